What follows belongs to an exercise in optimizing a design on an open flow for small area and a short achievable clock period; a production flow would make more cautious choices. At most, simulation tests tie the RTL to the original design; equivalence was not proved. Order is by start time. A run may have started before the one above it ended, and the first run may already hold edits. Not every run is shown, and edits may drop behaviour that the tests do not exercise. Function not checked in runs 2 to 5: the RTL went through the layout flow alone. No activity file was given, so power comes from the tool's default toggle rates.

[design.v]
package alu_opcodes_pkg;
localparam ALU_OP_WIDTH = 5;
localparam ALU_ADD  = 5'b00000;
localparam ALU_SUB  = 5'b01000;
localparam ALU_XOR  = 5'b00100;
localparam ALU_OR   = 5'b00110;
localparam ALU_AND  = 5'b00111;
localparam ALU_SRA  = 5'b01101;   
localparam ALU_SRL  = 5'b00101;   
localparam ALU_SLL  = 5'b00001;   
localparam ALU_LTS  = 5'b11100;   
localparam ALU_LTU  = 5'b11110;   
localparam ALU_GES  = 5'b11101;   
localparam ALU_GEU  = 5'b11111;   
localparam ALU_EQ   = 5'b11000;   
localparam ALU_NE   = 5'b11001;   
localparam ALU_SLTS = 5'b00010;   
localparam ALU_SLTU = 5'b00011;   
endpackage
package csr_pkg;
  localparam CSR_RW          = 3'b001;
  localparam CSR_RS          = 3'b010;
  localparam CSR_RC          = 3'b011;
  localparam CSR_RWI         = 3'b101;
  localparam CSR_RSI         = 3'b110;
  localparam CSR_RCI         = 3'b111;
  localparam MIE_ADDR        = 12'h304;
  localparam MTVEC_ADDR      = 12'h305;
  localparam MSCRATCH_ADDR   = 12'h340;
  localparam MEPC_ADDR       = 12'h341;
  localparam MCAUSE_ADDR     = 12'h342;
endpackage
package decoder_pkg;
  localparam LOAD_OPCODE     = 5'b00_000;
  localparam MISC_MEM_OPCODE = 5'b00_011;
  localparam OP_IMM_OPCODE   = 5'b00_100;
  localparam AUIPC_OPCODE    = 5'b00_101;
  localparam STORE_OPCODE    = 5'b01_000;
  localparam OP_OPCODE       = 5'b01_100;
  localparam LUI_OPCODE      = 5'b01_101;
  localparam BRANCH_OPCODE   = 5'b11_000;
  localparam JALR_OPCODE     = 5'b11_001;
  localparam JAL_OPCODE      = 5'b11_011;
  localparam SYSTEM_OPCODE   = 5'b11_100;
  localparam LDST_B          = 3'b000;
  localparam LDST_H          = 3'b001;
  localparam LDST_W          = 3'b010;
  localparam LDST_BU         = 3'b100;
  localparam LDST_HU         = 3'b101;
  localparam OP_A_RS1        = 2'b00;
  localparam OP_A_CURR_PC    = 2'b01;
  localparam OP_A_ZERO       = 2'b10;
  localparam OP_B_RS2        = 3'b000;
  localparam OP_B_IMM_I      = 3'b001;
  localparam OP_B_IMM_U      = 3'b010;
  localparam OP_B_IMM_S      = 3'b011;
  localparam OP_B_INCR       = 3'b100;
  localparam WB_EX_RESULT    = 2'd0;
  localparam WB_LSU_DATA     = 2'd1;
  localparam WB_CSR_DATA     = 2'd2;
endpackage
package memory_pkg;
  localparam INSTR_MEM_SIZE_BYTES = 512;
  localparam INSTR_MEM_SIZE_WORDS = INSTR_MEM_SIZE_BYTES / 4;
  localparam DATA_MEM_SIZE_BYTES  = 512;
  localparam DATA_MEM_SIZE_WORDS  = DATA_MEM_SIZE_BYTES / 4;
endpackage
module fulladder(
    input logic a_i,
    input logic b_i,
    input logic carry_i,  
    output logic sum_o, 
    output logic carry_o
);
assign sum_o = (a_i ^ b_i) ^ carry_i;
assign carry_o = (a_i & b_i) | ((a_i ^ b_i) & carry_i);
endmodule
module adder4(
    input logic [3:0] a_i,
    input logic [3:0] b_i,
    input logic carry_i,
    output logic [3:0] sum_o,
    output logic carry_o
);
    logic carry_0, carry_1, carry_2, carry_3;
    fulladder sum0(
        .a_i(a_i[0]),
        .b_i(b_i[0]),
        .carry_i(carry_i),
        .sum_o(sum_o[0]),
        .carry_o(carry_0)
    );
    fulladder sum1(
        .a_i(a_i[1]),
        .b_i(b_i[1]),
        .carry_i(carry_0),
        .sum_o(sum_o[1]),
        .carry_o(carry_1)
    );
    fulladder sum2(
        .a_i(a_i[2]),
        .b_i(b_i[2]),
        .carry_i(carry_1),
        .sum_o(sum_o[2]),
        .carry_o(carry_2)
    );
    fulladder sum3(
        .a_i(a_i[3]),
        .b_i(b_i[3]),
        .carry_i(carry_2),
        .sum_o(sum_o[3]),
        .carry_o(carry_o)
    );
endmodule
module adder32(
    input logic [31:0] a_i,
    input logic [31:0] b_i,
    input logic carry_i,
    output logic [31:0] sum_o,
    output logic carry_o
);
    logic carry_0, carry_1, carry_2, carry_3, carry_4, carry_5, carry_6;
    adder4 sum0 (
        .a_i(a_i[3:0]),
        .b_i(b_i[3:0]),
        .carry_i(carry_i),
        .sum_o(sum_o[3:0]),
        .carry_o(carry_0)
    );
    adder4 sum1 (
        .a_i(a_i[7:4]),
        .b_i(b_i[7:4]),
        .carry_i(carry_0),
        .sum_o(sum_o[7:4]),
        .carry_o(carry_1)
    );
    adder4 sum2 (
        .a_i(a_i[11:8]),
        .b_i(b_i[11:8]),
        .carry_i(carry_1),
        .sum_o(sum_o[11:8]),
        .carry_o(carry_2)
    );
    adder4 sum3 (
        .a_i(a_i[15:12]),
        .b_i(b_i[15:12]),
        .carry_i(carry_2),
        .sum_o(sum_o[15:12]),
        .carry_o(carry_3)
    );
    adder4 sum4 (
        .a_i(a_i[19:16]),
        .b_i(b_i[19:16]),
        .carry_i(carry_3),
        .sum_o(sum_o[19:16]),
        .carry_o(carry_4)
    );
    adder4 sum5 (
        .a_i(a_i[23:20]),
        .b_i(b_i[23:20]),
        .carry_i(carry_4),
        .sum_o(sum_o[23:20]),
        .carry_o(carry_5)
    );
    adder4 sum6 (
        .a_i(a_i[27:24]),
        .b_i(b_i[27:24]),
        .carry_i(carry_5),
        .sum_o(sum_o[27:24]),
        .carry_o(carry_6)
    );
    adder4 sum7 (
        .a_i(a_i[31:28]),
        .b_i(b_i[31:28]),
        .carry_i(carry_6),
        .sum_o(sum_o[31:28]),
        .carry_o(carry_o)
    );
endmodule
import alu_opcodes_pkg::*;
module alu (
    input  logic [31:0]  a_i,       
    input  logic [31:0]  b_i,       
    input  logic [4:0]   alu_op_i,  
    output logic [31:0]  result_o,  
    output logic         flag_o     
);
logic [31:0] tmp_res; 
   adder32 milashkaadder(
            .a_i(a_i),
            .b_i(b_i),
            .carry_i(1'b0),
            .sum_o(tmp_res),
            .carry_o()
            );
    always_comb begin
        result_o = 32'b0;  
        case (alu_op_i)
            ALU_ADD:  result_o = tmp_res;
            ALU_SUB:  result_o = a_i - b_i;
            ALU_XOR:  result_o = a_i ^ b_i;
            ALU_OR:   result_o = a_i | b_i;
            ALU_AND:  result_o = a_i & b_i;
            ALU_SLL:  result_o = a_i << b_i[4:0];  
            ALU_SRL:  result_o = a_i >> b_i[4:0];  
            ALU_SRA:  result_o = $signed(a_i) >>> b_i[4:0];  
            ALU_SLTS: result_o = ($signed(a_i) < $signed(b_i)) ? 32'd1 : 32'd0;
            ALU_SLTU: result_o = (a_i < b_i) ? 32'd1 : 32'd0;
            default:  result_o = 32'b0;
        endcase
    end
    always_comb begin
        flag_o = 1'b0;  
        case (alu_op_i)
            ALU_LTS:  flag_o = ($signed(a_i) < $signed(b_i));
            ALU_LTU:  flag_o = (a_i < b_i);
            ALU_GES:  flag_o = ($signed(a_i) >= $signed(b_i));
            ALU_GEU:  flag_o = (a_i >= b_i);
            ALU_EQ:   flag_o = (a_i == b_i);
            ALU_NE:   flag_o = (a_i != b_i);
            default:  flag_o = 1'b0;
        endcase
    end
endmodule
import memory_pkg::*;
module register_file (
  input  logic         clk_i,           
  input  logic         write_enable_i,  
  input  logic [4:0]   read_addr1_i,    
  input  logic [4:0]   read_addr2_i,    
  input  logic [4:0]   write_addr_i,    
  input  logic [31:0]  write_data_i,    
  output logic [31:0]  read_data1_o,    
  output logic [31:0]  read_data2_o     
);
  logic [31:0] rf_mem [31:0];
  assign read_data1_o = (read_addr1_i == 5'b0) ? 32'b0 : rf_mem[read_addr1_i];
  assign read_data2_o = (read_addr2_i == 5'b0) ? 32'b0 : rf_mem[read_addr2_i];
  always_ff @(posedge clk_i) begin
    if (write_enable_i && write_addr_i != 5'b0) begin
      rf_mem[write_addr_i] <= write_data_i;
    end
  end
endmodule
import alu_opcodes_pkg::*;
import csr_pkg::*;
import decoder_pkg::*;
module mega_decoder (
  input  logic [31:0]  fetched_instr_i,
  output logic [1:0]   a_sel_o,
  output logic [2:0]   b_sel_o,
  output logic [4:0]   alu_op_o,
  output logic [2:0]   csr_op_o,
  output logic         csr_we_o,
  output logic         mem_req_o,
  output logic         mem_we_o,
  output logic [2:0]   mem_size_o,
  output logic         gpr_we_o,
  output logic [1:0]   wb_sel_o,
  output logic         illegal_instr_o,
  output logic         branch_o,
  output logic         jal_o,
  output logic         jalr_o,
  output logic         mret_o
);
 logic [2:0]  funct3 ;
 logic [6:0]  funct7;
 logic [4:0] opcode;
assign funct3 = fetched_instr_i[14:12];
assign funct7 = fetched_instr_i[31:25];
assign opcode = fetched_instr_i[6:2];
  always_comb begin   
    illegal_instr_o = 1'b0;      
    mret_o = 1'b0;               
    jalr_o = 1'b0;               
    jal_o = 1'b0;                
    branch_o = 1'b0;             
    wb_sel_o = 2'b00;             
    alu_op_o = ALU_ADD;          
    csr_we_o = 1'b0;             
    csr_op_o = 3'd0;             
    mem_req_o = 1'b0;            
    mem_we_o = 1'b0;             
    gpr_we_o = 1'b0;             
    a_sel_o = 2'd0;              
    b_sel_o = 3'd0;              
    mem_size_o = 3'd0;           
    if(fetched_instr_i[1:0] == 2'b11) begin
    case (opcode)
    STORE_OPCODE: begin
              mem_req_o = 1;
              gpr_we_o = 0;
              mem_we_o = 1;
              b_sel_o = OP_B_IMM_S;
             case(funct3)
                    LDST_B, LDST_H, LDST_W: mem_size_o = funct3;     
                default : begin illegal_instr_o = 1;  mem_req_o = 0; mem_we_o = 0; end
              endcase
            end
     LOAD_OPCODE: begin
              mem_req_o = 1;
              gpr_we_o = 1;
              wb_sel_o = 1;
              b_sel_o = OP_B_IMM_I;
              case(funct3)
                    LDST_B, LDST_H, LDST_W, LDST_BU, LDST_HU: mem_size_o = funct3;     
              default: begin illegal_instr_o = 1; mem_req_o = 0; gpr_we_o = 0; end     
                endcase
            end 
        BRANCH_OPCODE: begin
            branch_o = 1'b1;  
            case({2'b11,funct3})
                ALU_EQ, ALU_NE, ALU_LTS, ALU_GES, ALU_LTU, ALU_GEU: mem_size_o = {2'b11,funct3};     
                default: begin  illegal_instr_o = 1; branch_o = 0; end    
            endcase
            alu_op_o = {2'b11, funct3};   
        end
        JALR_OPCODE: begin
           case(funct3)
            3'h0:  
              begin
                a_sel_o = OP_A_CURR_PC;    
                jalr_o = 1'b1; 
                b_sel_o = OP_B_INCR; 
                gpr_we_o = 1'b1; 
                alu_op_o = ALU_ADD;
              end
            default: illegal_instr_o = 1;
          endcase
        end
        JAL_OPCODE: begin
                  jal_o = 1;
                  gpr_we_o = 1;
                  a_sel_o = OP_A_CURR_PC;
                  b_sel_o  = OP_B_INCR;
                end
        AUIPC_OPCODE: begin
            a_sel_o = OP_A_CURR_PC;
            b_sel_o = OP_B_IMM_U;
            gpr_we_o = 1'b1;
        end
      MISC_MEM_OPCODE: begin
          case(funct3)
            3'h0 : begin alu_op_o = ALU_AND; b_sel_o = OP_B_IMM_I; end
            default: illegal_instr_o = 1;
          endcase
        end
 LUI_OPCODE: begin
          a_sel_o = OP_A_ZERO;
          b_sel_o = OP_B_IMM_U;
          alu_op_o = ALU_ADD;
          gpr_we_o = 1;
        end
        OP_OPCODE: begin
          gpr_we_o = 1;
            case(funct7)
                    7'b0100000 :case(funct3)
                         3'b000 : alu_op_o = ALU_SUB;
                         3'b101: alu_op_o = ALU_SRA;
                         default: begin illegal_instr_o = 1; gpr_we_o = 0; end
                         endcase 
                    7'b0000000 :case(funct3)      
                          3'b001: alu_op_o = ALU_SLL;
                        3'b010: alu_op_o = ALU_SLTS;
                        3'b011: alu_op_o = ALU_SLTU;
                        3'b100: alu_op_o = ALU_XOR;
                        3'b110: alu_op_o = ALU_OR;
                        3'b111: alu_op_o = ALU_AND;
                        3'b101:alu_op_o = ALU_SRL;
                        3'b000: alu_op_o = ALU_ADD;
                        default: begin illegal_instr_o = 1; gpr_we_o = 0; end
                        endcase
            default: begin illegal_instr_o = 1; gpr_we_o = 0; end
            endcase
         end   
      OP_IMM_OPCODE: begin
          gpr_we_o = 1;
          b_sel_o = OP_B_IMM_I;
          case(funct3)
               3'b001:  case(funct7)
                            7'b0:alu_op_o = ALU_SLL;
                            default: begin illegal_instr_o = 1; gpr_we_o = 0; end
                            endcase
                3'b101: case(funct7)
                            7'b0: alu_op_o = ALU_SRL;
                            7'b0100000: alu_op_o = ALU_SRA;
                            default: begin illegal_instr_o = 1; gpr_we_o = 0; end
                            endcase
                3'd0 : alu_op_o = ALU_ADD;
                3'd2 : alu_op_o = ALU_SLTS;
                3'd3 : alu_op_o = ALU_SLTU;
                3'd4 : alu_op_o = ALU_XOR;
                3'd6 : alu_op_o = ALU_OR;
                3'd7 : alu_op_o = ALU_AND;
          default: begin illegal_instr_o = 1; gpr_we_o = 0; end
          endcase
        end
  SYSTEM_OPCODE: begin
            case(funct3)
                          3'b000: begin 
                            case(funct7)
                              7'b000_0000: begin illegal_instr_o = 1'd1; gpr_we_o = 1'd0; end
                              7'b000_0001: begin illegal_instr_o = 1'd1; gpr_we_o = 1'd0; end
                              default:
                                        case(fetched_instr_i[31:0])
                                          32'b00110000001000000000000001110011: mret_o = 1'd1;
                                          default: illegal_instr_o = 1'd1;
                                        endcase
                              endcase
                              end
                          CSR_RW,CSR_RS, CSR_RC, CSR_RWI, CSR_RSI, CSR_RCI: begin
                            gpr_we_o = 1'd1;
                            wb_sel_o = WB_CSR_DATA;
                            csr_we_o = 1'd1;
                            csr_op_o = fetched_instr_i[14:12];
                            end
              default: begin illegal_instr_o = 1'd1;gpr_we_o = 1'd0; end
            endcase
          end
      default: begin illegal_instr_o = 1'd1;gpr_we_o = 1'd0; end
    endcase     
end
else begin 
      illegal_instr_o = 1; 
    end
    end
endmodule
module csr_controller (
    input logic clk_i,
    input logic rst_i,
    input logic trap_i,
    input logic [2:0] opcode_i,
    input logic [11:0] addr_i,
    input logic [31:0] pc_i,
    input logic [31:0] mcause_i,
    input logic [31:0] rs1_data_i,
    input logic [31:0] imm_data_i,
    input logic        write_enable_i,
    output logic [31:0] read_data_o,
    output logic [31:0] mie_o,
    output logic [31:0] mepc_o,
    output logic [31:0] mtvec_o
);
  logic [31:0] VeD, vXRXX, Tzi1KCKE, gfnK, gaSybr;
  logic [31:0] mcause, mscratch;
  logic asdfga;
  logic [31:0] fadfda;
  assign mscratch = Tzi1KCKE;
  logic adfader;
  logic [2:0] llafdh;
  logic [31:0] ljlkjavn;
  logic [31:0] ljljlj;
  assign mtvec_o = vXRXX;
  logic [31:0] abvD3l;
  assign mcause = gaSybr;
  logic [31:0] ljiuasdf;
  assign mepc_o = gfnK;
  logic [4:0] suabm1;
  assign asdfga = write_enable_i;
  logic [31:0] ljiufdqwq;
  assign suabm1[3] = asdfga & (fadfda == (32'h0a0f_030f & 32'hf500_0f05));
  assign adfader = trap_i;
  logic [31:0] lkjoiuqer;
  assign ljlkjavn = pc_i;
  assign fadfda = addr_i;
  assign suabm1[4] = asdfga & (fadfda == (32'h0000_0300 | 32'h0000_0004));
  assign lkjoiuqer = mcause_i;
  assign suabm1[2] = asdfga & (fadfda == (32'ha050_0300 ^ 32'ha050_0040));
  assign ljiuasdf = imm_data_i;
  assign llafdh = opcode_i;
  assign suabm1[1] = asdfga & (fadfda == (32'd1234 - 32'd401));
  assign mie_o   = VeD;
  assign suabm1[0] = asdfga & (fadfda == (32'h1dd + 32'h165));
  assign read_data_o = ljiufdqwq;
  assign ljljlj = rs1_data_i;
  always_comb begin
    case (llafdh[2:0])
      0: abvD3l = ljljlj ^ rs1_data_i;
      1: abvD3l = ljljlj;
      2: abvD3l = ljljlj | ljiufdqwq;
      3: abvD3l = ~ljljlj & ljiufdqwq;
      4: abvD3l = ~rs1_data_i ^ ~ljljlj;
      5: abvD3l = ljiuasdf;
      6: abvD3l = ljiuasdf | ljiufdqwq;
      7: abvD3l = ~ljiuasdf & ljiufdqwq;
    endcase
  end
  always_comb begin
    case (fadfda)
      772: ljiufdqwq = VeD;
      773: ljiufdqwq = vXRXX;
      832: ljiufdqwq = Tzi1KCKE;
      833: ljiufdqwq = gfnK;
      834: ljiufdqwq = gaSybr;
      default: ljiufdqwq = 32'd0;
    endcase
  end
  always_ff @(posedge clk_i) begin
    if (rst_i) begin
      VeD <= 32'd0;
    end else if (suabm1[4]) begin
      VeD <= abvD3l;
    end
  end
  always_ff @(posedge clk_i) begin
    if (rst_i) begin
      vXRXX <= 32'd0;
    end else if (suabm1[3]) begin
      vXRXX <= abvD3l;
    end
  end
  always_ff @(posedge clk_i) begin
    if (rst_i) begin
      Tzi1KCKE <= 32'd0;
    end else if (suabm1[2]) begin
      Tzi1KCKE <= abvD3l;
    end
  end
  always_ff @(posedge clk_i) begin
    if (rst_i) begin
      gfnK <= 32'd0;
    end else if (suabm1[1] | adfader) begin
      gfnK <= adfader ? ljlkjavn : abvD3l;
    end
  end
  always_ff @(posedge clk_i) begin
    if (rst_i) begin
      gaSybr <= 32'd0;
    end else if (suabm1[0] | adfader) begin
      gaSybr <= adfader ? lkjoiuqer : abvD3l;
    end
  end
endmodule
module interrupt_controller(
  input  logic        clk_i,
  input  logic        rst_i,
  input  logic        exception_i,
  input  logic        irq_req_i,
  input  logic        mie_i,
  input  logic        mret_i,
  output logic        irq_ret_o,
  output logic [31:0] irq_cause_o,
  output logic        irq_o
);
logic exc_h, irq_h;
always_ff @(posedge clk_i) begin
  if(rst_i) begin
    exc_h <= 1'b0;
  end
  else begin
    case({mret_i, exception_i, exc_h})
      0: exc_h <= 0;
      1: exc_h <= 1;
      2: exc_h <= 1;
      3: exc_h <= 1;
      4: exc_h <= 0;
      5: exc_h <= 0;
      6: exc_h <= 0;
      7: exc_h <= 0;
    endcase
  end
end
always_comb begin
  case({mret_i, exception_i, exc_h})
    0: irq_ret_o = 0;
    1: irq_ret_o = 0;
    2: irq_ret_o = 0;
    3: irq_ret_o = 0;
    4: irq_ret_o = 1;
    5: irq_ret_o = 0;
    6: irq_ret_o = 0;
    7: irq_ret_o = 0;
  endcase
end
always_ff @(posedge clk_i) begin
  if(rst_i) begin
    irq_h <= 1'b0;
  end
  else begin
    case({irq_ret_o, irq_o, irq_h})
      0: irq_h <= 0;
      1: irq_h <= 1;
      2: irq_h <= 1;
      3: irq_h <= 1;
      4: irq_h <= 0;
      5: irq_h <= 0;
      6: irq_h <= 0;
      7: irq_h <= 0;
    endcase
  end
end
assign irq_cause_o = 32'h8000_0010 | 32'haaaaaaaa & 32'h55555555;
always_comb begin
  case({irq_req_i, mie_i, exception_i, exc_h, irq_h})
  00: irq_o = 0;
  01: irq_o = 0;
  02: irq_o = 0;
  03: irq_o = 0;
  04: irq_o = 0;
  05: irq_o = 0;
  06: irq_o = 0;
  07: irq_o = 0;
  08: irq_o = 0;
  09: irq_o = 0;
  10: irq_o = 0;
  11: irq_o = 0;
  12: irq_o = 0;
  13: irq_o = 0;
  14: irq_o = 0;
  15: irq_o = 0;
  16: irq_o = 0;
  17: irq_o = 0;
  18: irq_o = 0;
  19: irq_o = 0;
  20: irq_o = 0;
  21: irq_o = 0;
  22: irq_o = 0;
  23: irq_o = 0;
  24: irq_o = 1;
  25: irq_o = 0;
  26: irq_o = 0;
  27: irq_o = 0;
  28: irq_o = 0;
  29: irq_o = 0;
  30: irq_o = 0;
  31: irq_o = 0;
  endcase
end
endmodule
import decoder_pkg::*;
module lsu (
  input logic clk_i,
  input logic rst_i,
  input  logic        core_req_i,
  input  logic        core_we_i,
  input  logic [ 2:0] core_size_i,
  input  logic [31:0] core_addr_i,
  input  logic [31:0] core_wd_i,
  output logic [31:0] core_rd_o,
  output logic        core_stall_o,
  output logic        mem_req_o,
  output logic        mem_we_o,
  output logic [ 3:0] mem_be_o,
  output logic [31:0] mem_addr_o,
  output logic [31:0] mem_wd_o,
  input  logic [31:0] mem_rd_i,
  input  logic        mem_ready_i
);
logic enable;
logic [32:0] cursed_numbers;
assign cursed_numbers = 33'd4_8_15_16_23_42;
assign core_stall_o = ({core_req_i, enable, mem_ready_i} >= (cursed_numbers >> 30)) && ({core_req_i, enable, mem_ready_i} != cursed_numbers[7:5]);
always_ff @(posedge clk_i) begin
  if(rst_i) begin
    enable <= 0;
  end
  else begin
    enable <= core_stall_o;
  end
end
logic [1:0] tesffo_etyb;
logic       tesffo_flah;
assign tesffo_etyb = core_addr_i[1:0];
assign tesffo_flah = core_addr_i[1];
always_comb begin
   case(core_size_i)
    LDST_B: begin
      case(tesffo_etyb)
        cursed_numbers[14:12]: for(int i=0; i < 32; i++)core_rd_o[i] <= i >= 7 ? mem_rd_i[7]    : mem_rd_i[i];
        cursed_numbers[ 4: 2]: for(int i=0; i < 32; i++)core_rd_o[i] <= i <= 7 ? mem_rd_i[i+8]  : mem_rd_i[15];
        cursed_numbers[12:10]: for(int i=0; i < 32; i++)core_rd_o[i] <= i <= 7 ? mem_rd_i[i+16] : mem_rd_i[23];
        cursed_numbers[10: 8]: for(int i=0; i < 32; i++)core_rd_o[i] <= i <= 7 ? mem_rd_i[i+24] : mem_rd_i[31];
        default: core_rd_o <= 32'd0;
      endcase
    end
    LDST_H: begin
      case(tesffo_flah)
       &'1: for(int i=0; i < 32; i++)core_rd_o[i] <= i <= 15 ? mem_rd_i[i+16] : mem_rd_i[31];
       |'0: for(int i=0; i < 32; i++)core_rd_o[i] <= i <= 15 ? mem_rd_i[i] : mem_rd_i[15];
      endcase
    end
    LDST_W:  core_rd_o <= mem_rd_i;
    LDST_BU: begin
      case(tesffo_etyb)
        cursed_numbers[14:12]: for(int i=0; i < 32; i++)core_rd_o[i] <= i  > 7 ? 0 : mem_rd_i[i];
        cursed_numbers[ 4: 2]: for(int i=0; i < 32; i++)core_rd_o[i] <= i <= 7 ? mem_rd_i[i+8] : 0;
        cursed_numbers[12:10]: for(int i=0; i < 32; i++)core_rd_o[i] <= i <= 7 ? mem_rd_i[i+16] : 0;
        cursed_numbers[10: 8]: for(int i=0; i < 32; i++)core_rd_o[i] <= i <= 7 ? mem_rd_i[i+24] : 0;
        default: core_rd_o <= 32'd0;
      endcase
    end
    LDST_HU: begin
      case(tesffo_flah)
       &'1: for(int i=0; i < 32; i++)core_rd_o[i] <= i <= 15 ? mem_rd_i[i+16] : 0;
       |'0: for(int i=0; i < 32; i++)core_rd_o[i] <= i <= 15 ? mem_rd_i[i] : 0;
      endcase
    end
    default: core_rd_o <= 32'd0;
  endcase
end
always_comb begin
  case(core_size_i)
    LDST_B: begin
      case(tesffo_etyb)
        cursed_numbers[14:12]: mem_be_o <= cursed_numbers[14:11];
        cursed_numbers[ 4: 2]: mem_be_o <= cursed_numbers[13:10];
        cursed_numbers[12:10]: mem_be_o <= {1'b0, cursed_numbers[32:30]};
        cursed_numbers[10: 8]: mem_be_o <= cursed_numbers[15:12];
        default: mem_be_o <= '0;
      endcase
    end
    LDST_H: begin
      case(tesffo_flah)
        |'0: mem_be_o <= cursed_numbers[30:27];
        &'1: mem_be_o <= cursed_numbers[16:13];
      endcase
    end
    default: mem_be_o <= 4'b1111;
  endcase
end
assign mem_we_o   = !core_we_i ? |'0 : &'1; assign mem_req_o  = core_req_i ? 1 : 0;
genvar gi;generate for(gi=0; gi<32; gi++)assign mem_addr_o[gi] = core_addr_i[gi];endgenerate
always_comb begin
  case(core_size_i)
    LDST_B: for(int i=0; i < 4; i++)for(int j=0; j < 8; j++)mem_wd_o[8*i+j] <= core_wd_i[j];
    LDST_H: for(int i=0; i < 2; i++)for(int j=0; j < 16; j++)mem_wd_o[16*i+j] <= core_wd_i[j];
    LDST_W: for(int i = 0; i < 32; i++)mem_wd_o[i] <= core_wd_i[i];
    default:mem_wd_o <= 32'd0;
  endcase
end
endmodule
`timescale 1ns / 1ps
module processor_core (
  input  logic        clk_i,
  input  logic        rst_i,
  input  logic        stall_i,
  input  logic [31:0] instr_i,
  input  logic [31:0] mem_rd_i,
  input  logic        irq_req_i,
  output logic [31:0] instr_addr_o,
  output logic [31:0] mem_addr_o,
  output logic [ 2:0] mem_size_o,
  output logic        mem_req_o,
  output logic        mem_we_o,
  output logic [31:0] mem_wd_o,
  output logic        irq_ret_o
);
  localparam ZERO = 32'd0;
  localparam FOUR = 32'd4;
  localparam TWO = 32'h0000_0002;
logic trap;
logic irq;
logic [31:0]  mie;
logic [31:0] mepc;
logic [31:0] mtvec;
logic [31:0] csr_wd;
logic [31:0] mcause;
logic [31:0] irq_cause;
  logic [11:0] imm_I;
  logic [11:0] imm_S;
  logic [12:0] imm_B;
  logic [20:0] imm_J; 
  logic [4:0]  imm_Z;
  logic [31:0] imm_U;
  assign imm_I = instr_i[31:20];                                                                    
  assign imm_U = { instr_i[31:12], 12'h000 };                                                       
  assign imm_S = { instr_i[31:25], instr_i[11:7] };                                                 
  assign imm_B = { instr_i[31], instr_i[7], instr_i[30:25], instr_i[11:8], 1'b0 };                  
  assign imm_J = { instr_i[31], instr_i[19:12], instr_i[20], instr_i[30:21], 1'b0 };                
  assign imm_Z = instr_i[19:15];     
  logic [31:0] SE_imm_I;
  logic [31:0] SE_imm_S;
  logic [31:0] SE_imm_B;
  logic [31:0] SE_imm_J;
  logic [31:0] ZE_imm_Z;
  assign SE_imm_I = { {20{imm_I[11]}}, imm_I };    
  assign SE_imm_S = { {20{imm_S[11]}}, imm_S };   
  assign SE_imm_B = { {19{imm_B[12]}}, imm_B };   
  assign SE_imm_J = { {11{imm_J[20]}}, imm_J };   
  assign ZE_imm_Z = { 27'd0, imm_Z};
  logic         b; 
  logic         jal; 
  logic         jalr; 
  logic         mret; 
  logic         illegal_instr; 
  logic         csr_we; 
  logic [2:0]   csr_op; 
  logic [1:0]   a_sel; 
  logic [2:0]   b_sel; 
  logic [4:0]   alu_op; 
  logic [1:0]   wb_sel; 
  logic         mem_we; 
  logic         mem_req; 
  logic         gpr_we; 
  mega_decoder decoder(
   .fetched_instr_i(instr_i),
  .a_sel_o(a_sel),
  .b_sel_o(b_sel),
  .alu_op_o(alu_op),
  .csr_op_o(csr_op),
  .csr_we_o(csr_we),
  .mem_req_o(mem_req),           
  .mem_we_o(mem_we),               
  .mem_size_o(mem_size_o),
  .gpr_we_o(gpr_we),
  .wb_sel_o(wb_sel),
  .illegal_instr_o(illegal_instr),
  .branch_o(b),
  .jal_o(jal),
  .jalr_o(jalr),
  .mret_o(mret)
  );
  logic [4:0]  RA1;
  logic [4:0]  RA2;
  logic [4:0]  WA;
  assign RA1 = instr_i[19:15];    
  assign RA2 = instr_i[24:20];    
  assign WA = instr_i[11:7];      
  logic [31:0] RD1;
  logic [31:0] RD2;
  logic        WE;
  logic [31:0] WD;
  assign mem_wd_o = RD2;
  assign WE = gpr_we &&!( trap || stall_i);  
  register_file RF(
    .clk_i(clk_i),
    .read_addr1_i(RA1),
    .read_addr2_i(RA2),
    .write_addr_i(WA),
    .write_data_i(WD),
    .read_data1_o(RD1),
    .read_data2_o(RD2),
    .write_enable_i(WE)
  );
  logic [31:0] a_i;
  logic [31:0] b_i;
  logic [31:0] result_o;
  logic        flag;
  alu ALU(
    .a_i(a_i),
    .b_i(b_i),
    .alu_op_i(alu_op),
    .flag_o(flag),
    .result_o(result_o)
  );
  logic [31:0] sum_for_PC;
  logic [31:0] PC;
  logic [31:0] jalr_mult;
  logic [31:0] jal_mult;
  logic [31:0] branch_mult;
  logic [31:0] trap_mult;
  logic [31:0] mret_mult;
  always_ff @(posedge clk_i) begin
    if(rst_i) begin
      PC <= ZERO;
    end 
    else begin
      if(!stall_i || trap)
        PC <= mret_mult;      
      end
    end
  always_comb begin
    case(trap)
      1'b0: trap_mult = jalr_mult;
      1'b1: trap_mult = mtvec;
    endcase
  end
  always_comb begin
    case(mret)
      1'b0: mret_mult = trap_mult;
      1'b1: mret_mult = mepc;
    endcase
  end
  logic [31:0] sum;
  adder32 pc_adder(  
    .a_i(RD1),                  
    .b_i(SE_imm_I),                  
    .sum_o(sum),                
    .carry_i('0)                      
  );
  logic [31:0] sum_left_summator_imm;
  assign sum_left_summator_imm = { sum[31:1], 1'b0 };  
  logic [31:0] sumator_praviy;
   adder32 pc_adder2( 
    .a_i(PC),                  
    .b_i(jal_mult),                  
    .sum_o(sumator_praviy),                
    .carry_i('0)                      
  );
  always_comb begin
    case(a_sel)
      2'd0: a_i = RD1;
      2'd1: a_i = PC;
      2'd2: a_i = ZERO;
      default: a_i = 0;
    endcase
  end
  always_comb begin
    case(b_sel)
      3'd0: b_i = RD2;
      3'd1: b_i = SE_imm_I;
      3'd2: b_i = imm_U;
      3'd3: b_i = SE_imm_S;
      3'd4: b_i = FOUR;
      default: b_i = 0;
    endcase
  end
  always_comb begin
    case(wb_sel)
      2'd0: WD = result_o;
      2'd1: WD = mem_rd_i;
      2'd2: WD = csr_wd;  
      default: WD = 0;
    endcase
  end
  always_comb begin
    case(b)
      1'b0: branch_mult = SE_imm_J;
      1'b1: branch_mult = SE_imm_B;
    endcase
  end
  always_comb begin
    case((flag && b) || jal)
      1'b0: jal_mult = FOUR;
      1'b1: jal_mult = branch_mult;
    endcase
  end
  always_comb begin
    case(jalr)
      1'b0: jalr_mult = sumator_praviy;
      1'b1: jalr_mult = sum_left_summator_imm;
    endcase
  end
assign mem_we_o = !trap && mem_we;
assign mem_req_o = !trap && mem_req;
  always_comb begin
    case(illegal_instr)
      1'b0: mcause = irq_cause;
      1'b1: mcause = TWO;
    endcase
  end
  csr_controller CSR(
    .clk_i(clk_i),
    .rst_i(rst_i),
    .trap_i(trap),
    .opcode_i(csr_op),
    .addr_i(instr_i[31:20]),
    .pc_i(PC),
    .mcause_i(mcause),
    .rs1_data_i(RD1),
    .imm_data_i(ZE_imm_Z),
    .write_enable_i(csr_we),
    .read_data_o(csr_wd),
    .mie_o(mie),
    .mepc_o(mepc),
    .mtvec_o(mtvec)
);
interrupt_controller IRQ(
  .clk_i(clk_i),
  .rst_i(rst_i),
  .exception_i(illegal_instr),
  .irq_req_i(irq_req_i),
  .mie_i(mie[16]),                                            
  .mret_i(mret),
  .irq_ret_o(irq_ret_o),
  .irq_cause_o(irq_cause),
  .irq_o(irq)
);
  assign trap = irq || illegal_instr;                
  assign instr_addr_o = PC;
  assign mem_addr_o = result_o;
  assign mem_wd_o = RD2;
endmodule
module rv32_core_lsu (
  input  logic        clk_i,
  input  logic        rst_i,
  input  logic [31:0] instr_i,
  output logic [31:0] instr_addr_o,
  output logic        mem_req_o,
  output logic        mem_we_o,
  output logic [ 3:0] mem_be_o,
  output logic [31:0] mem_addr_o,
  output logic [31:0] mem_wd_o,
  input  logic [31:0] mem_rd_i,
  input  logic        mem_ready_i,
  input  logic        irq_req_i,
  output logic        irq_ret_o
);
  logic        stall;
  logic        core_req;
  logic        core_we;
  logic [ 2:0] core_size;
  logic [31:0] core_wd;
  logic [31:0] core_addr;
  logic [31:0] core_rd;
  processor_core core (
    .clk_i        (clk_i),
    .rst_i        (rst_i),
    .stall_i      (stall),
    .instr_i      (instr_i),
    .mem_rd_i     (core_rd),
    .irq_req_i    (irq_req_i),
    .instr_addr_o (instr_addr_o),
    .mem_addr_o   (core_addr),
    .mem_size_o   (core_size),
    .mem_req_o    (core_req),
    .mem_we_o     (core_we),
    .mem_wd_o     (core_wd),
    .irq_ret_o    (irq_ret_o)
  );
  lsu lsu_i (
    .clk_i        (clk_i),
    .rst_i        (rst_i),
    .core_req_i   (core_req),
    .core_we_i    (core_we),
    .core_size_i  (core_size),
    .core_addr_i  (core_addr),
    .core_wd_i    (core_wd),
    .core_rd_o    (core_rd),
    .core_stall_o (stall),
    .mem_req_o    (mem_req_o),
    .mem_we_o     (mem_we_o),
    .mem_be_o     (mem_be_o),
    .mem_addr_o   (mem_addr_o),
    .mem_wd_o     (mem_wd_o),
    .mem_rd_i     (mem_rd_i),
    .mem_ready_i  (mem_ready_i)
  );
endmodule
[run.sh]
#!/bin/bash
# synth_recipe.tcl (not shown) runs the flow's synth.tcl, then flattens the netlist and writes it again
# the make line also repeats each setting of config.mk as NAME=value (left out here)
make -C /OpenROAD-flow-scripts/flow DESIGN_CONFIG=/design/flow/config.mk WORK_HOME=/design/flow/orfs CLKGATE_MAP_FILE= SYNTH_SCRIPT=/design/flow/synth_recipe.tcl finish
[config.mk]
export PLATFORM = sky130hd
export DESIGN_NAME = rv32_core_lsu
export DESIGN_NICKNAME = rv32_core_lsu
export VERILOG_FILES = /design/flow/design.v
export SDC_FILE = /design/flow/constraint.sdc
export NUM_CORES = 4
export LEC_CHECK = 0
export CAP_MARGIN = 20
export CORE_MARGIN = 2
export CORE_UTILIZATION = 40
export SLEW_MARGIN = 20
[constraint.sdc]
create_clock -name core_clock -period 25.0 [get_ports {clk_i}]
set_input_delay 5.0000 -clock core_clock [delete_from_list [all_inputs] [get_ports {clk_i}]]
set_output_delay 5.0000 -clock core_clock [all_outputs]
set_load 0.01 [all_outputs]
==> results of run 1 <==
## kinds of logic (layout without fill, tap and decap cells)
| logic type | count (synthesis) | after routing |
|---|---|---|
| xor+xnor | 15 | 15 |
| buf+inv | 614 | 941 |
| mux | 894 | 894 |
| flops | 1219 | 1219 |
| other cells | 1 | 44 |
| compound gates | 1301 | 1301 |
| simple gates | 1370 | 1370 |
| fa+ha+maj | 188 | 188 |
## worst min-delay path, stage by stage, from the launching register on
cell     delay [ns]
dfxtp_1        0.30
nand2_1        0.05
a21oi_1        0.05
## cell type report
class                           instances  area share (%)
Timing Repair Buffer                  583            6.14
Clock inverter                         67           0.867
Antenna cell                           12          0.0370
Tap cell                             2340            3.61
Sequential cell                      1219            42.7
Inverter                              121           0.566
Clock buffer                          170            4.44
Multi-Input combinational cell       3800            41.6
## sequential cells by signal, summed over array words and instances (netlist names)
register	flops
core.RF.rf_mem	1024
core.CSR.Tzi1KCKE	32
core.CSR.VeD	32
core.CSR.gaSybr	32
core.CSR.gfnK	32
core.CSR.vXRXX	32
core.PC	32
core.IRQ.exc_h	1
core.IRQ.irq_h	1
lsu_i.enable	1
## stage by stage
step / util, % / total power [mW] / cell area [um2] / hold WS (ns)
3_5_place_dp: 43.7 / 4.09 / 76700 / 0.446
3_3_place_gp: 43.7 / 4.08 / 76600 / 0.441
4_1_cts: 46.1 / 6.04 / 81000 / 0.454
2_1_floorplan: - / 3.34 / 70600 / 0.431
5_1_grt: 46.2 / 6.24 / 81100 / 0.474
6_report: 46.2 / 6.08 / 81100 / 0.454
## worst min path at each step
| stage | slack [ns] | to |
|---|---|---|
| 5_1_grt | 0.47 | core.CSR.gaSybr[2] |
| 2_1_floorplan | 0.43 | core.CSR.gaSybr[2] |
| 3_5_place_dp | 0.45 | core.CSR.VeD[3] |
| 3_3_place_gp | 0.44 | core.CSR.gaSybr[2] |
| 4_1_cts | 0.45 | core.CSR.Tzi1KCKE[8] |
| 6_report | 0.45 | core.CSR.Tzi1KCKE[8] |
## placed cells by master (no fill, tap or decap), drive strengths merged, types with 35 or more instances in the layout
cell           synthesis  layout
o221ai                38      38
clkdlybuf4s50          0     156
clkinv                 2      48
mux2                  64      64
o211ai                53      53
nand2                539     539
a211oi               128     128
and2                  40      40
fa                    90      90
ha                    98      98
nand3                 87      87
o21ai                135     135
o22ai                 64      64
mux2i                354     354
nor2                 440     440
buf                  190     425
inv                  119     129
a222oi                35      35
dfxtp                195     195
clkbuf               303     170
mux4                 476     476
edfxtp              1024    1024
a21oi                351     351
a22o                  64      64
nor3                  91      91
a22oi                172     172
## metal layers
| layer | global-route usage, % | up-vias |
|---|---|---|
| met2 | 52.2 | 3869 |
| met1 | 41.5 | 28300 |
| met5 | 0 | - |
| li1 | - | 22500 |
| met4 | 23.4 | 20 |
| met3 | 8.24 | 956 |
## power by group
| group | switching, mW | internal (mW) |
|---|---|---|
| registers | 0.0132 | 2.47 |
| clock network | 0.846 | 1.12 |
| logic | 1.12 | 0.509 |
| total | 1.98 | 4.10 |
## repair_timing
action,CTS,global route
setup buffers,0,0
pin swaps,1,3
gates resized for setup,8,22
setup endpoints to repair,2,5
==> key figures, run 1 <==
Worst setup path
  – Worst Setup Start Kind: input port
  – Crit path depth: a little under 50
  – R2r setup slk: ~5.5 ns
  – CP max stage delay: between 0.5 and 0.6 ns
  – Critical-path top delay cell: fa_1
  – Reg-to-reg startpoint: core.RF.rf_mem[11][15]
  – Critical Path RT: 20.00 ns
  – Crit path launch: instr_i[18]
  – CP endpoint: mem_addr_o[30]
  – Critical path buffer and inverter count: 9
  – Crit Path Category: input port to primary output
  – Setup crit end kind: primary output
  – R2r worst-path depth: 55
  – Arr. time, crit path: 19.54 ns
  – CP delay by family, top: adder cells
  – CP dominant cell by count: fa_1
  – CP max FO: 11
  – Reg2reg end: core.PC[31]

Synthesis
  – Largest family of logic cells by synthesized area: multiplexers
  – Sequential area share after synthesis: 49.2%
  – Count leader, synth: edfxtp_1
  – Post-synthesis xor/xnor area fraction: less than 1%
  – Most used DFF post-synth: edfxtp_1
  – Synth Cell Area: between 70000 and 80000 um2
  – Yosys warnings: 7
  – Synth Register Bits: between 1000 and 1500
  – Yosys top cell area share: 43.6%
  – Async SR Flop Fraction: 0%
  – Yosys top cell by area: edfxtp_1
  – Mean Syn Cell Area: 12.6 um2
  – Distinct cells, synth: between 90 and 100
  – Most instantiated cells after synthesis: edfxtp_1 (1024), nand2_1 (539), mux4_2 (476), nor2_1 (440), mux2i_1 (354)
  – Simple-gate share of the synthesized area: ~8.5%
  – Mux contribution to synthesized area: approximately a fifth
  – Cells after synthesis: about 5600
  – Main area contributors after synthesis: edfxtp_1 (44%), mux4_2 (15%), dfxtp_1 (5.5%)
  – Synth Area in Compound Gates: 12.8%
  – Post-synthesis adder-cell area fraction: 4.30%
  – Post-synth EDFFs: ~1000

Placement
  – Gpl congestion: ~1.0
  – Placed insts: between 8000 and 9000
  – Dpl hpwl: a little over 200000 um
  – Worst slack, placed: -0.437 ns
  – IO buf count: 170

Die
  – Die span in x: around 420 um
  – # IOs: between 150 and 200
  – Rows: between 150 and 200
  – Die area: around 180000 um2
  – DIE HEIGHT: between 400 and 500 um
  – Starting Density: between 40% and 50%
  – Core area: 176000 um2

Clock tree
  – Worst skew pair latency: ~0.80 ns
  – Post-CTS Hold Fix Bufs: 0
  – CTS clk-pin slew, worst paths: 0.05 ns
  – CTS tree: yes
  – Maximum root-to-sink buffer count: 3
  – H-Tree Depth: 4
  – Inserted Clock Buffers: 134
  – Clk sink count: ~1200
  – Root Driver: clkbuf_16

Timing
  – Slew headroom: around a tenth
  – Measured slew at the worst slew-check pin: between 1 and 1.5 ns
  – Final Hold Vio Count: 0
  – Final worst slack: between 0.4 and 0.5 ns
  – Setup TNS Final: 0 ns
  – Max Freq: roughly 40 MHz
  – Final Max Tran Viols: 0
  – Post-route minimum period: approximately 25 ns
  – Final setup violating endpoints: 0
  – Post-route clock period utilization: 98.2%
  – Clk_skew: between 0.04 and 0.05 ns

Drt
  – Vias post-DR: approximately 56000
  – Highest Signal Layer: met5
  – Count of antenna-violating nets left after detailed routing: 0
  – Final WL: approximately 310000 um
  – Post-route DRC violation count: 0
  – Met2 routed WL: between 100000 and 150000 um
  – DR WL/cell: about 37 um
  – 1st-iter DRT viols: 7737
  – Met3 routed WL: roughly 33000 um
  – Post-Route M1 WL: approximately 110000 um
  – Via density: 6.69
  – Pre-antenna DRT Iters: 7

Cells and area
  – Layout cells sized above 1: a little over a fifth
  – Final Net Count: roughly 6000
  – Non-filler cells, final: approximately 8300
  – Area of the multi-input gates: 33800 um2
  – Area grow syn2layout: 15.1%
  – Filler cell count: 15600
  – Flip-flop and latch area: 34700 um2

GRT
  – First-pass GRT wire length: around 430000 um
  – Largest net degree at the start of global routing: 103
  – Initial antenna violation count: 23
  – Vias in the first global route: 53200
  – Total grt overflow: 0
  – Total GRT Usage: about a third

Pwr
  – Pwr/cell area: roughly 75 nW/um2
  – Maximum vdd drop: ~0.000055 V
  – LEAKAGE: roughly 28 nW

Status
  – Outcome: timing/DRC/antenna clean

Worst hold path
  – Hold_sp: core.CSR.Tzi1KCKE[8]
  – Worst Hold Depth: 2
  – Worst hold path class: flop to flop

Flow run
  – Max_cap viols: 0
==> run 2, diff against run 1 <==
==> design.v (replaced) <==
package alu_opcodes_pkg;
localparam ALU_OP_WIDTH = 5;
localparam ALU_ADD  = 5'b00000;
localparam ALU_SUB  = 5'b01000;
localparam ALU_XOR  = 5'b00100;
localparam ALU_OR   = 5'b00110;
localparam ALU_AND  = 5'b00111;
localparam ALU_SRA  = 5'b01101;   
localparam ALU_SRL  = 5'b00101;   
localparam ALU_SLL  = 5'b00001;   
localparam ALU_LTS  = 5'b11100;   
localparam ALU_LTU  = 5'b11110;   
localparam ALU_GES  = 5'b11101;   
localparam ALU_GEU  = 5'b11111;   
localparam ALU_EQ   = 5'b11000;   
localparam ALU_NE   = 5'b11001;   
localparam ALU_SLTS = 5'b00010;   
localparam ALU_SLTU = 5'b00011;   
endpackage
package csr_pkg;
  localparam CSR_RW          = 3'b001;
  localparam CSR_RS          = 3'b010;
  localparam CSR_RC          = 3'b011;
  localparam CSR_RWI         = 3'b101;
  localparam CSR_RSI         = 3'b110;
  localparam CSR_RCI         = 3'b111;
  localparam MIE_ADDR        = 12'h304;
  localparam MTVEC_ADDR      = 12'h305;
  localparam MSCRATCH_ADDR   = 12'h340;
  localparam MEPC_ADDR       = 12'h341;
  localparam MCAUSE_ADDR     = 12'h342;
endpackage
package decoder_pkg;
  localparam LOAD_OPCODE     = 5'b00_000;
  localparam MISC_MEM_OPCODE = 5'b00_011;
  localparam OP_IMM_OPCODE   = 5'b00_100;
  localparam AUIPC_OPCODE    = 5'b00_101;
  localparam STORE_OPCODE    = 5'b01_000;
  localparam OP_OPCODE       = 5'b01_100;
  localparam LUI_OPCODE      = 5'b01_101;
  localparam BRANCH_OPCODE   = 5'b11_000;
  localparam JALR_OPCODE     = 5'b11_001;
  localparam JAL_OPCODE      = 5'b11_011;
  localparam SYSTEM_OPCODE   = 5'b11_100;
  localparam LDST_B          = 3'b000;
  localparam LDST_H          = 3'b001;
  localparam LDST_W          = 3'b010;
  localparam LDST_BU         = 3'b100;
  localparam LDST_HU         = 3'b101;
  localparam OP_A_RS1        = 2'b00;
  localparam OP_A_CURR_PC    = 2'b01;
  localparam OP_A_ZERO       = 2'b10;
  localparam OP_B_RS2        = 3'b000;
  localparam OP_B_IMM_I      = 3'b001;
  localparam OP_B_IMM_U      = 3'b010;
  localparam OP_B_IMM_S      = 3'b011;
  localparam OP_B_INCR       = 3'b100;
  localparam WB_EX_RESULT    = 2'd0;
  localparam WB_LSU_DATA     = 2'd1;
  localparam WB_CSR_DATA     = 2'd2;
endpackage
package memory_pkg;
  localparam INSTR_MEM_SIZE_BYTES = 512;
  localparam INSTR_MEM_SIZE_WORDS = INSTR_MEM_SIZE_BYTES / 4;
  localparam DATA_MEM_SIZE_BYTES  = 512;
  localparam DATA_MEM_SIZE_WORDS  = DATA_MEM_SIZE_BYTES / 4;
endpackage
module register_file (
  input  logic        clk_i,
  input  logic        we_i,
  input  logic [4:0]  ra1_i,
  input  logic [4:0]  ra2_i,
  input  logic [4:0]  wa_i,
  input  logic [31:0] wd_i,
  output logic [31:0] rd1_o,
  output logic [31:0] rd2_o
);
  logic [31:0] rf [1:31];
  always_comb begin
    rd1_o = '0;
    rd2_o = '0;
    for (int r = 1; r < 32; r++) begin
      if (ra1_i == r[4:0]) rd1_o = rf[r];
      if (ra2_i == r[4:0]) rd2_o = rf[r];
    end
  end
  always_ff @(posedge clk_i) begin
    for (int r = 1; r < 32; r++)
      if (we_i && wa_i == r[4:0]) rf[r] <= wd_i;
  end
endmodule
module rv32_core_lsu (
  input  logic        clk_i,
  input  logic        rst_i,
  input  logic [31:0] instr_i,
  output logic [31:0] instr_addr_o,
  output logic        mem_req_o,
  output logic        mem_we_o,
  output logic [ 3:0] mem_be_o,
  output logic [31:0] mem_addr_o,
  output logic [31:0] mem_wd_o,
  input  logic [31:0] mem_rd_i,
  input  logic        mem_ready_i,
  input  logic        irq_req_i,
  output logic        irq_ret_o
);
  logic [31:0] pc;
  logic [31:0] mie, mtvec, mscratch, mepc, mcause;
  logic        exc_h, irq_h;    
  logic        lsu_busy;        
  logic [31:0] ins;
  assign ins = instr_i;
  logic [4:0] opc;
  logic [2:0] f3;
  logic [6:0] f7;
  assign opc = ins[6:2];
  assign f3  = ins[14:12];
  assign f7  = ins[31:25];
  logic q;
  assign q = (ins[1:0] == 2'b11);
  logic op_load, op_misc, op_imm, op_auipc, op_store, op_op, op_lui, op_br, op_jalr, op_jal, op_sys;
  assign op_load  = q && opc == 5'b00000;
  assign op_misc  = q && opc == 5'b00011;
  assign op_imm   = q && opc == 5'b00100;
  assign op_auipc = q && opc == 5'b00101;
  assign op_store = q && opc == 5'b01000;
  assign op_op    = q && opc == 5'b01100;
  assign op_lui   = q && opc == 5'b01101;
  assign op_br    = q && opc == 5'b11000;
  assign op_jalr  = q && opc == 5'b11001;
  assign op_jal   = q && opc == 5'b11011;
  assign op_sys   = q && opc == 5'b11100;
  logic f7_zero, f7_alt;
  assign f7_zero = (f7 == 7'h00);
  assign f7_alt  = (f7 == 7'h20);
  logic ld_ok, st_ok, br_ok, op_ok, imm_ok, csr_ok, is_mret;
  assign ld_ok   = !(f3 == 3'd3 || f3 == 3'd6 || f3 == 3'd7);
  assign st_ok   = (f3 == 3'd0 || f3 == 3'd1 || f3 == 3'd2);
  assign br_ok   = !(f3 == 3'd2 || f3 == 3'd3);
  assign op_ok   = f7_zero || (f7_alt && (f3 == 3'd0 || f3 == 3'd5));
  assign imm_ok  = (f3 == 3'd1) ? f7_zero : (f3 == 3'd5) ? (f7_zero || f7_alt) : 1'b1;
  assign csr_ok  = !(f3 == 3'd0 || f3 == 3'd4);
  assign is_mret = (ins == 32'h3020_0073);
  logic is_load, is_store, is_alu, is_alui, is_branch, is_jalr, is_csr;
  assign is_load   = op_load  && ld_ok;
  assign is_store  = op_store && st_ok;
  assign is_alu    = op_op    && op_ok;
  assign is_alui   = op_imm   && imm_ok;
  assign is_branch = op_br    && br_ok;
  assign is_jalr   = op_jalr  && f3 == 3'd0;
  assign is_csr    = op_sys   && csr_ok;
  logic legal, illegal;
  assign legal = is_load || is_store || is_alu || is_alui || is_branch || is_jalr || is_csr ||
                 op_jal || op_lui || op_auipc || (op_misc && f3 == 3'd0) || is_mret;
  assign illegal = !legal;
  logic gpr_we;
  assign gpr_we = is_load || is_alu || is_alui || is_jalr || is_csr || op_jal || op_lui || op_auipc;
  logic irq, trap;
  assign irq  = irq_req_i && mie[16] && legal && !exc_h && !irq_h;
  assign trap = irq || illegal;
  assign irq_ret_o = is_mret && !exc_h;
  logic [31:0] imm_i, imm_s, imm_b, imm_j, imm_u;
  assign imm_i = {{20{ins[31]}}, ins[31:20]};
  assign imm_s = {{20{ins[31]}}, ins[31:25], ins[11:7]};
  assign imm_b = {{19{ins[31]}}, ins[31], ins[7], ins[30:25], ins[11:8], 1'b0};
  assign imm_j = {{11{ins[31]}}, ins[31], ins[19:12], ins[20], ins[30:21], 1'b0};
  assign imm_u = {ins[31:12], 12'h000};
  logic [31:0] rd1, rd2, wd;
  logic        rf_we;
  logic        stall;
  assign rf_we = gpr_we && !trap && !stall;
  register_file rf (
    .clk_i (clk_i),
    .we_i  (rf_we),
    .ra1_i (ins[19:15]),
    .ra2_i (ins[24:20]),
    .wa_i  (ins[11:7]),
    .wd_i  (wd),
    .rd1_o (rd1),
    .rd2_o (rd2)
  );
  logic [31:0] agu;
  assign agu = rd1 + (op_store ? imm_s : imm_i);
  logic [31:0] alu_b;
  logic        sub;
  assign alu_b = (op_op || op_br) ? rd2 : imm_i;
  assign sub   = op_br || (f3 != 3'd0) || (op_op && f7[5]);
  logic [32:0] diff;
  assign diff = {1'b0, rd1} + {1'b0, sub ? ~alu_b : alu_b} + {32'd0, sub};
  logic ltu, lts, eq;
  assign ltu = !diff[32];
  assign lts = (rd1[31] ^ alu_b[31]) ? rd1[31] : diff[31];
  assign eq  = (rd1 == alu_b);
  logic taken;
  assign taken = (f3[2] ? (f3[1] ? ltu : lts) : eq) ^ f3[0];
  logic [31:0] shl, shr;
  assign shl = rd1 << alu_b[4:0];
  assign shr = $signed({f7[5] & rd1[31], rd1}) >>> alu_b[4:0];
  logic [31:0] alu_res;
  always_comb begin
    case (f3)
      3'd0: alu_res = diff[31:0];
      3'd1: alu_res = shl;
      3'd2: alu_res = {31'd0, lts};
      3'd3: alu_res = {31'd0, ltu};
      3'd4: alu_res = rd1 ^ alu_b;
      3'd5: alu_res = shr;
      3'd6: alu_res = rd1 | alu_b;
      default: alu_res = rd1 & alu_b;
    endcase
  end
  logic [31:0] pc_inc, pc_tgt, pc_next;
  assign pc_inc = pc + 32'd4;
  assign pc_tgt = pc + (op_br ? imm_b : op_jal ? imm_j : imm_u);
  always_comb begin
    if (is_mret)                        pc_next = mepc;
    else if (trap)                      pc_next = mtvec;
    else if (is_jalr)                   pc_next = {agu[31:1], 1'b0};
    else if (op_jal || (is_branch && taken)) pc_next = pc_tgt;
    else                                pc_next = pc_inc;
  end
  always_ff @(posedge clk_i) begin
    if (rst_i)       pc <= '0;
    else if (!stall) pc <= pc_next;
  end
  assign instr_addr_o = pc;
  assign mem_req_o  = (is_load || is_store) && !trap;
  assign mem_we_o   = is_store && !trap;
  assign mem_addr_o = agu;
  assign stall      = mem_req_o && !(lsu_busy && mem_ready_i);
  always_ff @(posedge clk_i) begin
    if (rst_i) lsu_busy <= 1'b0;
    else       lsu_busy <= stall;
  end
  always_comb begin
    case (f3[1:0])
      2'd0:    mem_be_o = 4'b0001 << agu[1:0];
      2'd1:    mem_be_o = agu[1] ? 4'b1100 : 4'b0011;
      default: mem_be_o = 4'b1111;
    endcase
  end
  always_comb begin
    case (f3[1:0])
      2'd0:    mem_wd_o = {4{rd2[7:0]}};
      2'd1:    mem_wd_o = {2{rd2[15:0]}};
      default: mem_wd_o = rd2;
    endcase
  end
  logic [7:0]  ld_byte;
  logic [15:0] ld_half;
  logic [31:0] ld_data;
  assign ld_byte = mem_rd_i[8*agu[1:0] +: 8];
  assign ld_half = agu[1] ? mem_rd_i[31:16] : mem_rd_i[15:0];
  always_comb begin
    case (f3[1:0])
      2'd0:    ld_data = {{24{ld_byte[7] & !f3[2]}}, ld_byte};
      2'd1:    ld_data = {{16{ld_half[15] & !f3[2]}}, ld_half};
      default: ld_data = mem_rd_i;
    endcase
  end
  logic [11:0] csr_addr;
  assign csr_addr = ins[31:20];
  logic sel_mie, sel_mtvec, sel_mscratch, sel_mepc, sel_mcause;
  assign sel_mie      = (csr_addr == 12'h304);
  assign sel_mtvec    = (csr_addr == 12'h305);
  assign sel_mscratch = (csr_addr == 12'h340);
  assign sel_mepc     = (csr_addr == 12'h341);
  assign sel_mcause   = (csr_addr == 12'h342);
  logic [31:0] csr_rdata;
  assign csr_rdata = ({32{sel_mie}}      & mie)      |
                     ({32{sel_mtvec}}    & mtvec)    |
                     ({32{sel_mscratch}} & mscratch) |
                     ({32{sel_mepc}}     & mepc)     |
                     ({32{sel_mcause}}   & mcause);
  logic [31:0] csr_src, csr_wdata;
  assign csr_src = f3[2] ? {27'd0, ins[19:15]} : rd1;
  always_comb begin
    case (f3[1:0])
      2'd1:    csr_wdata = csr_src;
      2'd2:    csr_wdata = csr_src | csr_rdata;
      default: csr_wdata = ~csr_src & csr_rdata;
    endcase
  end
  always_ff @(posedge clk_i) begin
    if (rst_i) begin
      mie      <= '0;
      mtvec    <= '0;
      mscratch <= '0;
      mepc     <= '0;
      mcause   <= '0;
    end else begin
      if (is_csr && sel_mie)      mie      <= csr_wdata;
      if (is_csr && sel_mtvec)    mtvec    <= csr_wdata;
      if (is_csr && sel_mscratch) mscratch <= csr_wdata;
      if (trap)                   mepc     <= pc;
      else if (is_csr && sel_mepc) mepc    <= csr_wdata;
      if (trap)                   mcause   <= illegal ? 32'h0000_0002 : 32'h8000_0010;
      else if (is_csr && sel_mcause) mcause <= csr_wdata;
    end
  end
  always_ff @(posedge clk_i) begin
    if (rst_i) begin
      exc_h <= 1'b0;
      irq_h <= 1'b0;
    end else begin
      exc_h <= !is_mret && (illegal || exc_h);
      irq_h <= !irq_ret_o && (irq || irq_h);
    end
  end
  always_comb begin
    if (op_load)               wd = ld_data;
    else if (op_sys)           wd = csr_rdata;
    else if (op_lui)           wd = imm_u;
    else if (op_auipc)         wd = pc_tgt;
    else if (op_jal || op_jalr) wd = pc_inc;
    else                       wd = alu_res;
  end
endmodule
==> key figures, run 2 <==
Cells and area
  – Most frequent cells in the layout: edfxtp_1 (992), nor2_1 (707), nand2_1 (596)
  – Final Net Count: 7277 (+19%)
  – Largest Register: rf.rf
  – Commonest non-fill, non-tap cell in the layout: edfxtp_1
  – Max reg flops: 992 (-3.1%)
  – Layout cells sized above 1: 12.2% (-9.5 points)
  – Area grow syn2layout: 15.8%

Clock tree
  – Maximum root-to-sink buffer count: 3 (unchanged)
  – Inserted Clock Buffers: 135 (+0.75%)
  – CTS clk-pin slew, worst paths: 0.06 ns (about the same)
  – Post-CTS Hold Fix Bufs: 0 (unchanged)
  – Clk sink count: 1187 (-2.6%)
  – Worst skew pair latency: 0.85 ns (+0.05 ns)
  – CTS tree: yes
  – Root Driver: clkbuf_16
  – Post-CTS setup buffer count: 0 (unchanged)
  – H-Tree Depth: 4 (unchanged)
  – Cts repair resizes: 0 (-8)

Synthesis
  – Cells after synthesis: 6853 (+22%)
  – Count leader, synth: edfxtp_1
  – Most instantiated cells after synthesis: edfxtp_1 (992), nor2_1 (799), nand2_1 (599), a21oi_1 (494), a22oi_1 (417)
  – Sequential area share after synthesis: 49.4% (+0.27 points)
  – Synth Cell Area: 68200 um2 (-3.3%)
  – Synth Register Bits: 1187 (-2.6%)
  – Most used DFF post-synth: edfxtp_1
  – Mean Syn Cell Area: 9.95 um2 (-21%)
  – Async SR Flop Fraction: 0% (unchanged)
  – Yosys warnings: 3 (-4)
  – Yosys top cell area share: 43.7% (+0.082 points)
  – Post-synth EDFFs: 992 (-3.1%)
  – Distinct cells, synth: 94 (-3.1%)
  – Yosys top cell by area: edfxtp_1
  – Main area contributors after synthesis: edfxtp_1 (44%), dfxtp_1 (5.7%), a22oi_1 (4.6%)

GRT
  – Vias in the first global route: 63400 (+19%)
  – First-pass GRT wire length: 584000 um (+37%)
  – Largest net degree at the start of global routing: 85 (-17%)
  – Initial antenna violation count: 46 (+100%)
  – Total GRT Usage: 49.7% (+16 points)
  – Total grt overflow: 0 (unchanged)

Placement
  – Gpl congestion: 1.07 (+2.2%)
  – Dpl hpwl: 310000 um (+50%)
  – IO buf count: 170 (unchanged)
  – Worst slack, placed: 7.10 ns (+7.54 ns)

Drt
  – Count of antenna-violating nets left after detailed routing: 0 (unchanged)
  – Via density: 7.47 (+12%)
  – Vias post-DR: 70200 (+26%)
  – DR WL/cell: 47.4 um (+28%)
  – 1st-iter DRT viols: 13900 (+80%)
  – Final WL: 445000 um (+45%)
  – Pre-antenna DRT Iters: 13 (+6)
  – Post-route DRC violation count: 0 (unchanged)

Worst setup path
  – CP max FO: 33 (+22)
  – CP dominant cell by count: a21oi_1
  – CP max stage delay: 0.66 ns (+0.11 ns)
  – Arr. time, crit path: 13.18 ns (-6.36 ns)
  – Crit Path Category: input port to primary output
  – R2r setup slk: 14.32 ns (+8.79 ns)
  – Setup crit end kind: primary output
  – Critical Path RT: 20.00 ns (about the same)
  – Worst Setup Start Kind: input port
  – Critical-path top delay cell: or4_1

Pwr
  – Flop pwr share: 39.8% (-1.1 points)
  – LEAKAGE: 27.3 nW (-1.9%)
  – Switching Share: 33.4% (+0.90 points)
  – Sw power: 1.87 mW (-5.2%)
  – Clock network power share: 36.3% (+3.9 points)
  – Maximum vdd drop: 0.0000758 V (+37%)
  – Pwr/cell area: 71.0 nW/um2 (-5.2%)
  – Comb pwr share: 23.9% (-2.8 points)
  – Int Power: 3.74 mW (-9.0%)

Timing
  – Final setup violating endpoints: 0 (unchanged)
  – RSZ-0062 raised after global routing: no
  – Setup TNS Final: 0 ns (unchanged)
  – Final worst slack: 6.82 ns (+6.37 ns)
  – Post-route clock period utilization: 72.7% (-25 points)
  – Post-route minimum period: 18.18 ns (-6.37 ns)
  – Measured slew at the worst slew-check pin: 1.37 ns (+0.0272 ns)
  – Max Freq: 55.0 MHz (+35%)
  – Slew headroom: 8.82% (-1.5 points)
  – Clk_skew: 0.0438 ns (-0.00121 ns)
  – Final Max Tran Viols: 0 (unchanged)
  – Final Hold Vio Count: 0 (unchanged)

Status
  – Outcome: timing/DRC/antenna clean

Die
  – Die area: 174000 um2 (-3.3%)
  – # IOs: 171 (unchanged)
  – Core area: 169000 um2 (-3.6%)
  – Die span in x: 417 um (-1.7%)
  – Starting Density: 40.3% (+0.11 points)
  – Rows: 151 (-1.9%)
  – DIE HEIGHT: 417 um (-1.7%)

Worst hold path
  – Worst hold path class: flop to flop

Flow run
  – Max_cap viols: 0 (unchanged)
==> run 2: cell count changes after synthesis, moves of 64 or more <==
cell / delta
a21o_1: +74
a21oi_1: +143
a221oi_1: +65
a22oi_1: +246
fa_1: -87
ha_1: +64
mux2i_1: -149
mux4_2: -456
nand3_1: +68
nor2_1: +359
nor3_1: +74
o21ai_0: +248
xnor2_1: +82
==> run 2: worst max-delay path, delay by kind of cell <==
family	cells	cell delay, ns
buf+inv	6	2.16
simple gates	7	1.53
fa+ha+maj	2	0.69
compound gates	13	3.53
xor+xnor	1	0.20
==> run 2: power groups by stage <==
| stage | Sequential (mW) | Clock [mW] | Combinational [mW] |
|---|---|---|---|
| after CTS | 2.23 | 2.03 | 1.26 |
| after global placement | 2.27 | 0 | 1.26 |
| final | 2.23 | 2.04 | 1.34 |
| after floorplan | 2.28 | 0 | 0.589 |
| after global routing | 2.23 | 2.11 | 1.34 |
| after detailed placement | 2.27 | 0 | 1.26 |
==> run 2: kinds of logic after synthesis <==
group,after synthesis,synth area share (%)
buffers and inverters,603,3.47
flip-flops,1187,49.4
AND/OR/NAND/NOR,2117,14.0
adder cells (fa/ha/maj),165,3.06
XOR/XNOR,144,1.85
AO/OA/AOI/OAI,2337,23.3
multiplexers,300,4.91
==> run 2: final cells by class <==
type / count / area [um2]
Sequential cell: 1187 / 33700
Timing Repair Buffer: 544 / 4510
Tap cell: 2218 / 2780
Inverter: 113 / 424
Clock inverter: 77 / 946
Antenna cell: 37 / 92.6
Multi-Input combinational cell: 5063 / 33000
Fill cell: 15900 / 90300
Clock buffer: 159 / 3490
==> run 2: metal layers <==
metal | wire length, um | global-route usage [%]
met5 | 111 | 0.139
met4 | 50400 | 44.7
met3 | 60800 | 16.9
met2 | 181000 | 70.5
met1 | 153000 | 59.3
==> run 2: worst paths after layout <==
path	end	cells after the start	start
max	mem_addr_o[30]	29	instr_i[18]
min	mie[1]	2	mie[1]
min reg2reg	mie[1]	2	mie[1]
max reg2reg	pc[27]	27	rf.rf[2][1]
==> run 2: metrics by stage <==
step,hold slack (ns),total power [mW],area [um2],instances,util [%]
global route,0.479,5.68,78900,9365,46.6
CTS,0.457,5.53,78800,9360,46.5
floorplan,0.436,2.87,68200,6853,-
finish,0.460,5.61,78900,9398,46.6
detailed placement,0.449,3.53,74400,9124,43.9
global placement,0.441,3.54,74300,9123,43.9
==> run 3, diff against run 2 <==
--- a/design.v
+++ b/design.v
@@ -77,10 +77,17 @@
 );
   logic [31:0] rf [1:31];
+  logic [31:1] sel1, sel2;
+  always_comb begin
+    for (int r = 1; r < 32; r++) begin
+      sel1[r] = (ra1_i == r[4:0]);
+      sel2[r] = (ra2_i == r[4:0]);
+    end
+  end
   always_comb begin
     rd1_o = '0;
     rd2_o = '0;
     for (int r = 1; r < 32; r++) begin
-      if (ra1_i == r[4:0]) rd1_o = rf[r];
-      if (ra2_i == r[4:0]) rd2_o = rf[r];
+      rd1_o = rd1_o | ({32{sel1[r]}} & rf[r]);
+      rd2_o = rd2_o | ({32{sel2[r]}} & rf[r]);
     end
   end
==> flow/run.sh (new file) <==
#!/bin/bash
set -euo pipefail
bash standard.sh synth > synth.log 2>&1
bash standard.sh SETUP_SLACK_MARGIN=11 finish > layout.log 2>&1
==> standard.sh (new file) <==
#!/bin/bash
# synth_recipe.tcl (not shown) runs the flow's synth.tcl, then flattens the netlist and writes it again
# the make line also repeats each setting of config.mk as NAME=value (left out here)
make -C /OpenROAD-flow-scripts/flow DESIGN_CONFIG=/design/flow/config.mk WORK_HOME=/design/flow/orfs CLKGATE_MAP_FILE= SYNTH_SCRIPT=/design/flow/synth_recipe.tcl "${@:-finish}"
removed: run.sh
==> key figures, run 3 <==
Cells and area
  – Finished layout cell area: 80200 um2 (+1.6%)
  – Most frequent cells in the layout: edfxtp_1 (992), nand2_1 (477), a22oi_1 (443)
  – Area grow syn2layout: 21.8%
  – Largest Register: rf.rf
  – Max reg flops: 992 (unchanged)
  – Final Net Count: 6826 (-6.2%)
  – Filler cell count: 14800 (-7.4%)
  – Area of the multi-input gates: 31700 um2 (-3.9%)
  – Commonest non-fill, non-tap cell in the layout: edfxtp_1
  – Layout cells sized above 1: 17.0% (+4.8 points)
  – Flip-flop and latch area: 33700 um2 (unchanged)

Die
  – Die area: 168000 um2 (-3.4%)
  – Core area: 163000 um2 (-3.6%)
  – DIE HEIGHT: 410 um (-1.7%)
  – Starting Density: 40.3% (+0.078 points)
  – Rows: 148 (-2.0%)
  – # IOs: 171 (unchanged)
  – Die span in x: 410 um (-1.7%)

Timing
  – Final Hold Vio Count: 0 (unchanged)
  – Slew headroom: 13.2% (+4.4 points)
  – RSZ-0062 raised after global routing: yes
  – Measured slew at the worst slew-check pin: 1.29 ns (-0.0754 ns)
  – Worst Hold Margin: 0.455 ns (-0.00546 ns)
  – Max Freq: 67.7 MHz (+23%)
  – Clk_skew: 0.0876 ns (+0.0439 ns)
  – Post-route clock period utilization: 59.0% (-14 points)
  – Post-route minimum period: 14.76 ns (-3.41 ns)
  – Final setup violating endpoints: 0 (unchanged)
  – Setup TNS Final: 0 ns (unchanged)
  – Final Max Tran Viols: 0 (unchanged)

Worst hold path
  – Hold_sp: mcause[4]
  – WHS Endpoint: mcause[4]
  – Worst hold path class: flop to flop
  – Worst Hold Depth: 2 (unchanged)

Pwr
  – Clock network power share: 36.2% (about the same)
  – LEAKAGE: 28.4 nW (+3.9%)
  – Int Power: 3.77 mW (+1.0%)
  – Flop pwr share: 39.8% (about the same)
  – Maximum vdd drop: 0.0000770 V (+1.6%)
  – Pwr/cell area: 69.7 nW/um2 (-1.9%)
  – Sw power: 1.82 mW (-3.1%)
  – Switching Share: 32.5% (-0.92 points)
  – Comb pwr share: 24.0% (about the same)

Placement
  – Placed cell area: 71200 um2 (-4.2%)
  – Dpl hpwl: 261000 um (-16%)
  – IO buf count: 170 (unchanged)
  – Gpl congestion: 1.05 (-1.3%)

GRT
  – First-pass GRT wire length: 556000 um (-4.8%)
  – Largest net degree at the start of global routing: 77 (-9.4%)
  – Vias in the first global route: 62400 (-1.5%)
  – Initial antenna violation count: 40 (-13%)
  – Total grt overflow: 0 (unchanged)
  – Total GRT Usage: 48.8% (-0.83 points)

Synthesis
  – Yosys warnings: 3 (unchanged)
  – Synth Register Bits: 1187 (unchanged)
  – Async SR Flop Fraction: 0% (unchanged)
  – Synth Cell Area: 65800 um2 (-3.4%)
  – Most used DFF post-synth: edfxtp_1
  – Most instantiated cells after synthesis: edfxtp_1 (992), nand2_1 (482), a22oi_1 (449), nor2_1 (432), clkbuf_1 (425)
  – Distinct cells, synth: 90 (-4.3%)
  – Sequential area share after synthesis: 51.2% (+1.8 points)
  – Yosys top cell area share: 45.3% (+1.6 points)
  – Yosys top cell by area: edfxtp_1
  – Count leader, synth: edfxtp_1
  – Post-synth EDFFs: 992 (unchanged)
  – Mean Syn Cell Area: 10.5 um2 (+5.5%)
  – Main area contributors after synthesis: edfxtp_1 (45%), dfxtp_1 (5.9%), a22oi_1 (5.1%)
  – Cells after synthesis: 6275 (-8.4%)

Clock tree
  – CTS clk-pin slew, worst paths: 0.05 ns (about the same)
  – Clk sink count: 1187 (unchanged)
  – Worst skew pair latency: 0.86 ns (about the same)
  – Maximum root-to-sink buffer count: 3 (unchanged)
  – Root Driver: clkbuf_16
  – H-Tree Depth: 4 (unchanged)
  – Inserted Clock Buffers: 134 (-0.74%)
  – Post-CTS Hold Fix Bufs: 0 (unchanged)
  – CTS tree: yes

Worst setup path
  – Reg-to-reg startpoint: rf.rf[25][1]
  – R2r setup slk: 15.97 ns (+1.65 ns)
  – Setup crit end kind: primary output
  – Reg2reg end: pc[30]
  – Critical Path RT: 20.00 ns (about the same)
  – Critical-path top delay cell: o31a_1
  – CP max FO: 15 (-55%)
  – Arr. time, crit path: 9.76 ns (-3.42 ns)
  – R2r worst-path depth: 26 (-3.7%)
  – Critical path buffer and inverter count: 8 (+2)
  – CP delay by family, top: compound AO/OA/AOI/OAI gates
  – Crit Path Category: input port to primary output
  – Worst Setup Start Kind: input port
  – CP max stage delay: 0.32 ns (-0.34 ns)

Drt
  – DR WL/cell: 47.9 um (+1.1%)
  – Count of antenna-violating nets left after detailed routing: 0 (unchanged)
  – 1st-iter DRT viols: 15000 (+8.1%)
  – Post-route DRC violation count: 0 (unchanged)
  – Vias post-DR: 68100 (-3.0%)
  – Final WL: 427000 um (-4.2%)
  – Via density: 7.65 (+2.4%)
  – Pre-antenna DRT Iters: 9 (-4)

Status
  – Outcome: timing/DRC/antenna clean

Flow run
  – Max_cap viols: 0 (unchanged)
[run 3: cell types whose count changed after synthesis, sizes merged, moves of 84 or more]
cell	before	now
a21oi	494	290
a22o	37	127
and3	72	178
nand2	599	482
nand3	149	324
nor2	801	432
nor3	165	77
o21ai	388	234
o22ai	109	25
[run 3: worst max-delay path by stage]
stage / startpoint / endpoint / slack (ns) / cells after the start
4_1_cts: instr_i[18] / mem_addr_o[31] / 10.39 / 23
5_1_grt: instr_i[18] / mem_addr_o[31] / 10.18 / 23
6_report: instr_i[18] / mem_addr_o[31] / 10.24 / 25
2_1_floorplan: instr_i[18] / mem_addr_o[30] / 11.00 / 22
3_5_place_dp: instr_i[19] / mem_addr_o[31] / 7.37 / 24
3_3_place_gp: instr_i[19] / mem_addr_o[30] / 7.44 / 25
[run 3: layout make-up]
class | instances | area share [%]
clock inverters | 80 | 1.13
flip-flops and latches | 1187 | 42.0
well taps | 2175 | 3.39
diodes | 31 | 0.0967
inverters | 110 | 0.524
repair buffers | 701 | 8.89
multi-input cells | 4459 | 39.6
clock buffers | 163 | 4.38
[run 3: tightest hold or removal path, cell delays in order (launching register included)]
cell	delay, ns
dfxtp_1	0.31
nand2_1	0.05
a21oi_1	0.05
[run 3: power by group through the flow]
stage,combinational [mW],clock [mW],sequential (mW)
floorplan,0.522,0,2.27
global placement,1.11,0,2.27
detailed placement,1.11,0,2.27
CTS,1.21,2.02,2.23
global route,1.34,2.10,2.23
finish,1.34,2.02,2.23
[run 3: through the flow]
stage	cells	setup WS (ns)	utilization (%)	total power, mW
3_5_place_dp	8386	7.37	43.7	3.38
5_1_grt	8878	10.18	49.1	5.66
2_1_floorplan	6275	11.00	-	2.79
6_report	8906	10.24	49.2	5.59
3_3_place_gp	8386	7.44	43.7	3.38
4_1_cts	8821	10.39	48.5	5.46
[run 3: what timing repair did]
item                       4_1_cts  5_1_grt
setup endpoints to repair      104       86
cloned                          18        2
pin swaps                       81       63
setup buffers                  174       51
resized for setup              477      111
[run 3: cells by family after synthesis]
kind of cell    synth area share, %
simple gates                   14.5
compound gates                 21.2
flops                          51.2
buf+inv                        3.72
mux                            4.32
fa+ha+maj                      3.17
xor+xnor                       1.88
[run 3: metal layers]
layer | part of all wire, % | global-route usage (%) | vias to the layer above
met1 | 33 | 56.1 | 32700
met2 | 39 | 67.9 | 7411
met3 | 16 | 22.3 | 2560
li1 | - | - | 25400
met5 | 0.15 | 1.26 | -
met4 | 12 | 42.8 | 28
==> run 4, diff against run 3 <==
==> flow/run.sh (replaced) <==
#!/bin/bash
set -euo pipefail
bash standard.sh synth > synth.log 2>&1
bash standard.sh SETUP_SLACK_MARGIN=11 CORE_UTILIZATION=65 finish > layout.log 2>&1
==> key figures, run 4 <==
GRT
  – Total grt overflow: 403
  – Total GRT Usage: between 80% and 90%
  – Vias in the first global route: 78000
  – Largest net degree at the start of global routing: ~100
  – First-pass GRT wire length: approximately 640000 um

Status
  – Stop err: [ERROR GRT-0116] Global routing finished with congestion. Check the congestion regions in the DRC Viewer.
  – Last stage: global routing (5_1_grt)
  – Outcome: aborted with a tool error

Synthesis
  – Synth Cell Area: 65800 um2 (unchanged)
  – Post-synth EDFFs: 992 (unchanged)
  – Yosys warnings: 3 (unchanged)
  – Sequential area share after synthesis: 51.2% (unchanged)
  – Yosys top cell area share: 45.3% (unchanged)
  – Most used DFF post-synth: edfxtp_1
  – Synth Register Bits: 1187 (unchanged)
  – Yosys top cell by area: edfxtp_1
  – Cells after synthesis: 6275 (unchanged)
  – Most instantiated cells after synthesis: edfxtp_1 (992), nand2_1 (482), a22oi_1 (449), nor2_1 (432), clkbuf_1 (425)
  – Distinct cells, synth: 90 (unchanged)
  – Count leader, synth: edfxtp_1
  – Async SR Flop Fraction: 0% (unchanged)
  – Main area contributors after synthesis: edfxtp_1 (45%), dfxtp_1 (5.9%), a22oi_1 (5.1%)
  – Mean Syn Cell Area: 10.5 um2 (unchanged)

Placement
  – Worst slack, placed: 7.70 ns (+0.334 ns)
  – Dpl hpwl: 217000 um (-17%)
  – Gpl congestion: 1.14 (+8.2%)
  – IO buf count: 170 (unchanged)

Die
  – Die span in x: 322 um (-21%)
  – # IOs: 171 (unchanged)
  – DIE HEIGHT: 322 um (-21%)
  – Rows: 116 (-22%)
  – Starting Density: 65.6% (+25 points)

Clock tree
  – Maximum root-to-sink buffer count: 3 (unchanged)
  – Root Driver: clkbuf_16
  – Clk sink count: 1187 (unchanged)
  – H-Tree Depth: 3 (-1)
  – Inserted Clock Buffers: 114 (-15%)
## run 4: cell counts after synthesis
Identical to the previous run, type by type.
## run 4: stage by stage
| stage | total power [mW] | hold WS, ns | std cells | instance area [um2] |
|---|---|---|---|---|
| floorplan | 2.79 | 0.432 | 6275 | 65900 |
| global placement | 3.26 | 0.442 | 7523 | 69800 |
| detailed placement | 3.27 | 0.449 | 7523 | 69800 |
| CTS | 5.12 | 0.459 | 7978 | 78200 |
## run 4: repair_timing
action,CTS
endpoints found under the setup margin,69
gates cloned,34
endpoints found under the hold margin,0
hold buffers,0
pin swaps,106
setup buffers,210
resized for setup,531
## run 4: worst min path at each step
stage	from	endpoint	slack, ns	depth (start not counted)
4_1_cts	mcause[31]	mcause[31]	0.46	2
3_5_place_dp	mcause[31]	mcause[31]	0.45	2
3_3_place_gp	mcause[31]	mcause[31]	0.44	2
2_1_floorplan	mcause[31]	mcause[31]	0.43	2
## run 4: power groups by stage
stage	Combinational, mW	Sequential, mW	Clock [mW]
2_1_floorplan	0.522	2.27	0
3_3_place_gp	0.995	2.27	0
3_5_place_dp	1.00	2.27	0
4_1_cts	1.12	2.23	1.77
## run 4: per-layer routing
| layer | GRT usage, % | overflow |
|---|---|---|
| met5 | 60.5 | 10 |
| met1 | 87.4 | 49 |
| met4 | 85.0 | 138 |
| met2 | 95.3 | 152 |
| met3 | 79.8 | 54 |
## run 4: logic make-up after synthesis
kind of cell    share of synthesized area (%)
compound gates                           21.2
mux                                      4.32
fa+ha+maj                                3.17
flops                                    51.2
xor+xnor                                 1.88
simple gates                             14.5
buf+inv                                  3.72
==> run 5, diff against run 4 <==
==> design.v (replaced) <==
package alu_opcodes_pkg;
localparam ALU_OP_WIDTH = 5;
localparam ALU_ADD  = 5'b00000;
localparam ALU_SUB  = 5'b01000;
localparam ALU_XOR  = 5'b00100;
localparam ALU_OR   = 5'b00110;
localparam ALU_AND  = 5'b00111;
localparam ALU_SRA  = 5'b01101;   
localparam ALU_SRL  = 5'b00101;   
localparam ALU_SLL  = 5'b00001;   
localparam ALU_LTS  = 5'b11100;   
localparam ALU_LTU  = 5'b11110;   
localparam ALU_GES  = 5'b11101;   
localparam ALU_GEU  = 5'b11111;   
localparam ALU_EQ   = 5'b11000;   
localparam ALU_NE   = 5'b11001;   
localparam ALU_SLTS = 5'b00010;   
localparam ALU_SLTU = 5'b00011;   
endpackage
package csr_pkg;
  localparam CSR_RW          = 3'b001;
  localparam CSR_RS          = 3'b010;
  localparam CSR_RC          = 3'b011;
  localparam CSR_RWI         = 3'b101;
  localparam CSR_RSI         = 3'b110;
  localparam CSR_RCI         = 3'b111;
  localparam MIE_ADDR        = 12'h304;
  localparam MTVEC_ADDR      = 12'h305;
  localparam MSCRATCH_ADDR   = 12'h340;
  localparam MEPC_ADDR       = 12'h341;
  localparam MCAUSE_ADDR     = 12'h342;
endpackage
package decoder_pkg;
  localparam LOAD_OPCODE     = 5'b00_000;
  localparam MISC_MEM_OPCODE = 5'b00_011;
  localparam OP_IMM_OPCODE   = 5'b00_100;
  localparam AUIPC_OPCODE    = 5'b00_101;
  localparam STORE_OPCODE    = 5'b01_000;
  localparam OP_OPCODE       = 5'b01_100;
  localparam LUI_OPCODE      = 5'b01_101;
  localparam BRANCH_OPCODE   = 5'b11_000;
  localparam JALR_OPCODE     = 5'b11_001;
  localparam JAL_OPCODE      = 5'b11_011;
  localparam SYSTEM_OPCODE   = 5'b11_100;
  localparam LDST_B          = 3'b000;
  localparam LDST_H          = 3'b001;
  localparam LDST_W          = 3'b010;
  localparam LDST_BU         = 3'b100;
  localparam LDST_HU         = 3'b101;
  localparam OP_A_RS1        = 2'b00;
  localparam OP_A_CURR_PC    = 2'b01;
  localparam OP_A_ZERO       = 2'b10;
  localparam OP_B_RS2        = 3'b000;
  localparam OP_B_IMM_I      = 3'b001;
  localparam OP_B_IMM_U      = 3'b010;
  localparam OP_B_IMM_S      = 3'b011;
  localparam OP_B_INCR       = 3'b100;
  localparam WB_EX_RESULT    = 2'd0;
  localparam WB_LSU_DATA     = 2'd1;
  localparam WB_CSR_DATA     = 2'd2;
endpackage
package memory_pkg;
  localparam INSTR_MEM_SIZE_BYTES = 512;
  localparam INSTR_MEM_SIZE_WORDS = INSTR_MEM_SIZE_BYTES / 4;
  localparam DATA_MEM_SIZE_BYTES  = 512;
  localparam DATA_MEM_SIZE_WORDS  = DATA_MEM_SIZE_BYTES / 4;
endpackage
module aoi222 (
  input  logic a1, a2, b1, b2, c1, c2,
  output logic y
);
  assign y = ~((a1 & a2) | (b1 & b2) | (c1 & c2));
endmodule
module aoi22 (
  input  logic a1, a2, b1, b2,
  output logic y
);
  assign y = ~((a1 & a2) | (b1 & b2));
endmodule
module mux2i (
  input  logic a, b, s,
  output logic y
);
  assign y = ~(s ? b : a);
endmodule
module mux2 (
  input  logic a, b, s,
  output logic y
);
  assign y = s ? b : a;
endmodule
module agu_adder (
  input  logic [31:0] a_i,
  input  logic [31:0] b_i,
  output logic [31:0] s_o
);
  localparam int W = 32;
  localparam int L = 5;
  logic [W-1:0] g [0:L];
  logic [W-1:0] p [0:L];
  logic [W-1:0] p0;
  assign p0   = a_i ^ b_i;
  assign g[0] = a_i & b_i;
  assign p[0] = p0;
  for (genvar k = 1; k <= L; k++) begin : g_lvl
    localparam int D = 1 << (k - 1);
    for (genvar j = 0; j < W; j++) begin : g_bit
      if (j < D) begin : g_pass
        assign g[k][j] = ~g[k-1][j];
        assign p[k][j] = 1'b0;
      end else if (j < 2 * D) begin : g_last
        if (k % 2 == 1) begin : g_a
          g_aoi u (.gh_i(g[k-1][j]), .ph_i(p[k-1][j]), .gl_i(g[k-1][j-D]), .g_o(g[k][j]));
        end else begin : g_o
          g_oai u (.gh_i(g[k-1][j]), .ph_i(p[k-1][j]), .gl_i(g[k-1][j-D]), .g_o(g[k][j]));
        end
        assign p[k][j] = 1'b0;
      end else if (k % 2 == 1) begin : g_aoi
        pg_aoi u (.gh_i(g[k-1][j]), .ph_i(p[k-1][j]), .gl_i(g[k-1][j-D]), .pl_i(p[k-1][j-D]),
                  .g_o(g[k][j]), .p_o(p[k][j]));
      end else begin : g_oai
        pg_oai u (.gh_i(g[k-1][j]), .ph_i(p[k-1][j]), .gl_i(g[k-1][j-D]), .pl_i(p[k-1][j-D]),
                  .g_o(g[k][j]), .p_o(p[k][j]));
      end
    end
  end
  assign s_o[0] = p0[0];
  for (genvar j = 1; j < W; j++) begin : g_sum
    assign s_o[j] = ~(p0[j] ^ g[L][j-1]);
  end
endmodule
module pg_aoi (
  input  logic gh_i, ph_i, gl_i, pl_i,
  output logic g_o, p_o
);
  assign g_o = ~(gh_i | (ph_i & gl_i));
  assign p_o = ~(ph_i & pl_i);
endmodule
module pg_oai (
  input  logic gh_i, ph_i, gl_i, pl_i,
  output logic g_o, p_o
);
  assign g_o = ~(gh_i & (ph_i | gl_i));
  assign p_o = ~(ph_i | pl_i);
endmodule
module g_aoi (
  input  logic gh_i, ph_i, gl_i,
  output logic g_o
);
  assign g_o = ~(gh_i | (ph_i & gl_i));
endmodule
module g_oai (
  input  logic gh_i, ph_i, gl_i,
  output logic g_o
);
  assign g_o = ~(gh_i & (ph_i | gl_i));
endmodule
module bk_adder #(
  parameter int W = 32
) (
  input  logic [W-1:0] a_i,
  input  logic [W-1:0] b_i,
  input  logic         c_i,
  output logic [W-1:0] s_o,
  output logic [W-1:0] p_o,      
  output logic [W-1:0] g_o,      
  output logic         c_o
);
  localparam int L = $clog2(W);
  logic [W-1:0] p0, g, p;
  always_comb begin
    p0 = a_i ^ b_i;
    g  = a_i & b_i;
    p  = p0;
    g[0] = g[0] | (p[0] & c_i);
    for (int d = 0; d < L; d++) begin
      for (int j = (2 << d) - 1; j < W; j += (2 << d)) begin
        g[j] = g[j] | (p[j] & g[j - (1 << d)]);
        p[j] = p[j] & p[j - (1 << d)];
      end
    end
    for (int d = L - 2; d >= 0; d--) begin
      for (int j = 3 * (1 << d) - 1; j < W; j += (2 << d)) begin
        g[j] = g[j] | (p[j] & g[j - (1 << d)]);
        p[j] = p[j] & p[j - (1 << d)];
      end
    end
  end
  assign s_o = p0 ^ {g[W-2:0], c_i};
  assign p_o = p0;
  assign g_o = a_i & b_i;
  assign c_o = g[W-1];
endmodule
module alu (
  input  logic [31:0] a_i,
  input  logic [31:0] b_i,
  input  logic [2:0]  f3_i,       
  input  logic        alt_i,      
  input  logic        sub_i,      
  output logic [31:0] result_o,
  output logic        taken_o     
);
  logic [31:0] bx, sum, p, g;
  logic        carry;
  assign bx = b_i ^ {32{sub_i}};
  bk_adder #(.W(32)) adder (
    .a_i (a_i),
    .b_i (bx),
    .c_i (sub_i),
    .s_o (sum),
    .p_o (p),
    .g_o (g),
    .c_o (carry)
  );
  logic ltu, lts, eq;
  assign ltu = !carry;
  assign lts = (a_i[31] ^ b_i[31]) ? a_i[31] : sum[31];
  assign eq  = (sum == 32'd0);
  assign taken_o = (f3_i[2] ? (f3_i[1] ? ltu : lts) : eq) ^ f3_i[0];
  logic        shl, fill;
  logic [31:0] x [0:5];
  logic [31:0] sh;
  assign shl  = !f3_i[2];
  assign fill = alt_i & !shl & a_i[31];
  for (genvar i = 0; i < 32; i++) begin : g_rev_in
    mux2i u (.a(a_i[i]), .b(a_i[31 - i]), .s(shl), .y(x[0][i]));
  end
  for (genvar k = 0; k < 5; k++) begin : g_lvl
    localparam int D = 1 << k;
    logic f;
    assign f = (k % 2 == 0) ? !fill : fill;
    for (genvar i = 0; i < 32; i++) begin : g_bit
      if (i + D < 32) begin : g_m
        mux2i u (.a(x[k][i]), .b(x[k][i + D]), .s(b_i[k]), .y(x[k+1][i]));
      end else begin : g_f
        mux2i u (.a(x[k][i]), .b(f), .s(b_i[k]), .y(x[k+1][i]));
      end
    end
  end
  for (genvar i = 0; i < 32; i++) begin : g_rev_out
    mux2 u (.a(x[5][i]), .b(x[5][31 - i]), .s(shl), .y(sh[i]));
  end
  logic s_sum, s_sh, s_p, s_g, s_slt, slt;
  assign s_sum = (f3_i == 3'd0);
  assign s_sh  = (f3_i[1:0] == 2'd1);
  assign s_p   = (f3_i == 3'd4) || (f3_i == 3'd6);
  assign s_g   = (f3_i == 3'd6) || (f3_i == 3'd7);
  assign s_slt = (f3_i[2:1] == 2'd1);
  assign slt   = f3_i[0] ? ltu : lts;
  for (genvar i = 0; i < 32; i++) begin : g_res
    logic n0, n1;
    aoi22 u0 (.a1(s_sum), .a2(sum[i]), .b1(s_sh), .b2(sh[i]), .y(n0));
    if (i == 0) begin : g_b0
      aoi222 u1 (.a1(s_p), .a2(p[i]), .b1(s_g), .b2(g[i]), .c1(s_slt), .c2(slt), .y(n1));
    end else begin : g_bn
      aoi22  u1 (.a1(s_p), .a2(p[i]), .b1(s_g), .b2(g[i]), .y(n1));
    end
    assign result_o[i] = ~(n0 & n1);
  end
endmodule
module register_file (
  input  logic        clk_i,
  input  logic        we_i,
  input  logic [4:0]  ra1_i,
  input  logic [4:0]  ra2_i,
  input  logic [4:0]  wa_i,
  input  logic [31:0] wd_i,
  output logic [31:0] rd1_o,
  output logic [31:0] rd2_o
);
  logic [31:0]  rf [1:31];
  logic [991:0] rows;
  always_ff @(posedge clk_i) begin
    for (int r = 1; r < 32; r++)
      if (we_i && wa_i == r[4:0]) rf[r] <= wd_i;
  end
  always_comb begin
    for (int r = 1; r < 32; r++) rows[32*(r-1) +: 32] = rf[r];
  end
  rf_read_port port1 (.addr_i(ra1_i), .rows_i(rows), .data_o(rd1_o));
  rf_read_port port2 (.addr_i(ra2_i), .rows_i(rows), .data_o(rd2_o));
endmodule
module rf_read_port (
  input  logic [4:0]   addr_i,
  input  logic [991:0] rows_i,
  output logic [31:0]  data_o
);
  logic [30:0] sel;
  always_comb begin
    for (int r = 1; r < 32; r++) sel[r-1] = (addr_i == r[4:0]);
  end
  for (genvar b = 0; b < 32; b++) begin : g_bit
    logic [30:0] col;
    for (genvar r = 0; r < 31; r++) begin : g_row
      assign col[r] = rows_i[32*r + b];
    end
    rf_read_bit u_bit (.sel_i(sel), .col_i(col), .data_o(data_o[b]));
  end
endmodule
module rf_read_bit (
  input  logic [30:0] sel_i,
  input  logic [30:0] col_i,
  output logic        data_o
);
  logic [10:0] n;
  for (genvar k = 0; k < 10; k++) begin : g_aoi
    aoi222 u_aoi (
      .a1(sel_i[3*k]),   .a2(col_i[3*k]),
      .b1(sel_i[3*k+1]), .b2(col_i[3*k+1]),
      .c1(sel_i[3*k+2]), .c2(col_i[3*k+2]),
      .y (n[k])
    );
  end
  assign n[10] = ~(sel_i[30] & col_i[30]);
  assign data_o = ~&n;
endmodule
module csr_controller (
  input  logic        clk_i,
  input  logic        rst_i,
  input  logic        trap_i,
  input  logic        illegal_i,    
  input  logic        we_i,         
  input  logic [2:0]  op_i,         
  input  logic [11:0] addr_i,
  input  logic [31:0] pc_i,
  input  logic [31:0] rs1_i,
  input  logic [4:0]  zimm_i,
  output logic [31:0] rdata_o,
  output logic        mie16_o,
  output logic [31:0] mtvec_o,
  output logic [31:0] mepc_o
);
  logic [31:0] mie, mtvec, mscratch, mepc, mcause;
  logic sel_mie, sel_mtvec, sel_mscratch, sel_mepc, sel_mcause;
  assign sel_mie      = (addr_i == 12'h304);
  assign sel_mtvec    = (addr_i == 12'h305);
  assign sel_mscratch = (addr_i == 12'h340);
  assign sel_mepc     = (addr_i == 12'h341);
  assign sel_mcause   = (addr_i == 12'h342);
  for (genvar b = 0; b < 32; b++) begin : g_rd
    logic n0, n1;
    aoi222 u0 (.a1(sel_mie), .a2(mie[b]), .b1(sel_mtvec), .b2(mtvec[b]),
               .c1(sel_mscratch), .c2(mscratch[b]), .y(n0));
    aoi22  u1 (.a1(sel_mepc), .a2(mepc[b]), .b1(sel_mcause), .b2(mcause[b]), .y(n1));
    assign rdata_o[b] = ~(n0 & n1);
  end
  logic [31:0] src, wdata;
  assign src = op_i[2] ? {27'd0, zimm_i} : rs1_i;
  always_comb begin
    case (op_i[1:0])
      2'd1:    wdata = src;
      2'd2:    wdata = src | rdata_o;
      default: wdata = ~src & rdata_o;
    endcase
  end
  logic keep, take_trap, take_wr;
  assign keep      = !rst_i;
  assign take_trap = trap_i && !rst_i;
  assign take_wr   = !trap_i && !rst_i;
  logic [31:0] wdata_r, mepc_d, mcause_d, trap_cause;
  assign wdata_r    = wdata & {32{keep}};
  assign trap_cause = illegal_i ? 32'h0000_0002 : 32'h8000_0010;
  assign mepc_d     = (pc_i & {32{take_trap}}) | (wdata & {32{take_wr}});
  assign mcause_d   = (trap_cause & {32{take_trap}}) | (wdata & {32{take_wr}});
  always_ff @(posedge clk_i) begin
    if (rst_i || (we_i && sel_mie))               mie      <= wdata_r;
    if (rst_i || (we_i && sel_mtvec))             mtvec    <= wdata_r;
    if (rst_i || (we_i && sel_mscratch))          mscratch <= wdata_r;
    if (rst_i || trap_i || (we_i && sel_mepc))    mepc     <= mepc_d;
    if (rst_i || trap_i || (we_i && sel_mcause))  mcause   <= mcause_d;
  end
  assign mie16_o = mie[16];
  assign mtvec_o = mtvec;
  assign mepc_o  = mepc;
endmodule
module lsu (
  input  logic [2:0]  size_i,      
  input  logic [1:0]  addr_i,      
  input  logic [31:0] wd_i,        
  input  logic [31:0] rd_i,        
  output logic [3:0]  be_o,
  output logic [31:0] wd_o,
  output logic [31:0] ld_o
);
  always_comb begin
    case (size_i[1:0])
      2'd0:    be_o = 4'b0001 << addr_i;
      2'd1:    be_o = addr_i[1] ? 4'b1100 : 4'b0011;
      default: be_o = 4'b1111;
    endcase
  end
  always_comb begin
    case (size_i[1:0])
      2'd0:    wd_o = {4{wd_i[7:0]}};
      2'd1:    wd_o = {2{wd_i[15:0]}};
      default: wd_o = wd_i;
    endcase
  end
  logic [7:0]  ld_byte;
  logic [15:0] ld_half;
  assign ld_byte = rd_i[8*addr_i +: 8];
  assign ld_half = addr_i[1] ? rd_i[31:16] : rd_i[15:0];
  always_comb begin
    case (size_i[1:0])
      2'd0:    ld_o = {{24{ld_byte[7] & !size_i[2]}}, ld_byte};
      2'd1:    ld_o = {{16{ld_half[15] & !size_i[2]}}, ld_half};
      default: ld_o = rd_i;
    endcase
  end
endmodule
module rv32_core_lsu (
  input  logic        clk_i,
  input  logic        rst_i,
  input  logic [31:0] instr_i,
  output logic [31:0] instr_addr_o,
  output logic        mem_req_o,
  output logic        mem_we_o,
  output logic [ 3:0] mem_be_o,
  output logic [31:0] mem_addr_o,
  output logic [31:0] mem_wd_o,
  input  logic [31:0] mem_rd_i,
  input  logic        mem_ready_i,
  input  logic        irq_req_i,
  output logic        irq_ret_o
);
  logic [31:0] pc;
  logic        exc_h, irq_h;    
  logic        lsu_busy;        
  logic [31:0] ins;
  assign ins = instr_i;
  logic [4:0] opc;
  logic [2:0] f3;
  logic [6:0] f7;
  assign opc = ins[6:2];
  assign f3  = ins[14:12];
  assign f7  = ins[31:25];
  logic q;
  assign q = (ins[1:0] == 2'b11);
  logic op_load, op_misc, op_imm, op_auipc, op_store, op_op, op_lui, op_br, op_jalr, op_jal, op_sys;
  assign op_load  = q && opc == 5'b00000;
  assign op_misc  = q && opc == 5'b00011;
  assign op_imm   = q && opc == 5'b00100;
  assign op_auipc = q && opc == 5'b00101;
  assign op_store = q && opc == 5'b01000;
  assign op_op    = q && opc == 5'b01100;
  assign op_lui   = q && opc == 5'b01101;
  assign op_br    = q && opc == 5'b11000;
  assign op_jalr  = q && opc == 5'b11001;
  assign op_jal   = q && opc == 5'b11011;
  assign op_sys   = q && opc == 5'b11100;
  logic f7_zero, f7_alt;
  assign f7_zero = (f7 == 7'h00);
  assign f7_alt  = (f7 == 7'h20);
  logic ld_ok, st_ok, br_ok, op_ok, imm_ok, csr_ok, is_mret;
  assign ld_ok   = !(f3 == 3'd3 || f3 == 3'd6 || f3 == 3'd7);
  assign st_ok   = (f3 == 3'd0 || f3 == 3'd1 || f3 == 3'd2);
  assign br_ok   = !(f3 == 3'd2 || f3 == 3'd3);
  assign op_ok   = f7_zero || (f7_alt && (f3 == 3'd0 || f3 == 3'd5));
  assign imm_ok  = (f3 == 3'd1) ? f7_zero : (f3 == 3'd5) ? (f7_zero || f7_alt) : 1'b1;
  assign csr_ok  = !(f3 == 3'd0 || f3 == 3'd4);
  assign is_mret = (ins == 32'h3020_0073);
  logic is_load, is_store, is_alu, is_alui, is_branch, is_jalr, is_csr;
  assign is_load   = op_load  && ld_ok;
  assign is_store  = op_store && st_ok;
  assign is_alu    = op_op    && op_ok;
  assign is_alui   = op_imm   && imm_ok;
  assign is_branch = op_br    && br_ok;
  assign is_jalr   = op_jalr  && f3 == 3'd0;
  assign is_csr    = op_sys   && csr_ok;
  logic legal, illegal;
  assign legal = is_load || is_store || is_alu || is_alui || is_branch || is_jalr || is_csr ||
                 op_jal || op_lui || op_auipc || (op_misc && f3 == 3'd0) || is_mret;
  assign illegal = !legal;
  logic gpr_we;
  assign gpr_we = is_load || is_alu || is_alui || is_jalr || is_csr || op_jal || op_lui || op_auipc;
  logic mie16, irq, trap;
  assign irq  = irq_req_i && mie16 && legal && !exc_h && !irq_h;
  assign trap = irq || illegal;
  assign irq_ret_o = is_mret && !exc_h;
  always_ff @(posedge clk_i) begin
    if (rst_i) begin
      exc_h <= 1'b0;
      irq_h <= 1'b0;
    end else begin
      exc_h <= !is_mret && (illegal || exc_h);
      irq_h <= !irq_ret_o && (irq || irq_h);
    end
  end
  logic [31:0] imm_i, imm_s, imm_b, imm_j, imm_u;
  assign imm_i = {{20{ins[31]}}, ins[31:20]};
  assign imm_s = {{20{ins[31]}}, ins[31:25], ins[11:7]};
  assign imm_b = {{19{ins[31]}}, ins[31], ins[7], ins[30:25], ins[11:8], 1'b0};
  assign imm_j = {{11{ins[31]}}, ins[31], ins[19:12], ins[20], ins[30:21], 1'b0};
  assign imm_u = {ins[31:12], 12'h000};
  logic [31:0] rd1, rd2, wd;
  logic        stall;
  register_file rf (
    .clk_i (clk_i),
    .we_i  (gpr_we && !trap && !stall),
    .ra1_i (ins[19:15]),
    .ra2_i (ins[24:20]),
    .wa_i  (ins[11:7]),
    .wd_i  (wd),
    .rd1_o (rd1),
    .rd2_o (rd2)
  );
  logic [31:0] agu;
  agu_adder agu_add (
    .a_i (rd1),
    .b_i (op_store ? imm_s : imm_i),
    .s_o (agu)
  );
  logic [31:0] alu_res;
  logic        taken;
  alu alu_i (
    .a_i      (rd1),
    .b_i      ((op_op || op_br) ? rd2 : imm_i),
    .f3_i     (f3),
    .alt_i    (f7[5]),
    .sub_i    (op_br || f3 == 3'd2 || f3 == 3'd3 || (op_op && f7[5] && f3 == 3'd0)),
    .result_o (alu_res),
    .taken_o  (taken)
  );
  logic [31:0] csr_rdata, mtvec, mepc;
  csr_controller csr (
    .clk_i     (clk_i),
    .rst_i     (rst_i),
    .trap_i    (trap),
    .illegal_i (illegal),
    .we_i      (is_csr),
    .op_i      (f3),
    .addr_i    (ins[31:20]),
    .pc_i      (pc),
    .rs1_i     (rd1),
    .zimm_i    (ins[19:15]),
    .rdata_o   (csr_rdata),
    .mie16_o   (mie16),
    .mtvec_o   (mtvec),
    .mepc_o    (mepc)
  );
  logic [31:0] pc_inc, pc_tgt, pc_next;
  assign pc_inc = pc + 32'd4;
  bk_adder #(.W(32)) tgt_adder (
    .a_i (pc),
    .b_i (op_br ? imm_b : op_jal ? imm_j : imm_u),
    .c_i (1'b0),
    .s_o (pc_tgt),
    .p_o (),
    .g_o (),
    .c_o ()
  );
  logic s_mepc, s_mtvec, s_jalr, s_tgt, s_inc;
  assign s_mepc  = !rst_i && is_mret;
  assign s_mtvec = !rst_i && !is_mret && trap;
  assign s_jalr  = !rst_i && !trap && is_jalr;
  assign s_tgt   = !rst_i && !trap && (op_jal || (is_branch && taken));
  assign s_inc   = !rst_i && !is_mret && !trap && !is_jalr && !op_jal && !(is_branch && taken);
  for (genvar i = 0; i < 32; i++) begin : g_pc
    logic n0, n1;
    aoi222 u0 (.a1(s_mepc), .a2(mepc[i]), .b1(s_mtvec), .b2(mtvec[i]),
               .c1(s_jalr), .c2(i == 0 ? 1'b0 : agu[i]), .y(n0));
    aoi22  u1 (.a1(s_tgt), .a2(pc_tgt[i]), .b1(s_inc), .b2(pc_inc[i]), .y(n1));
    assign pc_next[i] = ~(n0 & n1);
  end
  always_ff @(posedge clk_i) begin
    if (rst_i || !stall) pc <= pc_next;
  end
  assign instr_addr_o = pc;
  logic [31:0] ld_data;
  assign mem_req_o  = (is_load || is_store) && !trap;
  assign mem_we_o   = is_store && !trap;
  assign mem_addr_o = agu;
  assign stall      = mem_req_o && !(lsu_busy && mem_ready_i);
  always_ff @(posedge clk_i) begin
    if (rst_i) lsu_busy <= 1'b0;
    else       lsu_busy <= stall;
  end
  lsu lsu_i (
    .size_i (f3),
    .addr_i (agu[1:0]),
    .wd_i   (rd2),
    .rd_i   (mem_rd_i),
    .be_o   (mem_be_o),
    .wd_o   (mem_wd_o),
    .ld_o   (ld_data)
  );
  logic s_ld, s_csr, s_lui, s_auipc, s_link, s_alu;
  assign s_ld    = op_load;
  assign s_csr   = op_sys;
  assign s_lui   = op_lui;
  assign s_auipc = op_auipc;
  assign s_link  = op_jal || op_jalr;
  assign s_alu   = op_op || op_imm;
  for (genvar i = 0; i < 32; i++) begin : g_wb
    logic n0, n1;
    aoi222 u0 (.a1(s_ld), .a2(ld_data[i]), .b1(s_csr), .b2(csr_rdata[i]),
               .c1(s_lui), .c2(imm_u[i]), .y(n0));
    aoi222 u1 (.a1(s_auipc), .a2(pc_tgt[i]), .b1(s_link), .b2(pc_inc[i]),
               .c1(s_alu), .c2(alu_res[i]), .y(n1));
    assign wd[i] = ~(n0 & n1);
  end
endmodule
==> flow/run.sh (replaced) <==
#!/bin/bash
# Standard ORFS layout (standard.sh, unchanged synthesis), with:
#  - small port buffers (every port still gets one);
#  - power/area recovery on paths that keep their slack.
set -euo pipefail
bash standard.sh synth > synth.log 2>&1
bash standard.sh SETUP_SLACK_MARGIN=11.5 TNS_END_PERCENT=20 RECOVER_POWER=100 \
  "BUFFER_PORTS_ARGS=-buffer_cell sky130_fd_sc_hd__buf_2" finish > layout.log 2>&1
--- a/config.mk
+++ b/config.mk
@@ -8,4 +8,5 @@
 export CAP_MARGIN = 20
 export CORE_MARGIN = 2
-export CORE_UTILIZATION = 40
+export CORE_UTILIZATION = 50
 export SLEW_MARGIN = 20
+export SYNTH_HIERARCHICAL = 1
==> key figures, run 5 <==
Worst setup path
  – Critical Path RT: ~26 ns
  – Crit Path Category: input port to flop
  – Worst Setup Start Kind: input port
  – Arr. time, crit path: slightly below 20 ns
  – CP max FO: 33
  – Setup crit end kind: flop
  – Critical path buffer and inverter count: 6
  – CP dominant cell by count: clkbuf_1
  – Critical-path top delay cell: clkbuf_1
  – CP max stage delay: between 1.5 and 2 ns
  – CP delay by family, top: buffers and inverters

Status
  – SO Viols: capacitance limit, slew limit
  – Outcome: complete, but fails checks

Drt
  – Vias post-DR: just over 50000
  – Pre-antenna DRT Iters: 14
  – Post-route DRC violation count: 0
  – 1st-iter DRT viols: ~14000
  – Count of antenna-violating nets left after detailed routing: 0
  – Via density: slightly below 8
  – Final WL: 274000 um
  – DR WL/cell: 42.1 um

GRT
  – Initial antenna violation count: 35
  – First-pass GRT wire length: between 300000 and 400000 um
  – Vias in the first global route: around 46000
  – Total grt overflow: 0
  – Largest net degree at the start of global routing: 98
  – Total GRT Usage: between 40% and 50%

Clock tree
  – Root Driver: clkbuf_16
  – Clk sink count: 1187 (unchanged)
  – CTS clk-pin slew, worst paths: 0.06 ns
  – Inserted Clock Buffers: 121 (+6.1%)
  – H-Tree Depth: 3 (unchanged)
  – Worst skew pair latency: around 0.79 ns
  – CTS tree: yes
  – Maximum root-to-sink buffer count: 3 (unchanged)

Die
  – Die area: approximately 120000 um2
  – Core area: approximately 120000 um2
  – Die span in x: 352 um (+9.3%)
  – # IOs: 171 (unchanged)
  – DIE HEIGHT: 352 um (+9.3%)
  – Starting Density: 50.5% (-15 points)
  – Rows: 127 (+9.5%)

Synthesis
  – Cells after synthesis: 4266 (-32%)
  – Synth Cell Area: 60600 um2 (-7.9%)
  – Mean Syn Cell Area: 14.2 um2 (+36%)
  – Yosys warnings: 20 (+17)

Placement
  – Placed insts: 6154 (-18%)
  – IO buf count: 170 (unchanged)
  – Gpl congestion: 1.02 (-9.9%)
  – Dpl hpwl: 176000 um (-19%)

Cells and area
  – Commonest non-fill, non-tap cell in the layout: edfxtp_1
  – Most frequent cells in the layout: edfxtp_1 (1184), a222oi_1 (769), nand2_1 (333)
  – Final Net Count: ~5000
  – Filler cell count: a little under 10000
  – Max reg flops: 992
  – Largest Register: rf.rf
  – Area grow syn2layout: 17.0%
  – Non-filler cells, final: around 6500
  – Layout cells sized above 1: 21.0%

Timing
  – Post-route minimum period: around 19 ns
  – Clk_skew: approximately 0.066 ns
  – Setup TNS Final: 0 ns
  – Final Max Tran Viols: between 2000 and 3000
  – Measured slew at the worst slew-check pin: 4.03 ns
  – RSZ-0062 raised after global routing: yes
  – Final Hold Vio Count: 0
  – Final setup violating endpoints: 0
  – Post-route clock period utilization: 76.8%
  – Slew headroom: -169%
  – Max Freq: ~52 MHz

Pwr
  – Final total power: between 5 and 6 mW
  – Maximum vdd drop: 0.0000763 V
  – LEAKAGE: roughly 25 nW
  – Pwr/cell area: 71.2 nW/um2

Worst hold path
  – Worst hold path class: flop to flop

Flow run
  – Max_cap viols: 80
## run 5: cell type report
type | count | area [um2] | share of cell area [%]
tap | 1612 | 2020 | 2.84
clock inverter | 81 | 917 | 1.29
inverter | 69 | 260 | 0.367
sequential | 1187 | 35600 | 50.2
antenna | 10 | 25.0 | 0.0353
multi-input combinational | 2933 | 25700 | 36.3
timing repair buffer | 464 | 3250 | 4.58
clock buffer | 145 | 3140 | 4.42
## run 5: path summary, 6_finish.rpt
kind,start,end,slack (ns),cells after the start
worst max register to register,rf.rf[1][1],pc[17],13.82,27
worst min register to register,csr.mtvec[9],pc[9],0.58,2
worst min-delay path,csr.mtvec[9],pc[9],0.58,2
worst max-delay path,instr_i[20],pc[17],5.81,31
## run 5: power breakdown
part | internal, mW | total, mW | switching, mW | leakage [nW]
Sequential | 2.19 | 2.21 | 0.0191 | 11.7
Clock | 1.05 | 1.87 | 0.813 | 1.96
Combinational | 0.322 | 0.973 | 0.652 | 11.6
Total | 3.57 | 5.05 | 1.48 | 25.3
## run 5: metal layers
metal  part of all wire [%]  vias to the layer above  track usage [%]
li1                       -                    20000                -
met1                     37                    25300             59.0
met2                     40                     4935             57.7
met3                     18                      781             17.3
met4                    5.6                       30             18.1
met5                  0.076                        -                0
## run 5: timing repair
item / 4_1_cts / 5_1_grt
hold buffers: 0 / 0
setup buffers: 87 / 16
cloned: 4 / 1
gates resized for setup: 295 / 27
pin swaps: 148 / 22
endpoints found under the setup margin: 83 / 83
## run 5: worst register-to-register path: cells and delay by family, from the launching register on
family | cells | cell delay, ns
buf+inv | 4 | 2.38
xor+xnor | 3 | 0.75
compound gates | 10 | 3.36
flops | 1 | 0.40
mux | 1 | 1.07
fa+ha+maj | 2 | 0.97
simple gates | 7 | 2.05
## run 5: metrics by stage
| stage | instance area [um2] | util, % | hold slack (ns) | worst slack (ns) |
|---|---|---|---|---|
| 3_3_place_gp | 65300 | 54.4 | 0.547 | 9.88 |
| 5_1_grt | 70900 | 59.0 | 0.590 | 5.65 |
| 4_1_cts | 71600 | 59.6 | 0.572 | 11.10 |
| 2_1_floorplan | 60700 | - | 0.454 | 11.61 |
| 3_5_place_dp | 65300 | 54.4 | 0.564 | 9.94 |
| 6_report | 71000 | 59.1 | 0.577 | 5.81 |
==> run 6, diff against run 5 <==
--- a/design.v
+++ b/design.v
@@ -90,4 +90,22 @@
   assign y = s ? b : a;
 endmodule
+module nand2 (
+  input  logic a, b,
+  output logic y
+);
+  assign y = ~(a & b);
+endmodule
+module nand3 (
+  input  logic a, b, c,
+  output logic y
+);
+  assign y = ~(a & b & c);
+endmodule
+module nor2 (
+  input  logic a, b,
+  output logic y
+);
+  assign y = ~(a | b);
+endmodule
 module agu_adder (
   input  logic [31:0] a_i,
@@ -167,5 +185,5 @@
   output logic         c_o
 );
-  localparam int L = $clog2(W);
+  localparam int L = (W > 16) ? 5 : (W > 8) ? 4 : (W > 4) ? 3 : (W > 2) ? 2 : 1;
   logic [W-1:0] p0, g, p;
   always_comb begin
@@ -198,6 +216,6 @@
   input  logic        alt_i,      
   input  logic        sub_i,      
-  output logic [31:0] result_o,
-  output logic        taken_o     
+  output logic [31:0] sum_o,      
+  output logic [31:0] result_o
 );
   logic [31:0] bx, sum, p, g;
@@ -213,9 +231,8 @@
     .c_o (carry)
   );
-  logic ltu, lts, eq;
+  logic ltu, lts;
   assign ltu = !carry;
   assign lts = (a_i[31] ^ b_i[31]) ? a_i[31] : sum[31];
-  assign eq  = (sum == 32'd0);
-  assign taken_o = (f3_i[2] ? (f3_i[1] ? ltu : lts) : eq) ^ f3_i[0];
+  assign sum_o = sum;
   logic        shl, fill;
   logic [31:0] x [0:5];
@@ -312,6 +329,14 @@
     );
   end
-  assign n[10] = ~(sel_i[30] & col_i[30]);
-  assign data_o = ~&n;
+  nand2 u_t30 (.a(sel_i[30]), .b(col_i[30]), .y(n[10]));
+  logic [3:0] x;
+  logic [1:0] z;
+  nand3 u_x0 (.a(n[0]), .b(n[1]), .c(n[2]), .y(x[0]));
+  nand3 u_x1 (.a(n[3]), .b(n[4]), .c(n[5]), .y(x[1]));
+  nand3 u_x2 (.a(n[6]), .b(n[7]), .c(n[8]), .y(x[2]));
+  nand2 u_x3 (.a(n[9]), .b(n[10]), .y(x[3]));
+  nor2  u_z0 (.a(x[0]), .b(x[1]), .y(z[0]));
+  nor2  u_z1 (.a(x[2]), .b(x[3]), .y(z[1]));
+  nand2 u_d  (.a(z[0]), .b(z[1]), .y(data_o));
 endmodule
 module csr_controller (
@@ -409,4 +434,16 @@
   end
 endmodule
+module branch_cmp (
+  input  logic [31:0] a_i,
+  input  logic [31:0] b_i,
+  input  logic [2:0]  f3_i,
+  output logic        taken_o
+);
+  logic sgn, eq, lt;
+  assign sgn = !f3_i[1];
+  assign eq  = (a_i == b_i);
+  assign lt  = {a_i[31] ^ sgn, a_i[30:0]} < {b_i[31] ^ sgn, b_i[30:0]};
+  assign taken_o = (f3_i[2] ? lt : eq) ^ f3_i[0];
+endmodule
 module rv32_core_lsu (
   input  logic        clk_i,
@@ -511,14 +548,24 @@
     .s_o (agu)
   );
-  logic [31:0] alu_res;
-  logic        taken;
+  logic [31:0] alu_res, alu_sum, alu_a, alu_b, imm_x;
+  logic        use_pc, taken;
+  assign use_pc = op_br || op_jal || op_auipc;
+  assign alu_a  = use_pc ? pc : rd1;
+  assign imm_x  = op_br ? imm_b : op_jal ? imm_j : op_auipc ? imm_u : imm_i;
+  assign alu_b  = op_op ? rd2 : imm_x;
   alu alu_i (
-    .a_i      (rd1),
-    .b_i      ((op_op || op_br) ? rd2 : imm_i),
+    .a_i      (alu_a),
+    .b_i      (alu_b),
     .f3_i     (f3),
     .alt_i    (f7[5]),
-    .sub_i    (op_br || f3 == 3'd2 || f3 == 3'd3 || (op_op && f7[5] && f3 == 3'd0)),
-    .result_o (alu_res),
-    .taken_o  (taken)
+    .sub_i    ((op_op || op_imm) && (f3 == 3'd2 || f3 == 3'd3 || (op_op && f7[5] && f3 == 3'd0))),
+    .sum_o    (alu_sum),
+    .result_o (alu_res)
+  );
+  branch_cmp cmp (
+    .a_i     (rd1),
+    .b_i     (rd2),
+    .f3_i    (f3),
+    .taken_o (taken)
   );
   logic [31:0] csr_rdata, mtvec, mepc;
@@ -541,13 +588,5 @@
   logic [31:0] pc_inc, pc_tgt, pc_next;
   assign pc_inc = pc + 32'd4;
-  bk_adder #(.W(32)) tgt_adder (
-    .a_i (pc),
-    .b_i (op_br ? imm_b : op_jal ? imm_j : imm_u),
-    .c_i (1'b0),
-    .s_o (pc_tgt),
-    .p_o (),
-    .g_o (),
-    .c_o ()
-  );
+  assign pc_tgt = alu_sum;
   logic s_mepc, s_mtvec, s_jalr, s_tgt, s_inc;
   assign s_mepc  = !rst_i && is_mret;
==> flow/run.sh (replaced) <==
#!/bin/bash
# Standard ORFS layout (standard.sh, unchanged synthesis), with:
#  - small port buffers (every port still gets one);
#  - smaller clock buffers in larger clusters.
set -euo pipefail
bash standard.sh synth > synth.log 2>&1
bash standard.sh SETUP_SLACK_MARGIN=12 TNS_END_PERCENT=20 \
  "BUFFER_PORTS_ARGS=-buffer_cell sky130_fd_sc_hd__buf_2" \
  CTS_CLUSTER_SIZE=22 CTS_CLUSTER_DIAMETER=50 CTS_BUF_LIST=sky130_fd_sc_hd__clkbuf_8 \
  finish > layout.log 2>&1
==> key figures, run 6 <==
Worst setup path
  – Setup crit end kind: primary output
  – R2r setup slk: 17.25 ns (+3.43 ns)
  – R2r worst-path depth: 26 (-3.7%)
  – Crit path launch: instr_i[15]
  – Arr. time, crit path: 8.58 ns (-11.21 ns)
  – Reg2reg end: rf.rf[22][0]
  – CP endpoint: mem_addr_o[31]
  – Critical Path RT: 20.00 ns (-5.59 ns)
  – Crit Path Category: input port to primary output
  – Worst Setup Start Kind: input port
  – CP max FO: 8 (-76%)
  – Reg-to-reg startpoint: rf.rf[4][0]

GRT
  – Total GRT Usage: 42.4% (+0.19 points)
  – Largest net degree at the start of global routing: 68 (-31%)
  – Vias in the first global route: 47800 (+2.7%)
  – Total grt overflow: 0 (unchanged)
  – Initial antenna violation count: 23 (-34%)
  – First-pass GRT wire length: 372000 um (+0.28%)

Synthesis
  – Main area contributors after synthesis: edfxtp_1 (58%), a222oi_1 (13%), mux2i_1 (3.5%)
  – Yosys warnings: 20 (unchanged)
  – Count leader, synth: edfxtp_1
  – Most used DFF post-synth: edfxtp_1
  – Most instantiated cells after synthesis: edfxtp_1 (1184), a222oi_1 (769), nand2_1 (495), nor2_1 (397), nand3_1 (222)
  – Post-synth EDFFs: between 1000 and 1500
  – Sequential area share after synthesis: 58.5%
  – Cells after synthesis: 4532 (+6.2%)
  – Synth Register Bits: approximately 1200
  – Async SR Flop Fraction: 0%
  – Mean Syn Cell Area: 13.4 um2 (-5.5%)
  – Distinct cells, synth: around 90
  – Yosys top cell area share: around three fifths
  – Synth Cell Area: 60900 um2 (+0.36%)
  – Yosys top cell by area: edfxtp_1

Pwr
  – LEAKAGE: 26.2 nW (+3.4%)
  – Maximum vdd drop: 0.0000607 V (-20%)
  – Pwr/cell area: 63.9 nW/um2 (-10%)

Timing
  – Setup TNS Final: 0 ns (unchanged)
  – Slew headroom: 20.0% (+190 points)
  – Final worst slack: 11.42 ns (+5.61 ns)
  – Final setup violating endpoints: 0 (unchanged)
  – Post-route clock period utilization: 54.3% (-22 points)
  – Max Freq: 73.6 MHz (+41%)
  – Final Max Tran Viols: 0 (-100%)
  – Post-route minimum period: 13.58 ns (-5.61 ns)
  – Measured slew at the worst slew-check pin: 1.20 ns (-2.83 ns)
  – Clk_skew: 0.0586 ns (-0.00720 ns)
  – Final Hold Vio Count: 0 (unchanged)
  – RSZ-0062 raised after global routing: yes

Cells and area
  – Most frequent cells in the layout: edfxtp_1 (1184), a222oi_1 (769), nand2_1 (400)
  – Commonest non-fill, non-tap cell in the layout: edfxtp_1
  – Filler cell count: 9748 (+1.0%)
  – Max reg flops: 992 (unchanged)
  – Area of the multi-input gates: 27900 um2 (+8.4%)
  – Largest Register: rf.rf
  – Final Net Count: 5216 (+4.8%)
  – Area grow syn2layout: 19.0%
  – Flip-flop and latch area: 35600 um2 (unchanged)
  – Final Util: 59.8% (+0.70 points)
  – Layout cells sized above 1: 29.3% (+8.3 points)

Drt
  – Count of antenna-violating nets left after detailed routing: 0 (unchanged)
  – Post-route DRC violation count: 0 (unchanged)
  – 1st-iter DRT viols: 12400 (-9.7%)
  – Pre-antenna DRT Iters: 17 (+3)
  – Via density: 7.59 (-3.5%)
  – DR WL/cell: 40.6 um (-3.6%)
  – Vias post-DR: 51300 (+0.36%)
  – Final WL: 274000 um (+0.32%)

Clock tree
  – Inserted Clock Buffers: 110 (-9.1%)
  – CTS clk-pin slew, worst paths: 0.11 ns (+0.05 ns)
  – CTS tree: yes
  – Worst skew pair latency: 0.92 ns (+0.13 ns)
  – Clk sink count: 1187 (unchanged)
  – Maximum root-to-sink buffer count: 3 (unchanged)
  – Post-CTS Hold Fix Bufs: 0 (unchanged)
  – Root Driver: clkbuf_8
  – H-Tree Depth: 3 (unchanged)

Worst hold path
  – Worst hold path class: flop to flop
  – Hold_sp: irq_h

Placement
  – Dpl hpwl: 173000 um (-1.7%)
  – Worst slack, placed: 9.72 ns (-0.223 ns)
  – IO buf count: 170 (unchanged)
  – Gpl congestion: 1.02 (-0.65%)

Die
  – Die area: 125000 um2 (+0.36%)
  – Rows: 128 (+0.79%)
  – Core area: 121000 um2 (+0.92%)
  – DIE HEIGHT: 353 um (+0.18%)
  – Starting Density: 50.2% (-0.28 points)
  – # IOs: 171 (unchanged)
  – Die span in x: 353 um (+0.18%)

Flow run
  – Max_cap viols: 0 (-100%)

Status
  – Outcome: timing/DRC/antenna clean
==> run 6: worst max-delay path: stages <==
cell	delay (ns)
buf_12	0.12
buf_8	0.12
nand3b_1	0.15
buf_4	0.16
nor2_4	0.07
buf_16	0.17
a222oi_1	0.50
nand3_2	0.24
nor2_4	0.38
nand2_4	0.15
ha_4	0.29
a21oi_4	0.18
o21ai_4	0.10
a21oi_4	0.18
o21ai_2	0.08
a21oi_2	0.17
xnor3_2	0.34
buf_6	0.15
==> run 6: what timing repair did <==
item	in CTS	in global routing
endpoints found under the setup margin	98	208
setup buffers	104	25
cloned	14	2
resized for setup	572	85
pin swaps	267	96
endpoints found under the hold margin	0	0
==> run 6: routing by layer <==
| metal | global-route usage (%) | vias up | routed length [um] |
|---|---|---|---|
| met5 | 0 | - | 103 |
| met4 | 30.2 | 16 | 23800 |
| met3 | 14.4 | 839 | 41300 |
| met2 | 61.2 | 4436 | 115000 |
| met1 | 53.6 | 25500 | 94100 |
| li1 | - | 20600 | - |
==> run 6: per-module statistics from Yosys (local to each module, per instance), excerpt <==
module | flip-flops and latches | cells | copies in the design | cell area [um2]
csr_controller | 160 | 544 | 1 | 7160
register_file | 992 | 1041 | 1 | 30000
branch_cmp | 0 | 114 | 1 | 833
rf_read_port | 0 | 46 | 2 | 218
aoi22 | 0 | 1 | 127 | 12.5
aoi222 | 0 | 1 | 769 | 10.0
==> run 6: kinds of logic (layout without fill, tap and decap cells) <==
family | count (synthesis) | after routing | share of synthesized area, %
other | 1 | 23 | 0.00616
adders and majority gates | 117 | 117 | 2.61
and+or+nand+nor | 1358 | 1362 | 10.2
xor gates and xnor gates | 108 | 108 | 1.58
AOI/OAI and AO/OA | 1286 | 1286 | 20.4
muxes | 295 | 295 | 5.25
buffers and inverters | 180 | 760 | 1.40
DFF | 1187 | 1187 | 58.5
==> run 6: worst min path at each step <==
| stage | end | slack [ns] | depth (start not counted) |
|---|---|---|---|
| floorplan | irq_h | 0.43 | 2 |
| global placement | irq_h | 0.44 | 2 |
| detailed placement | irq_h | 0.45 | 2 |
| CTS | irq_h | 0.47 | 2 |
| global route | irq_h | 0.50 | 2 |
| finish | irq_h | 0.47 | 2 |
==> run 6: per-stage QoR <==
stage / power [mW] / hold WS (ns) / instance area, um2 / cells
after floorplan: 2.75 / 0.434 / 61000 / 4544
after global placement: 3.09 / 0.441 / 65300 / 6398
after detailed placement: 3.09 / 0.452 / 65300 / 6400
after CTS: 4.57 / 0.467 / 71800 / 6726
after global routing: 4.73 / 0.497 / 72400 / 6756
final: 4.63 / 0.471 / 72500 / 6763
==> run 6: final cells by class <==
| class | instances | share of cell area (%) |
|---|---|---|
| antenna | 10 | 0.0345 |
| clock inverter | 96 | 1.52 |
| multi-input combinational | 3181 | 38.5 |
| sequential | 1187 | 49.2 |
| clock buffer | 112 | 2.13 |
| tap | 1625 | 2.81 |
| timing repair buffer | 473 | 5.44 |
| inverter | 79 | 0.411 |
==> run 6: power by group <==
group / internal (mW) / switching [mW]
Sequential: 2.19 / 0.0188
Clock: 0.552 / 0.811
Combinational: 0.368 / 0.691
Total: 3.11 / 1.52
==> run 7, diff against run 6 <==
--- a/design.v
+++ b/design.v
@@ -108,6 +108,14 @@
   assign y = ~(a | b);
 endmodule
+module aoi21 (
+  input  logic a1, a2, b1,
+  output logic y
+);
+  assign y = ~((a1 & a2) | b1);
+endmodule
 module agu_adder (
   input  logic [31:0] a_i,
+  input  logic [31:0] az0_i,
+  input  logic [31:0] az1_i,
   input  logic [31:0] b_i,
   output logic [31:0] s_o
@@ -118,7 +126,9 @@
   logic [W-1:0] p [0:L];
   logic [W-1:0] p0;
-  assign p0   = a_i ^ b_i;
-  assign g[0] = a_i & b_i;
-  assign p[0] = p0;
+  assign p0 = a_i ^ b_i;
+  for (genvar j = 0; j < W; j++) begin : g_pg0
+    aoi21 u_g (.a1(az0_i[j]), .a2(az1_i[j]), .b1(~b_i[j]), .y(g[0][j]));
+    nand3 u_t (.a(az0_i[j]), .b(az1_i[j]), .c(~b_i[j]), .y(p[0][j]));
+  end
   for (genvar k = 1; k <= L; k++) begin : g_lvl
     localparam int D = 1 << (k - 1);
@@ -217,5 +227,8 @@
   input  logic        sub_i,      
   output logic [31:0] sum_o,      
-  output logic [31:0] result_o
+  output logic [31:0] shr_o,      
+  output logic [31:0] p_o,        
+  output logic [31:0] g_o,        
+  output logic        slt_o       
 );
   logic [31:0] bx, sum, p, g;
@@ -237,5 +250,4 @@
   logic        shl, fill;
   logic [31:0] x [0:5];
-  logic [31:0] sh;
   assign shl  = !f3_i[2];
   assign fill = alt_i & !shl & a_i[31];
@@ -255,24 +267,8 @@
     end
   end
-  for (genvar i = 0; i < 32; i++) begin : g_rev_out
-    mux2 u (.a(x[5][i]), .b(x[5][31 - i]), .s(shl), .y(sh[i]));
-  end
-  logic s_sum, s_sh, s_p, s_g, s_slt, slt;
-  assign s_sum = (f3_i == 3'd0);
-  assign s_sh  = (f3_i[1:0] == 2'd1);
-  assign s_p   = (f3_i == 3'd4) || (f3_i == 3'd6);
-  assign s_g   = (f3_i == 3'd6) || (f3_i == 3'd7);
-  assign s_slt = (f3_i[2:1] == 2'd1);
-  assign slt   = f3_i[0] ? ltu : lts;
-  for (genvar i = 0; i < 32; i++) begin : g_res
-    logic n0, n1;
-    aoi22 u0 (.a1(s_sum), .a2(sum[i]), .b1(s_sh), .b2(sh[i]), .y(n0));
-    if (i == 0) begin : g_b0
-      aoi222 u1 (.a1(s_p), .a2(p[i]), .b1(s_g), .b2(g[i]), .c1(s_slt), .c2(slt), .y(n1));
-    end else begin : g_bn
-      aoi22  u1 (.a1(s_p), .a2(p[i]), .b1(s_g), .b2(g[i]), .y(n1));
-    end
-    assign result_o[i] = ~(n0 & n1);
-  end
+  assign shr_o = x[5];
+  assign p_o   = p;
+  assign g_o   = g;
+  assign slt_o = f3_i[0] ? ltu : lts;
 endmodule
 module register_file (
@@ -284,5 +280,7 @@
   input  logic [31:0] wd_i,
   output logic [31:0] rd1_o,
-  output logic [31:0] rd2_o
+  output logic [31:0] rd2_o,
+  output logic [31:0] rd1_z0_o,    
+  output logic [31:0] rd1_z1_o
 );
   logic [31:0]  rf [1:31];
@@ -295,11 +293,13 @@
     for (int r = 1; r < 32; r++) rows[32*(r-1) +: 32] = rf[r];
   end
-  rf_read_port port1 (.addr_i(ra1_i), .rows_i(rows), .data_o(rd1_o));
-  rf_read_port port2 (.addr_i(ra2_i), .rows_i(rows), .data_o(rd2_o));
+  rf_read_port port1 (.addr_i(ra1_i), .rows_i(rows), .data_o(rd1_o), .z0_o(rd1_z0_o), .z1_o(rd1_z1_o));
+  rf_read_port port2 (.addr_i(ra2_i), .rows_i(rows), .data_o(rd2_o), .z0_o(), .z1_o());
 endmodule
 module rf_read_port (
   input  logic [4:0]   addr_i,
   input  logic [991:0] rows_i,
-  output logic [31:0]  data_o
+  output logic [31:0]  data_o,
+  output logic [31:0]  z0_o,
+  output logic [31:0]  z1_o
 );
   logic [30:0] sel;
@@ -312,5 +312,5 @@
       assign col[r] = rows_i[32*r + b];
     end
-    rf_read_bit u_bit (.sel_i(sel), .col_i(col), .data_o(data_o[b]));
+    rf_read_bit u_bit (.sel_i(sel), .col_i(col), .data_o(data_o[b]), .z0_o(z0_o[b]), .z1_o(z1_o[b]));
   end
 endmodule
@@ -318,5 +318,7 @@
   input  logic [30:0] sel_i,
   input  logic [30:0] col_i,
-  output logic        data_o
+  output logic        data_o,
+  output logic        z0_o,       
+  output logic        z1_o
 );
   logic [10:0] n;
@@ -339,4 +341,6 @@
   nor2  u_z1 (.a(x[2]), .b(x[3]), .y(z[1]));
   nand2 u_d  (.a(z[0]), .b(z[1]), .y(data_o));
+  assign z0_o = z[0];
+  assign z1_o = z[1];
 endmodule
 module csr_controller (
@@ -530,5 +534,5 @@
   assign imm_j = {{11{ins[31]}}, ins[31], ins[19:12], ins[20], ins[30:21], 1'b0};
   assign imm_u = {ins[31:12], 12'h000};
-  logic [31:0] rd1, rd2, wd;
+  logic [31:0] rd1, rd2, wd, rd1_z0, rd1_z1;
   logic        stall;
   register_file rf (
@@ -540,13 +544,18 @@
     .wd_i  (wd),
     .rd1_o (rd1),
-    .rd2_o (rd2)
+    .rd2_o (rd2),
+    .rd1_z0_o (rd1_z0),
+    .rd1_z1_o (rd1_z1)
   );
   logic [31:0] agu;
   agu_adder agu_add (
     .a_i (rd1),
+    .az0_i (rd1_z0),
+    .az1_i (rd1_z1),
     .b_i (op_store ? imm_s : imm_i),
     .s_o (agu)
   );
-  logic [31:0] alu_res, alu_sum, alu_a, alu_b, imm_x;
+  logic [31:0] alu_sum, alu_shr, alu_p, alu_g, alu_a, alu_b, imm_x;
+  logic        alu_slt;
   logic        use_pc, taken;
   assign use_pc = op_br || op_jal || op_auipc;
@@ -561,5 +570,8 @@
     .sub_i    ((op_op || op_imm) && (f3 == 3'd2 || f3 == 3'd3 || (op_op && f7[5] && f3 == 3'd0))),
     .sum_o    (alu_sum),
-    .result_o (alu_res)
+    .shr_o    (alu_shr),
+    .p_o      (alu_p),
+    .g_o      (alu_g),
+    .slt_o    (alu_slt)
   );
   branch_cmp cmp (
@@ -624,18 +636,32 @@
     .ld_o   (ld_data)
   );
-  logic s_ld, s_csr, s_lui, s_auipc, s_link, s_alu;
-  assign s_ld    = op_load;
-  assign s_csr   = op_sys;
-  assign s_lui   = op_lui;
-  assign s_auipc = op_auipc;
-  assign s_link  = op_jal || op_jalr;
-  assign s_alu   = op_op || op_imm;
+  logic s_ld, s_csr, s_lui, s_sum, s_link, s_shr, s_shl, s_p, s_g, s_slt, s_alu;
+  assign s_alu  = op_op || op_imm;
+  assign s_ld   = op_load;
+  assign s_csr  = op_sys;
+  assign s_lui  = op_lui;
+  assign s_sum  = op_auipc || (s_alu && f3 == 3'd0);
+  assign s_link = op_jal || op_jalr;
+  assign s_shr  = s_alu && f3 == 3'd5;
+  assign s_shl  = s_alu && f3 == 3'd1;
+  assign s_p    = s_alu && (f3 == 3'd4 || f3 == 3'd6);
+  assign s_g    = s_alu && (f3 == 3'd6 || f3 == 3'd7);
+  assign s_slt  = s_alu && (f3 == 3'd2 || f3 == 3'd3);
   for (genvar i = 0; i < 32; i++) begin : g_wb
-    logic n0, n1;
+    logic n0, n1, n2;
     aoi222 u0 (.a1(s_ld), .a2(ld_data[i]), .b1(s_csr), .b2(csr_rdata[i]),
-               .c1(s_lui), .c2(imm_u[i]), .y(n0));
-    aoi222 u1 (.a1(s_auipc), .a2(pc_tgt[i]), .b1(s_link), .b2(pc_inc[i]),
-               .c1(s_alu), .c2(alu_res[i]), .y(n1));
-    assign wd[i] = ~(n0 & n1);
+               .c1(s_sum), .c2(alu_sum[i]), .y(n0));
+    aoi222 u1 (.a1(s_link), .a2(pc_inc[i]), .b1(s_shr), .b2(alu_shr[i]),
+               .c1(s_shl), .c2(alu_shr[31 - i]), .y(n1));
+    if (i == 0) begin : g_b0
+      aoi222 u2 (.a1(s_p), .a2(alu_p[i]), .b1(s_g), .b2(alu_g[i]),
+                 .c1(s_slt), .c2(alu_slt), .y(n2));
+    end else if (i < 12) begin : g_lo
+      aoi22  u2 (.a1(s_p), .a2(alu_p[i]), .b1(s_g), .b2(alu_g[i]), .y(n2));
+    end else begin : g_hi
+      aoi222 u2 (.a1(s_p), .a2(alu_p[i]), .b1(s_g), .b2(alu_g[i]),
+                 .c1(s_lui), .c2(imm_u[i]), .y(n2));
+    end
+    nand3 u3 (.a(n0), .b(n1), .c(n2), .y(wd[i]));
   end
 endmodule
==> flow/run.sh (replaced) <==
#!/bin/bash
# Standard ORFS layout (standard.sh, unchanged synthesis), with:
#  - small port buffers (every port still gets one);
#  - smaller clock buffers in larger clusters.
# Each step's full log is in synth.log / layout.log here and in orfs/logs/.
set -euo pipefail
bash standard.sh synth > synth.log 2>&1
bash standard.sh SETUP_SLACK_MARGIN=11.75 TNS_END_PERCENT=20 \
  "BUFFER_PORTS_ARGS=-buffer_cell sky130_fd_sc_hd__buf_2" \
  CTS_CLUSTER_SIZE=22 CTS_CLUSTER_DIAMETER=50 CTS_BUF_LIST=sky130_fd_sc_hd__clkbuf_8 \
  finish > layout.log 2>&1
--- a/config.mk
+++ b/config.mk
@@ -6,7 +6,7 @@
 export NUM_CORES = 4
 export LEC_CHECK = 0
-export CAP_MARGIN = 20
+export CAP_MARGIN = 10
 export CORE_MARGIN = 2
-export CORE_UTILIZATION = 50
-export SLEW_MARGIN = 20
+export CORE_UTILIZATION = 54
+export SLEW_MARGIN = 10
 export SYNTH_HIERARCHICAL = 1
==> key figures, run 7 <==
Placement
  – Gpl congestion: 1.05 (+2.9%)
  – Worst slack, placed: 10.27 ns (+0.552 ns)
  – Dpl hpwl: 169000 um (-2.4%)
  – IO buf count: 170 (unchanged)
  – Placed insts: 6240 (-2.5%)

Pwr
  – Clock network power share: 29.9% (+0.5 points)
  – Sw power: 1.44 mW (-5.1%)
  – Comb pwr share: 20.6% (-2.3 points)
  – Maximum vdd drop: 0.0000681 V (+12%)
  – Final total power: 4.46 mW (-3.7%)
  – Switching Share: 32.3% (-0.50 points)
  – Int Power: 3.02 mW (-3.0%)
  – Pwr/cell area: 63.4 nW/um2 (-0.75%)
  – LEAKAGE: 25.6 nW (-2.1%)
  – Flop pwr share: 49.5% (+1.8 points)

Synthesis
  – Most instantiated cells after synthesis: edfxtp_1 (1184), a222oi_1 (789), nand2_1 (445), nor2_1 (396), nand3_1 (288)
  – Main area contributors after synthesis: edfxtp_1 (59%), a222oi_1 (13%), mux2i_1 (3.5%)
  – Cells after synthesis: 4514 (-0.40%)
  – Sequential area share after synthesis: 58.9% (+0.39 points)
  – Post-synth EDFFs: 1184 (unchanged)
  – Yosys top cell area share: 58.8% (+0.39 points)
  – Distinct cells, synth: 96 (+4.3%)
  – Synth Register Bits: 1187 (unchanged)
  – Synth Cell Area: 60500 um2 (-0.66%)
  – Most used DFF post-synth: edfxtp_1
  – Async SR Flop Fraction: 0% (unchanged)
  – Yosys warnings: 20 (unchanged)
  – Mean Syn Cell Area: 13.4 um2 (-0.26%)
  – Count leader, synth: edfxtp_1
  – Yosys top cell by area: edfxtp_1

GRT
  – Total GRT Usage: 44.9% (+2.5 points)
  – Initial antenna violation count: 15 (-35%)
  – First-pass GRT wire length: 363000 um (-2.3%)
  – Vias in the first global route: 46600 (-2.5%)
  – Total grt overflow: 0 (unchanged)
  – Largest net degree at the start of global routing: 83 (+22%)

Worst hold path
  – Worst Hold Depth: 2 (unchanged)
  – Worst hold path class: flop to flop
  – WHS Endpoint: irq_h
  – Hold_sp: irq_h

Drt
  – 1st-iter DRT viols: 13700 (+11%)
  – Vias post-DR: 51700 (+0.70%)
  – Count of antenna-violating nets left after detailed routing: 0 (unchanged)
  – Pre-antenna DRT Iters: 14 (-3)
  – DR WL/cell: 41.4 um (+2.1%)
  – Post-route DRC violation count: 0 (unchanged)
  – Via density: 7.90 (+4.2%)
  – Final WL: 271000 um (-1.4%)

Worst setup path
  – Crit path cell chain: buf_2 -> buf_4 -> or3b_4 -> nor2_2 -> buf_4 -> a222oi_1 -> nand3_1 -> nor2_2 -> nand2_1 -> mux2_2 -> buf_2
  – Crit Path Category: input port to primary output
  – Reg-to-reg startpoint: rf.rf[16][0]
  – Critical-path top delay cell: a222oi_1
  – Crit path launch: instr_i[21]
  – Worst Setup Start Kind: input port
  – Critical Path RT: 20.00 ns (about the same)
  – Setup crit end kind: primary output
  – CP max FO: 32 (+24)
  – Arr. time, crit path: 8.56 ns (-0.02 ns)
  – CP max stage delay: 0.57 ns (+0.07 ns)
  – R2r setup slk: 16.98 ns (-0.27 ns)
  – CP delay by family, top: simple AND/OR/NAND/NOR gates
  – Reg2reg end: rf.rf[6][29]
  – R2r worst-path depth: 22 (-15%)
  – Critical path buffer and inverter count: 4 (-1)
  – Crit path depth: 11 (-7)

Die
  – Die span in x: 339 um (-4.0%)
  – DIE HEIGHT: 339 um (-4.0%)
  – Die area: 115000 um2 (-7.9%)
  – Core area: 111000 um2 (-8.6%)
  – # IOs: 171 (unchanged)
  – Starting Density: 54.6% (+4.4 points)
  – Rows: 122 (-4.7%)

Clock tree
  – Worst skew pair latency: 0.90 ns (-0.02 ns)
  – Inserted Clock Buffers: 105 (-4.5%)
  – CTS tree: yes
  – Clk sink count: 1187 (unchanged)
  – CTS clk-pin slew, worst paths: 0.07 ns (-0.04 ns)
  – Post-CTS Hold Fix Bufs: 0 (unchanged)
  – Maximum root-to-sink buffer count: 3 (unchanged)
  – H-Tree Depth: 3 (unchanged)
  – Root Driver: clkbuf_8

Timing
  – Final setup violating endpoints: 0 (unchanged)
  – RSZ-0062 raised after global routing: yes
  – Clk_skew: 0.100 ns (+0.0415 ns)
  – Setup TNS Final: 0 ns (unchanged)
  – Slew headroom: 11.6% (-8.4 points)
  – Post-route minimum period: 13.56 ns (-0.0194 ns)
  – Measured slew at the worst slew-check pin: 1.32 ns (+0.121 ns)
  – Post-route clock period utilization: 54.3% (-0.078 points)
  – Worst Hold Margin: 0.478 ns (+0.00654 ns)
  – Final Hold Vio Count: 0 (unchanged)
  – Final Max Tran Viols: 0 (unchanged)
  – Final worst slack: 11.44 ns (+0.0194 ns)
  – Max Freq: 73.7 MHz (+0.14%)

Cells and area
  – Layout cells sized above 1: 25.1% (-4.2 points)
  – Commonest non-fill, non-tap cell in the layout: edfxtp_1
  – Non-filler cells, final: 6537 (-3.3%)
  – Area grow syn2layout: 16.3%
  – Largest Register: rf.rf
  – Max reg flops: 992 (unchanged)
  – Most frequent cells in the layout: edfxtp_1 (1184), a222oi_1 (789), nand2_1 (435)
  – Final Net Count: 5104 (-2.1%)

Flow run
  – Max_cap viols: 0 (unchanged)

Status
  – Outcome: timing/DRC/antenna clean
## run 7: cell types whose count changed in the layout (fill, tap and decap cells not counted), moves of 28 or more
| cell | before | now |
|---|---|---|
| a22oi_2 | 127 | 75 |
| nand3_1 | 189 | 229 |
| a21oi_2 | 30 | 64 |
| inv_1 | 83 | 111 |
| nand2_2 | 46 | 10 |
| mux2_4 | 37 | 5 |
| nand2_4 | 46 | 1 |
| buf_4 | 239 | 178 |
| ha_4 | 31 | 0 |
| nand2_1 | 400 | 435 |
## run 7: timing repair
action,in CTS,in global routing
gates cloned,12,12
endpoints found under the setup margin,63,55
buffers inserted,53,16
resized for setup,372,65
pin swaps,151,73
## run 7: Yosys stat by module, one instance, submodules excluded, excerpt
module	cell area (um2)	flops+latches	times used	cells inside
csr_controller	7160	160	1	544
aoi22	12.5	0	75	1
nand2	3.75	0	192	1
rf_read_port	218	0	2	46
agu_adder	867	0	1	71
aoi222	10.0	0	789	1
lsu	1260	0	1	188
pg_oai	12.5	0	42	2
nand3	5.00	0	254	1
alu	374	0	1	43
nor2	3.75	0	128	1
g_aoi	8.76	0	20	1
mux2i	10.0	0	192	1
pg_aoi	12.5	0	52	2
branch_cmp	833	0	1	114
## run 7: final cells by class
class / count / area (um2)
Sequential cell: 1187 / 35600
Multi-Input combinational cell: 3123 / 26100
Fill cell: 8537 / 40500
Clock inverter: 95 / 1120
Tap cell: 1488 / 1860
Antenna cell: 4 / 10.0
Inverter: 112 / 420
Clock buffer: 105 / 1450
Timing Repair Buffer: 423 / 3730
## run 7: worst max path at each step
stage                     endpoint  slack [ns]
global route           mem_be_o[3]       11.52
floorplan              mem_be_o[2]       11.70
detailed placement  mem_addr_o[31]       10.27
CTS                   mem_wd_o[30]       11.66
finish                mem_wd_o[19]       11.44
global placement    mem_addr_o[31]       10.33
## run 7: logic make-up after synthesis
family / count (synthesis) / share of synthesized area (%)
flip-flops: 1187 / 58.9
AND/OR/NAND/NOR: 1379 / 10.7
buffers and inverters: 211 / 1.57
AO/OA/AOI/OAI: 1285 / 20.2
other: 1 / 0.00620
XOR/XNOR: 110 / 2.32
multiplexers: 256 / 4.36
adder cells (fa/ha/maj): 85 / 1.97
## run 7: per-layer routing
layer / GRT usage (%) / up-vias / part of all wire, %
li1: - / 20400 / -
met1: 59.2 / 25300 / 34
met2: 63.8 / 5079 / 41
met3: 16.4 / 845 / 17
met4: 26.0 / 14 / 7.3
met5: 1.42 / - / 0.13
## run 7: through the flow
| step | cell area [um2] | util [%] |
|---|---|---|
| 2_1_floorplan | 60500 | - |
| 3_3_place_gp | 64700 | 58.4 |
| 3_5_place_dp | 64700 | 58.4 |
| 4_1_cts | 69700 | 62.9 |
| 5_1_grt | 70300 | 63.4 |
| 6_report | 70300 | 63.5 |
## run 7: power by group through the flow
stage	registers [mW]	clock network, mW	logic, mW
2_1_floorplan	2.25	0	0.457
3_3_place_gp	2.25	0	0.794
3_5_place_dp	2.25	0	0.794
4_1_cts	2.21	1.33	0.860
5_1_grt	2.21	1.41	0.936
6_report	2.21	1.33	0.921
## run 7: worst reg2reg max path: stages, from the launching register on
cell       delay (ns)
edfxtp_1         0.41
a222oi_1         0.45
nand3_1          0.16
nor2_1           0.62
nand2_1          0.48
nand2_1          0.19
nand2_2          0.55
xor2_1           0.36
inv_1            0.13
fa_1             0.17
inv_1            0.05
fa_1             0.47
a211oi_2         0.26
o21ai_2          0.15
o2111ai_2        0.34
o22ai_2          0.24
a21oi_2          0.37
inv_1            0.10
fa_1             0.38
xor2_1           0.21
a222oi_1         0.52
nand3_1          0.66
buf_4            0.48
==> run 8, diff against run 7 <==
--- a/flow/run.sh
+++ b/flow/run.sh
@@ -6,6 +6,6 @@
 set -euo pipefail
 bash standard.sh synth > synth.log 2>&1
-bash standard.sh SETUP_SLACK_MARGIN=11.75 TNS_END_PERCENT=20 \
+bash standard.sh SETUP_SLACK_MARGIN=11.75 TNS_END_PERCENT=5 \
   "BUFFER_PORTS_ARGS=-buffer_cell sky130_fd_sc_hd__buf_2" \
-  CTS_CLUSTER_SIZE=22 CTS_CLUSTER_DIAMETER=50 CTS_BUF_LIST=sky130_fd_sc_hd__clkbuf_8 \
+  CTS_CLUSTER_SIZE=16 CTS_CLUSTER_DIAMETER=40 CTS_BUF_LIST=sky130_fd_sc_hd__clkbuf_8 \
   finish > layout.log 2>&1
==> key figures, run 8 <==
Synthesis
  – Most instantiated cells after synthesis: edfxtp_1 (1184), a222oi_1 (789), nand2_1 (445), nor2_1 (396), nand3_1 (288)
  – Synth Register Bits: 1187 (unchanged)
  – Yosys top cell by area: edfxtp_1
  – Sequential area share after synthesis: 58.9% (unchanged)
  – Mean Syn Cell Area: 13.4 um2 (unchanged)
  – Post-synth EDFFs: 1184 (unchanged)
  – Distinct cells, synth: 96 (unchanged)
  – Cells after synthesis: 4514 (unchanged)
  – Count leader, synth: edfxtp_1
  – Most used DFF post-synth: edfxtp_1
  – Yosys top cell area share: 58.8% (unchanged)
  – Main area contributors after synthesis: edfxtp_1 (59%), a222oi_1 (13%), mux2i_1 (3.5%)
  – Async SR Flop Fraction: 0% (unchanged)
  – Yosys warnings: 20 (unchanged)
  – Synth Cell Area: 60500 um2 (unchanged)

Worst setup path
  – Arr. time, crit path: 8.82 ns (+0.26 ns)
  – Worst Setup Start Kind: input port
  – Reg2reg end: rf.rf[11][29]
  – Setup crit end kind: primary output
  – R2r worst-path depth: 22 (unchanged)
  – Critical Path RT: 20.00 ns (about the same)
  – CP max FO: 32 (unchanged)
  – R2r setup slk: 17.29 ns (+0.31 ns)
  – Crit Path Category: input port to primary output
  – Reg-to-reg startpoint: rf.rf[16][0]

Pwr
  – Comb pwr share: 19.1% (-1.5 points)
  – Sw power: 1.45 mW (+0.35%)
  – Switching Share: 31.1% (-1.3 points)
  – Pwr/cell area: 67.0 nW/um2 (+5.5%)
  – Clock network power share: 33.6% (+3.7 points)
  – Maximum vdd drop: 0.0000612 V (-10%)
  – Flop pwr share: 47.4% (-2.1 points)
  – LEAKAGE: 25.5 nW (-0.52%)
  – Int Power: 3.21 mW (+6.4%)
  – Final total power: 4.66 mW (+4.5%)

Die
  – Die span in x: 339 um (unchanged)
  – Starting Density: 54.6% (unchanged)
  – Die area: 115000 um2 (unchanged)
  – # IOs: 171 (unchanged)
  – Core area: 111000 um2 (unchanged)
  – DIE HEIGHT: 339 um (unchanged)
  – Rows: 122 (unchanged)

Drt
  – Pre-antenna DRT Iters: 14 (unchanged)
  – 1st-iter DRT viols: 12800 (-6.5%)
  – Count of antenna-violating nets left after detailed routing: 0 (unchanged)
  – Final WL: 265000 um (-2.2%)
  – Vias post-DR: 50900 (-1.5%)
  – Via density: 7.76 (-1.8%)
  – Post-route DRC violation count: 0 (unchanged)
  – DR WL/cell: 40.4 um (-2.5%)

Worst hold path
  – Worst Hold Depth: 2 (unchanged)
  – Hold_sp: irq_h
  – WHS Endpoint: irq_h
  – Worst hold path class: flop to flop

Cells and area
  – Largest Register: rf.rf
  – Max reg flops: 992 (unchanged)
  – Non-filler cells, final: 6557 (+0.31%)
  – Most frequent cells in the layout: edfxtp_1 (1184), a222oi_1 (789), nand2_1 (439)
  – Final Net Count: 5097 (-0.14%)
  – Area grow syn2layout: 15.1%
  – Layout cells sized above 1: 24.0% (-1.1 points)
  – Commonest non-fill, non-tap cell in the layout: edfxtp_1

Timing
  – Post-route clock period utilization: 55.3% (+1.0 points)
  – Measured slew at the worst slew-check pin: 1.26 ns (-0.0608 ns)
  – Clk_skew: 0.0542 ns (-0.0460 ns)
  – RSZ-0062 raised after global routing: yes
  – Post-route minimum period: 13.82 ns (+0.255 ns)
  – Final setup violating endpoints: 0 (unchanged)
  – Slew headroom: 15.7% (+4.1 points)
  – Max Freq: 72.4 MHz (-1.8%)
  – Setup TNS Final: 0 ns (unchanged)
  – Final Hold Vio Count: 0 (unchanged)
  – Final Max Tran Viols: 0 (unchanged)

GRT
  – Largest net degree at the start of global routing: 83 (unchanged)
  – Total grt overflow: 0 (unchanged)
  – Initial antenna violation count: 23 (+8)
  – Vias in the first global route: 46400 (-0.26%)
  – First-pass GRT wire length: 360000 um (-0.78%)
  – Total GRT Usage: 44.6% (-0.35 points)

Clock tree
  – CTS tree: yes
  – Worst skew pair latency: 0.93 ns (+0.03 ns)
  – CTS clk-pin slew, worst paths: 0.07 ns (about the same)
  – Maximum root-to-sink buffer count: 3 (unchanged)
  – Clk sink count: 1187 (unchanged)
  – Inserted Clock Buffers: 140 (+33%)
  – H-Tree Depth: 4 (+1)
  – Post-CTS Hold Fix Bufs: 0 (unchanged)
  – Root Driver: clkbuf_8

Flow run
  – Max_cap viols: 0 (unchanged)

Placement
  – Gpl congestion: 1.05 (unchanged)
  – Dpl hpwl: 169000 um (unchanged)
  – Placed insts: 6240 (unchanged)
  – IO buf count: 170 (unchanged)

Status
  – Outcome: timing/DRC/antenna clean
[run 8: per-stage QoR]
step / cell area, um2 / utilization (%) / hold slack (ns) / worst slack, ns
after floorplan: 60500 / - / 0.425 / 11.70
after global placement: 64700 / 58.4 / 0.448 / 10.33
after detailed placement: 64700 / 58.4 / 0.467 / 10.27
after CTS: 69200 / 62.5 / 0.477 / 11.58
after global routing: 69600 / 62.8 / 0.488 / 11.45
final: 69600 / 62.8 / 0.480 / 11.18
[run 8: what timing repair did]
item                                    4_1_cts  5_1_grt
pin swaps                                    78       43
endpoints found under the setup margin       63       59
gates cloned                                  3        1
gates resized for setup                     233       46
buffers inserted                             30       17
[run 8: logic make-up after synthesis]
kind of cell	share of synthesized area (%)
adder cells (fa/ha/maj)	1.97
flip-flops	58.9
XOR/XNOR	2.32
AND/OR/NAND/NOR	10.7
buffers and inverters	1.57
multiplexers	4.36
other	0.00620
AO/OA/AOI/OAI	20.2
[run 8: power groups by stage]
| stage | Clock (mW) | Sequential, mW | Combinational (mW) |
|---|---|---|---|
| after global routing | 1.65 | 2.21 | 0.904 |
| after CTS | 1.57 | 2.21 | 0.829 |
| after floorplan | 0 | 2.25 | 0.457 |
| final | 1.57 | 2.21 | 0.888 |
| after detailed placement | 0 | 2.25 | 0.794 |
| after global placement | 0 | 2.25 | 0.794 |
[run 8: layer usage]
metal	global-route usage (%)	part of all wire, %	up-vias
met5	0	0.021	-
met4	25.2	6.9	8
met3	16.9	17	747
met2	64.1	42	4748
met1	58.0	34	25000
li1	-	-	20400
[run 8: final cells by class]
type / count / area (um2)
Clock inverter: 112 / 1220
Multi-Input combinational cell: 3118 / 25600
Inverter: 112 / 420
Tap cell: 1488 / 1860
Clock buffer: 145 / 2000
Antenna cell: 9 / 22.5
Sequential cell: 1187 / 35600
Fill cell: 8598 / 41200
Timing Repair Buffer: 386 / 2900
[run 8: modules after synthesis (local to each module, per instance), excerpt]
module | times used | cell area, um2
agu_adder | 1 | 867
csr_controller | 1 | 7160
mux2i | 192 | 10.0
aoi21 | 31 | 8.76
rf_read_port | 2 | 218
aoi222 | 789 | 10.0
g_aoi | 20 | 8.76
nand3 | 254 | 5.00
lsu | 1 | 1260
register_file | 1 | 30000
aoi22 | 75 | 12.5
rv32_core_lsu | 1 | 3230
branch_cmp | 1 | 833
nand2 | 192 | 3.75
pg_oai | 42 | 12.5
g_oai | 10 | 5.00
[run 8: worst max path at each step]
stage,to,slack (ns),cells after the start,start
floorplan,mem_be_o[2],11.70,12,instr_i[19]
global placement,mem_addr_o[31],10.33,15,instr_i[18]
detailed placement,mem_addr_o[31],10.27,15,instr_i[18]
CTS,mem_wd_o[24],11.58,10,instr_i[20]
global route,mem_addr_o[30],11.45,17,instr_i[19]
finish,mem_wd_o[25],11.18,11,instr_i[24]
[run 8: worst max-delay path: stages]
cell      delay, ns
buf_2          0.43
or2_2          0.42
nor2_2         0.09
buf_4          0.32
a222oi_1       0.49
nand3_1        0.34
nor2_1         0.67
nand2_1        0.41
mux2i_1        0.24
o21ai_0        0.14
buf_2          0.22
==> run 9, diff against run 8 <==
--- a/design.v
+++ b/design.v
@@ -114,4 +114,16 @@
   assign y = ~((a1 & a2) | b1);
 endmodule
+module xor2 (
+  input  logic a, b,
+  output logic y
+);
+  assign y = a ^ b;
+endmodule
+module xnor2 (
+  input  logic a, b,
+  output logic y
+);
+  assign y = ~(a ^ b);
+endmodule
 module agu_adder (
   input  logic [31:0] a_i,
@@ -126,5 +138,7 @@
   logic [W-1:0] p [0:L];
   logic [W-1:0] p0;
-  assign p0 = a_i ^ b_i;
+  for (genvar j = 0; j < W; j++) begin : g_p0
+    xor2 u (.a(a_i[j]), .b(b_i[j]), .y(p0[j]));
+  end
   for (genvar j = 0; j < W; j++) begin : g_pg0
     aoi21 u_g (.a1(az0_i[j]), .a2(az1_i[j]), .b1(~b_i[j]), .y(g[0][j]));
@@ -155,5 +169,5 @@
   assign s_o[0] = p0[0];
   for (genvar j = 1; j < W; j++) begin : g_sum
-    assign s_o[j] = ~(p0[j] ^ g[L][j-1]);
+    xnor2 u (.a(p0[j]), .b(g[L][j-1]), .y(s_o[j]));
   end
 endmodule
==> flow/run.sh (replaced) <==
#!/bin/bash
# Standard ORFS layout (standard.sh, unchanged synthesis), with:
#  - combinational cells put at their smallest drive strength before floorplanning
#    (flow/downsize.tcl, through ORFS's PRE_FLOORPLAN_TCL hook); the repair steps
#    size up what timing, slew and capacitance need;
#  - denser global placement;
#  - small port buffers (every port still gets one);
#  - smaller clock buffers in larger clusters.
# Each step's full log is in synth.log / layout.log here and in orfs/logs/.
set -euo pipefail
bash standard.sh synth > synth.log 2>&1
bash standard.sh SETUP_SLACK_MARGIN=11.75 TNS_END_PERCENT=5 PLACE_DENSITY=0.72 \
  "PRE_FLOORPLAN_TCL=$PWD/flow/downsize.tcl" \
  "BUFFER_PORTS_ARGS=-buffer_cell sky130_fd_sc_hd__buf_2" \
  CTS_CLUSTER_SIZE=16 CTS_CLUSTER_DIAMETER=40 CTS_BUF_LIST=sky130_fd_sc_hd__clkbuf_8 \
  finish > layout.log 2>&1
==> flow/downsize.tcl (new file) <==
# Sourced by ORFS's floorplan step (PRE_FLOORPLAN_TCL), after it loads the synthesized
# netlist: put every combinational cell at the smallest drive strength of its function.
# The floorplan, placement and CTS repair steps then size up what timing, slew and
# capacitance need. Flip-flops are left as synthesis made them.
set db [ord::get_db]
set n 0
set saved 0
foreach inst [[ord::get_db_block] getInsts] {
  set master [$inst getMaster]
  set name [$master getName]
  if {![regexp {^(sky130_fd_sc_hd__[a-z0-9]+)_([0-9]+)$} $name -> base size]} { continue }
  if {[regexp {df|dl|sdf|edf|conb|tap|fill|decap|diode} $base]} { continue }
  set best $master
  set best_area [expr {[$master getWidth] * [$master getHeight]}]
  foreach s {0 1 2 4 6 8 12 16} {
    set cand [$db findMaster "${base}_$s"]
    if {$cand == "NULL" || $cand == ""} { continue }
    set a [expr {[$cand getWidth] * [$cand getHeight]}]
    if {$a < $best_area} {
      set best $cand
      set best_area $a
    }
  }
  if {$best != $master} {
    set saved [expr {$saved + [$master getWidth] * [$master getHeight] - $best_area}]
    $inst swapMaster $best
    incr n
  }
}
puts "downsize: $n cells set to their smallest drive strength, [expr {$saved / 1e6}] um2 less"
==> key figures, run 9 <==
Worst setup path
  – Worst Setup Start Kind: input port
  – Setup crit end kind: primary output
  – Arr. time, crit path: 8.61 ns (-0.21 ns)
  – Reg2reg end: rf.rf[20][0]
  – Crit Path Category: input port to primary output
  – CP max FO: 32 (unchanged)
  – R2r setup slk: 16.97 ns (-0.32 ns)
  – Reg-to-reg startpoint: rf.rf[10][0]
  – R2r worst-path depth: 26 (+18%)
  – Crit path launch: instr_i[22]
  – Critical Path RT: 20.00 ns (about the same)

Pwr
  – Clock network power share: 32.0% (-1.6 points)
  – Pwr/cell area: 66.5 nW/um2 (-0.64%)
  – Maximum vdd drop: 0.0000688 V (+13%)
  – Final total power: 4.51 mW (-3.3%)
  – LEAKAGE: 24.9 nW (-2.3%)
  – Comb pwr share: 19.0% (about the same)
  – Sw power: 1.42 mW (-1.7%)
  – Switching Share: 31.6% (+0.50 points)
  – Flop pwr share: 48.9% (+1.5 points)
  – Int Power: 3.08 mW (-4.0%)

Die
  – Rows: 121 (-0.82%)
  – DIE HEIGHT: 334 um (-1.3%)
  – Core area: 109000 um2 (-2.0%)
  – Starting Density: 54.2% (-0.34 points)
  – # IOs: 171 (unchanged)
  – Die span in x: 334 um (-1.3%)
  – Die area: 112000 um2 (-2.6%)

Drt
  – 1st-iter DRT viols: 13800 (+8.1%)
  – Pre-antenna DRT Iters: 16 (+2)
  – Via density: 7.91 (+2.0%)
  – Post-route DRC violation count: 0 (unchanged)
  – DR WL/cell: 40.6 um (+0.58%)
  – Vias post-DR: 51500 (+1.2%)
  – Count of antenna-violating nets left after detailed routing: 0 (unchanged)
  – Final WL: 264000 um (-0.19%)

Placement
  – Gpl congestion: 1.08 (+3.0%)
  – Placed cell area: 63100 um2 (-2.5%)
  – Dpl hpwl: 172000 um (+1.8%)
  – IO buf count: 170 (unchanged)

GRT
  – Vias in the first global route: 46600 (+0.29%)
  – Total GRT Usage: 45.8% (+1.2 points)
  – Largest net degree at the start of global routing: 89 (+7.2%)
  – First-pass GRT wire length: 357000 um (-0.87%)
  – Total grt overflow: 0 (unchanged)
  – Initial antenna violation count: 13 (-43%)

Synthesis
  – Yosys warnings: 20 (unchanged)
  – Cells after synthesis: 4554 (+0.89%)

Clock tree
  – Root Driver: clkbuf_8
  – H-Tree Depth: 4 (unchanged)
  – Clk sink count: 1187 (unchanged)
  – CTS tree: yes
  – Maximum root-to-sink buffer count: 3 (unchanged)
  – Worst skew pair latency: 0.90 ns (-0.03 ns)
  – CTS clk-pin slew, worst paths: 0.06 ns (about the same)
  – Inserted Clock Buffers: 138 (-1.4%)

Timing
  – Measured slew at the worst slew-check pin: 1.43 ns (+0.173 ns)
  – Setup TNS Final: 0 ns (unchanged)
  – Clk_skew: 0.0978 ns (+0.0436 ns)
  – Post-route clock period utilization: 54.5% (-0.82 points)
  – Max Freq: 73.5 MHz (+1.5%)
  – Final setup violating endpoints: 0 (unchanged)
  – Post-route minimum period: 13.61 ns (-0.204 ns)
  – Worst Hold Margin: 0.486 ns (+0.00563 ns)
  – RSZ-0062 raised after global routing: yes
  – Slew headroom: 3.65% (-12 points)
  – Final Hold Vio Count: 0 (unchanged)
  – Final Max Tran Viols: 0 (unchanged)

Worst hold path
  – Worst hold path class: flop to flop
  – Worst Hold Depth: 2 (unchanged)
  – Hold_sp: irq_h
  – WHS Endpoint: irq_h

Status
  – Outcome: timing/DRC/antenna clean

Cells and area
  – Commonest non-fill, non-tap cell in the layout: edfxtp_1
  – Layout cells sized above 1: 19.2% (-4.7 points)
  – Filler cell count: 8419 (-2.1%)
  – Final Util: 62.4% (-0.40 points)
  – Max reg flops: 992 (unchanged)
  – Finished layout cell area: 67700 um2 (-2.7%)
  – Most frequent cells in the layout: edfxtp_1 (1184), a222oi_1 (789), nand2_1 (442)
  – Largest Register: rf.rf
  – Final Net Count: 5123 (+0.51%)

Flow run
  – Max_cap viols: 0 (unchanged)
==> run 9: cell types whose count changed in the layout (fill, tap and decap cells not counted), sizes merged, moves of 5 or more <==
cell | before | now
clkinv | 40 | 50
xor2 | 57 | 88
clkbuf | 147 | 142
xor3 | 11 | 0
clkinvlp | 6 | 15
buf | 383 | 375
xnor2 | 22 | 53
bufinv | 16 | 7
xnor3 | 20 | 0
==> run 9: timing repair <==
item,in CTS,in global routing
hold buffers,0,0
setup buffers,14,8
pin swaps,33,67
endpoints found under the setup margin,50,79
resized for setup,219,137
==> run 9: area by class of cell <==
class | count | area [um2] | share of cell area (%)
Multi-Input combinational cell | 3147 | 24100 | 35.6
Timing Repair Buffer | 377 | 2760 | 4.07
Clock buffer | 140 | 1930 | 2.84
Tap cell | 1414 | 1770 | 2.61
Inverter | 120 | 454 | 0.670
Sequential cell | 1187 | 35600 | 52.6
Antenna cell | 10 | 25.0 | 0.0369
Clock inverter | 112 | 1050 | 1.55
==> run 9: metrics by stage <==
step / instances / worst slack, ns
final: 6507 / 11.39
after global routing: 6501 / 11.57
after CTS: 6489 / 11.67
after detailed placement: 6223 / 10.72
after global placement: 6223 / 10.67
after floorplan: 4554 / 11.73
==> run 9: how the worst max path moves through the flow <==
stage	end	slack [ns]
floorplan	mem_be_o[1]	11.73
global placement	mem_addr_o[11]	10.67
detailed placement	mem_addr_o[11]	10.72
CTS	mem_addr_o[30]	11.67
global route	mem_wd_o[31]	11.57
finish	mem_wd_o[31]	11.39
==> run 9: critical path: stages <==
cell      delay, ns
buf_2          0.39
or3_1          0.38
nor2_2         0.07
buf_4          0.29
a222oi_1       0.44
nand3_1        0.32
nor2_2         0.46
nand2_1        0.51
mux2i_1        0.33
o21ai_2        0.17
buf_2          0.20
==> run 9: metal layers <==
metal  vias up  share of wire [%]  global-route usage [%]
met3       939                 18                    18.1
met1     24900                 33                    58.6
li1      20400                  -                       -
met4         6                8.3                    29.4
met2      5232                 41                    64.7
met5         -              0.020                       0
==> run 9: power by group through the flow <==
stage	clock network, mW	registers [mW]	logic [mW]
floorplan	0	2.24	0.399
global placement	0	2.25	0.748
detailed placement	0	2.25	0.749
CTS	1.44	2.20	0.783
global route	1.52	2.21	0.871
finish	1.44	2.21	0.858
==> run 10, diff against run 9 <==
--- a/design.v
+++ b/design.v
@@ -126,6 +126,17 @@
   assign y = ~(a ^ b);
 endmodule
+module and2 (
+  input  logic a, b,
+  output logic y
+);
+  assign y = a & b;
+endmodule
+module and3 (
+  input  logic a, b, c,
+  output logic y
+);
+  assign y = a & b & c;
+endmodule
 module agu_adder (
-  input  logic [31:0] a_i,
   input  logic [31:0] az0_i,
   input  logic [31:0] az1_i,
@@ -138,6 +149,8 @@
   logic [W-1:0] p [0:L];
   logic [W-1:0] p0;
+  logic [W-1:0] a_loc;
   for (genvar j = 0; j < W; j++) begin : g_p0
-    xor2 u (.a(a_i[j]), .b(b_i[j]), .y(p0[j]));
+    nand2 u_a (.a(az0_i[j]), .b(az1_i[j]), .y(a_loc[j]));
+    xor2  u_p (.a(a_loc[j]), .b(b_i[j]), .y(p0[j]));
   end
   for (genvar j = 0; j < W; j++) begin : g_pg0
@@ -296,5 +309,7 @@
   output logic [31:0] rd2_o,
   output logic [31:0] rd1_z0_o,    
-  output logic [31:0] rd1_z1_o
+  output logic [31:0] rd1_z1_o,
+  output logic [31:0] rd2_z0_o,    
+  output logic [31:0] rd2_z1_o
 );
   logic [31:0]  rf [1:31];
@@ -308,5 +323,5 @@
   end
   rf_read_port port1 (.addr_i(ra1_i), .rows_i(rows), .data_o(rd1_o), .z0_o(rd1_z0_o), .z1_o(rd1_z1_o));
-  rf_read_port port2 (.addr_i(ra2_i), .rows_i(rows), .data_o(rd2_o), .z0_o(), .z1_o());
+  rf_read_port port2 (.addr_i(ra2_i), .rows_i(rows), .data_o(rd2_o), .z0_o(rd2_z0_o), .z1_o(rd2_z1_o));
 endmodule
 module rf_read_port (
@@ -420,5 +435,6 @@
   input  logic [2:0]  size_i,      
   input  logic [1:0]  addr_i,      
-  input  logic [31:0] wd_i,        
+  input  logic [31:0] wz0_i,       
+  input  logic [31:0] wz1_i,
   input  logic [31:0] rd_i,        
   output logic [3:0]  be_o,
@@ -433,10 +449,21 @@
     endcase
   end
-  always_comb begin
-    case (size_i[1:0])
-      2'd0:    wd_o = {4{wd_i[7:0]}};
-      2'd1:    wd_o = {2{wd_i[15:0]}};
-      default: wd_o = wd_i;
-    endcase
+  logic sb, sh, sw;
+  assign sb = (size_i[1:0] == 2'd0);
+  assign sh = (size_i[1:0] == 2'd1);
+  assign sw = size_i[1];
+  for (genvar i = 0; i < 8; i++) begin : g_wd
+    logic l1a, l1b, l2a, l2b, l3a, l3b, l3c;
+    nand2 u0 (.a(wz0_i[i]), .b(wz1_i[i]), .y(wd_o[i]));
+    nand3 u1a (.a(sb),  .b(wz0_i[i]),      .c(wz1_i[i]),      .y(l1a));
+    nand3 u1b (.a(!sb), .b(wz0_i[8 + i]),  .c(wz1_i[8 + i]),  .y(l1b));
+    and2  u1 (.a(l1a), .b(l1b), .y(wd_o[8 + i]));
+    nand3 u2a (.a(!sw), .b(wz0_i[i]),      .c(wz1_i[i]),      .y(l2a));
+    nand3 u2b (.a(sw),  .b(wz0_i[16 + i]), .c(wz1_i[16 + i]), .y(l2b));
+    and2  u2 (.a(l2a), .b(l2b), .y(wd_o[16 + i]));
+    nand3 u3a (.a(sb),  .b(wz0_i[i]),      .c(wz1_i[i]),      .y(l3a));
+    nand3 u3b (.a(sh),  .b(wz0_i[8 + i]),  .c(wz1_i[8 + i]),  .y(l3b));
+    nand3 u3c (.a(sw),  .b(wz0_i[24 + i]), .c(wz1_i[24 + i]), .y(l3c));
+    and3  u3 (.a(l3a), .b(l3b), .c(l3c), .y(wd_o[24 + i]));
   end
   logic [7:0]  ld_byte;
@@ -548,5 +575,5 @@
   assign imm_j = {{11{ins[31]}}, ins[31], ins[19:12], ins[20], ins[30:21], 1'b0};
   assign imm_u = {ins[31:12], 12'h000};
-  logic [31:0] rd1, rd2, wd, rd1_z0, rd1_z1;
+  logic [31:0] rd1, rd2, wd, rd1_z0, rd1_z1, rd2_z0, rd2_z1;
   logic        stall;
   register_file rf (
@@ -560,9 +587,10 @@
     .rd2_o (rd2),
     .rd1_z0_o (rd1_z0),
-    .rd1_z1_o (rd1_z1)
+    .rd1_z1_o (rd1_z1),
+    .rd2_z0_o (rd2_z0),
+    .rd2_z1_o (rd2_z1)
   );
   logic [31:0] agu;
   agu_adder agu_add (
-    .a_i (rd1),
     .az0_i (rd1_z0),
     .az1_i (rd1_z1),
@@ -644,5 +672,6 @@
     .size_i (f3),
     .addr_i (agu[1:0]),
-    .wd_i   (rd2),
+    .wz0_i  (rd2_z0),
+    .wz1_i  (rd2_z1),
     .rd_i   (mem_rd_i),
     .be_o   (mem_be_o),
==> key figures, run 10 <==
Worst setup path
  – CP max FO: 32 (unchanged)
  – CP max stage delay: 0.42 ns (-0.09 ns)
  – Setup crit end kind: primary output
  – Crit Path Category: input port to primary output
  – Critical-path top delay cell: a222oi_1
  – Crit path cell chain: buf_6 -> nand3b_1 -> buf_4 -> nor2_2 -> buf_8 -> a222oi_1 -> nand3_1 -> nor2_4 -> nand3_1 -> a21oi_4 -> inv_1 -> a21oi_2 -> o21ai_1 -> a21oi_1 -> xnor2_2 -> buf_2
  – Critical Path RT: 20.00 ns (about the same)
  – CP dominant cell by count: nand3_1
  – Arr. time, crit path: 8.44 ns (-0.17 ns)
  – Worst Setup Start Kind: input port

GRT
  – Largest net degree at the start of global routing: 69 (-22%)
  – First-pass GRT wire length: 359000 um (+0.35%)
  – Total GRT Usage: 45.5% (-0.26 points)
  – Vias in the first global route: 47400 (+1.7%)
  – Total grt overflow: 0 (unchanged)
  – Initial antenna violation count: 7 (-6)

Status
  – Outcome: timing/DRC/antenna clean

Clock tree
  – CTS clk-pin slew, worst paths: 0.08 ns (+0.02 ns)
  – Maximum root-to-sink buffer count: 3 (unchanged)
  – Worst skew pair latency: 0.90 ns (about the same)
  – Root Driver: clkbuf_8
  – CTS tree: yes
  – H-Tree Depth: 4 (unchanged)
  – Inserted Clock Buffers: 135 (-2.2%)
  – Clk sink count: 1187 (unchanged)

Flow run
  – Max_cap viols: 0 (unchanged)

Cells and area
  – Max reg flops: 992 (unchanged)
  – Largest Register: rf.rf
  – Most frequent cells in the layout: edfxtp_1 (1184), a222oi_1 (789), nand2_1 (463)
  – Layout cells sized above 1: 17.5% (-1.7 points)
  – Non-filler cells, final: 6538 (+0.48%)
  – Final Net Count: 5166 (+0.84%)
  – Commonest non-fill, non-tap cell in the layout: edfxtp_1

Timing
  – Measured slew at the worst slew-check pin: 1.27 ns (-0.157 ns)
  – Clk_skew: 0.0601 ns (-0.0377 ns)
  – Final Max Tran Viols: 0 (unchanged)
  – Post-route clock period utilization: 53.7% (-0.71 points)
  – Setup TNS Final: 0 ns (unchanged)
  – Slew headroom: 15.0% (+11 points)
  – Worst Hold Margin: 0.482 ns (-0.00401 ns)
  – Post-route minimum period: 13.44 ns (-0.179 ns)
  – RSZ-0062 raised after global routing: yes
  – Max Freq: 74.4 MHz (+1.3%)
  – Final setup violating endpoints: 0 (unchanged)
  – Final Hold Vio Count: 0 (unchanged)

Placement
  – IO buf count: 170 (unchanged)
  – Gpl congestion: 1.10 (+1.8%)
  – Dpl hpwl: 172000 um (+0.11%)
  – Placed insts: 6263 (+0.64%)

Die
  – # IOs: 171 (unchanged)
  – DIE HEIGHT: 335 um (+0.17%)
  – Starting Density: 54.3% (+0.11 points)
  – Core area: 109000 um2 (+0.14%)
  – Die area: 112000 um2 (+0.33%)
  – Rows: 121 (unchanged)
  – Die span in x: 335 um (+0.17%)

Drt
  – Vias post-DR: 51700 (+0.43%)
  – Via density: 7.91 (about the same)
  – 1st-iter DRT viols: 13400 (-3.3%)
  – Count of antenna-violating nets left after detailed routing: 0 (unchanged)
  – Pre-antenna DRT Iters: 15 (-1)
  – Post-route DRC violation count: 0 (unchanged)
  – DR WL/cell: 40.1 um (-1.3%)
  – Final WL: 262000 um (-0.78%)

Pwr
  – Maximum vdd drop: 0.0000690 V (+0.27%)
  – LEAKAGE: 25.1 nW (+0.98%)
  – Pwr/cell area: 67.3 nW/um2 (+1.2%)

Worst hold path
  – Worst hold path class: flop to flop

Synthesis
  – Cells after synthesis: 4591 (+0.81%)
  – Yosys warnings: 20 (unchanged)
==> run 10: cell types whose count changed in the layout (fill, tap and decap cells not counted), moves of 17 or more <==
cell	delta
a21oi_1	+19
mux2_1	+20
mux2_2	-23
nand2_1	+21
nand3_1	+65
nor2_2	-19
o211ai_1	+19
o22ai_1	-17
==> run 10: worst paths after layout <==
path / startpoint / to / slack [ns] / depth (start not counted)
hold reg to reg: irq_h / irq_h / 0.48 / 1
hold / removal: irq_h / irq_h / 0.48 / 1
setup reg to reg: rf.rf[7][0] / rf.rf[16][0] / 17.04 / 25
setup / recovery: instr_i[17] / mem_addr_o[30] / 11.56 / 16
==> run 10: report_power, final <==
group | switching [mW] | internal [mW] | total, mW
combinational | 0.604 | 0.250 | 0.854
sequential | 0.0173 | 2.19 | 2.21
clock | 0.789 | 0.725 | 1.51
total | 1.41 | 3.16 | 4.57
==> run 10: repair_timing <==
action | 4_1_cts | 5_1_grt
buffers inserted | 10 | 18
pin swaps | 15 | 86
gates cloned | 0 | 0
endpoints found under the setup margin | 35 | 67
hold buffers | 0 | 0
gates resized for setup | 135 | 161
==> run 10: metrics by stage <==
stage / power [mW] / setup slack [ns] / instance area [um2] / util (%)
after detailed placement: 3.00 / 10.67 / 63300 / 58.2
after CTS: 4.49 / 11.53 / 67000 / 61.7
after floorplan: 2.64 / 11.68 / 59100 / -
final: 4.57 / 11.56 / 68000 / 62.5
after global placement: 2.99 / 10.73 / 63300 / 58.2
after global routing: 4.66 / 11.52 / 68000 / 62.5
==> run 10: final cells by class <==
cell class / count / area, um2
multi-input cells: 3204 / 24300
fillers: 8378 / 40700
flip-flops and latches: 1187 / 35600
inverters: 115 / 435
repair buffers: 371 / 2750
diodes: 4 / 10.0
well taps: 1414 / 1770
clock inverters: 107 / 1240
clock buffers: 136 / 1870
==> run 10: per-layer routing <==
metal / routed length [um] / global-route usage [%] / up-vias
met5: 139 / 0.825 / -
met4: 23000 / 31.0 / 4
met3: 44200 / 16.1 / 962
met2: 111000 / 66.4 / 5203
met1: 84300 / 57.0 / 25000
li1: - / - / 20600
==> run 10: critical path, delay by kind of cell <==
family          cells  cell delay (ns)
xor+xnor            1             0.19
buf+inv             5             0.85
simple gates        5             0.98
compound gates      5             1.37
==> run 11, diff against run 10 <==
--- a/flow/run.sh
+++ b/flow/run.sh
@@ -10,7 +10,7 @@
 set -euo pipefail
 bash standard.sh synth > synth.log 2>&1
-bash standard.sh SETUP_SLACK_MARGIN=11.75 TNS_END_PERCENT=5 PLACE_DENSITY=0.72 \
+bash standard.sh SETUP_SLACK_MARGIN=11.75 TNS_END_PERCENT=5 PLACE_DENSITY=0.75 \
   "PRE_FLOORPLAN_TCL=$PWD/flow/downsize.tcl" \
   "BUFFER_PORTS_ARGS=-buffer_cell sky130_fd_sc_hd__buf_2" \
-  CTS_CLUSTER_SIZE=16 CTS_CLUSTER_DIAMETER=40 CTS_BUF_LIST=sky130_fd_sc_hd__clkbuf_8 \
+  CTS_CLUSTER_SIZE=19 CTS_CLUSTER_DIAMETER=45 CTS_BUF_LIST=sky130_fd_sc_hd__clkbuf_8 \
   finish > layout.log 2>&1
==> key figures, run 11 <==
Status
  – Outcome: timing/DRC/antenna clean

Pwr
  – LEAKAGE: 25.1 nW (-0.24%)
  – Pwr/cell area: 65.2 nW/um2 (-3.2%)
  – Maximum vdd drop: 0.0000667 V (-3.4%)

GRT
  – First-pass GRT wire length: 351000 um (-2.2%)
  – Total grt overflow: 0 (unchanged)
  – Total GRT Usage: 44.4% (-1.2 points)
  – Vias in the first global route: 47400 (+0.040%)
  – Largest net degree at the start of global routing: 77 (+12%)
  – Initial antenna violation count: 8 (+1)

Timing
  – Slew headroom: 9.96% (-5.0 points)
  – Post-route clock period utilization: 54.1% (+0.33 points)
  – Measured slew at the worst slew-check pin: 1.35 ns (+0.0754 ns)
  – Post-route minimum period: 13.52 ns (+0.0819 ns)
  – Max Freq: 74.0 MHz (-0.61%)
  – Final Hold Vio Count: 0 (unchanged)
  – Final Max Tran Viols: 0 (unchanged)
  – Final setup violating endpoints: 0 (unchanged)
  – Clk_skew: 0.0776 ns (+0.0175 ns)
  – RSZ-0062 raised after global routing: yes
  – Setup TNS Final: 0 ns (unchanged)

Worst setup path
  – CP max FO: 33 (+3.1%)
  – Arr. time, crit path: 14.13 ns (+5.69 ns)
  – Critical path buffer and inverter count: 7 (+2)
  – Worst Setup Start Kind: input port
  – Reg-to-reg startpoint: rf.rf[13][0]
  – CP max stage delay: 0.60 ns (+0.18 ns)
  – Critical-path top delay cell: o2111ai_1
  – R2r setup slk: 16.58 ns (-0.46 ns)
  – CP delay by family, top: simple AND/OR/NAND/NOR gates
  – Critical Path RT: 25.61 ns (+5.61 ns)
  – R2r worst-path depth: 26 (+4.0%)
  – Setup crit end kind: flop
  – Crit Path Category: input port to flop
  – Reg2reg end: rf.rf[1][0]

Worst hold path
  – Worst hold path class: flop to flop
  – WHS Endpoint: irq_h
  – Worst Hold Depth: 1 (unchanged)
  – Hold_sp: irq_h

Clock tree
  – Clk sink count: 1187 (unchanged)
  – Root Driver: clkbuf_8
  – CTS tree: yes
  – Inserted Clock Buffers: 113 (-16%)
  – H-Tree Depth: 3 (-1)
  – Maximum root-to-sink buffer count: 3 (unchanged)
  – CTS clk-pin slew, worst paths: 0.10 ns (+0.02 ns)
  – Post-CTS Hold Fix Bufs: 0 (unchanged)
  – Worst skew pair latency: 0.89 ns (about the same)

Synthesis
  – Cells after synthesis: 4591 (unchanged)
  – Yosys warnings: 20 (unchanged)

Cells and area
  – Largest Register: rf.rf
  – Flip-flop and latch area: 35600 um2 (unchanged)
  – Final Net Count: 5149 (-0.33%)
  – Most frequent cells in the layout: edfxtp_1 (1184), a222oi_1 (789), nand2_1 (462)
  – Max reg flops: 992 (unchanged)
  – Filler cell count: 8344 (-0.41%)
  – Layout cells sized above 1: 18.2% (+0.64 points)
  – Non-filler cells, final: 6522 (-0.24%)
  – Commonest non-fill, non-tap cell in the layout: edfxtp_1
  – Area of the multi-input gates: 24400 um2 (+0.62%)

Drt
  – Count of antenna-violating nets left after detailed routing: 0 (unchanged)
  – Met3 routed WL: 44700 um (+1.2%)
  – 1st-iter DRT viols: 14300 (+6.7%)
  – Final WL: 258000 um (-1.8%)
  – Vias post-DR: 52200 (+0.91%)
  – Post-Route M1 WL: 82200 um (-2.5%)
  – Post-route DRC violation count: 0 (unchanged)
  – Highest Signal Layer: met5
  – DR WL/cell: 39.5 um (-1.5%)
  – Met2 routed WL: 107000 um (-3.7%)
  – Pre-antenna DRT Iters: 15 (unchanged)
  – Via density: 8.00 (+1.2%)

Die
  – Rows: 121 (unchanged)
  – Core area: 109000 um2 (unchanged)
  – DIE HEIGHT: 335 um (unchanged)
  – Starting Density: 54.3% (unchanged)
  – # IOs: 171 (unchanged)
  – Die area: 112000 um2 (unchanged)
  – Die span in x: 335 um (unchanged)

Placement
  – Placed insts: 6255 (-0.13%)
  – Gpl congestion: 1.15 (+4.5%)
  – Dpl hpwl: 169000 um (-1.8%)
  – IO buf count: 170 (unchanged)

Flow run
  – Max_cap viols: 0 (unchanged)
## run 11: final cells by class
| class | count | area share, % |
|---|---|---|
| Sequential cell | 1187 | 52.6 |
| Multi-Input combinational cell | 3204 | 36.0 |
| Timing Repair Buffer | 376 | 4.20 |
| Tap cell | 1414 | 2.61 |
| Clock buffer | 114 | 2.32 |
| Clock inverter | 99 | 1.60 |
| Inverter | 115 | 0.639 |
| Antenna cell | 13 | 0.0480 |
## run 11: repair_timing
action                                  CTS  global route
pin swaps                                23            97
endpoints found under the setup margin   35           185
gates resized for setup                 176           182
setup buffers                            11            30
## run 11: worst max path at each step
stage / startpoint / end / depth (start not counted)
6_report: instr_i[24] / rf.rf[1][0] / 30
5_1_grt: instr_i[24] / rf.rf[3][0] / 30
4_1_cts: instr_i[16] / mem_addr_o[30] / 15
3_5_place_dp: instr_i[15] / mem_addr_o[12] / 15
3_3_place_gp: instr_i[15] / mem_addr_o[12] / 15
2_1_floorplan: instr_i[17] / mem_be_o[1] / 11
## run 11: stage by stage
step | power (mW) | worst slack [ns] | area [um2] | hold slack (ns) | utilization [%]
2_1_floorplan | 2.64 | 11.68 | 59100 | 0.441 | -
3_3_place_gp | 2.99 | 10.71 | 63200 | 0.453 | 58.1
3_5_place_dp | 3.00 | 10.72 | 63200 | 0.462 | 58.1
4_1_cts | 4.33 | 11.59 | 66700 | 0.479 | 61.4
5_1_grt | 4.50 | 11.54 | 67700 | 0.505 | 62.3
6_report | 4.42 | 11.48 | 67800 | 0.471 | 62.3
## run 11: metal layers
layer  track usage (%)  vias up
met3              16.8     1101
li1                  -    20600
met2              63.9     5463
met4              32.1        2
met5                 0        -
met1              54.8    25000
## run 11: power by group
part | total, mW | leakage (nW) | switching [mW] | internal [mW]
combinational | 0.860 | 12.0 | 0.607 | 0.253
clock | 1.35 | 1.33 | 0.788 | 0.563
sequential | 2.21 | 11.8 | 0.0168 | 2.19

[separate check: timing with driven ports]
The results above use ideal ports. As a check the final layouts listed here were re-extracted and re-timed, cells and wires unchanged. Step 1, drivers: a clkbuf_16 drives clk_i and a buf_2 each remaining input, both assumed. Step 2 adds t to the input delays and takes it off the output delays; t is the mean of the earliest and latest rising clock arrival at the registers after step 1. Input paths then give back, and output paths get back, about the clock's delay inside the block. Three values: no drivers, after step 1, after step 2; two values: the first two.
run	t, ns	setup WS [ns]	hold WS [ns]
run 1	0.861	0.458 / 0.437 / -0.235	0.454 / 0.454 / 0.454
run 2	0.906	6.824 / 6.686 / 6.686	0.460 / 0.460 / 0.460
run 3	0.904	10.238 / 10.130 / 10.057	0.455 / 0.455 / 0.455
run 5	0.839	5.805 / 5.851 / 5.012	0.577 / 0.577 / 0.577
run 6	0.962	11.417 / 11.299 / 11.299	0.471 / 0.471 / 0.471
run 7	0.924	11.437 / 11.325 / 11.125	0.478 / 0.478 / 0.478
run 8	0.977	11.182 / 11.154 / 11.154	0.480 / 0.480 / 0.480
run 9	0.925	11.386 / 11.365 / 10.980	0.486 / 0.486 / 0.486
run 10	0.933	11.565 / 11.523 / 11.129	0.482 / 0.482 / 0.482
run 11	0.922	11.483 / 11.509 / 10.601	0.471 / 0.471 / 0.471
With both steps, setup timing fails in run 1, where it was met with ideal ports. For run 11, which loses most, drivers alone change the setup slack by +0.026 ns; drivers and shift together by -0.882 ns.
